Context: an optimization exercise on an open-source flow, tuned for small area, a short achievable clock period and few clock cycles. The choices shown serve that exercise and are no tape-out recipe.
At most, simulation tests tie the RTL to the original design; equivalence was not proved.
The runs stand in the order in which they began. Some may have run side by side, so a run need not build on the results above it, and the first need not be the original design.
The series may have gaps, and a smaller design here may also do less where the tests do not look.
Function not checked in run 1: the RTL went through the layout flow alone.
No activity file was given, so power comes from the tool's default toggle rates.

`run.sh`:
```
#!/bin/bash
# synth_recipe.tcl (not shown) runs the flow's synth.tcl, then flattens the netlist and writes it again
# the make line also repeats each setting of config.mk as NAME=value (left out here)
make -C /OpenROAD-flow-scripts/flow DESIGN_CONFIG=/design/flow/config.mk WORK_HOME=/design/flow/orfs CLKGATE_MAP_FILE= SYNTH_SCRIPT=/design/flow/synth_recipe.tcl finish
```
`config.mk`:
```
export PLATFORM = sky130hd
export DESIGN_NAME = packet_chopper
export DESIGN_NICKNAME = packet_chopper
export VERILOG_FILES = /design/flow/design.v
export SDC_FILE = /design/flow/constraint.sdc
export NUM_CORES = 4
export LEC_CHECK = 0
export ABC_CLOCK_PERIOD_IN_PS = 3000
export CAP_MARGIN = 20
export CORE_MARGIN = 2
export CORE_UTILIZATION = 40
export PLACE_DENSITY = 0.6
export SETUP_SLACK_MARGIN = 5
export SLEW_MARGIN = 20
```
`constraint.sdc`:
```
create_clock -name core_clock -period 10.0 [get_ports {Clk}]
set_input_delay 2.0000 -clock core_clock [delete_from_list [all_inputs] [get_ports {Clk}]]
set_output_delay 2.0000 -clock core_clock [all_outputs]
set_load 0.01 [all_outputs]
```
`design.v`:
```
`timescale 1ns / 1ps
module sync_fifo (
	input				Clk,
	input				Rst,
	output reg			InBus_Rdy,
	input				InBus_Val,
	input [63:0]		InBus_Dat,
	output				wr,
	input [2:0]			free,		 
	output reg [63:0]	slot0,
	output reg [63:0]	slot1,
	output reg [63:0]	slot2,
	output reg [2:0]	val,
	output reg [2:0]	wp			 
);
assign wr = InBus_Val && InBus_Rdy;
wire [2:0]	wsel     = wr ? wp : 3'b000;
wire [2:0]	val_next = (val & ~free) | wsel;
wire [2:0]	wp_next  = wr ? {wp[1:0], wp[2]} : wp;
always @(posedge Clk)
begin
	if (wsel[0]) slot0 <= InBus_Dat;
	if (wsel[1]) slot1 <= InBus_Dat;
	if (wsel[2]) slot2 <= InBus_Dat;
end
always @(posedge Clk)
begin
	if (Rst)
	begin
		val			<= 3'b000;
		wp			<= 3'b001;
		InBus_Rdy	<= 1'b1;
	end
	else
	begin
		val			<= val_next;
		wp			<= wp_next;
		InBus_Rdy	<= ~|(val_next & wp_next);
	end
end
endmodule
`timescale 1ns / 1ps
module receive_packet (
	input				Rst,
	input				Clk,
	input				wr,
	input				InBus_Sop,
	input				InBus_Eop,
	input [7:0]			InBus_Mod,
	input [63:0]		slot0,
	input [63:0]		slot1,
	input [63:0]		slot2,
	input [2:0]			wp,			 
	output reg			InBus_Error
);
reg			e_val;
reg			e_sop;
reg			e_eop;
reg			e_bad;
reg [3:0]	e_bytes;
reg [15:0]	remain_length;
wire		mod_bad = InBus_Eop ? (InBus_Mod > 8'd8) : (InBus_Mod != 8'd0);
wire [3:0]	beat_bytes = (InBus_Mod[3:0] == 4'd0) ? 4'd8 : InBus_Mod[3:0];
wire [15:0]	big_len = ({16{wp[1]}} & slot0[63:48]) |
					  ({16{wp[2]}} & slot1[63:48]) |
					  ({16{wp[0]}} & slot2[63:48]);
wire [15:0]	cur_len = e_sop ? big_len : remain_length;
always @(posedge Clk)
begin
	e_sop	<= InBus_Sop;
	e_eop	<= InBus_Eop;
	e_bad	<= mod_bad;
	e_bytes	<= beat_bytes;
	if (e_val)
		remain_length	<= cur_len - 16'd8;
end
always @(posedge Clk)
begin
	if (Rst)
	begin
		e_val		<= 1'b0;
		InBus_Error	<= 1'b0;
	end
	else
	begin
		e_val		<= wr;
		if (e_val && (e_bad || (e_eop && (cur_len != {12'b0, e_bytes}))))
			InBus_Error	<= 1'b1;
	end
end
endmodule
`timescale 1ns / 1ps
module out_packet (	 
    input 						Rst,   
    input 						Clk,   
	input [63:0]				slot0,
	input [63:0]				slot1,
	input [63:0]				slot2,
	input [2:0]					val,
	output [2:0]				free,
    output reg					OutBus_Val,   
    output reg					OutBus_Sop,   
    output reg					OutBus_Eop,   
    output reg [3:0]			OutBus_Mod,   
    output reg [63:0]			OutBus_Dat,   
    output reg [15:0] 			OutBus_PktLen,   
    output reg [7:0] 			OutBus_PktType   
    );
reg [2:0]		s;			 
reg [2:0]		a;			 
reg				insub;		 
reg				first;		 
reg				lastsub;	 
reg [15:0]		rem;		 
reg [15:0]		tot;		 
wire [2:0]		s1 = {s[1:0], s[2]};
wire [2:0]		s2 = {s[0], s[2:1]};
wire [63:0]		cur = ({64{s[0]}} & slot0) | ({64{s[1]}} & slot1) | ({64{s[2]}} & slot2);
wire [63:0]		nxt = ({64{s[2]}} & slot0) | ({64{s[0]}} & slot1) | ({64{s[1]}} & slot2);
wire			cur_val = |(s & val);
wire			nxt_val = |(s1 & val);
reg [63:0]		lane_mask;
always @*
begin
	case (a)
	3'd0: lane_mask = 64'hFFFF_FFFF_FFFF_FFFF;
	3'd1: lane_mask = 64'h00FF_FFFF_FFFF_FFFF;
	3'd2: lane_mask = 64'h0000_FFFF_FFFF_FFFF;
	3'd3: lane_mask = 64'h0000_00FF_FFFF_FFFF;
	3'd4: lane_mask = 64'h0000_0000_FFFF_FFFF;
	3'd5: lane_mask = 64'h0000_0000_00FF_FFFF;
	3'd6: lane_mask = 64'h0000_0000_0000_FFFF;
	default: lane_mask = 64'h0000_0000_0000_00FF;
	endcase
end
wire [63:0]		merged = (cur & lane_mask) | (nxt & ~lane_mask);
wire [127:0]	rot2   = {merged, merged} << {a, 3'b000};
wire [63:0]		beat   = rot2[127:64];
wire [15:0]		hdr_len  = beat[63:48];
wire [7:0]		hdr_type = beat[47:40];
wire [15:0]		big_len  = cur[63:48];
wire [15:0]		len   = insub ? rem : hdr_len;
wire			le8   = (len <= 16'd8);
wire [3:0]		k     = le8 ? len[3:0] : 4'd8;
wire [3:0]		p     = {1'b0, a} + k;
wire			span = (p > 4'd8) || (!insub && (a[2:1] == 2'b11));
wire			go    = cur_val && (!span || nxt_val);
wire [15:0]		avail = first ? (big_len - 16'd3) : tot;
wire			done  = insub ? lastsub : (avail == hdr_len);
wire			jump  = le8 && done;
wire [63:0]		keep  = ~(64'hFFFF_FFFF_FFFF_FFFF >> {k, 3'b000});
assign free = !go ? 3'b000 :
			  jump ? ((p > 4'd8) ? (s | s1) : s) :
			  (p[3] ? s : 3'b000);
always @(posedge Clk)
begin
	OutBus_Sop		<= !insub;
	OutBus_Eop		<= le8;
	OutBus_Mod		<= k;
	OutBus_Dat		<= beat & keep;
	if (go && !insub)
	begin
		OutBus_PktLen	<= hdr_len;
		OutBus_PktType	<= hdr_type;
		tot				<= avail - hdr_len;
		lastsub			<= (avail == hdr_len);
	end
	if (go)
		rem			<= len - 16'd8;
end
always @(posedge Clk)
begin
	if (Rst)
	begin
		s			<= 3'b001;
		a			<= 3'd3;
		insub		<= 1'b0;
		first		<= 1'b1;
		OutBus_Val	<= 1'b0;
	end
	else
	begin
		OutBus_Val	<= go;
		if (go)
		begin
			insub	<= !le8;
			if (!insub)
				first	<= 1'b0;
			if (jump)
			begin
				s		<= (p > 4'd8) ? s2 : s1;
				a		<= 3'd3;
				first	<= 1'b1;
			end
			else
			begin
				if (p[3])
					s	<= s1;
				a		<= p[2:0];
			end
		end
	end
end
endmodule
`timescale 1ns / 1ps
module packet_chopper
(
    input 					Rst,   
    input 					Clk,   
    output 					InBus_Rdy,   
    input 					InBus_Val,   
    input 					InBus_Sop,   
    input 					InBus_Eop,   
    input [7:0]				InBus_Mod,   
    input [63:0]			InBus_Dat,   
    output 					OutBus_Val,   
    output 					OutBus_Sop,   
    output 					OutBus_Eop,   
    output [3:0]			OutBus_Mod,   
    output [63:0]			OutBus_Dat,   
    output [15:0] 			OutBus_PktLen,   
    output [7:0] 			OutBus_PktType,   
    output 					Error				 
    );
wire [63:0]		slot0, slot1, slot2;
wire [2:0]		slot_val;
wire [2:0]		slot_wp;
wire [2:0]		slot_free;
wire			wr;
sync_fifo ring_inst (
	.Clk		(Clk),
	.Rst		(Rst),
	.InBus_Rdy	(InBus_Rdy),
	.InBus_Val	(InBus_Val),
	.InBus_Dat	(InBus_Dat),
	.wr			(wr),
	.free		(slot_free),
	.slot0		(slot0),
	.slot1		(slot1),
	.slot2		(slot2),
	.val		(slot_val),
	.wp			(slot_wp)
);
receive_packet recv_packet_inst (
	.Rst		(Rst),
	.Clk		(Clk),
	.wr			(wr),
	.InBus_Sop	(InBus_Sop),
	.InBus_Eop	(InBus_Eop),
	.InBus_Mod	(InBus_Mod),
	.slot0		(slot0),
	.slot1		(slot1),
	.slot2		(slot2),
	.wp			(slot_wp),
	.InBus_Error(Error)
);
out_packet out_packet_inst (
	.Rst			(Rst),
	.Clk			(Clk),
	.slot0			(slot0),
	.slot1			(slot1),
	.slot2			(slot2),
	.val			(slot_val),
	.free			(slot_free),
	.OutBus_Val		(OutBus_Val),
	.OutBus_Sop		(OutBus_Sop),
	.OutBus_Eop		(OutBus_Eop),
	.OutBus_Mod		(OutBus_Mod),
	.OutBus_Dat		(OutBus_Dat),
	.OutBus_PktLen	(OutBus_PktLen),
	.OutBus_PktType	(OutBus_PktType)
);
endmodule
```
==> results of run 1 <==
registers in the layout (all words and copies together), names as in the netlist, 3 cells and up:
register,count
ring_inst.slot1,64
recv_packet_inst.e_bytes,4
ring_inst.slot0,64
out_packet_inst.OutBus_PktLen,16
recv_packet_inst.remain_length,16
ring_inst.val,3
out_packet_inst.rem,16
out_packet_inst.a,3
out_packet_inst.OutBus_Mod,4
ring_inst.slot2,64
ring_inst.wp,3
out_packet_inst.s,3
out_packet_inst.OutBus_PktType,8
out_packet_inst.OutBus_Dat,64
out_packet_inst.tot,16
cell type report:
type | instances | area [um^2]
repair buffers | 392 | 4100
multi-input cells | 1144 | 8340
clock inverters | 24 | 353
fillers | 3869 | 20500
clock buffers | 50 | 1050
flip-flops and latches | 360 | 9880
inverters | 47 | 220
diodes | 1 | 2.50
well taps | 600 | 751
report_power, final:
group	switching [mW]	total [mW]	internal, mW
Clock	0.626	1.58	0.959
Combinational	0.531	0.947	0.416
Sequential	0.0566	1.78	1.72
Total	1.21	4.31	3.10
metal layers:
layer	track usage	vias to the layer above
met5	0	-
met1	0.411	7949
li1	-	7065
met3	0.0597	193
met4	0.132	2
met2	0.443	1113
worst max-delay path: stages (launching register included):
cell       delay (ps)
dfxtp_4           410
buf_12            160
buf_12            150
a222oi_1          590
mux4_2            420
a222oi_1           80
buf_4             190
mux2i_4           210
o21ai_0           230
a211oi_4          380
nand2_4           130
nor2_4            140
ha_4              160
fa_2              450
nor3_4            260
o31ai_4           130
buf_6             140
nor2_4            140
buf_12            140
buf_12            120
clkbuf_16         150
worst max path at each step:
stage | startpoint | to | slack [ps] | depth (start not counted)
2_1_floorplan | out_packet_inst.a[2] | out_packet_inst.OutBus_PktLen[0] | 5000 | 16
3_3_place_gp | out_packet_inst.a[1] | ring_inst.InBus_Rdy | 3440 | 18
3_5_place_dp | out_packet_inst.a[1] | ring_inst.InBus_Rdy | 3220 | 18
4_1_cts | out_packet_inst.s[2] | out_packet_inst.tot[11] | 4930 | 18
5_1_grt | out_packet_inst.s[1] | out_packet_inst.a[2] | 4850 | 21
6_report | out_packet_inst.s[1] | out_packet_inst.OutBus_PktType[0] | 4910 | 20
timing repair:
item | CTS | global route
endpoints found under the setup margin | 135 | 76
resized for setup | 95 | 95
pin swaps | 56 | 51
gates cloned | 8 | 7
buffers inserted | 134 | 38
placed cells by master, fill, tap and decap left out, types with 20 or more instances in the layout:
cell type / netlist / routed
buf_12: 0 / 20
clkdlybuf4s50_1: 0 / 173
a211oi_1: 31 / 26
dfxtp_1: 95 / 89
buf_4: 2 / 160
clkbuf_16: 0 / 47
a222oi_1: 100 / 100
o21ai_0: 69 / 60
nor2_1: 169 / 157
nand3_1: 27 / 26
nor3_1: 25 / 23
inv_1: 46 / 38
edfxtp_1: 265 / 265
nor2b_1: 22 / 20
mux2i_1: 63 / 62
a22oi_1: 33 / 32
xnor2_1: 30 / 29
nand2_1: 193 / 187
a21oi_1: 88 / 79
mux2_2: 36 / 31
cell families (layout without fill, tap and decap cells):
group           count (synthesis)  count (layout)  synth area share
xor+xnor                       48              48            0.0230
fa+ha+maj                      23              23            0.0164
mux                           110             110            0.0698
flops                         360             360             0.540
buf+inv                       171             513            0.0403
compound gates                453             454             0.186
other cells                     0               1                 0
simple gates                  509             509             0.125
through the flow:
stage	instance area (um^2)	setup WS (ps)	instances
floorplan	18300	5000	1674
global placement	20500	3440	2355
global route	24700	4850	2617
CTS	23700	4930	2572
detailed placement	20500	3220	2356
finish	24700	4910	2618
==> qor.csv, run 1 <==
stage;metric;value;unit
run_status;outcome;finished clean;
cts;Clock Tree Buf Depth;3;
detailed_routing;vias;16300;
pwr;leakage;9.05;nW
worst_hold_path;WHS Path Cells;2;
yosys;Synthesized Nets;1773;
pwr;IR drop worst, VDD;0.000101;V
yosys;Synth top area share;0.436;
yosys;syn_area_per_cell;10.9;um^2
cts;htree depth;2;
timing;Worst slew margin;0.304;
worst_hold_path;worst hold start;recv_packet_inst.InBus_Error;
cts;TritonCTS Sinks;360;
global_routing;first-pass GRT wire length;102000;um
pwr;pwr dens;175;nW/um^2
final_layout;nets;2084;
floorplanning;die area;47400;um^2
timing;final setup vio count;0;
detailed_routing;final wirelength;73300;um
yosys;cell count after synthesis;1674;
cts;CTS Hold Bufs;0;
final_layout;layout cells sized above 1;0.223;
global_routing;grt ovf;0;
timing;Final Cycle Share;0.509;
setup_path;crit path kind;reg2reg;
yosys;most frequent cells after synthesis;265 x edfxtp_1, 193 x nand2_1, 169 x nor2_1;
timing;Final Hold Vio Count;0;
setup_path;Worst EP arrival;5380;ps
yosys;most common cell in the netlist;edfxtp_1;
placed_design;PortBufs;173;
cts;worst-skew pair later-pin latency;590;ps
timing;RSZ-0062 raised after global routing;true;
setup_path;reg2reg setup slack;4910;ps
timing;Worst Clk Skew;20.6;ps
cts;CTS buffer count;40;
detailed_routing;vias per cell;6.23;
yosys;top post-synthesis cells by area;edfxtp_1 44%, dfxtp_1 10%, a222oi_1 5.5%;
global_routing;largest net degree at the start of global routing;69;
timing;Max Fclk;197;MHz
yosys;number of flops mapped to enable cells by yosys;265;
pwr;Tot Pwr;4.31;mW
final_layout;Core Util, Final;0.546;
setup_path;Worst Path Max Fanout;18;
yosys;Post-Syn Area;18300;um^2
final_layout;synth-to-layout area growth;35.1;%
timing;hold_ws;494;ps
floorplanning;Core Footprint;45200;um^2
floorplanning;Die W;218;um
floorplanning;# IOs;174;
detailed_routing;Met1 Routed Length;29500;um
yosys;Seq cells post-synth;360;
global_routing;GRT Overall Usage;0.295;
detailed_routing;DRT antenna net count;0;
detailed_routing;DR DRC count;0;
cts;clk slew on worst S/H paths;60;ps
setup_path;CP Capture Type;flop;
worst_hold_path;hold path endpoint;recv_packet_inst.InBus_Error;
detailed_routing;highest routed layer;met5;
setup_path;FF-to-FF Start;out_packet_inst.s[1];
yosys;cell taking the most area after synthesis;edfxtp_1;
timing;Final min period;5090;ps
floorplanning;Cell Rows;78;
setup_path;Reg2Reg Depth;20;
cts;Root Driver;clkbuf_16;
placed_design;hpwl dp;46500;um
detailed_routing;met2 wire len;32300;um
yosys;Most used DFF post-synth;edfxtp_1;
placed_design;GP Congestion;0.980;
timing;setup_tns;0;ps
yosys;Synth async-reset ratio;0;
worst_hold_path;min-delay worst type;reg2reg;
yosys;Netlist cell types;85;
global_routing;initial antenna violation count;2;
yosys;Ys Warns;3;
global_routing;vias in the first global route;15100;
job;number of max-cap violations;0;
detailed_routing;metal3 WL;7970;um
detailed_routing;drt wl/cell;28.0;um
cts;CTS tree;done;
detailed_routing;initial DRC count;2495;
setup_path;element type at the critical path start;flop;
timing;Slew Limit Fails;0;
detailed_routing;DRT Pass-1 Iters;12;
setup_path;CP required;10290;ps
floorplanning;Starting Density;0.404;
setup_path;Reg2Reg Capture Point;out_packet_inst.OutBus_PktType[0];
timing;Tightest Pin Transition;1040;ps
yosys;Seq/Total Area, Yosys;0.540;
floorplanning;Die H;218;um
==> inputs of run 2 (changes only) <==
--- a/design.v
+++ b/design.v
@@ -4,12 +4,16 @@
 	input				Rst,
 	output reg			InBus_Rdy,
 	input				InBus_Val,
+	input				InBus_Eop,
+	input [7:0]			InBus_Mod,
 	input [63:0]		InBus_Dat,
 	output				wr,
 	input [2:0]			free,		 
 	output reg [63:0]	slot0,
 	output reg [63:0]	slot1,
 	output reg [63:0]	slot2,
+	output reg [2:0]	eop,		 
+	output reg [8:0]	last,		 
 	output reg [2:0]	val,
 	output reg [2:0]	wp			 
 );
@@ -17,11 +21,12 @@
 wire [2:0]	wsel     = wr ? wp : 3'b000;
 wire [2:0]	val_next = (val & ~free) | wsel;
 wire [2:0]	wp_next  = wr ? {wp[1:0], wp[2]} : wp;
-always @(posedge Clk)
-begin
-	if (wsel[0]) slot0 <= InBus_Dat;
-	if (wsel[1]) slot1 <= InBus_Dat;
-	if (wsel[2]) slot2 <= InBus_Dat;
+wire [2:0]	last_in  = InBus_Mod[2:0] - 3'd1;	 
+always @(posedge Clk)
+begin
+	if (wsel[0]) begin slot0 <= InBus_Dat; eop[0] <= InBus_Eop; last[2:0] <= last_in; end
+	if (wsel[1]) begin slot1 <= InBus_Dat; eop[1] <= InBus_Eop; last[5:3] <= last_in; end
+	if (wsel[2]) begin slot2 <= InBus_Dat; eop[2] <= InBus_Eop; last[8:6] <= last_in; end
 end
 always @(posedge Clk)
 begin
@@ -96,6 +101,8 @@
 	input [63:0]				slot0,
 	input [63:0]				slot1,
 	input [63:0]				slot2,
+	input [2:0]					eop,
+	input [8:0]					last,
 	input [2:0]					val,
 	output [2:0]				free,
     output reg					OutBus_Val,   
@@ -109,16 +116,18 @@
 reg [2:0]		s;			 
 reg [2:0]		a;			 
 reg				insub;		 
-reg				first;		 
-reg				lastsub;	 
-reg [15:0]		rem;		 
-reg [15:0]		tot;		 
+reg [15:3]		rem;		 
+reg				fit;		 
 wire [2:0]		s1 = {s[1:0], s[2]};
 wire [2:0]		s2 = {s[0], s[2:1]};
 wire [63:0]		cur = ({64{s[0]}} & slot0) | ({64{s[1]}} & slot1) | ({64{s[2]}} & slot2);
 wire [63:0]		nxt = ({64{s[2]}} & slot0) | ({64{s[0]}} & slot1) | ({64{s[1]}} & slot2);
 wire			cur_val = |(s & val);
 wire			nxt_val = |(s1 & val);
+wire			cur_eop = |(s & eop);
+wire			nxt_eop = |(s1 & eop);
+wire [2:0]		cur_last = ({3{s[0]}} & last[2:0]) | ({3{s[1]}} & last[5:3]) | ({3{s[2]}} & last[8:6]);
+wire [2:0]		nxt_last = ({3{s[2]}} & last[2:0]) | ({3{s[0]}} & last[5:3]) | ({3{s[1]}} & last[8:6]);
 reg [63:0]		lane_mask;
 always @*
 begin
@@ -138,20 +147,41 @@
 wire [63:0]		beat   = rot2[127:64];
 wire [15:0]		hdr_len  = beat[63:48];
 wire [7:0]		hdr_type = beat[47:40];
-wire [15:0]		big_len  = cur[63:48];
-wire [15:0]		len   = insub ? rem : hdr_len;
-wire			le8   = (len <= 16'd8);
-wire [3:0]		k     = le8 ? len[3:0] : 4'd8;
+reg [3:0]		hk;		 
+reg				hle8;	 
+integer			l;
+always @*
+begin
+	hk   = 4'd0;
+	hle8 = 1'b0;
+	for (l = 0; l < 8; l = l + 1)
+		if (a == l)
+		begin
+			if (cur[63-8*l -: 8] == 8'd0 &&
+				((l < 7) ? (cur[55-8*l -: 8] <= 8'd8) : (nxt[63:56] <= 8'd8)))
+			begin
+				hle8 = 1'b1;
+				hk   = (l < 7) ? cur[51-8*l -: 4] : nxt[59:56];
+			end
+			else
+				hk   = 4'd8;
+		end
+end
+wire			rle8  = (rem == 13'd1) || (rem == 13'd2 && OutBus_PktLen[2:0] == 3'd0);
+wire [3:0]		rk    = rle8 ? {1'b0, OutBus_PktLen[2:0]} | {rem[4], 3'b000} : 4'd8;
+wire			le8   = insub ? rle8 : hle8;
+wire [3:0]		k     = insub ? rk : hk;
 wire [3:0]		p     = {1'b0, a} + k;
-wire			span = (p > 4'd8) || (!insub && (a[2:1] == 2'b11));
-wire			go    = cur_val && (!span || nxt_val);
-wire [15:0]		avail = first ? (big_len - 16'd3) : tot;
-wire			done  = insub ? lastsub : (avail == hdr_len);
-wire			jump  = le8 && done;
+wire			pge8  = (k >= 4'd8 - {1'b0, a});
+wire			span  = (k > 4'd8 - {1'b0, a}) || (!insub && (a[2:1] == 2'b11));
+wire			go    = cur_val && (nxt_val || fit);
+wire [3:0]		k_cur = {1'b0, cur_last} + 4'd1 - {1'b0, a};
+wire [3:0]		k_nxt = {1'b0, nxt_last} + 4'd9 - {1'b0, a};
+wire			jump_cur = le8 && cur_eop && (k == k_cur);
+wire			jump_nxt = le8 && nxt_eop && (k == k_nxt);
+wire			jump  = jump_cur || jump_nxt;
 wire [63:0]		keep  = ~(64'hFFFF_FFFF_FFFF_FFFF >> {k, 3'b000});
-assign free = !go ? 3'b000 :
-			  jump ? ((p > 4'd8) ? (s | s1) : s) :
-			  (p[3] ? s : 3'b000);
+assign free = ({3{go && (pge8 || jump)}} & s) | ({3{go && jump_nxt}} & s1);
 always @(posedge Clk)
 begin
 	OutBus_Sop		<= !insub;
@@ -162,11 +192,9 @@
 	begin
 		OutBus_PktLen	<= hdr_len;
 		OutBus_PktType	<= hdr_type;
-		tot				<= avail - hdr_len;
-		lastsub			<= (avail == hdr_len);
 	end
 	if (go)
-		rem			<= len - 16'd8;
+		rem			<= insub ? rem - 13'd1 : hdr_len[15:3];
 end
 always @(posedge Clk)
 begin
@@ -175,26 +203,24 @@
 		s			<= 3'b001;
 		a			<= 3'd3;
 		insub		<= 1'b0;
-		first		<= 1'b1;
+		fit			<= 1'b0;
 		OutBus_Val	<= 1'b0;
 	end
 	else
 	begin
 		OutBus_Val	<= go;
+		fit			<= !go && cur_val && !span;
 		if (go)
 		begin
 			insub	<= !le8;
-			if (!insub)
-				first	<= 1'b0;
 			if (jump)
 			begin
-				s		<= (p > 4'd8) ? s2 : s1;
+				s		<= jump_nxt ? s2 : s1;
 				a		<= 3'd3;
-				first	<= 1'b1;
 			end
 			else
 			begin
-				if (p[3])
+				if (pge8)
 					s	<= s1;
 				a		<= p[2:0];
 			end
@@ -224,6 +250,8 @@
     );
 wire [63:0]		slot0, slot1, slot2;
 wire [2:0]		slot_val;
+wire [2:0]		slot_eop;
+wire [8:0]		slot_last;
 wire [2:0]		slot_wp;
 wire [2:0]		slot_free;
 wire			wr;
@@ -232,12 +260,16 @@
 	.Rst		(Rst),
 	.InBus_Rdy	(InBus_Rdy),
 	.InBus_Val	(InBus_Val),
+	.InBus_Eop	(InBus_Eop),
+	.InBus_Mod	(InBus_Mod),
 	.InBus_Dat	(InBus_Dat),
 	.wr			(wr),
 	.free		(slot_free),
 	.slot0		(slot0),
 	.slot1		(slot1),
 	.slot2		(slot2),
+	.eop		(slot_eop),
+	.last		(slot_last),
 	.val		(slot_val),
 	.wp			(slot_wp)
 );
@@ -260,6 +292,8 @@
 	.slot0			(slot0),
 	.slot1			(slot1),
 	.slot2			(slot2),
+	.eop			(slot_eop),
+	.last			(slot_last),
 	.val			(slot_val),
 	.free			(slot_free),
 	.OutBus_Val		(OutBus_Val),
==> config.mk (replaced) <==
export PLATFORM = sky130hd
export DESIGN_NAME = packet_chopper
export DESIGN_NICKNAME = packet_chopper
export VERILOG_FILES = /design/flow/design.v
export SDC_FILE = /design/flow/constraint.sdc
export NUM_CORES = 4
export LEC_CHECK = 0
export CAP_MARGIN = 20
export CORE_MARGIN = 2
export CORE_UTILIZATION = 45
export PLACE_DENSITY = 0.65
export SETUP_SLACK_MARGIN = 5
export SLEW_MARGIN = 20
export TNS_END_PERCENT = 5
==> run 2 against run 1 <==
Compared with the run above: critical endpoint is now out_packet_inst.s[0]; clock power decreased by 13%; clock skew decreased by 4.5 ps; die area decreased by 14%.
==> qor.csv, run 2 <==
stage;metric;value;unit;change
detailed_routing;final wirelength;57900;um;-21%
timing;Worst Clk Skew;16.1;ps;-4.46 ps
cts;CTS tree;done;;
setup_path;CP required;10430;ps;+140 ps
yosys;top post-synthesis cells by area;edfxtp_1 44%, dfxtp_1 11%, a222oi_1 8.2%;;
final_layout;post-route insts no fill;2282;;-13%
cts;clk slew on worst S/H paths;60;ps;about the same
yosys;Ys Warns;3;;unchanged
timing;Worst slew margin;0.252;;-0.0519
yosys;Synth top area share;0.438;;+0.00260
floorplanning;Die H;202;um;-7.3%
cts;htree depth;2;;unchanged
cts;Clock Tree Buf Depth;3;;unchanged
global_routing;GRT Overall Usage;0.278;;-0.0167
yosys;most frequent cells after synthesis;257 x edfxtp_1, 191 x nor2_1, 144 x a222oi_1;;
pwr;IR drop worst, VDD;0.000145;V;+43%
setup_path;Worst Setup SP;out_packet_inst.s[1];;
floorplanning;die area;40700;um^2;-14%
yosys;syn_area_per_cell;11.3;um^2;+3.4%
worst_hold_path;min-delay worst type;reg2reg;;
global_routing;grt ovf;0;;unchanged
run_status;outcome;finished clean;;
global_routing;vias in the first global route;13400;;-11%
floorplanning;Die W;202;um;-7.3%
timing;setup_tns;0;ps;unchanged
yosys;Post-Syn Area;17600;um^2;-3.6%
detailed_routing;DRT antenna net count;0;;unchanged
cts;Root Driver;clkbuf_16;;
worst_hold_path;worst hold start;recv_packet_inst.InBus_Error;;
yosys;Synth async-reset ratio;0;;unchanged
pwr;Tot Pwr;3.56;mW;-17%
timing;Tightest Pin Transition;1110;ps;+65.2 ps
floorplanning;Starting Density;0.456;;+0.0514
global_routing;largest net degree at the start of global routing;69;;unchanged
final_layout;Fillers;3268;;-16%
final_layout;layout cells sized above 1;0.117;;-0.106
pwr;leakage;7.69;nW;-15%
job;number of max-cap violations;0;;unchanged
setup_path;crit path kind;reg2reg;;
floorplanning;# IOs;174;;unchanged
global_routing;initial antenna violation count;0;;-2
timing;Setup WS post-layout;5200;ps;+289 ps
timing;hold_ws;487;ps;-6.59 ps
cts;CTS buffer count;36;;-10%
yosys;Synthesized Nets;1666;;-6.0%
placed_design;hpwl dp;41400;um;-11%
cts;TritonCTS Sinks;352;;-2.2%
final_layout;Ant. Diodes;0;;-1
final_layout;final instance area;21700;um^2;-12%
detailed_routing;initial DRC count;2051;;-18%
setup_path;element type at the critical path start;flop;;
final_layout;FF+latch area;9630;um^2;-2.5%
yosys;most common cell in the netlist;edfxtp_1;;
yosys;number of flops mapped to enable cells by yosys;257;;-3.0%
timing;Final Hold Vio Count;0;;unchanged
detailed_routing;vias per cell;6.24;;about the same
final_layout;Core Util, Final;0.562;;+0.0152
placed_design;PortBufs;173;;unchanged
global_routing;first-pass GRT wire length;85200;um;-17%
timing;final setup vio count;0;;unchanged
yosys;Seq cells post-synth;352;;-2.2%
detailed_routing;drt wl/cell;25.4;um;-9.3%
timing;Final Cycle Share;0.480;;-0.0289
floorplanning;Cell Rows;72;;-7.7%
timing;Max Fclk;208;MHz;+6.0%
final_layout;most frequent cells in the layout;257 x edfxtp_1, 189 x nor2_1, 173 x clkdlybuf4s50_1;;
yosys;Most used DFF post-synth;edfxtp_1;;
setup_path;Worst EP arrival;5230;ps;-150 ps
placed_design;worst slack, placed;4150;ps;+926 ps
floorplanning;Core Footprint;38600;um^2;-14%
detailed_routing;DRT Pass-1 Iters;13;;+1
placed_design;Placed Cells;2189;;-7.1%
setup_path;Worst Path Max Fanout;41;;+23
yosys;Netlist cell types;81;;-4.7%
yosys;cell taking the most area after synthesis;edfxtp_1;;
placed_design;Area after DPL;19900;um^2;-3.0%
pwr;pwr dens;164;nW/um^2;-6.1%
timing;Slew Limit Fails;0;;unchanged
final_layout;footprint of the multi-input gates;7480;um^2;-10%
final_layout;commonest non-fill, non-tap cell in the layout;edfxtp_1;;
setup_path;CP Capture Type;flop;;
detailed_routing;vias;14200;;-13%
setup_path;FF-to-FF Start;out_packet_inst.s[1];;
final_layout;nets;1843;;-12%
yosys;Seq/Total Area, Yosys;0.546;;+0.00649
detailed_routing;DR DRC count;0;;unchanged
timing;Final min period;4800;ps;-289 ps
placed_design;GP Congestion;0.942;;-3.9%
final_layout;synth-to-layout area growth;23.2;%;
timing;RSZ-0062 raised after global routing;true;;
cts;worst-skew pair later-pin latency;550;ps;-40 ps
yosys;cell count after synthesis;1561;;-6.8%
==> run 2: cell types whose count changed after synthesis, sizes merged, moves of 13 or more <==
cell,delta
a211oi,-25
a21oi,-18
a222oi,+44
a22oi,-24
buf,-31
mux2i,+60
nand2,-70
nor2,+22
nor2b,-17
nor4,+15
o21a,+13
o21ai,-24
xnor2,-13
==> run 2: layer usage <==
layer	vias to the layer above	track usage	part of all wire
met5	-	0	0
met3	113	0.0387	0.079
met4	0	0.0977	0.035
li1	6473	-	-
met2	748	0.438	0.45
met1	6907	0.395	0.43
==> run 2: logic make-up after synthesis <==
logic type                 Yosys count  share of synthesized area
muxes                              161                     0.0941
xor gates and xnor gates            31                     0.0158
adders and majority gates           28                     0.0212
AOI/OAI and AO/OA                  363                      0.166
DFF                                352                      0.546
buffers and inverters              159                     0.0353
and+or+nand+nor                    467                      0.122
==> run 2: area by class of cell <==
cell class                 count  area share
sequential                   352       0.444
clock inverter                12     0.00686
timing repair buffer         238       0.115
multi-input combinational   1051       0.344
tap                          518      0.0299
inverter                      59      0.0105
clock buffer                  52      0.0497
==> run 2: path summary, 6_finish.rpt <==
path                                        to  slack, ps  cells after the start
setup / recovery          out_packet_inst.s[0]       5200                     15
hold reg to reg   recv_packet_inst.InBus_Error        490                      2
setup reg to reg          out_packet_inst.s[0]       5200                     15
hold / removal    recv_packet_inst.InBus_Error        490                      2
==> run 2: power breakdown <==
part | switching (mW) | internal (mW) | total (mW)
combinational | 0.280 | 0.201 | 0.480
clock | 0.549 | 0.830 | 1.38
sequential | 0.0437 | 1.66 | 1.70
==> run 2: worst max-delay path, cell delays in order, from the launching register on <==
cell	delay, ps
dfxtp_4	450
buf_6	250
a222oi_1	600
nand4_1	220
buf_4	200
or4_1	580
nand2_1	100
o21ai_0	170
a2111o_1	540
nand2_4	170
inv_2	80
a2111oi_4	400
a41oi_4	250
a21oi_4	280
nor2b_1	80
a211o_1	260
==> run 2: timing repair <==
action / 4_1_cts / 5_1_grt
endpoints found under the hold margin: 0 / 0
setup endpoints to repair: 62 / 33
buffers inserted: 16 / 8
gates cloned: 2 / 3
hold buffers: 0 / 0
gates resized for setup: 29 / 17
pin swaps: 12 / 14
Testbench counts for the RTL of run 2, summed over its fixed seeds: cycles 9,508.
==> inputs of run 3 (changes only) <==
--- a/design.v
+++ b/design.v
@@ -52,46 +52,24 @@
 	input				InBus_Sop,
 	input				InBus_Eop,
 	input [7:0]			InBus_Mod,
-	input [63:0]		slot0,
-	input [63:0]		slot1,
-	input [63:0]		slot2,
-	input [2:0]			wp,			 
+	input [15:0]		InBus_Len,
 	output reg			InBus_Error
 );
-reg			e_val;
-reg			e_sop;
-reg			e_eop;
-reg			e_bad;
-reg [3:0]	e_bytes;
 reg [15:0]	remain_length;
 wire		mod_bad = InBus_Eop ? (InBus_Mod > 8'd8) : (InBus_Mod != 8'd0);
 wire [3:0]	beat_bytes = (InBus_Mod[3:0] == 4'd0) ? 4'd8 : InBus_Mod[3:0];
-wire [15:0]	big_len = ({16{wp[1]}} & slot0[63:48]) |
-					  ({16{wp[2]}} & slot1[63:48]) |
-					  ({16{wp[0]}} & slot2[63:48]);
-wire [15:0]	cur_len = e_sop ? big_len : remain_length;
-always @(posedge Clk)
-begin
-	e_sop	<= InBus_Sop;
-	e_eop	<= InBus_Eop;
-	e_bad	<= mod_bad;
-	e_bytes	<= beat_bytes;
-	if (e_val)
+wire [15:0]	cur_len = InBus_Sop ? InBus_Len : remain_length;
+always @(posedge Clk)
+begin
+	if (wr)
 		remain_length	<= cur_len - 16'd8;
 end
 always @(posedge Clk)
 begin
 	if (Rst)
-	begin
-		e_val		<= 1'b0;
 		InBus_Error	<= 1'b0;
-	end
-	else
-	begin
-		e_val		<= wr;
-		if (e_val && (e_bad || (e_eop && (cur_len != {12'b0, e_bytes}))))
-			InBus_Error	<= 1'b1;
-	end
+	else if (wr && (mod_bad || (InBus_Eop && (cur_len != {12'b0, beat_bytes}))))
+		InBus_Error	<= 1'b1;
 end
 endmodule
 `timescale 1ns / 1ps
@@ -280,10 +258,7 @@
 	.InBus_Sop	(InBus_Sop),
 	.InBus_Eop	(InBus_Eop),
 	.InBus_Mod	(InBus_Mod),
-	.slot0		(slot0),
-	.slot1		(slot1),
-	.slot2		(slot2),
-	.wp			(slot_wp),
+	.InBus_Len	(InBus_Dat[63:48]),
 	.InBus_Error(Error)
 );
 out_packet out_packet_inst (
==> flow/run.sh (new file) <==
#!/bin/bash
set -euo pipefail
bash standard.sh SETUP_SLACK_MARGIN=7 finish > make.log 2>&1
==> standard.sh (new file) <==
#!/bin/bash
# synth_recipe.tcl (not shown) runs the flow's synth.tcl, then flattens the netlist and writes it again
# the make line also repeats each setting of config.mk as NAME=value (left out here)
make -C /OpenROAD-flow-scripts/flow DESIGN_CONFIG=/design/flow/config.mk WORK_HOME=/design/flow/orfs CLKGATE_MAP_FILE= SYNTH_SCRIPT=/design/flow/synth_recipe.tcl "${@:-finish}"
--- a/config.mk
+++ b/config.mk
@@ -5,10 +5,9 @@
 export SDC_FILE = /design/flow/constraint.sdc
 export NUM_CORES = 4
 export LEC_CHECK = 0
+export ABC_AREA = 1
 export CAP_MARGIN = 20
 export CORE_MARGIN = 2
 export CORE_UTILIZATION = 45
 export PLACE_DENSITY = 0.65
-export SETUP_SLACK_MARGIN = 5
 export SLEW_MARGIN = 20
-export TNS_END_PERCENT = 5
removed: run.sh
==> run 3 against run 2 <==
Compared with the run above: final cell count up 30%; synthesized cell count grew 34%; critical endpoint is now ring_inst.InBus_Rdy; power increased by 19%; first-iteration DRC count rose by 0.63%; worst hold slack gained 2.2 ps; sequential power grew 4%; sequential share of layout area shrank 6.8 points; largest power group unchanged; still clean; worst setup slack improved by 1000 ps; critical path depth rose by 15; count of clock-buffer cells in the layout is 4 lower; final area increased by 17%.
==> qor.csv, run 3 <==
stage;metric;value;unit;change
run_status;outcome;finished clean;;
timing;setup_tns;0;ps;unchanged
placed_design;hpwl dp;37600;um;-9.3%
setup_path;max incr delay on CP;370;ps;-230 ps
final_layout;layout cells sized above 1;0.351;;+0.234
timing;hold_ws;489;ps;+2.22 ps
setup_path;Worst Path Max Fanout;7;;-83%
timing;Final min period;3770;ps;-1030 ps
floorplanning;# IOs;174;;unchanged
detailed_routing;DR DRC count;0;;unchanged
global_routing;M1 GR Usage;0.399;;+0.00480
yosys;Ys Warns;3;;unchanged
cts;CTS tree;done;;
global_routing;Top Usage Layer GRT;met2;;
final_layout;post-route insts no fill;2973;;+30%
yosys;number of flops mapped to enable cells by yosys;257;;unchanged
timing;Final Cycle Share;0.377;;-0.103
floorplanning;Die W;202;um;+0.19%
setup_path;element type at the critical path start;flop;;
timing;final setup vio count;0;;unchanged
yosys;cell count after synthesis;2093;;+34%
floorplanning;Starting Density;0.456;;+0.000749
yosys;Seq cells post-synth;344;;-2.3%
detailed_routing;final wirelength;65800;um;+14%
yosys;cell taking the most area after synthesis;edfxtp_1;;
pwr;IR drop worst, VDD;0.000123;V;-15%
timing;RSZ-0062 raised after global routing;true;;
timing;Worst Clk Skew;16.2;ps;+0.0945 ps
global_routing;vias in the first global route;15500;;+16%
final_layout;nets;2531;;+37%
global_routing;grt ovf;0;;unchanged
yosys;Synth top area share;0.436;;-0.00174
cts;CTS buffer count;37;;+2.8%
cts;clk slew on worst S/H paths;60;ps;about the same
timing;Worst slew margin;0.466;;+0.214
final_layout;Ant. Diodes;0;;unchanged
setup_path;Worst EP arrival;4190;ps;-1040 ps
pwr;Tot Pwr;4.25;mW;+19%
yosys;Synthesized Nets;2197;;+32%
timing;Tightest Pin Transition;799;ps;-308 ps
global_routing;met3 Usage GRT;0.0577;;+0.0190
cts;htree depth;2;;unchanged
floorplanning;Cell Rows;72;;unchanged
yosys;most common cell in the netlist;nand2_1;;
detailed_routing;vias per cell;5.73;;-8.2%
cts;worst-skew pair later-pin latency;560;ps;about the same
detailed_routing;initial DRC count;2064;;+0.63%
yosys;Netlist cell types;54;;-33%
setup_path;CP Capture Type;flop;;
detailed_routing;drt wl/cell;22.1;um;-13%
cts;TritonCTS Sinks;344;;-2.3%
floorplanning;die area;40900;um^2;+0.39%
yosys;syn_area_per_cell;8.45;um^2;-25%
yosys;Post-Syn Area;17700;um^2;+0.40%
yosys;Synth async-reset ratio;0;;unchanged
yosys;Most used DFF post-synth;edfxtp_1;;
placed_design;worst slack, placed;5030;ps;+879 ps
detailed_routing;DRT Pass-1 Iters;6;;-7
pwr;leakage;10.5;nW;+36%
timing;Setup WS post-layout;6230;ps;+1030 ps
setup_path;cell at the slowest stage of the critical path;dfxtp_4;;
placed_design;Placed Cells;2692;;+23%
final_layout;synth-to-layout area growth;43.6;%;
global_routing;GR Util met2;0.473;;+0.0349
floorplanning;Core Footprint;38700;um^2;+0.23%
yosys;most frequent cells after synthesis;780 x nand2_1, 257 x edfxtp_1, 165 x o21ai_0;;
global_routing;largest net degree at the start of global routing;71;;+2.9%
yosys;Seq/Total Area, Yosys;0.535;;-0.0112
detailed_routing;DRT antenna net count;0;;unchanged
detailed_routing;vias;17000;;+20%
global_routing;initial antenna violation count;0;;unchanged
final_layout;most frequent cells in the layout;691 x nand2_1, 257 x edfxtp_1, 146 x buf_4;;
cts;Root Driver;clkbuf_16;;
yosys;top post-synthesis cells by area;edfxtp_1 44%, nand2_1 17%, dfxtp_1 9.8%;;
floorplanning;Die H;202;um;+0.19%
timing;Max Fclk;265;MHz;+27%
setup_path;most frequent CP cell;nand2_1;;
job;number of max-cap violations;0;;unchanged
pwr;pwr dens;167;nW/um^2;+2.1%
placed_design;GP Congestion;0.948;;+0.63%
placed_design;PortBufs;173;;unchanged
global_routing;first-pass GRT wire length;92900;um;+9.1%
cts;Clock Tree Buf Depth;3;;unchanged
timing;Slew Limit Fails;0;;unchanged
setup_path;crit path kind;reg2reg;;
timing;Final Hold Vio Count;0;;unchanged
final_layout;commonest non-fill, non-tap cell in the layout;nand2_1;;
setup_path;CP required;10420;ps;about the same
global_routing;GRT Overall Usage;0.298;;+0.0198
worst_hold_path;min-delay worst type;reg2reg;;
==> run 3: cells by family (layout without fill, tap and decap cells) <==
kind of cell	Yosys count	in the layout	share of synthesized area
flops	344	344	0.535
buf+inv	249	608	0.0599
mux	14	14	0.00792
simple gates	1135	1138	0.265
compound gates	297	297	0.0985
fa+ha+maj	27	27	0.0204
xor+xnor	27	27	0.0134
==> run 3: report_power, final <==
group | switching, mW | internal [mW] | total, mW
registers | 0.0637 | 1.70 | 1.76
clock network | 0.577 | 0.817 | 1.39
logic | 0.644 | 0.453 | 1.10
total | 1.29 | 2.97 | 4.25
==> run 3: stage by stage <==
stage,area (um^2),utilization
final,25400,0.655
after global routing,25400,0.655
after CTS,23200,0.599
after detailed placement,20000,0.517
after global placement,20000,0.517
after floorplan,18300,-
==> run 3: routing by layer <==
layer | up-vias | share of wire
met4 | 0 | 0.053
met2 | 994 | 0.45
li1 | 7725 | -
met1 | 8078 | 0.39
met5 | - | 0
met3 | 232 | 0.10
==> run 3: worst max-delay path, delay by kind of cell, from the launching register on <==
kind / cells / cell delay (ps)
and+or+nand+nor: 25 / 2370
adders and majority gates: 1 / 220
buffers and inverters: 3 / 500
AOI/OAI and AO/OA: 1 / 170
DFF: 1 / 370
==> run 3: final timing paths <==
path / from / end / slack, ps / depth (start not counted)
hold reg to reg: ring_inst.wp[0] / ring_inst.wp[0] / 490 / 2
hold / removal: ring_inst.wp[0] / ring_inst.wp[0] / 490 / 2
setup reg to reg: out_packet_inst.s[2] / ring_inst.InBus_Rdy / 6230 / 30
setup / recovery: out_packet_inst.s[2] / ring_inst.InBus_Rdy / 6230 / 30
==> run 3: what timing repair did <==
| item | CTS | global route |
|---|---|---|
| buffers inserted | 100 | 87 |
| resized for setup | 741 | 343 |
| setup endpoints to repair | 470 | 280 |
| gates cloned | 16 | 11 |
| hold buffers | 0 | 0 |
| pin swaps | 64 | 126 |
==> run 3: cell type report <==
| cell class | count | area [um^2] |
|---|---|---|
| Clock inverter | 19 | 156 |
| Tap cell | 518 | 648 |
| Multi-Input combinational cell | 1503 | 9290 |
| Timing Repair Buffer | 390 | 3980 |
| Clock buffer | 48 | 1080 |
| Sequential cell | 344 | 9540 |
| Timing Repair inverter | 4 | 35.0 |
| Fill cell | 3018 | 13300 |
| Inverter | 147 | 652 |
Testbench counts for the RTL of run 3, summed over its fixed seeds: cycles 9,508.
==> inputs of run 4 (changes only) <==
--- a/design.v
+++ b/design.v
@@ -19,14 +19,15 @@
 );
 assign wr = InBus_Val && InBus_Rdy;
 wire [2:0]	wsel     = wr ? wp : 3'b000;
+wire [2:0]	load     = InBus_Rdy ? wp : 3'b000;
 wire [2:0]	val_next = (val & ~free) | wsel;
 wire [2:0]	wp_next  = wr ? {wp[1:0], wp[2]} : wp;
 wire [2:0]	last_in  = InBus_Mod[2:0] - 3'd1;	 
 always @(posedge Clk)
 begin
-	if (wsel[0]) begin slot0 <= InBus_Dat; eop[0] <= InBus_Eop; last[2:0] <= last_in; end
-	if (wsel[1]) begin slot1 <= InBus_Dat; eop[1] <= InBus_Eop; last[5:3] <= last_in; end
-	if (wsel[2]) begin slot2 <= InBus_Dat; eop[2] <= InBus_Eop; last[8:6] <= last_in; end
+	if (load[0]) begin slot0 <= InBus_Dat; eop[0] <= InBus_Eop; last[2:0] <= last_in; end
+	if (load[1]) begin slot1 <= InBus_Dat; eop[1] <= InBus_Eop; last[5:3] <= last_in; end
+	if (load[2]) begin slot2 <= InBus_Dat; eop[2] <= InBus_Eop; last[8:6] <= last_in; end
 end
 always @(posedge Clk)
 begin
@@ -55,14 +56,15 @@
 	input [15:0]		InBus_Len,
 	output reg			InBus_Error
 );
-reg [15:0]	remain_length;
+reg [15:0]	beat_length;	 
 wire		mod_bad = InBus_Eop ? (InBus_Mod > 8'd8) : (InBus_Mod != 8'd0);
 wire [3:0]	beat_bytes = (InBus_Mod[3:0] == 4'd0) ? 4'd8 : InBus_Mod[3:0];
-wire [15:0]	cur_len = InBus_Sop ? InBus_Len : remain_length;
+wire [15:0]	rest_length = beat_length - 16'd8;
+wire [15:0]	cur_len = InBus_Sop ? InBus_Len : rest_length;
 always @(posedge Clk)
 begin
 	if (wr)
-		remain_length	<= cur_len - 16'd8;
+		beat_length	<= cur_len;
 end
 always @(posedge Clk)
 begin
==> flow/run.sh (replaced) <==
#!/bin/bash
set -euo pipefail
bash standard.sh SETUP_SLACK_MARGIN=6.5 "BUFFER_PORTS_ARGS=-buffer_cell sky130_fd_sc_hd__buf_1" finish > make.log 2>&1
==> run 4 against run 3 <==
Compared with the run above: clock skew is 9.2 ps higher; non-clock buffer count is 110 lower; combinational power is 12% lower; power is 2.6% lower; final area is 12% lower; area after synthesis is 1.4% higher; register-to-register slack worse by 80 ps; count of clock-buffer cells in the layout is 1 lower; clock power hardly changed; sequential power is 2% higher; via count is 5.0% lower; die area is 1.4% higher.
==> qor.csv, run 4 <==
stage;metric;value;unit;change
worst_hold_path;WHS Path Cells;2;;unchanged
floorplanning;Die W;204;um;+0.68%
yosys;Netlist cell types;57;;+5.6%
cts;CTS tree;done;;
yosys;largest family of logic cells by synthesized area;simple AND/OR/NAND/NOR gates;;
worst_hold_path;worst hold start;recv_packet_inst.InBus_Error;;
pwr;Tot Pwr;4.14;mW;-2.6%
final_layout;Ant. Diodes;0;;unchanged
yosys;cell taking the most area after synthesis;edfxtp_1;;
job;number of max-cap violations;0;;unchanged
setup_path;CP required;10450;ps;+30 ps
final_layout;layout cells sized above 1;0.167;;-0.184
setup_path;Reg2Reg Capture Point;ring_inst.InBus_Rdy;;
placed_design;worst slack, placed;4850;ps;-172 ps
setup_path;crit path kind;reg2reg;;
setup_path;cell at the slowest stage of the critical path;dfxtp_4;;
final_layout;final instance area;22300;um^2;-12%
timing;Max Fclk;260;MHz;-2.1%
pwr;pwr dens;186;nW/um^2;+11%
detailed_routing;DR DRC count;0;;unchanged
floorplanning;Cell Rows;73;;+1.4%
setup_path;Worst EP arrival;4290;ps;+100 ps
yosys;number of flops mapped to enable cells by yosys;257;;unchanged
placed_design;GP Congestion;0.930;;-1.9%
global_routing;vias in the first global route;14900;;-4.0%
timing;Final Hold Vio Count;0;;unchanged
global_routing;first-pass GRT wire length;89000;um;-4.2%
cts;CTS buffer count;38;;+2.7%
yosys;post-synthesis mux area share;0.00893;;+0.00101
timing;Final min period;3850;ps;+79.8 ps
run_status;outcome;finished clean;;
final_layout;nets;2439;;-3.6%
detailed_routing;initial DRC count;1552;;-25%
yosys;Most used DFF post-synth;edfxtp_1;;
pwr;leakage;8.85;nW;-16%
timing;Worst slew margin;0.259;;-0.207
yosys;adder-cell area share of the yosys netlist;0.0201;;-0.000279
yosys;Seq cells post-synth;344;;unchanged
placed_design;hpwl dp;38000;um;+1.2%
cts;Clock Tree Buf Depth;3;;unchanged
setup_path;Worst Path Max Fanout;8;;+1
detailed_routing;DRT Pass-1 Iters;5;;-1
floorplanning;Starting Density;0.453;;-0.00317
setup_path;most frequent CP cell;nand2_1;;
setup_path;element type at the critical path start;flop;;
placed_design;Area after DPL;18900;um^2;-5.8%
pwr;IR drop worst, VDD;0.000113;V;-8.6%
yosys;Simple-Gate Fraction of Synth Area;0.265;;-0.000414
floorplanning;# IOs;174;;unchanged
yosys;Post-Syn Area;17900;um^2;+1.4%
global_routing;largest net degree at the start of global routing;73;;+2.8%
timing;Worst Clk Skew;25.5;ps;+9.23 ps
cts;clk slew on worst S/H paths;60;ps;about the same
floorplanning;Die H;204;um;+0.68%
yosys;Synthesized Nets;2220;;+1.0%
setup_path;Reg2Reg Depth;32;;+6.7%
timing;Slew Limit Fails;0;;unchanged
global_routing;grt ovf;0;;unchanged
detailed_routing;DRT antenna net count;0;;unchanged
setup_path;max incr delay on CP;440;ps;+70 ps
placed_design;PortBufs;173;;unchanged
detailed_routing;vias per cell;5.60;;-2.2%
yosys;syn_area_per_cell;8.47;um^2;+0.28%
yosys;XOR/XNOR Fraction of Synth Area;0.00733;;-0.00605
final_layout;most frequent cells in the layout;742 x nand2_1, 257 x edfxtp_1, 170 x buf_1;;
yosys;Synth async-reset ratio;0;;unchanged
detailed_routing;final wirelength;60700;um;-7.9%
cts;CTS Hold Bufs;0;;unchanged
timing;Tightest Pin Transition;1110;ps;+312 ps
yosys;Seq/Total Area, Yosys;0.528;;-0.00732
yosys;top post-synthesis cells by area;edfxtp_1 43%, nand2_1 16%, dfxtp_1 9.7%;;
yosys;most frequent cells after synthesis;764 x nand2_1, 257 x edfxtp_1, 168 x o21ai_0;;
setup_path;reg2reg setup slack;6150;ps;-80 ps
cts;TritonCTS Sinks;344;;unchanged
cts;Root Driver;clkbuf_16;;
cts;htree depth;2;;unchanged
global_routing;initial antenna violation count;0;;unchanged
setup_path;CP Capture Type;flop;;
yosys;Ys Warns;3;;unchanged
global_routing;GRT Overall Usage;0.285;;-0.0128
final_layout;commonest non-fill, non-tap cell in the layout;nand2_1;;
timing;Final Cycle Share;0.385;;+0.00798
detailed_routing;drt wl/cell;21.0;um;-5.2%
detailed_routing;vias;16200;;-5.0%
timing;Setup WS post-layout;6150;ps;-79.8 ps
timing;setup_tns;0;ps;unchanged
yosys;Synth top area share;0.430;;-0.00597
timing;final setup vio count;0;;unchanged
final_layout;synth-to-layout area growth;24.2;%;
floorplanning;die area;41500;um^2;+1.4%
yosys;Compound-Gate Fraction of Synth Area;0.105;;+0.00682
floorplanning;Core Footprint;39500;um^2;+2.1%
yosys;cell count after synthesis;2116;;+1.1%
worst_hold_path;hold path endpoint;recv_packet_inst.InBus_Error;;
setup_path;FF-to-FF Start;out_packet_inst.s[0];;
cts;worst-skew pair later-pin latency;560;ps;about the same
yosys;most common cell in the netlist;nand2_1;;
worst_hold_path;min-delay worst type;reg2reg;;
timing;RSZ-0062 raised after global routing;true;;
## run 4: cell count changes in the layout (fill, tap and decap cells not counted), moves of 40 or more
cell,delta
buf_1,+170
buf_4,-88
buf_6,-62
o21ai_0,+60
clkdlybuf4s50_1,-59
buf_2,-55
nand2_1,+51
o21ai_2,-47
dfxtp_1,+45
dfxtp_2,-43
nand2_2,-40
## run 4: critical path: cells and delay by family, from the launching register on
family / cells / cell delay [ps]
compound gates: 1 / 210
flops: 1 / 440
fa+ha+maj: 1 / 200
simple gates: 27 / 2440
buf+inv: 3 / 420
## run 4: cell type report
cell class | count | area [um^2]
fill | 3478 | 17300
sequential | 344 | 9480
multi-input combinational | 1511 | 8080
timing repair buffer | 280 | 2170
clock buffer | 47 | 1010
inverter | 158 | 657
tap | 525 | 657
clock inverter | 21 | 199
timing repair inverter | 2 | 16.3
## run 4: repair_timing
action                     in CTS  in global routing
pin swaps                      32                 46
setup endpoints to repair     116                108
cloned                         14                  4
resized for setup             151                122
setup buffers                  51                 26
## run 4: metrics by stage
stage	utilization	std cells	hold WS [ps]
floorplan	-	2116	469
global placement	0.477	2724	471
detailed placement	0.477	2724	484
CTS	0.544	2857	502
global route	0.563	2888	523
finish	0.563	2888	500
## run 4: worst max path at each step
| stage | from | endpoint | slack (ps) | cells past startpoint |
|---|---|---|---|---|
| after floorplan | InBus_Mod[1] | recv_packet_inst.InBus_Error | 6310 | 12 |
| after global placement | out_packet_inst.a[2] | out_packet_inst.rem[3] | 4920 | 19 |
| after global routing | out_packet_inst.s[0] | ring_inst.InBus_Rdy | 5920 | 36 |
| after CTS | out_packet_inst.s[0] | ring_inst.InBus_Rdy | 6310 | 36 |
| final | out_packet_inst.s[0] | ring_inst.InBus_Rdy | 6150 | 32 |
| after detailed placement | out_packet_inst.a[2] | out_packet_inst.rem[6] | 4850 | 21 |
## run 4: report_power, final
part	internal, mW	switching [mW]	leakage [nW]
clock	0.797	0.574	0.587
combinational	0.311	0.655	5.12
sequential	1.73	0.0729	3.14
## run 4: logic make-up (layout without fill, tap and decap cells)
family	count (synthesis)	in the layout
compound gates	323	323
xor+xnor	15	15
fa+ha+maj	27	27
buf+inv	261	508
flops	344	344
simple gates	1130	1130
mux	16	16
## run 4: layer usage
metal	part of all wire	vias to the layer above	GRT usage
li1	-	7555	-
met1	0.42	7682	0.390
met2	0.46	798	0.450
met3	0.084	140	0.0476
met4	0.039	0	0.121
met5	0	-	0
Testbench counts for the RTL of run 4, summed over its fixed seeds: cycles 9,508.
==> inputs of run 5 (changes only) <==
==> flow/run.sh (replaced) <==
#!/bin/bash
# The standard layout with these changes:
#  - the port buffers are buf_1 cells rather than the delay buffers
#    buffer_ports picks by default.
# Each make run's full output goes to its own log file here.
set -euo pipefail
B="BUFFER_PORTS_ARGS=-buffer_cell sky130_fd_sc_hd__buf_1"
bash standard.sh SETUP_SLACK_MARGIN=6.5 "$B" cts > make_cts.log 2>&1
bash standard.sh SETUP_SLACK_MARGIN=0 "$B" finish > make_finish.log 2>&1
==> run 5 against run 4 <==
Compared with the run above: still clean; maximum frequency rose by 2.5%; sequential cell count stayed put; count of clock-buffer cells in the layout unchanged; die area unchanged; register-to-register slack improved by 90 ps; combinational power decreased by 6.7%; final cell count decreased by 1.0%; worst hold slack improved by 1.1 ps; critical path type unchanged; largest cell class unchanged.
==> qor.csv, run 5 <==
stage;metric;value;unit;change
setup_path;Worst EP arrival;4200;ps;-90 ps
setup_path;most frequent CP cell;nand2_1;;
timing;Max Fclk;266;MHz;+2.5%
global_routing;largest net degree at the start of global routing;73;;unchanged
setup_path;Worst Path Max Fanout;8;;unchanged
yosys;most frequent cells after synthesis;764 x nand2_1, 257 x edfxtp_1, 168 x o21ai_0;;
cts;Clock Tree Buf Depth;3;;unchanged
final_layout;commonest non-fill, non-tap cell in the layout;nand2_1;;
yosys;top post-synthesis cells by area;edfxtp_1 43%, nand2_1 16%, dfxtp_1 9.7%;;
timing;Final Cycle Share;0.375;;-0.00928
cts;CTS tree;done;;
placed_design;PortBufs;173;;unchanged
timing;Tightest Pin Transition;1110;ps;+3.60 ps
pwr;IR drop worst, VDD;0.000112;V;-0.52%
timing;setup_tns;0;ps;unchanged
timing;Setup WS post-layout;6250;ps;+92.8 ps
floorplanning;# IOs;174;;unchanged
yosys;Synth top area share;0.430;;unchanged
detailed_routing;final wirelength;59300;um;-2.2%
global_routing;grt ovf;0;;unchanged
floorplanning;Core Footprint;39500;um^2;unchanged
cts;TritonCTS Sinks;344;;unchanged
yosys;syn_area_per_cell;8.47;um^2;unchanged
floorplanning;Cell Rows;73;;unchanged
floorplanning;Starting Density;0.453;;unchanged
yosys;cell count after synthesis;2116;;unchanged
setup_path;Reg2Reg Depth;34;;+6.3%
pwr;leakage;8.58;nW;-3.0%
cts;CTS buffer count;38;;unchanged
pwr;pwr dens;189;nW/um^2;+1.9%
detailed_routing;vias per cell;5.59;;-0.16%
yosys;Synthesized Nets;2220;;unchanged
yosys;Post-Syn Area;17900;um^2;unchanged
detailed_routing;DR DRC count;0;;unchanged
setup_path;crit path kind;reg2reg;;
setup_path;max incr delay on CP;460;ps;+20 ps
timing;Slew Limit Fails;0;;unchanged
worst_hold_path;WHS Path Cells;2;;unchanged
timing;Worst slew margin;0.257;;-0.00240
global_routing;GRT Overall Usage;0.285;;unchanged
yosys;Most used DFF post-synth;edfxtp_1;;
floorplanning;Die W;204;um;unchanged
timing;Worst Clk Skew;28.1;ps;+2.65 ps
yosys;Seq/Total Area, Yosys;0.528;;unchanged
final_layout;synth-to-layout area growth;20.0;%;
cts;htree depth;2;;unchanged
yosys;cell taking the most area after synthesis;edfxtp_1;;
final_layout;most frequent cells in the layout;747 x nand2_1, 257 x edfxtp_1, 170 x buf_1;;
timing;final setup vio count;0;;unchanged
yosys;Ys Warns;3;;unchanged
setup_path;element type at the critical path start;flop;;
placed_design;worst slack, placed;4850;ps;unchanged
timing;Final Hold Vio Count;0;;unchanged
final_layout;post-route insts no fill;2858;;-1.0%
timing;RSZ-0062 raised after global routing;false;;
yosys;most common cell in the netlist;nand2_1;;
worst_hold_path;min-delay worst type;reg2reg;;
placed_design;GP Congestion;0.930;;unchanged
global_routing;initial antenna violation count;0;;unchanged
floorplanning;Die H;204;um;unchanged
detailed_routing;vias;16000;;-1.2%
yosys;Netlist cell types;57;;unchanged
detailed_routing;initial DRC count;1682;;+8.4%
job;number of max-cap violations;0;;unchanged
global_routing;vias in the first global route;14900;;unchanged
detailed_routing;drt wl/cell;20.8;um;-1.2%
placed_design;Placed Cells;2724;;unchanged
yosys;Synth async-reset ratio;0;;unchanged
setup_path;CP Capture Type;flop;;
cts;Root Driver;clkbuf_16;;
timing;Final min period;3750;ps;-92.8 ps
detailed_routing;DRT antenna net count;0;;unchanged
cts;clk slew on worst S/H paths;60;ps;about the same
yosys;Seq cells post-synth;344;;unchanged
setup_path;CP required;10450;ps;about the same
final_layout;Ant. Diodes;0;;unchanged
setup_path;cell at the slowest stage of the critical path;dfxtp_4;;
final_layout;layout cells sized above 1;0.135;;-0.0321
detailed_routing;DRT Pass-1 Iters;5;;unchanged
cts;worst-skew pair later-pin latency;570;ps;about the same
run_status;outcome;finished clean;;
floorplanning;die area;41500;um^2;unchanged
placed_design;hpwl dp;38000;um;unchanged
global_routing;first-pass GRT wire length;89000;um;unchanged
yosys;number of flops mapped to enable cells by yosys;257;;unchanged
final_layout;nets;2409;;-1.2%
-- run 5: where the power goes --
part | internal (mW) | total (mW) | switching [mW]
clock network | 0.797 | 1.37 | 0.577
registers | 1.73 | 1.80 | 0.0719
logic | 0.277 | 0.901 | 0.623
total | 2.80 | 4.08 | 1.27
-- run 5: logic make-up (layout without fill, tap and decap cells) --
kind of cell,Yosys count,count (layout),share of synthesized area
compound gates,323,323,0.105
fa+ha+maj,27,27,0.0201
xor+xnor,15,15,0.00733
simple gates,1130,1130,0.265
buf+inv,261,478,0.0662
flops,344,344,0.528
mux,16,16,0.00893
-- run 5: per-layer routing --
metal  vias to the layer above  track usage  routed length, um
met5                         -            0                  0
met1                      7583        0.390              25200
met4                         0        0.121               2440
met3                       132       0.0476               4820
li1                       7499            -                  -
met2                       768        0.450              26900
-- run 5: worst max-delay path: cells and delay by family (launching register included) --
kind	cells	cell delay, ps
AND/OR/NAND/NOR	25	1940
AO/OA/AOI/OAI	4	550
flip-flops	1	460
buffers and inverters	4	450
adder cells (fa/ha/maj)	1	200
-- run 5: cell type report --
type                       instances  area, um^2
fill                            3583       18000
sequential                       344        9480
multi-input combinational       1511        7730
timing repair buffer             250        1800
clock buffer                      47        1010
tap                              525         657
inverter                         158         642
clock inverter                    21         199
timing repair inverter             2        13.8
-- run 5: path summary, 6_finish.rpt --
check / slack, ps / endpoint / from
min: 500 / recv_packet_inst.InBus_Error / recv_packet_inst.InBus_Error
min reg2reg: 500 / recv_packet_inst.InBus_Error / recv_packet_inst.InBus_Error
max reg2reg: 6250 / out_packet_inst.s[1] / out_packet_inst.s[0]
max: 6250 / out_packet_inst.s[1] / out_packet_inst.s[0]
-- run 5: what timing repair did --
item | CTS | global route
hold buffers | 0 | 0
endpoints found under the setup margin | 116 | 0
buffers inserted | 51 | 0
resized for setup | 151 | 0
-- run 5: through the flow --
| stage | util | power [mW] | hold WS, ps | cell area [um^2] |
|---|---|---|---|---|
| 2_1_floorplan | - | 2.31 | 469 | 18100 |
| 3_3_place_gp | 0.477 | 2.62 | 471 | 18900 |
| 3_5_place_dp | 0.477 | 2.63 | 484 | 18900 |
| 4_1_cts | 0.544 | 4.08 | 502 | 21500 |
| 5_1_grt | 0.544 | 4.24 | 523 | 21500 |
| 6_report | 0.544 | 4.08 | 501 | 21500 |
==> inputs of run 6 (changes only) <==
--- a/flow/run.sh
+++ b/flow/run.sh
@@ -5,5 +5,5 @@
 # Each make run's full output goes to its own log file here.
 set -euo pipefail
 B="BUFFER_PORTS_ARGS=-buffer_cell sky130_fd_sc_hd__buf_1"
-bash standard.sh SETUP_SLACK_MARGIN=6.5 "$B" cts > make_cts.log 2>&1
+bash standard.sh SETUP_SLACK_MARGIN=7 TNS_END_PERCENT=0 "$B" cts > make_cts.log 2>&1
 bash standard.sh SETUP_SLACK_MARGIN=0 "$B" finish > make_finish.log 2>&1
==> run 6 against run 5 <==
Compared with the run above: still clean; via count down 1.8%; clock skew about the same; non-clock buffer count down 30; largest cell class unchanged; largest power group unchanged.
==> qor.csv, run 6 <==
stage;metric;value;unit;change
timing;Final min period;3850;ps;+101 ps
setup_path;crit path kind;reg2reg;;
detailed_routing;highest routed layer;met5;;
setup_path;CP Capture Type;flop;;
timing;Slew Limit Fails;0;;unchanged
detailed_routing;metal3 WL;4740;um;-1.5%
detailed_routing;vias per cell;5.55;;-0.83%
cts;htree depth;2;;unchanged
timing;final setup vio count;0;;unchanged
floorplanning;Die W;204;um;unchanged
setup_path;Worst Path Max Fanout;55;;+47
final_layout;most frequent cells in the layout;760 x nand2_1, 257 x edfxtp_1, 172 x buf_1;;
final_layout;Ant. Diodes;0;;unchanged
yosys;number of flops mapped to enable cells by yosys;257;;unchanged
placed_design;Area after DPL;18800;um^2;-0.14%
detailed_routing;vias;15700;;-1.8%
final_layout;nets;2380;;-1.2%
yosys;top post-synthesis cells by area;edfxtp_1 43%, nand2_1 16%, dfxtp_1 9.7%;;
setup_path;Worst EP arrival;4250;ps;+50 ps
placed_design;PortBufs;173;;unchanged
setup_path;element type at the critical path start;flop;;
detailed_routing;drt wl/cell;20.0;um;-3.6%
global_routing;initial antenna violation count;2;;+2
pwr;pwr dens;197;nW/um^2;+3.9%
yosys;Synthesized Nets;2220;;unchanged
detailed_routing;Met1 Routed Length;24400;um;-3.1%
yosys;Most used DFF post-synth;edfxtp_1;;
yosys;cell count after synthesis;2116;;unchanged
detailed_routing;final wirelength;56700;um;-4.5%
floorplanning;Starting Density;0.453;;unchanged
final_layout;commonest non-fill, non-tap cell in the layout;nand2_1;;
timing;Final Cycle Share;0.385;;+0.0101
yosys;cell taking the most area after synthesis;edfxtp_1;;
yosys;Netlist cell types;57;;unchanged
yosys;Synth async-reset ratio;0;;unchanged
global_routing;largest net degree at the start of global routing;76;;+4.1%
timing;Setup WS post-layout;6150;ps;-101 ps
final_layout;synth-to-layout area growth;17.0;%;
global_routing;vias in the first global route;14500;;-2.9%
final_layout;Core Util, Final;0.530;;-0.0137
yosys;syn_area_per_cell;8.47;um^2;unchanged
run_status;outcome;finished clean;;
worst_hold_path;min-delay worst type;reg2reg;;
global_routing;first-pass GRT wire length;85900;um;-3.5%
pwr;leakage;8.35;nW;-2.6%
setup_path;Worst Setup SP;out_packet_inst.a[1];;
detailed_routing;initial DRC count;1670;;-0.71%
pwr;IR drop worst, VDD;0.000169;V;+51%
floorplanning;# IOs;174;;unchanged
timing;Worst slew margin;0.272;;+0.0149
global_routing;grt ovf;0;;unchanged
cts;worst-skew pair later-pin latency;560;ps;about the same
cts;Root Driver;clkbuf_16;;
floorplanning;Die H;204;um;unchanged
placed_design;hpwl dp;38100;um;+0.17%
final_layout;final instance area;21000;um^2;-2.5%
worst_hold_path;worst hold start;recv_packet_inst.InBus_Error;;
global_routing;GRT Overall Usage;0.274;;-0.0116
placed_design;worst slack, placed;4750;ps;-108 ps
floorplanning;Cell Rows;73;;unchanged
final_layout;layout cells sized above 1;0.104;;-0.0305
setup_path;FF-to-FF Start;out_packet_inst.a[1];;
timing;Worst Clk Skew;27.7;ps;-0.378 ps
timing;RSZ-0062 raised after global routing;false;;
timing;Tightest Pin Transition;1090;ps;-22.3 ps
yosys;Seq/Total Area, Yosys;0.528;;unchanged
yosys;Ys Warns;3;;unchanged
timing;hold_ws;492;ps;-8.81 ps
detailed_routing;DR DRC count;0;;unchanged
cts;TritonCTS Sinks;344;;unchanged
yosys;Post-Syn Area;17900;um^2;unchanged
yosys;Synth top area share;0.430;;unchanged
job;number of max-cap violations;0;;unchanged
floorplanning;die area;41500;um^2;unchanged
yosys;most common cell in the netlist;nand2_1;;
timing;setup_tns;0;ps;unchanged
detailed_routing;DRT Pass-1 Iters;8;;+3
detailed_routing;met2 wire len;25900;um;-3.8%
timing;Max Fclk;259;MHz;-2.6%
timing;Final Hold Vio Count;0;;unchanged
placed_design;GP Congestion;0.908;;-2.3%
floorplanning;Core Footprint;39500;um^2;unchanged
cts;Clock Tree Buf Depth;3;;unchanged
cts;CTS buffer count;38;;unchanged
yosys;Seq cells post-synth;344;;unchanged
detailed_routing;DRT antenna net count;0;;unchanged
setup_path;CP required;10390;ps;-60 ps
cts;clk slew on worst S/H paths;70;ps;about the same
cts;CTS tree;done;;
yosys;most frequent cells after synthesis;764 x nand2_1, 257 x edfxtp_1, 168 x o21ai_0;;
-- run 6: cell counts after synthesis --
No cell type changed its count.
-- run 6: per-stage QoR --
stage | total power, mW | std cells
6_report | 4.13 | 2831
5_1_grt | 4.30 | 2831
3_5_place_dp | 2.63 | 2725
2_1_floorplan | 2.31 | 2116
3_3_place_gp | 2.62 | 2725
4_1_cts | 4.14 | 2830
-- run 6: worst max-delay path: stages, from the launching register on --
cell and delay (ps):
dfxtp_2 330, buf_4 290, ha_1 290, nand2_1 220, inv_1 130, nor2_4 120, inv_2 50, nor2_4 230
inv_2 120, a21oi_4 140, inv_2 90, nor3_4 220, buf_12 150, buf_12 120, nor2_1 40, a41oi_1 210
mux2i_1 140, nand2_1 80, o21ai_0 110, a211oi_1 590
-- run 6: final cells by class --
class / count / area [um^2]
sequential: 344 / 9480
clock inverter: 21 / 244
fill: 3597 / 18600
timing repair buffer: 220 / 1370
multi-input combinational: 1511 / 7500
tap: 525 / 657
clock buffer: 49 / 1080
timing repair inverter: 3 / 22.5
inverter: 158 / 634
-- run 6: repair_timing --
item	4_1_cts	5_1_grt
hold buffers	0	0
setup endpoints to repair	254	0
setup buffers	26	0
gates resized for setup	82	0
-- run 6: path summary, 6_finish.rpt --
kind	endpoint	slack, ps	depth (start not counted)
worst max-delay path	out_packet_inst.OutBus_Dat[28]	6150	19
worst min-delay path	recv_packet_inst.InBus_Error	490	2
worst max register to register	out_packet_inst.OutBus_Dat[28]	6150	19
worst min register to register	recv_packet_inst.InBus_Error	490	2
-- run 6: layer usage --
metal  GRT usage  vias to the layer above
met5           0                        -
li1            -                     7438
met4      0.0881                        4
met3      0.0524                      108
met1       0.377                     7459
met2       0.436                      690
-- run 6: kinds of logic (layout without fill, tap and decap cells) --
group / count (synthesis) / after routing / synth area share
and+or+nand+nor: 1130 / 1130 / 0.265
DFF: 344 / 344 / 0.528
AOI/OAI and AO/OA: 323 / 323 / 0.105
buffers and inverters: 261 / 451 / 0.0662
adders and majority gates: 27 / 27 / 0.0201
muxes: 16 / 16 / 0.00893
xor gates and xnor gates: 15 / 15 / 0.00733
-- run 6: power by group --
part	internal (mW)	switching [mW]	total, mW
logic	0.253	0.606	0.859
clock network	0.895	0.573	1.47
registers	1.73	0.0708	1.80
==> inputs of run 7 (changes only) <==
--- a/flow/run.sh
+++ b/flow/run.sh
@@ -5,5 +5,5 @@
 # Each make run's full output goes to its own log file here.
 set -euo pipefail
 B="BUFFER_PORTS_ARGS=-buffer_cell sky130_fd_sc_hd__buf_1"
-bash standard.sh SETUP_SLACK_MARGIN=7 TNS_END_PERCENT=0 "$B" cts > make_cts.log 2>&1
+bash standard.sh SETUP_SLACK_MARGIN=6.5 TNS_END_PERCENT=0 "$B" cts > make_cts.log 2>&1
 bash standard.sh SETUP_SLACK_MARGIN=0 "$B" finish > make_finish.log 2>&1
==> run 7 against run 6 <==
Compared with the run above: worst setup slack unchanged; sequential share of layout area unchanged; largest power group unchanged; critical endpoint unchanged; non-clock buffer count unchanged; routed wire length unchanged; combinational power about the same; area after synthesis unchanged.
==> qor.csv, run 7 <==
stage;metric;value;unit;change
placed_design;PortBufs;173;;unchanged
worst_hold_path;min-delay worst type;reg2reg;;
worst_hold_path;WHS Path Cells;2;;unchanged
cts;Root Driver;clkbuf_16;;
floorplanning;Starting Density;0.453;;unchanged
yosys;cell count after synthesis;2116;;unchanged
floorplanning;# IOs;174;;unchanged
placed_design;GP Congestion;0.908;;unchanged
cts;CTS buffer count;38;;unchanged
worst_hold_path;worst hold start;recv_packet_inst.InBus_Error;;
yosys;Seq cells post-synth;344;;unchanged
setup_path;crit-path cells;buf_4, ha_1, nand2_1, inv_1, nor2_4, inv_2, nor2_4, inv_2, a21oi_4, inv_2, nor3_4, buf_12, buf_12, nor2_1, a41oi_1, mux2i_1, nand2_1, o21ai_0, a211oi_1;;
pwr;pwr dens;197;nW/um^2;unchanged
final_layout;Fillers;3597;;unchanged
setup_path;Reg2Reg Capture Point;out_packet_inst.OutBus_Dat[28];;
yosys;syn_area_per_cell;8.47;um^2;unchanged
cts;clk slew on worst S/H paths;70;ps;about the same
final_layout;commonest non-fill, non-tap cell in the layout;nand2_1;;
setup_path;max incr delay on CP;590;ps;about the same
global_routing;GRT Overall Usage;0.274;;unchanged
timing;Final Cycle Share;0.385;;unchanged
final_layout;most frequent cells in the layout;760 x nand2_1, 257 x edfxtp_1, 172 x buf_1;;
global_routing;first-pass GRT wire length;85900;um;unchanged
setup_path;element type at the critical path start;flop;;
worst_hold_path;hold path endpoint;recv_packet_inst.InBus_Error;;
cts;CTS Hold Bufs;0;;unchanged
job;number of max-cap violations;0;;unchanged
setup_path;most frequent CP cell;inv_2;;
timing;Tightest Pin Transition;1090;ps;unchanged
yosys;Netlist cell types;57;;unchanged
detailed_routing;DRT antenna net count;0;;unchanged
final_layout;Core Util, Final;0.530;;unchanged
timing;Max Fclk;259;MHz;unchanged
setup_path;FF-to-FF Start;out_packet_inst.a[1];;
detailed_routing;vias;15700;;unchanged
cts;Clock Tree Buf Depth;3;;unchanged
setup_path;crit path kind;reg2reg;;
final_layout;synth-to-layout area growth;17.0;%;unchanged
detailed_routing;drt wl/cell;20.0;um;unchanged
final_layout;Ant. Diodes;0;;unchanged
cts;TritonCTS Sinks;344;;unchanged
final_layout;nets;2380;;unchanged
timing;setup_tns;0;ps;unchanged
global_routing;grt ovf;0;;unchanged
floorplanning;Die W;204;um;unchanged
floorplanning;die area;41500;um^2;unchanged
setup_path;Reg2Reg Depth;19;;unchanged
global_routing;vias in the first global route;14500;;unchanged
yosys;Simple-Gate Fraction of Synth Area;0.265;;unchanged
yosys;Synth top area share;0.430;;unchanged
yosys;Synthesized Nets;2220;;unchanged
floorplanning;Cell Rows;73;;unchanged
setup_path;cell at the slowest stage of the critical path;a211oi_1;;
setup_path;CP Capture Type;flop;;
timing;Worst Clk Skew;27.7;ps;unchanged
final_layout;layout cells sized above 1;0.104;;unchanged
yosys;Seq/Total Area, Yosys;0.528;;unchanged
timing;final setup vio count;0;;unchanged
yosys;number of flops mapped to enable cells by yosys;257;;unchanged
pwr;leakage;8.35;nW;unchanged
detailed_routing;initial DRC count;1670;;unchanged
yosys;cell taking the most area after synthesis;edfxtp_1;;
placed_design;hpwl dp;38100;um;unchanged
detailed_routing;DRT Pass-1 Iters;8;;unchanged
setup_path;CP required;10390;ps;about the same
timing;RSZ-0062 raised after global routing;false;;
yosys;most common cell in the netlist;nand2_1;;
yosys;most frequent cells after synthesis;764 x nand2_1, 257 x edfxtp_1, 168 x o21ai_0;;
setup_path;Worst EP arrival;4250;ps;about the same
yosys;post-synthesis mux area share;0.00893;;unchanged
timing;Worst slew margin;0.272;;unchanged
yosys;Compound-Gate Fraction of Synth Area;0.105;;unchanged
timing;Final min period;3850;ps;unchanged
floorplanning;Core Footprint;39500;um^2;unchanged
floorplanning;Die H;204;um;unchanged
yosys;Most used DFF post-synth;edfxtp_1;;
setup_path;reg2reg setup slack;6150;ps;about the same
yosys;Post-Syn Area;17900;um^2;unchanged
pwr;IR drop worst, VDD;0.000169;V;unchanged
timing;Final Hold Vio Count;0;;unchanged
yosys;adder-cell area share of the yosys netlist;0.0201;;unchanged
timing;Slew Limit Fails;0;;unchanged
yosys;top post-synthesis cells by area;edfxtp_1 43%, nand2_1 16%, dfxtp_1 9.7%;;
yosys;Ys Warns;3;;unchanged
cts;CTS tree;done;;
detailed_routing;vias per cell;5.55;;unchanged
yosys;Synth async-reset ratio;0;;unchanged
detailed_routing;DR DRC count;0;;unchanged
cts;htree depth;2;;unchanged
yosys;XOR/XNOR Fraction of Synth Area;0.00733;;unchanged
yosys;largest family of logic cells by synthesized area;simple AND/OR/NAND/NOR gates;;
global_routing;initial antenna violation count;2;;unchanged
cts;worst-skew pair later-pin latency;560;ps;about the same
detailed_routing;final wirelength;56700;um;unchanged
run_status;outcome;finished clean;;
global_routing;largest net degree at the start of global routing;76;;unchanged
setup_path;Worst Path Max Fanout;55;;unchanged
run 7: through the flow:
step           power [mW]  setup slack, ps  std cells  area, um^2  hold WS (ps)
2_1_floorplan        2.31             6310       2116       18000           469
3_3_place_gp         2.62             4820       2725       18800           468
3_5_place_dp         2.63             4750       2725       18800           480
4_1_cts              4.14             6200       2830       21000           498
5_1_grt              4.30             5640       2831       21000           560
6_report             4.13             6150       2831       21000           492
run 7: repair_timing:
item / 4_1_cts / 5_1_grt
buffers inserted: 26 / 0
endpoints found under the setup margin: 116 / 0
resized for setup: 82 / 0
run 7: metal layers:
metal	global-route usage	vias to the layer above	part of all wire	routed length (um)
met5	0	-	0.00048	27
met4	0.0881	4	0.028	1610
met3	0.0524	108	0.084	4740
met2	0.436	690	0.46	25900
met1	0.377	7459	0.43	24400
li1	-	7438	-	-
run 7: kinds of logic (layout without fill, tap and decap cells):
family                     after synthesis  count (layout)
adders and majority gates               27              27
and+or+nand+nor                       1130            1130
xor gates and xnor gates                15              15
buffers and inverters                  261             451
DFF                                    344             344
muxes                                   16              16
AOI/OAI and AO/OA                      323             323
run 7: final cells by class:
class / count / area [um^2] / share of cell area
multi-input combinational: 1511 / 7500 / 0.357
sequential: 344 / 9480 / 0.452
inverter: 158 / 634 / 0.0302
clock inverter: 21 / 244 / 0.0116
clock buffer: 49 / 1080 / 0.0514
tap: 525 / 657 / 0.0313
timing repair buffer: 220 / 1370 / 0.0652
timing repair inverter: 3 / 22.5 / 0.00107
run 7: where the power goes:
part | internal (mW) | switching, mW
Clock | 0.895 | 0.573
Sequential | 1.73 | 0.0708
Combinational | 0.253 | 0.606
Total | 2.88 | 1.25
run 7: critical path, delay by kind of cell (launching register included):
kind / cells / cell delay [ps]
AO/OA/AOI/OAI: 4 / 1050
adder cells (fa/ha/maj): 1 / 290
buffers and inverters: 7 / 950
flip-flops: 1 / 330
multiplexers: 1 / 140
AND/OR/NAND/NOR: 6 / 910
run 7: how the worst max path moves through the flow:
stage                     slack (ps)                        endpoint            startpoint  cells after the start
after CTS                       6200             ring_inst.InBus_Rdy  out_packet_inst.s[0]                     36
after floorplan                 6310    recv_packet_inst.InBus_Error          InBus_Mod[1]                     12
after global placement          4820         out_packet_inst.rem[14]  out_packet_inst.a[2]                     19
after global routing            5640             ring_inst.InBus_Rdy  out_packet_inst.s[0]                     36
after detailed placement        4750          out_packet_inst.rem[7]  out_packet_inst.a[2]                     19
final                           6150  out_packet_inst.OutBus_Dat[28]  out_packet_inst.a[1]                     19
==> inputs of run 8 (changes only) <==
--- a/flow/run.sh
+++ b/flow/run.sh
@@ -5,5 +5,5 @@
 # Each make run's full output goes to its own log file here.
 set -euo pipefail
 B="BUFFER_PORTS_ARGS=-buffer_cell sky130_fd_sc_hd__buf_1"
-bash standard.sh SETUP_SLACK_MARGIN=6.5 TNS_END_PERCENT=0 "$B" cts > make_cts.log 2>&1
+bash standard.sh SETUP_SLACK_MARGIN=6.5 "$B" cts > make_cts.log 2>&1
 bash standard.sh SETUP_SLACK_MARGIN=0 "$B" finish > make_finish.log 2>&1
--- a/config.mk
+++ b/config.mk
@@ -8,6 +8,6 @@
 export ABC_AREA = 1
 export CAP_MARGIN = 20
 export CORE_MARGIN = 2
-export CORE_UTILIZATION = 45
-export PLACE_DENSITY = 0.65
+export CORE_UTILIZATION = 55
+export PLACE_DENSITY = 0.72
 export SLEW_MARGIN = 20
==> run 8 against run 7 <==
Compared with the run above: still clean; power is 2.6% lower; sequential share of layout area shrank 0.17 points; maximum frequency is 2.2% lower; clock power shrank 8%; critical path depth grew 8; clock skew fell by 7.7 ps; non-clock buffer count up 14; sequential power is essentially flat.
==> qor.csv, run 8 <==
stage;metric;value;unit;change
cts;CTS buffer count;37;;-2.6%
floorplanning;Die H;185;um;-9.4%
yosys;Most used DFF post-synth;edfxtp_1;;
pwr;Comb pwr share;0.218;;+0.010
timing;RSZ-0062 raised after global routing;false;;
cts;TritonCTS Sinks;344;;unchanged
worst_hold_path;worst hold start;recv_packet_inst.InBus_Error;;
timing;setup_tns;0;ps;unchanged
final_layout;Ant. Diodes;0;;unchanged
placed_design;PortBufs;173;;unchanged
yosys;most frequent cells after synthesis;764 x nand2_1, 257 x edfxtp_1, 168 x o21ai_0;;
setup_path;Worst Path Max Fanout;12;;-78%
placed_design;GP Congestion;0.978;;+7.7%
detailed_routing;final wirelength;55700;um;-1.7%
global_routing;grt ovf;0;;unchanged
detailed_routing;DR DRC count;0;;unchanged
global_routing;GRT Overall Usage;0.326;;+0.0523
cts;CTS tree;done;;
pwr;leakage;8.44;nW;+1.1%
run_status;outcome;finished clean;;
yosys;number of flops mapped to enable cells by yosys;257;;unchanged
yosys;Synth async-reset ratio;0;;unchanged
floorplanning;Starting Density;0.555;;+0.102
detailed_routing;DRT antenna net count;0;;unchanged
global_routing;vias in the first global route;14700;;+1.5%
setup_path;Worst EP arrival;4360;ps;+110 ps
cts;worst-skew pair later-pin latency;530;ps;-30 ps
cts;Root Driver;clkbuf_16;;
timing;Worst slew margin;0.292;;+0.0202
floorplanning;Core Footprint;32300;um^2;-18%
global_routing;largest net degree at the start of global routing;76;;unchanged
final_layout;layout cells sized above 1;0.122;;+0.0182
detailed_routing;drt wl/cell;20.2;um;+0.93%
yosys;syn_area_per_cell;8.47;um^2;unchanged
timing;final setup vio count;0;;unchanged
yosys;Post-Syn Area;17900;um^2;unchanged
pwr;Switch Pwr;1.24;mW;-0.63%
final_layout;Core Util, Final;0.652;;+0.122
timing;Final min period;3940;ps;+87.2 ps
pwr;IR drop worst, VDD;0.000180;V;+6.2%
pwr;clock network fraction of total power;0.335;;-0.021
floorplanning;Cell Rows;66;;-9.6%
worst_hold_path;min-delay worst type;reg2reg;;
yosys;Netlist cell types;57;;unchanged
setup_path;buffers plus inverters on the worst setup path;2;;-5
setup_path;crit path kind;reg2reg;;
floorplanning;Die W;185;um;-9.4%
pwr;cell-internal power;2.78;mW;-3.4%
cts;htree depth;2;;unchanged
setup_path;cell at the slowest stage of the critical path;dfxtp_4;;
yosys;Synthesized Nets;2220;;unchanged
pwr;pwr dens;191;nW/um^2;-2.9%
yosys;Seq cells post-synth;344;;unchanged
yosys;Seq/Total Area, Yosys;0.528;;unchanged
final_layout;nets;2391;;+0.46%
setup_path;Worst Setup SP;out_packet_inst.s[0];;
timing;Tightest Pin Transition;1060;ps;-31.5 ps
timing;Final Hold Vio Count;0;;unchanged
yosys;cell count after synthesis;2116;;unchanged
job;number of max-cap violations;0;;unchanged
yosys;Synth top area share;0.430;;unchanged
cts;clk slew on worst S/H paths;60;ps;about the same
cts;Clock Tree Buf Depth;3;;unchanged
setup_path;most frequent CP cell;nand2_1;;
setup_path;element type at the critical path start;flop;;
setup_path;max incr delay on CP;430;ps;-160 ps
setup_path;CP Capture Type;flop;;
final_layout;commonest non-fill, non-tap cell in the layout;nand2_1;;
floorplanning;die area;34100;um^2;-18%
pwr;Flop pwr share;0.447;;+0.011
timing;Worst Clk Skew;20.1;ps;-7.69 ps
floorplanning;# IOs;174;;unchanged
yosys;Ys Warns;3;;unchanged
setup_path;CP required;10410;ps;+20 ps
setup_path;FF-to-FF Start;out_packet_inst.s[0];;
final_layout;footprint of the multi-input gates;7640;um^2;+1.9%
timing;Final Cycle Share;0.394;;+0.00872
yosys;top post-synthesis cells by area;edfxtp_1 43%, nand2_1 16%, dfxtp_1 9.7%;;
detailed_routing;DRT Pass-1 Iters;5;;-3
cts;CTS Hold Bufs;0;;unchanged
final_layout;most frequent cells in the layout;754 x nand2_1, 257 x edfxtp_1, 170 x buf_1;;
global_routing;first-pass GRT wire length;84100;um;-2.2%
final_layout;FF+latch area;9470;um^2;about the same
detailed_routing;vias per cell;5.76;;+3.9%
detailed_routing;initial DRC count;1915;;+15%
yosys;most common cell in the netlist;nand2_1;;
global_routing;initial antenna violation count;1;;-1
timing;Slew Limit Fails;0;;unchanged
final_layout;Fillers;2634;;-27%
timing;Max Fclk;254;MHz;-2.2%
detailed_routing;vias;15900;;+1.2%
final_layout;synth-to-layout area growth;17.4;%;
setup_path;crit-path leading delay family;simple AND/OR/NAND/NOR gates;;
pwr;switching part of the total;0.309;;+0.00601
yosys;cell taking the most area after synthesis;edfxtp_1;;
placed_design;hpwl dp;36100;um;-5.2%
==> run 8: cell counts after synthesis <==
No cell type changed its count.
==> run 8: area by class of cell <==
type | instances | area share
Clock buffer | 47 | 0.0487
Inverter | 158 | 0.0295
Multi-Input combinational cell | 1511 | 0.363
Sequential cell | 344 | 0.450
Timing Repair inverter | 1 | 0.000238
Clock inverter | 20 | 0.00814
Timing Repair Buffer | 234 | 0.0743
Tap cell | 442 | 0.0263
==> run 8: stage by stage <==
stage	setup slack [ps]	hold WS (ps)	instances	power (mW)	instance area [um^2]
6_report	6060	491	2757	4.02	21100
5_1_grt	5780	547	2757	4.18	21100
4_1_cts	6280	495	2757	4.01	21100
3_5_place_dp	4650	480	2642	2.61	18800
3_3_place_gp	4820	490	2642	2.60	18800
2_1_floorplan	6310	469	2116	2.31	18100
==> run 8: worst reg2reg max path: stages, from the launching register on <==
cell	delay, ps
dfxtp_4	430
buf_12	190
bufbuf_16	290
nand2_1	80
nand3_1	200
nor4_1	390
nand3_1	200
nor2_2	170
nand2_1	70
nand2_1	70
nand2_1	60
nand2_2	90
nand2_1	50
nand2_1	100
nand2_1	100
nand2_4	110
ha_1	230
nand2_1	100
o21bai_1	140
nand2_1	90
nor2_2	120
nand3_2	150
nand3_2	130
nand2_2	70
nand2_1	60
nand2_1	60
nand3_1	70
nand2_1	50
==> run 8: layer usage <==
| layer | global-route usage | share of wire | up-vias |
|---|---|---|---|
| li1 | - | - | 7458 |
| met1 | 0.453 | 0.41 | 7417 |
| met2 | 0.512 | 0.45 | 872 |
| met3 | 0.0591 | 0.099 | 133 |
| met4 | 0.120 | 0.033 | 2 |
| met5 | 0 | 0.00031 | - |
==> run 8: what timing repair did <==
action | in CTS | in global routing
setup buffers | 35 | 0
resized for setup | 116 | 0
endpoints found under the hold margin | 0 | 0
setup endpoints to repair | 115 | 0
==> run 8: path summary, 6_finish.rpt <==
kind,endpoint,slack [ps],depth (start not counted)
min,recv_packet_inst.InBus_Error,490,2
min reg2reg,recv_packet_inst.InBus_Error,490,2
max reg2reg,ring_inst.InBus_Rdy,6060,27
max,ring_inst.InBus_Rdy,6060,27
==> run 8: kinds of logic (layout without fill, tap and decap cells) <==
family	count (synthesis)	after routing	synth area share
xor+xnor	15	15	0.00733
compound gates	323	323	0.105
simple gates	1130	1130	0.265
flops	344	344	0.528
mux	16	16	0.00893
fa+ha+maj	27	27	0.0201
buf+inv	261	460	0.0662
==> run 8: power by group through the flow <==
stage / combinational [mW] / sequential (mW) / clock (mW)
after floorplan: 0.458 / 1.85 / 0
after CTS: 0.859 / 1.80 / 1.36
after global placement: 0.776 / 1.82 / 0
final: 0.876 / 1.80 / 1.35
after detailed placement: 0.786 / 1.83 / 0
after global routing: 0.957 / 1.81 / 1.41
==> inputs of run 9 (changes only) <==
--- a/config.mk
+++ b/config.mk
@@ -8,6 +8,6 @@
 export ABC_AREA = 1
 export CAP_MARGIN = 20
 export CORE_MARGIN = 2
-export CORE_UTILIZATION = 55
-export PLACE_DENSITY = 0.72
+export CORE_UTILIZATION = 35
+export PLACE_DENSITY = 0.55
 export SLEW_MARGIN = 20
==> run 9 against run 8 <==
Compared with the run above: still clean; critical path depth rose by 5; routed wire length rose by 8.1%; sequential cell count stayed put; synthesized cell count is the same; combinational power rose by 5.9%; clock power about the same; final area is 3.4% higher; critical endpoint unchanged; highest routed layer unchanged.
==> qor.csv, run 9 <==
stage;metric;value;unit;change
yosys;Synth async-reset ratio;0;;unchanged
cts;htree depth;2;;unchanged
yosys;cell count after synthesis;2116;;unchanged
setup_path;cell at the slowest stage of the critical path;dfxtp_4;;
worst_hold_path;min-delay worst type;reg2reg;;
final_layout;most frequent cells in the layout;753 x nand2_1, 257 x edfxtp_1, 170 x buf_1;;
floorplanning;Cell Rows;82;;+24%
yosys;adder-cell area share of the yosys netlist;0.0201;;unchanged
yosys;Simple-Gate Fraction of Synth Area;0.265;;unchanged
cts;CTS Hold Bufs;0;;unchanged
worst_hold_path;worst hold start;recv_packet_inst.InBus_Error;;
yosys;cell taking the most area after synthesis;edfxtp_1;;
setup_path;most frequent CP cell;nand2_1;;
run_status;outcome;finished clean;;
setup_path;FF-to-FF Start;out_packet_inst.s[2];;
setup_path;Reg2Reg Depth;32;;+19%
detailed_routing;initial DRC count;1395;;-27%
yosys;most frequent cells after synthesis;764 x nand2_1, 257 x edfxtp_1, 168 x o21ai_0;;
cts;TritonCTS Sinks;344;;unchanged
floorplanning;# IOs;174;;unchanged
setup_path;element type at the critical path start;flop;;
yosys;Seq/Total Area, Yosys;0.528;;unchanged
setup_path;CP required;10440;ps;+30 ps
timing;Final Hold Vio Count;0;;unchanged
worst_hold_path;WHS Path Cells;2;;unchanged
timing;RSZ-0062 raised after global routing;false;;
global_routing;vias in the first global route;14600;;-0.54%
pwr;Tot Pwr;4.10;mW;+2.1%
yosys;Synth top area share;0.430;;unchanged
yosys;XOR/XNOR Fraction of Synth Area;0.00733;;unchanged
setup_path;Worst Path Max Fanout;36;;+24
yosys;syn_area_per_cell;8.47;um^2;unchanged
final_layout;Core Util, Final;0.432;;-0.220
yosys;post-synthesis mux area share;0.00893;;unchanged
setup_path;Reg2Reg Capture Point;ring_inst.InBus_Rdy;;
final_layout;synth-to-layout area growth;21.4;%;
setup_path;CP Capture Type;flop;;
timing;Final min period;3760;ps;-186 ps
detailed_routing;vias per cell;5.18;;-10%
global_routing;first-pass GRT wire length;89800;um;+6.8%
yosys;number of flops mapped to enable cells by yosys;257;;unchanged
yosys;Post-Syn Area;17900;um^2;unchanged
cts;CTS tree;done;;
timing;Final Cycle Share;0.376;;-0.0186
cts;Clock Tree Buf Depth;3;;unchanged
floorplanning;die area;53000;um^2;+56%
pwr;IR drop worst, VDD;0.000106;V;-41%
global_routing;grt ovf;0;;unchanged
worst_hold_path;hold path endpoint;recv_packet_inst.InBus_Error;;
setup_path;crit path kind;reg2reg;;
final_layout;commonest non-fill, non-tap cell in the layout;nand2_1;;
yosys;Seq cells post-synth;344;;unchanged
detailed_routing;vias;15600;;-1.9%
pwr;leakage;8.56;nW;+1.4%
global_routing;largest net degree at the start of global routing;72;;-5.3%
yosys;largest family of logic cells by synthesized area;simple AND/OR/NAND/NOR gates;;
cts;Root Driver;clkbuf_16;;
timing;Tightest Pin Transition;1050;ps;-7.60 ps
global_routing;GRT Overall Usage;0.224;;-0.101
detailed_routing;final wirelength;60200;um;+8.1%
setup_path;reg2reg setup slack;6240;ps;+190 ps
yosys;Netlist cell types;57;;unchanged
placed_design;PortBufs;173;;unchanged
placed_design;GP Congestion;0.910;;-7.0%
detailed_routing;DRT Pass-1 Iters;6;;+1
detailed_routing;DRT antenna net count;0;;unchanged
setup_path;max incr delay on CP;390;ps;-40 ps
yosys;Most used DFF post-synth;edfxtp_1;;
timing;final setup vio count;0;;unchanged
cts;worst-skew pair later-pin latency;560;ps;+30 ps
global_routing;initial antenna violation count;7;;+6
timing;Slew Limit Fails;0;;unchanged
yosys;most common cell in the netlist;nand2_1;;
floorplanning;Die W;230;um;+25%
final_layout;nets;2409;;+0.75%
yosys;top post-synthesis cells by area;edfxtp_1 43%, nand2_1 16%, dfxtp_1 9.7%;;
yosys;Compound-Gate Fraction of Synth Area;0.105;;unchanged
final_layout;layout cells sized above 1;0.133;;+0.0110
timing;Worst Clk Skew;14.8;ps;-5.28 ps
floorplanning;Starting Density;0.356;;-0.199
cts;clk slew on worst S/H paths;60;ps;about the same
final_layout;Ant. Diodes;0;;unchanged
detailed_routing;DR DRC count;0;;unchanged
final_layout;Fillers;4934;;+87%
job;number of max-cap violations;0;;unchanged
yosys;Synthesized Nets;2220;;unchanged
timing;Worst slew margin;0.290;;-0.00158
detailed_routing;drt wl/cell;20.0;um;-0.83%
cts;CTS buffer count;38;;+2.7%
floorplanning;Die H;230;um;+25%
yosys;Ys Warns;3;;unchanged
pwr;pwr dens;189;nW/um^2;-1.2%
timing;Max Fclk;266;MHz;+5.0%
placed_design;hpwl dp;39900;um;+11%
floorplanning;Core Footprint;50400;um^2;+56%
setup_path;Worst EP arrival;4190;ps;-170 ps
timing;setup_tns;0;ps;unchanged
[run 9: metrics by stage]
stage | area, um^2 | instances | worst slack [ps] | hold WS, ps
6_report | 21800 | 3006 | 6240 | 500
5_1_grt | 21800 | 3006 | 5790 | 540
4_1_cts | 21800 | 3006 | 6270 | 497
3_5_place_dp | 19000 | 2871 | 4650 | 485
3_3_place_gp | 19000 | 2871 | 4750 | 471
2_1_floorplan | 18100 | 2116 | 6310 | 469
[run 9: worst max path at each step]
stage | to | depth (start not counted) | start | slack (ps)
finish | ring_inst.InBus_Rdy | 32 | out_packet_inst.s[2] | 6240
global route | ring_inst.InBus_Rdy | 36 | out_packet_inst.s[1] | 5790
CTS | ring_inst.InBus_Rdy | 34 | out_packet_inst.s[1] | 6270
detailed placement | out_packet_inst.rem[14] | 19 | out_packet_inst.a[2] | 4650
global placement | out_packet_inst.rem[14] | 19 | out_packet_inst.a[2] | 4750
floorplan | recv_packet_inst.InBus_Error | 12 | InBus_Mod[1] | 6310
[run 9: kinds of logic (layout without fill, tap and decap cells)]
| logic type | after synthesis | count (layout) |
|---|---|---|
| buf+inv | 261 | 479 |
| simple gates | 1130 | 1130 |
| mux | 16 | 16 |
| flops | 344 | 344 |
| compound gates | 323 | 323 |
| fa+ha+maj | 27 | 27 |
| xor+xnor | 15 | 15 |
[run 9: timing repair]
item / 4_1_cts / 5_1_grt
buffers inserted: 55 / 0
gates resized for setup: 160 / 0
endpoints found under the hold margin: 0 / 0
setup endpoints to repair: 116 / 0
[run 9: power breakdown]
group / switching, mW / leakage [nW] / internal [mW]
clock: 0.573 / 0.593 / 0.806
combinational: 0.639 / 4.83 / 0.289
sequential: 0.0696 / 3.14 / 1.73
total: 1.28 / 8.56 / 2.82
[run 9: layout make-up]
class	count	area [um^2]	share of cell area
sequential	344	9480	0.435
multi-input combinational	1511	7790	0.358
timing repair buffer	251	1800	0.0827
clock buffer	47	1020	0.0469
tap	672	841	0.0386
inverter	158	633	0.0291
clock inverter	22	194	0.00891
timing repair inverter	1	5.00	0.000230
[run 9: metal layers]
| layer | part of all wire | global-route usage | routed length (um) |
|---|---|---|---|
| met5 | 0.0016 | 0 | 98 |
| met4 | 0.034 | 0.0877 | 2050 |
| met3 | 0.069 | 0.0423 | 4130 |
| met2 | 0.45 | 0.356 | 27200 |
| met1 | 0.44 | 0.303 | 26800 |
[run 9: worst max-delay path, delay by kind of cell (launching register included)]
family / cells / cell delay [ps]
flops: 1 / 390
compound gates: 1 / 110
buf+inv: 2 / 250
simple gates: 28 / 2670
fa+ha+maj: 1 / 200
==> inputs of run 10 (changes only) <==
--- a/design.v
+++ b/design.v
@@ -101,28 +101,37 @@
 wire [2:0]		s1 = {s[1:0], s[2]};
 wire [2:0]		s2 = {s[0], s[2:1]};
 wire [63:0]		cur = ({64{s[0]}} & slot0) | ({64{s[1]}} & slot1) | ({64{s[2]}} & slot2);
-wire [63:0]		nxt = ({64{s[2]}} & slot0) | ({64{s[0]}} & slot1) | ({64{s[1]}} & slot2);
+wire [7:0]		nxt0 = ({8{s[2]}} & slot0[63:56]) | ({8{s[0]}} & slot1[63:56]) | ({8{s[1]}} & slot2[63:56]);
 wire			cur_val = |(s & val);
 wire			nxt_val = |(s1 & val);
 wire			cur_eop = |(s & eop);
 wire			nxt_eop = |(s1 & eop);
 wire [2:0]		cur_last = ({3{s[0]}} & last[2:0]) | ({3{s[1]}} & last[5:3]) | ({3{s[2]}} & last[8:6]);
 wire [2:0]		nxt_last = ({3{s[2]}} & last[2:0]) | ({3{s[0]}} & last[5:3]) | ({3{s[1]}} & last[8:6]);
-reg [63:0]		lane_mask;
+reg [7:0]		lane_ge;
 always @*
 begin
 	case (a)
-	3'd0: lane_mask = 64'hFFFF_FFFF_FFFF_FFFF;
-	3'd1: lane_mask = 64'h00FF_FFFF_FFFF_FFFF;
-	3'd2: lane_mask = 64'h0000_FFFF_FFFF_FFFF;
-	3'd3: lane_mask = 64'h0000_00FF_FFFF_FFFF;
-	3'd4: lane_mask = 64'h0000_0000_FFFF_FFFF;
-	3'd5: lane_mask = 64'h0000_0000_00FF_FFFF;
-	3'd6: lane_mask = 64'h0000_0000_0000_FFFF;
-	default: lane_mask = 64'h0000_0000_0000_00FF;
+	3'd0: lane_ge = 8'b1111_1111;
+	3'd1: lane_ge = 8'b0111_1111;
+	3'd2: lane_ge = 8'b0011_1111;
+	3'd3: lane_ge = 8'b0001_1111;
+	3'd4: lane_ge = 8'b0000_1111;
+	3'd5: lane_ge = 8'b0000_0111;
+	3'd6: lane_ge = 8'b0000_0011;
+	default: lane_ge = 8'b0000_0001;
 	endcase
 end
-wire [63:0]		merged = (cur & lane_mask) | (nxt & ~lane_mask);
+wire [7:0]		pick0 = ({8{s[0]}} & lane_ge) | ({8{s[2]}} & ~lane_ge);
+wire [7:0]		pick1 = ({8{s[1]}} & lane_ge) | ({8{s[0]}} & ~lane_ge);
+wire [7:0]		pick2 = ({8{s[2]}} & lane_ge) | ({8{s[1]}} & ~lane_ge);
+reg [63:0]		merged;
+integer			b;
+always @*
+	for (b = 0; b < 8; b = b + 1)
+		merged[63-8*b -: 8] = ({8{pick0[7-b]}} & slot0[63-8*b -: 8]) |
+							  ({8{pick1[7-b]}} & slot1[63-8*b -: 8]) |
+							  ({8{pick2[7-b]}} & slot2[63-8*b -: 8]);
 wire [127:0]	rot2   = {merged, merged} << {a, 3'b000};
 wire [63:0]		beat   = rot2[127:64];
 wire [15:0]		hdr_len  = beat[63:48];
@@ -138,10 +147,10 @@
 		if (a == l)
 		begin
 			if (cur[63-8*l -: 8] == 8'd0 &&
-				((l < 7) ? (cur[55-8*l -: 8] <= 8'd8) : (nxt[63:56] <= 8'd8)))
+				((l < 7) ? (cur[55-8*l -: 8] <= 8'd8) : (nxt0 <= 8'd8)))
 			begin
 				hle8 = 1'b1;
-				hk   = (l < 7) ? cur[51-8*l -: 4] : nxt[59:56];
+				hk   = (l < 7) ? cur[51-8*l -: 4] : nxt0[3:0];
 			end
 			else
 				hk   = 4'd8;
--- a/config.mk
+++ b/config.mk
@@ -8,6 +8,6 @@
 export ABC_AREA = 1
 export CAP_MARGIN = 20
 export CORE_MARGIN = 2
-export CORE_UTILIZATION = 35
-export PLACE_DENSITY = 0.55
+export CORE_UTILIZATION = 45
+export PLACE_DENSITY = 0.65
 export SLEW_MARGIN = 20
==> run 10 against run 9 <==
Compared with the run above: synthesized cell count decreased by 4.2%; combinational power down 5.9%; non-clock buffer count up 6; highest routed layer is now met4; still clean.
==> qor.csv, run 10 <==
stage;metric;value;unit;change
yosys;Post-Syn Area;17500;um^2;-2.5%
pwr;IR drop worst, VDD;0.000142;V;+34%
setup_path;CP required;10440;ps;about the same
yosys;Seq/Total Area, Yosys;0.541;;+0.0134
pwr;Tot Pwr;3.99;mW;-2.8%
setup_path;crit path kind;reg2reg;;
floorplanning;die area;40400;um^2;-24%
setup_path;Worst Path Max Fanout;11;;-69%
yosys;top post-synthesis cells by area;edfxtp_1 44%, nand2_1 15%, dfxtp_1 10%;;
timing;Final Hold Vio Count;0;;unchanged
yosys;Ys Warns;3;;unchanged
cts;Root Driver;clkbuf_16;;
cts;htree depth;2;;unchanged
final_layout;Ant. Diodes;0;;unchanged
setup_path;Worst EP arrival;4450;ps;+260 ps
yosys;Netlist cell types;59;;+3.5%
yosys;Most used DFF post-synth;edfxtp_1;;
global_routing;grt ovf;0;;unchanged
yosys;cell taking the most area after synthesis;edfxtp_1;;
run_status;outcome;finished clean;;
floorplanning;Starting Density;0.455;;+0.0986
final_layout;synth-to-layout area growth;20.4;%;
cts;TritonCTS Sinks;344;;unchanged
yosys;Synth top area share;0.441;;+0.0109
detailed_routing;DRT Pass-1 Iters;5;;-1
placed_design;Area after DPL;18600;um^2;-2.3%
setup_path;buffers plus inverters on the worst setup path;3;;+1
yosys;syn_area_per_cell;8.63;um^2;+1.8%
pwr;pwr dens;189;nW/um^2;+0.44%
yosys;Seq cells post-synth;344;;unchanged
yosys;Synth async-reset ratio;0;;unchanged
job;number of max-cap violations;0;;unchanged
floorplanning;Die W;201;um;-13%
timing;Worst Clk Skew;11.4;ps;-3.34 ps
timing;Slew Limit Fails;0;;unchanged
cts;Clock Tree Buf Depth;3;;unchanged
timing;Final Cycle Share;0.401;;+0.0254
final_layout;final instance area;21100;um^2;-3.2%
yosys;Synthesized Nets;2131;;-4.0%
global_routing;vias in the first global route;14500;;-0.77%
setup_path;max incr delay on CP;410;ps;+20 ps
floorplanning;Cell Rows;72;;-12%
cts;CTS Hold Bufs;0;;unchanged
timing;Worst slew margin;0.303;;+0.0126
cts;clk slew on worst S/H paths;60;ps;about the same
setup_path;cell at the slowest stage of the critical path;dfxtp_4;;
worst_hold_path;min-delay worst type;reg2reg;;
cts;worst-skew pair later-pin latency;560;ps;about the same
final_layout;commonest non-fill, non-tap cell in the layout;nand2_1;;
floorplanning;Die H;201;um;-13%
cts;CTS buffer count;37;;-2.6%
setup_path;crit-path leading delay family;simple AND/OR/NAND/NOR gates;;
detailed_routing;DRT antenna net count;0;;unchanged
timing;Final min period;4010;ps;+254 ps
timing;RSZ-0062 raised after global routing;false;;
global_routing;largest net degree at the start of global routing;71;;-1.4%
detailed_routing;vias;15400;;-1.5%
timing;final setup vio count;0;;unchanged
cts;CTS tree;done;;
detailed_routing;vias per cell;5.49;;+5.9%
timing;Max Fclk;249;MHz;-6.3%
detailed_routing;initial DRC count;1576;;+13%
final_layout;most frequent cells in the layout;679 x nand2_1, 257 x edfxtp_1, 170 x buf_1;;
setup_path;element type at the critical path start;flop;;
final_layout;layout cells sized above 1;0.131;;-0.00255
global_routing;first-pass GRT wire length;84500;um;-5.9%
placed_design;PortBufs;173;;unchanged
placed_design;GP Congestion;0.941;;+3.4%
floorplanning;# IOs;174;;unchanged
timing;setup_tns;0;ps;unchanged
global_routing;initial antenna violation count;0;;-7
setup_path;most frequent CP cell;nand2_1;;
timing;hold_ws;471;ps;-28.8 ps
final_layout;nets;2355;;-2.2%
floorplanning;Core Footprint;38500;um^2;-24%
timing;Tightest Pin Transition;1050;ps;-7.73 ps
pwr;leakage;8.55;nW;-0.11%
yosys;most common cell in the netlist;nand2_1;;
setup_path;CP Capture Type;flop;;
detailed_routing;drt wl/cell;19.9;um;-0.75%
yosys;cell count after synthesis;2027;;-4.2%
detailed_routing;final wirelength;55600;um;-7.6%
placed_design;hpwl dp;37500;um;-6.1%
yosys;number of flops mapped to enable cells by yosys;257;;unchanged
detailed_routing;DR DRC count;0;;unchanged
yosys;most frequent cells after synthesis;688 x nand2_1, 257 x edfxtp_1, 184 x inv_1;;
global_routing;GRT Overall Usage;0.273;;+0.0485
run 10: final cells by class:
class,instances,area [um^2]
clock buffers,50,995
clock inverters,18,170
fillers,3475,17400
inverters,196,815
multi-input cells,1413,7310
flip-flops and latches,344,9480
well taps,518,648
repair buffers,257,1620
repair inverters,2,21.3
run 10: where the power goes:
part	total, mW	switching [mW]	internal, mW
clock network	1.32	0.559	0.758
registers	1.80	0.0709	1.73
logic	0.873	0.606	0.266
total	3.99	1.24	2.75
run 10: metrics by stage:
stage	instances	worst slack, ps	util
floorplan	2027	6220	-
global placement	2654	4930	0.484
detailed placement	2654	4840	0.484
CTS	2798	6200	0.547
global route	2798	5590	0.547
finish	2798	5990	0.547
run 10: final timing paths:
| kind | end | cells past startpoint | start | slack (ps) |
|---|---|---|---|---|
| hold / removal | recv_packet_inst.InBus_Error | 2 | recv_packet_inst.InBus_Error | 470 |
| setup reg to reg | ring_inst.InBus_Rdy | 32 | out_packet_inst.s[1] | 5990 |
| hold reg to reg | recv_packet_inst.InBus_Error | 2 | recv_packet_inst.InBus_Error | 470 |
| setup / recovery | ring_inst.InBus_Rdy | 32 | out_packet_inst.s[1] | 5990 |
run 10: layer usage:
| layer | GRT usage | routed length [um] | up-vias |
|---|---|---|---|
| li1 | - | - | 7253 |
| met1 | 0.370 | 23500 | 7236 |
| met2 | 0.441 | 25300 | 736 |
| met3 | 0.0547 | 4970 | 128 |
| met4 | 0.0870 | 1810 | 0 |
| met5 | 0 | 0 | - |
run 10: worst reg2reg max path: cells and delay by family, from the launching register on:
| family | cells | cell delay [ps] |
|---|---|---|
| and+or+nand+nor | 26 | 2530 |
| DFF | 1 | 410 |
| buffers and inverters | 3 | 320 |
| AOI/OAI and AO/OA | 2 | 440 |
| adders and majority gates | 1 | 200 |
run 10: cells by family after synthesis:
family / after synthesis / synth area share
simple gates: 1040 / 0.253
buf+inv: 270 / 0.0618
flops: 344 / 0.541
mux: 22 / 0.0126
compound gates: 311 / 0.105
fa+ha+maj: 27 / 0.0206
xor+xnor: 13 / 0.00651
run 10: what timing repair did:
action                     CTS  global route
setup buffers               64             0
setup endpoints to repair  114             0
resized for setup          131             0
Testbench counts for the RTL of run 10, summed over its fixed seeds: cycles 9,508.
==> inputs of run 11 (changes only) <==
--- a/design.v
+++ b/design.v
@@ -97,80 +97,99 @@
 reg [2:0]		a;			 
 reg				insub;		 
 reg [15:3]		rem;		 
-reg				fit;		 
+reg				lastc;		 
+reg [4:0]		lastc_end;	 
+reg				nb_ok;		 
+reg [3:0]		nb_k;		 
+reg				nb_le8;		 
+reg [4:0]		nb_end;		 
+reg				nb_span;	 
 wire [2:0]		s1 = {s[1:0], s[2]};
 wire [2:0]		s2 = {s[0], s[2:1]};
 wire [63:0]		cur = ({64{s[0]}} & slot0) | ({64{s[1]}} & slot1) | ({64{s[2]}} & slot2);
-wire [7:0]		nxt0 = ({8{s[2]}} & slot0[63:56]) | ({8{s[0]}} & slot1[63:56]) | ({8{s[1]}} & slot2[63:56]);
+wire [63:0]		nxt = ({64{s[2]}} & slot0) | ({64{s[0]}} & slot1) | ({64{s[1]}} & slot2);
 wire			cur_val = |(s & val);
 wire			nxt_val = |(s1 & val);
 wire			cur_eop = |(s & eop);
 wire			nxt_eop = |(s1 & eop);
 wire [2:0]		cur_last = ({3{s[0]}} & last[2:0]) | ({3{s[1]}} & last[5:3]) | ({3{s[2]}} & last[8:6]);
 wire [2:0]		nxt_last = ({3{s[2]}} & last[2:0]) | ({3{s[0]}} & last[5:3]) | ({3{s[1]}} & last[8:6]);
-reg [7:0]		lane_ge;
+reg [63:0]		lane_mask;
 always @*
 begin
 	case (a)
-	3'd0: lane_ge = 8'b1111_1111;
-	3'd1: lane_ge = 8'b0111_1111;
-	3'd2: lane_ge = 8'b0011_1111;
-	3'd3: lane_ge = 8'b0001_1111;
-	3'd4: lane_ge = 8'b0000_1111;
-	3'd5: lane_ge = 8'b0000_0111;
-	3'd6: lane_ge = 8'b0000_0011;
-	default: lane_ge = 8'b0000_0001;
+	3'd0: lane_mask = 64'hFFFF_FFFF_FFFF_FFFF;
+	3'd1: lane_mask = 64'h00FF_FFFF_FFFF_FFFF;
+	3'd2: lane_mask = 64'h0000_FFFF_FFFF_FFFF;
+	3'd3: lane_mask = 64'h0000_00FF_FFFF_FFFF;
+	3'd4: lane_mask = 64'h0000_0000_FFFF_FFFF;
+	3'd5: lane_mask = 64'h0000_0000_00FF_FFFF;
+	3'd6: lane_mask = 64'h0000_0000_0000_FFFF;
+	default: lane_mask = 64'h0000_0000_0000_00FF;
 	endcase
 end
-wire [7:0]		pick0 = ({8{s[0]}} & lane_ge) | ({8{s[2]}} & ~lane_ge);
-wire [7:0]		pick1 = ({8{s[1]}} & lane_ge) | ({8{s[0]}} & ~lane_ge);
-wire [7:0]		pick2 = ({8{s[2]}} & lane_ge) | ({8{s[1]}} & ~lane_ge);
-reg [63:0]		merged;
-integer			b;
-always @*
-	for (b = 0; b < 8; b = b + 1)
-		merged[63-8*b -: 8] = ({8{pick0[7-b]}} & slot0[63-8*b -: 8]) |
-							  ({8{pick1[7-b]}} & slot1[63-8*b -: 8]) |
-							  ({8{pick2[7-b]}} & slot2[63-8*b -: 8]);
+wire [63:0]		merged = (cur & lane_mask) | (nxt & ~lane_mask);
 wire [127:0]	rot2   = {merged, merged} << {a, 3'b000};
 wire [63:0]		beat   = rot2[127:64];
 wire [15:0]		hdr_len  = beat[63:48];
 wire [7:0]		hdr_type = beat[47:40];
-reg [3:0]		hk;		 
-reg				hle8;	 
+wire			rle8  = lastc;
+wire [3:0]		rk    = (lastc && OutBus_PktLen[2:0] != 3'd0) ? {1'b0, OutBus_PktLen[2:0]} : 4'd8;
+wire [4:0]		r_end = lastc ? lastc_end : {2'b01, a};
+wire			le8   = insub ? rle8  : nb_le8;
+wire [3:0]		k     = insub ? rk    : nb_k;
+wire [4:0]		e     = insub ? r_end : nb_end;
+wire			span  = insub ? (r_end > 5'd8) : nb_span;
+wire			pge8  = e[4] | e[3];
+wire			go    = cur_val && (insub || nb_ok) && (nxt_val || !span);
+wire [4:0]		end_cur  = {2'b00, cur_last} + 5'd1;
+wire [4:0]		end_nxt  = {2'b00, nxt_last} + 5'd9;
+wire			jump_cur = le8 && cur_eop && (e == end_cur);
+wire			jump_nxt = le8 && nxt_eop && (e == end_nxt);
+wire			jump     = jump_cur || jump_nxt;
+wire [63:0]		keep  = ~(64'hFFFF_FFFF_FFFF_FFFF >> {k, 3'b000});
+assign free = ({3{go && (pge8 || jump)}} & s) | ({3{go && jump_nxt}} & s1);
+wire			here  = !insub && !nb_ok;
+wire			adv   = !here && pge8;
+wire [2:0]		ha    = here ? a : e[2:0];			 
+wire [63:0]		s2_dat = ({64{s[1]}} & slot0) | ({64{s[2]}} & slot1) | ({64{s[0]}} & slot2);
+wire			s2_val = |(s2 & val);
+wire [63:0]		h_cur = adv ? nxt : cur;
+wire [7:0]		h_nxt = adv ? s2_dat[63:56] : nxt[63:56];
+wire			hn_ok = (adv ? nxt_val : cur_val) && (ha != 3'd7 || (adv ? s2_val : nxt_val));
+reg				hn_le8;
+reg [3:0]		hn_k;
+reg [4:0]		hn_end;
+reg [3:0]		l_k;
+reg [7:0]		l_hi, l_lo;
+reg				l_le8;
 integer			l;
 always @*
 begin
-	hk   = 4'd0;
-	hle8 = 1'b0;
+	hn_le8 = 1'b0;
+	hn_k   = 4'd0;
+	hn_end = 5'd0;
 	for (l = 0; l < 8; l = l + 1)
-		if (a == l)
+	begin
+		l_hi  = h_cur[63-8*l -: 8];
+		l_lo  = (l < 7) ? h_cur[55-8*l -: 8] : h_nxt;
+		l_le8 = (l_hi == 8'd0) && (l_lo <= 8'd8);
+		l_k   = l_le8 ? l_lo[3:0] : 4'd8;
+		if (ha == l)
 		begin
-			if (cur[63-8*l -: 8] == 8'd0 &&
-				((l < 7) ? (cur[55-8*l -: 8] <= 8'd8) : (nxt0 <= 8'd8)))
-			begin
-				hle8 = 1'b1;
-				hk   = (l < 7) ? cur[51-8*l -: 4] : nxt0[3:0];
-			end
-			else
-				hk   = 4'd8;
+			hn_le8 = l_le8;
+			hn_k   = l_k;
+			hn_end = l + l_k;
 		end
+	end
 end
-wire			rle8  = (rem == 13'd1) || (rem == 13'd2 && OutBus_PktLen[2:0] == 3'd0);
-wire [3:0]		rk    = rle8 ? {1'b0, OutBus_PktLen[2:0]} | {rem[4], 3'b000} : 4'd8;
-wire			le8   = insub ? rle8 : hle8;
-wire [3:0]		k     = insub ? rk : hk;
-wire [3:0]		p     = {1'b0, a} + k;
-wire			pge8  = (k >= 4'd8 - {1'b0, a});
-wire			span  = (k > 4'd8 - {1'b0, a}) || (!insub && (a[2:1] == 2'b11));
-wire			go    = cur_val && (nxt_val || fit);
-wire [3:0]		k_cur = {1'b0, cur_last} + 4'd1 - {1'b0, a};
-wire [3:0]		k_nxt = {1'b0, nxt_last} + 4'd9 - {1'b0, a};
-wire			jump_cur = le8 && cur_eop && (k == k_cur);
-wire			jump_nxt = le8 && nxt_eop && (k == k_nxt);
-wire			jump  = jump_cur || jump_nxt;
-wire [63:0]		keep  = ~(64'hFFFF_FFFF_FFFF_FFFF >> {k, 3'b000});
-assign free = ({3{go && (pge8 || jump)}} & s) | ({3{go && jump_nxt}} & s1);
+wire [2:0]		js    = jump_nxt ? s2 : s1;			 
+wire [15:0]		jn    = jump_nxt ? s2_dat[39:24] : nxt[39:24];
+wire			jn_ok = jump_nxt ? s2_val : nxt_val;
+wire			jn_le8 = (jn <= 16'd8);
+wire [3:0]		jn_k  = jn_le8 ? jn[3:0] : 4'd8;
+wire [4:0]		jn_end = 5'd3 + {1'b0, jn_k};
+wire			to_j  = go && jump;
 always @(posedge Clk)
 begin
 	OutBus_Sop		<= !insub;
@@ -184,6 +203,18 @@
 	end
 	if (go)
 		rem			<= insub ? rem - 13'd1 : hdr_len[15:3];
+	if (go && !insub)
+		lastc_end	<= {2'b00, a} + ((hdr_len[2:0] == 3'd0) ? 5'd8 : {2'b00, hdr_len[2:0]});
+	if (go)
+		lastc		<= insub ? (rem == 13'd2 || (rem == 13'd3 && OutBus_PktLen[2:0] == 3'd0))
+							 : (hdr_len[15:3] == 13'd1 || (hdr_len[15:3] == 13'd2 && hdr_len[2:0] == 3'd0));
+	if (go || here)
+	begin
+		nb_k		<= to_j ? jn_k   : hn_k;
+		nb_le8		<= to_j ? jn_le8 : hn_le8;
+		nb_end		<= to_j ? jn_end : hn_end;
+		nb_span		<= to_j ? (jn_end > 5'd8) : ((hn_end > 5'd8) || (ha[2:1] == 2'b11));
+	end
 end
 always @(posedge Clk)
 begin
@@ -192,26 +223,27 @@
 		s			<= 3'b001;
 		a			<= 3'd3;
 		insub		<= 1'b0;
-		fit			<= 1'b0;
+		nb_ok		<= 1'b0;
 		OutBus_Val	<= 1'b0;
 	end
 	else
 	begin
 		OutBus_Val	<= go;
-		fit			<= !go && cur_val && !span;
+		if (go || here)
+			nb_ok	<= to_j ? jn_ok : hn_ok;
 		if (go)
 		begin
 			insub	<= !le8;
 			if (jump)
 			begin
-				s		<= jump_nxt ? s2 : s1;
+				s		<= js;
 				a		<= 3'd3;
 			end
 			else
 			begin
 				if (pge8)
 					s	<= s1;
-				a		<= p[2:0];
+				a		<= e[2:0];
 			end
 		end
 	end
==> run 11 against run 10 <==
Compared with the run above: core utilization down 2.6 points; sequential power up 9%; global-route usage up 0.74 points; power up 24%; final cell count up 21%; combinational power up 74%; via count up 20%; register-to-register slack better by 350 ps; die area up 15%; routed wire length up 18%; critical path type unchanged; highest routed layer is now met5.
==> qor.csv, run 11 <==
stage;metric;value;unit;change
floorplanning;Die W;215;um;+7.0%
cts;CTS buffer count;40;;+8.1%
final_layout;synth-to-layout area growth;14.5;%;
setup_path;CP required;10330;ps;-110 ps
final_layout;most frequent cells in the layout;969 x nand2_1, 274 x edfxtp_1, 211 x nor2_1;;
setup_path;Reg2Reg Capture Point;out_packet_inst.nb_span;;
yosys;Seq/Total Area, Yosys;0.497;;-0.0445
detailed_routing;initial DRC count;1672;;+6.1%
timing;final setup vio count;0;;unchanged
timing;hold_ws;485;ps;+13.9 ps
setup_path;reg2reg setup slack;6340;ps;+350 ps
cts;clk slew on worst S/H paths;70;ps;about the same
yosys;Synth top area share;0.410;;-0.0316
detailed_routing;final wirelength;65800;um;+18%
floorplanning;Starting Density;0.455;;+0.000528
yosys;top post-synthesis cells by area;edfxtp_1 41%, nand2_1 18%, dfxtp_1 8.7%;;
timing;Worst slew margin;0.229;;-0.0743
timing;Final min period;3660;ps;-350 ps
global_routing;GRT Overall Usage;0.280;;+0.00740
setup_path;element type at the critical path start;flop;;
global_routing;grt ovf;0;;unchanged
pwr;IR drop worst, VDD;0.000150;V;+5.4%
yosys;Synth async-reset ratio;0;;unchanged
worst_hold_path;WHS Path Cells;2;;unchanged
detailed_routing;vias per cell;5.48;;about the same
cts;worst-skew pair later-pin latency;570;ps;about the same
run_status;outcome;finished clean;;
timing;Final Cycle Share;0.366;;-0.0350
yosys;Post-Syn Area;20100;um^2;+15%
cts;Clock Tree Buf Depth;3;;unchanged
yosys;most frequent cells after synthesis;972 x nand2_1, 274 x edfxtp_1, 227 x o21ai_0;;
placed_design;GP Congestion;0.985;;+4.8%
global_routing;largest net degree at the start of global routing;82;;+15%
worst_hold_path;min-delay worst type;reg2reg;;
cts;CTS tree;done;;
setup_path;CP Capture Type;flop;;
setup_path;FF-to-FF Start;out_packet_inst.a[0];;
setup_path;Worst EP arrival;3990;ps;-460 ps
yosys;cell count after synthesis;2613;;+29%
timing;Max Fclk;273;MHz;+9.6%
worst_hold_path;hold path endpoint;recv_packet_inst.InBus_Error;;
pwr;leakage;9.52;nW;+11%
yosys;number of flops mapped to enable cells by yosys;274;;+6.6%
placed_design;worst slack, placed;5300;ps;+468 ps
floorplanning;Core Footprint;44100;um^2;+15%
timing;Final Hold Vio Count;0;;unchanged
yosys;XOR/XNOR Fraction of Synth Area;0.00829;;+0.00178
timing;Slew Limit Fails;0;;unchanged
yosys;largest family of logic cells by synthesized area;simple AND/OR/NAND/NOR gates;;
yosys;Synthesized Nets;2710;;+27%
detailed_routing;DR DRC count;0;;unchanged
pwr;pwr dens;215;nW/um^2;+13%
global_routing;initial antenna violation count;1;;+1
placed_design;PortBufs;173;;unchanged
timing;setup_tns;0;ps;unchanged
floorplanning;# IOs;174;;unchanged
yosys;Seq cells post-synth;361;;+4.9%
cts;htree depth;2;;unchanged
setup_path;Worst Path Max Fanout;81;;+70
yosys;Simple-Gate Fraction of Synth Area;0.293;;+0.0405
yosys;Compound-Gate Fraction of Synth Area;0.119;;+0.0147
cts;CTS Hold Bufs;0;;unchanged
detailed_routing;drt wl/cell;19.5;um;-1.9%
final_layout;post-route insts no fill;3374;;+21%
placed_design;hpwl dp;46300;um;+24%
yosys;Most used DFF post-synth;edfxtp_1;;
global_routing;vias in the first global route;16900;;+17%
floorplanning;Cell Rows;77;;+6.9%
cts;Root Driver;clkbuf_16;;
detailed_routing;DRT antenna net count;0;;unchanged
timing;RSZ-0062 raised after global routing;false;;
setup_path;Reg2Reg Depth;22;;-31%
setup_path;crit path kind;reg2reg;;
worst_hold_path;worst hold start;recv_packet_inst.InBus_Error;;
timing;Tightest Pin Transition;1150;ps;+99.3 ps
placed_design;Placed Cells;3276;;+23%
timing;Worst Clk Skew;27.3;ps;+15.9 ps
final_layout;nets;2849;;+21%
final_layout;Core Util, Final;0.521;;-0.0262
yosys;most common cell in the netlist;nand2_1;;
detailed_routing;DRT Pass-1 Iters;6;;+1
yosys;Ys Warns;3;;unchanged
job;number of max-cap violations;0;;unchanged
yosys;syn_area_per_cell;7.68;um^2;-11%
yosys;adder-cell area share of the yosys netlist;0.0128;;-0.00777
timing;Setup WS post-layout;6340;ps;+350 ps
global_routing;first-pass GRT wire length;99600;um;+18%
final_layout;commonest non-fill, non-tap cell in the layout;nand2_1;;
floorplanning;Die H;215;um;+7.0%
yosys;post-synthesis mux area share;0.00399;;-0.00861
yosys;cell taking the most area after synthesis;edfxtp_1;;
final_layout;layout cells sized above 1;0.0651;;-0.0656
yosys;Netlist cell types;53;;-10%
detailed_routing;vias;18500;;+20%
cts;TritonCTS Sinks;361;;+4.9%
floorplanning;die area;46300;um^2;+15%
-- run 11: cell types whose count changed in the layout (fill, tap and decap cells not counted), moves of 20 or more --
cell,delta
a21oi_1,+30
buf_4,-42
inv_1,+20
nand2_1,+290
nand3_1,+78
nand3_2,-21
nor2_1,+74
o21ai_0,+87
-- run 11: kinds of logic after synthesis --
group	after synthesis
simple gates	1449
buf+inv	323
fa+ha+maj	20
xor+xnor	19
compound gates	433
mux	8
flops	361
-- run 11: per-layer routing --
layer,up-vias,global-route usage,routed length (um)
met2,764,0.459,30300
met5,-,0,13
met1,8629,0.376,28400
met4,2,0.0989,2350
met3,125,0.0461,4740
li1,8979,-,-
-- run 11: how the worst max path moves through the flow --
stage,startpoint,endpoint,slack [ps],cells past startpoint
6_report,out_packet_inst.a[0],out_packet_inst.nb_span,6340,22
5_1_grt,out_packet_inst.s[2],out_packet_inst.nb_span,6030,24
4_1_cts,out_packet_inst.a[1],out_packet_inst.nb_span,6440,24
3_5_place_dp,InBus_Sop,recv_packet_inst.InBus_Error,5300,13
3_3_place_gp,InBus_Sop,recv_packet_inst.InBus_Error,5370,13
2_1_floorplan,InBus_Mod[0],recv_packet_inst.InBus_Error,6430,16
-- run 11: cell type report --
class	instances	area, um^2
antenna	1	2.50
clock buffer	57	1210
clock inverter	14	100
fill	4233	21100
inverter	201	781
multi-input combinational	1932	8970
sequential	361	9990
tap	592	741
timing repair buffer	215	1200
timing repair inverter	1	5.00
-- run 11: report_power, final --
group          switching [mW]  internal, mW  leakage, nW  total [mW]
combinational            1.11         0.417         5.56        1.52
clock                   0.586         0.869        0.652        1.46
sequential             0.0895          1.87         3.30        1.96
-- run 11: stage by stage --
stage                     power, mW  cell area [um^2]
final                          4.94             23000
after global routing           5.18             23000
after CTS                      4.95             23000
after detailed placement       3.37             21100
after global placement         3.34             21100
after floorplan                2.88             20100
-- run 11: worst max-delay path: stages, from the launching register on --
cell and delay [ps]:
dfxtp_2 320, buf_6 400, inv_8 210, o21ai_0 280
nand2_1 190, nand2_1 230, nand2_1 90, nand2_1 70
nor2_1 60, nand3_4 150, or2_2 140, o21ai_1 100
o21ai_1 190, nand2_1 110, nor2_1 140, inv_1 90
ha_1 210, nand3_1 110, nand3_1 80, nand2_1 60
nand2_1 40, inv_1 50, nand2_1 50
-- run 11: repair_timing --
item | in CTS | in global routing
buffers inserted | 20 | 0
resized for setup | 86 | 0
setup endpoints to repair | 84 | 0
Testbench counts for the RTL of run 11, summed over its fixed seeds: cycles 9,508.
==> inputs of run 12 (changes only) <==
==> design.v: back to that of run 4 <==
--- a/flow/run.sh
+++ b/flow/run.sh
@@ -5,5 +5,5 @@
 # Each make run's full output goes to its own log file here.
 set -euo pipefail
 B="BUFFER_PORTS_ARGS=-buffer_cell sky130_fd_sc_hd__buf_1"
-bash standard.sh SETUP_SLACK_MARGIN=6.5 "$B" cts > make_cts.log 2>&1
+bash standard.sh SETUP_SLACK_MARGIN=6 "$B" cts > make_cts.log 2>&1
 bash standard.sh SETUP_SLACK_MARGIN=0 "$B" finish > make_finish.log 2>&1
==> run 12 against run 11 <==
Compared with the run above: final cell count down 16%; clock skew decreased by 6.8 ps; sequential share of layout area rose by 2.7 points; critical path depth is 12 higher; first-iteration DRC count fell by 18%; worst setup slack worse by 380 ps; via count is 17% lower; routed wire length decreased by 14%; critical path type unchanged; critical endpoint is now ring_inst.InBus_Rdy.
==> qor.csv, run 12 <==
stage;metric;value;unit;change
yosys;syn_area_per_cell;8.47;um^2;+10%
timing;RSZ-0062 raised after global routing;false;;
global_routing;grt ovf;0;;unchanged
yosys;top post-synthesis cells by area;edfxtp_1 43%, nand2_1 16%, dfxtp_1 9.7%;;
setup_path;crit path kind;reg2reg;;
global_routing;GRT Overall Usage;0.270;;-0.00978
yosys;cell count after synthesis;2116;;-19%
global_routing;largest net degree at the start of global routing;76;;-7.3%
yosys;Most used DFF post-synth;edfxtp_1;;
global_routing;initial antenna violation count;1;;unchanged
yosys;Seq cells post-synth;344;;-4.7%
setup_path;Worst EP arrival;4490;ps;+500 ps
detailed_routing;vias;15400;;-17%
floorplanning;Cell Rows;73;;-5.2%
yosys;Seq/Total Area, Yosys;0.528;;+0.0311
floorplanning;die area;41500;um^2;-11%
worst_hold_path;min-delay worst type;reg2reg;;
floorplanning;# IOs;174;;unchanged
final_layout;most frequent cells in the layout;763 x nand2_1, 257 x edfxtp_1, 172 x buf_1;;
placed_design;hpwl dp;38400;um;-17%
pwr;pwr dens;193;nW/um^2;-10%
cts;htree depth;2;;unchanged
run_status;outcome;finished clean;;
timing;Max Fclk;247;MHz;-9.5%
placed_design;Placed Cells;2724;;-17%
floorplanning;Die H;204;um;-5.4%
yosys;number of flops mapped to enable cells by yosys;257;;-6.2%
yosys;cell taking the most area after synthesis;edfxtp_1;;
timing;Worst Clk Skew;20.6;ps;-6.76 ps
timing;Worst slew margin;0.255;;+0.0264
setup_path;CP required;10440;ps;+110 ps
placed_design;PortBufs;173;;unchanged
placed_design;Area after DPL;18800;um^2;-11%
setup_path;most frequent CP cell;nand2_1;;
yosys;most common cell in the netlist;nand2_1;;
detailed_routing;vias per cell;5.48;;about the same
setup_path;CP Capture Type;flop;;
yosys;most frequent cells after synthesis;764 x nand2_1, 257 x edfxtp_1, 168 x o21ai_0;;
job;number of max-cap violations;0;;unchanged
setup_path;Worst Path Max Fanout;72;;-11%
yosys;Netlist cell types;57;;+7.5%
final_layout;post-route insts no fill;2818;;-16%
cts;CTS buffer count;37;;-7.5%
timing;final setup vio count;0;;unchanged
final_layout;layout cells sized above 1;0.0846;;+0.0195
cts;TritonCTS Sinks;344;;-4.7%
global_routing;first-pass GRT wire length;84700;um;-15%
yosys;Synth async-reset ratio;0;;unchanged
floorplanning;Starting Density;0.453;;-0.00174
timing;Tightest Pin Transition;1120;ps;-28.8 ps
cts;Root Driver;clkbuf_16;;
final_layout;Ant. Diodes;0;;-1
cts;clk slew on worst S/H paths;60;ps;about the same
setup_path;cell at the slowest stage of the critical path;buf_6;;
cts;worst-skew pair later-pin latency;560;ps;about the same
floorplanning;Die W;204;um;-5.4%
detailed_routing;initial DRC count;1365;;-18%
pwr;IR drop worst, VDD;0.000147;V;-1.7%
final_layout;synth-to-layout area growth;14.5;%;about the same
detailed_routing;DRT antenna net count;0;;unchanged
final_layout;final instance area;20500;um^2;-11%
pwr;leakage;8.19;nW;-14%
yosys;Synthesized Nets;2220;;-18%
timing;Final Cycle Share;0.404;;+0.0385
final_layout;commonest non-fill, non-tap cell in the layout;nand2_1;;
pwr;Tot Pwr;3.97;mW;-20%
yosys;Post-Syn Area;17900;um^2;-11%
timing;Slew Limit Fails;0;;unchanged
setup_path;element type at the critical path start;flop;;
cts;CTS tree;done;;
detailed_routing;drt wl/cell;20.0;um;+2.5%
cts;Clock Tree Buf Depth;3;;unchanged
timing;setup_tns;0;ps;unchanged
timing;Final Hold Vio Count;0;;unchanged
yosys;Ys Warns;3;;unchanged
detailed_routing;final wirelength;56300;um;-14%
detailed_routing;DR DRC count;0;;unchanged
floorplanning;Core Footprint;39500;um^2;-10%
yosys;Synth top area share;0.430;;+0.0207
global_routing;vias in the first global route;13900;;-18%
final_layout;nets;2371;;-17%
timing;Final min period;4040;ps;+385 ps
placed_design;GP Congestion;0.918;;-6.9%
setup_path;max incr delay on CP;420;ps;+20 ps
detailed_routing;DRT Pass-1 Iters;5;;-1
==> run 12: power breakdown <==
group          leakage (nW)  internal (mW)  switching [mW]  total (mW)
Sequential             3.14           1.73          0.0729        1.80
Combinational          4.47          0.241           0.593       0.834
Clock                 0.580          0.776           0.553        1.33
==> run 12: layout make-up <==
| class | count | area [um^2] |
|---|---|---|
| Fill cell | 3697 | 19000 |
| Sequential cell | 344 | 9470 |
| Multi-Input combinational cell | 1511 | 7330 |
| Timing Repair Buffer | 214 | 1270 |
| Clock buffer | 52 | 1080 |
| Tap cell | 525 | 657 |
| Inverter | 158 | 612 |
| Clock inverter | 13 | 91.3 |
| Timing Repair inverter | 1 | 5.00 |
==> run 12: cells by family after synthesis <==
group / after synthesis / synth area share
simple gates: 1130 / 0.265
xor+xnor: 15 / 0.00733
fa+ha+maj: 27 / 0.0201
buf+inv: 261 / 0.0662
compound gates: 323 / 0.105
flops: 344 / 0.528
mux: 16 / 0.00893
==> run 12: final timing paths <==
kind	start	endpoint	slack, ps	depth (start not counted)
min reg2reg	recv_packet_inst.InBus_Error	recv_packet_inst.InBus_Error	480	2
max	out_packet_inst.a[1]	ring_inst.InBus_Rdy	5960	34
min	recv_packet_inst.InBus_Error	recv_packet_inst.InBus_Error	480	2
max reg2reg	out_packet_inst.a[1]	ring_inst.InBus_Rdy	5960	34
==> run 12: critical path, delay by kind of cell, from the launching register on <==
family	cells	cell delay, ps
DFF	1	330
buffers and inverters	3	620
AOI/OAI and AO/OA	1	130
and+or+nand+nor	28	2200
adders and majority gates	2	570
==> run 12: routing by layer <==
metal,GRT usage,vias up,part of all wire
met1,0.382,7292,0.44
met2,0.426,643,0.45
met4,0.0933,2,0.031
met5,0,-,0.00021
met3,0.0404,101,0.077
li1,-,7405,-
==> run 12: through the flow <==
step / utilization / hold WS [ps] / setup slack (ps)
6_report: 0.519 / 483 / 5960
5_1_grt: 0.519 / 505 / 5530
4_1_cts: 0.519 / 479 / 6020
3_5_place_dp: 0.474 / 464 / 4400
3_3_place_gp: 0.474 / 454 / 4550
2_1_floorplan: - / 469 / 6020
==> run 12: what timing repair did <==
| item | in CTS | in global routing |
|---|---|---|
| gates resized for setup | 39 | 0 |
| setup buffers | 23 | 0 |
| endpoints found under the setup margin | 113 | 0 |
| hold buffers | 0 | 0 |
| endpoints found under the hold margin | 0 | 0 |
Testbench counts for the RTL of run 12, summed over its fixed seeds: cycles 9,508.
==> inputs of run 13 (changes only) <==
--- a/flow/run.sh
+++ b/flow/run.sh
@@ -5,5 +5,5 @@
 # Each make run's full output goes to its own log file here.
 set -euo pipefail
 B="BUFFER_PORTS_ARGS=-buffer_cell sky130_fd_sc_hd__buf_1"
-bash standard.sh SETUP_SLACK_MARGIN=6 "$B" cts > make_cts.log 2>&1
+bash standard.sh SETUP_SLACK_MARGIN=7 "$B" cts > make_cts.log 2>&1
 bash standard.sh SETUP_SLACK_MARGIN=0 "$B" finish > make_finish.log 2>&1
==> run 13 against run 12 <==
Compared with the run above: worst hold slack worse by 4.7 ps; maximum frequency up 5.6%; die area unchanged; clock power about the same; sequential cell count unchanged; sequential share of layout area down 5.1 points; critical path depth down 10; critical path type unchanged; still clean on timing, DRC and antenna; synthesized cell count unchanged; non-clock buffer count up 107; worst setup slack better by 220 ps; sequential power about the same.
==> qor.csv, run 13 <==
stage;metric;value;unit;change
run_status;outcome;finished clean;;
setup_path;crit path kind;reg2reg;;
yosys;Ys Warns;3;;unchanged
yosys;top post-synthesis cells by area;edfxtp_1 43%, nand2_1 16%, dfxtp_1 9.7%;;
global_routing;largest net degree at the start of global routing;72;;-5.3%
timing;Max Fclk;261;MHz;+5.6%
cts;CTS buffer count;38;;+2.7%
setup_path;crit-path cells;buf_6, buf_16, nand2_4, nand3_2, buf_4, buf_4, buf_4, buf_4, buf_4, buf_4, buf_4, buf_4, buf_4, buf_4, buf_4, buf_4, buf_4, a21o_1, inv_1, o21ai_0, mux2i_1, nand2_1, o21ai_4, o21ai_1;;
final_layout;layout cells sized above 1;0.252;;+0.168
timing;setup_tns;0;ps;unchanged
setup_path;buffers plus inverters on the worst setup path;16;;+13
placed_design;hpwl dp;37800;um;-1.6%
detailed_routing;final wirelength;60800;um;+7.9%
timing;Final min period;3830;ps;-216 ps
cts;CTS Hold Bufs;0;;unchanged
setup_path;CP required;10300;ps;-140 ps
pwr;IR drop worst, VDD;0.000137;V;-6.9%
yosys;cell count after synthesis;2116;;unchanged
timing;Tightest Pin Transition;953;ps;-163 ps
setup_path;crit-path leading delay family;buffers and inverters;;
floorplanning;Cell Rows;73;;unchanged
pwr;leakage;9.45;nW;+15%
floorplanning;Starting Density;0.453;;unchanged
setup_path;CP Capture Type;flop;;
global_routing;grt ovf;0;;unchanged
cts;htree depth;2;;unchanged
detailed_routing;initial DRC count;1770;;+30%
timing;Worst slew margin;0.364;;+0.109
job;number of max-cap violations;0;;unchanged
cts;Clock Tree Buf Depth;3;;unchanged
timing;Worst Clk Skew;31.0;ps;+10.4 ps
cts;CTS tree;done;;
setup_path;element type at the critical path start;flop;;
yosys;syn_area_per_cell;8.47;um^2;unchanged
final_layout;post-route insts no fill;2932;;+4.0%
cts;clk slew on worst S/H paths;70;ps;about the same
detailed_routing;DR DRC count;0;;unchanged
yosys;most frequent cells after synthesis;764 x nand2_1, 257 x edfxtp_1, 168 x o21ai_0;;
yosys;number of flops mapped to enable cells by yosys;257;;unchanged
timing;Final Hold Vio Count;0;;unchanged
detailed_routing;vias;16400;;+6.3%
yosys;cell taking the most area after synthesis;edfxtp_1;;
timing;final setup vio count;0;;unchanged
yosys;Synthesized Nets;2220;;unchanged
yosys;Post-Syn Area;17900;um^2;unchanged
global_routing;first-pass GRT wire length;92500;um;+9.3%
placed_design;GP Congestion;0.928;;+1.1%
final_layout;nets;2482;;+4.7%
cts;worst-skew pair later-pin latency;560;ps;about the same
setup_path;Worst Path Max Fanout;8;;-89%
setup_path;max incr delay on CP;430;ps;about the same
final_layout;commonest non-fill, non-tap cell in the layout;nand2_1;;
floorplanning;die area;41500;um^2;unchanged
timing;Final Cycle Share;0.383;;-0.0216
timing;Slew Limit Fails;0;;unchanged
timing;RSZ-0062 raised after global routing;false;;
final_layout;Fillers;3409;;-7.8%
worst_hold_path;min-delay worst type;reg2reg;;
global_routing;initial antenna violation count;0;;-1
detailed_routing;drt wl/cell;20.7;um;+3.7%
cts;Root Driver;clkbuf_16;;
final_layout;most frequent cells in the layout;725 x nand2_1, 257 x edfxtp_1, 131 x nor2_1;;
detailed_routing;DRT Pass-1 Iters;8;;+3
yosys;Seq/Total Area, Yosys;0.528;;unchanged
floorplanning;Die W;204;um;unchanged
global_routing;vias in the first global route;15500;;+11%
yosys;Seq cells post-synth;344;;unchanged
setup_path;most frequent CP cell;buf_4;;
final_layout;Core Util, Final;0.586;;+0.0673
placed_design;Placed Cells;2721;;-0.11%
floorplanning;Core Footprint;39500;um^2;unchanged
pwr;pwr dens;184;nW/um^2;-4.7%
final_layout;synth-to-layout area growth;29.3;%;
yosys;Synth top area share;0.430;;unchanged
floorplanning;# IOs;174;;unchanged
yosys;Synth async-reset ratio;0;;unchanged
pwr;Tot Pwr;4.27;mW;+7.6%
setup_path;Worst EP arrival;4130;ps;-360 ps
detailed_routing;vias per cell;5.60;;+2.2%
yosys;most common cell in the netlist;nand2_1;;
global_routing;GRT Overall Usage;0.295;;+0.0244
placed_design;PortBufs;173;;unchanged
floorplanning;Die H;204;um;unchanged
cts;TritonCTS Sinks;344;;unchanged
setup_path;cell at the slowest stage of the critical path;dfxtp_4;;
yosys;Most used DFF post-synth;edfxtp_1;;
yosys;Netlist cell types;57;;unchanged
detailed_routing;DRT antenna net count;0;;unchanged
-- run 13: worst register-to-register path, stage by stage, from the launching register on --
cell and delay [ps]:
dfxtp_4 430, buf_6 180, buf_16 140, nand2_4 60
nand3_2 80, buf_4 140, buf_4 120, buf_4 120
buf_4 120, buf_4 120, buf_4 120, buf_4 120
buf_4 120, buf_4 120, buf_4 120, buf_4 120
buf_4 120, buf_4 120, a21o_1 150, inv_1 180
o21ai_0 160, mux2i_1 230, nand2_1 130, o21ai_4 140
o21ai_1 100
-- run 13: final timing paths --
check | from | endpoint | slack, ps | cells after the start
min | recv_packet_inst.InBus_Error | recv_packet_inst.InBus_Error | 480 | 2
min reg2reg | recv_packet_inst.InBus_Error | recv_packet_inst.InBus_Error | 480 | 2
max reg2reg | out_packet_inst.s[2] | out_packet_inst.rem[7] | 6170 | 24
max | out_packet_inst.s[2] | out_packet_inst.rem[7] | 6170 | 24
-- run 13: what timing repair did --
action | 4_1_cts | 5_1_grt
buffers inserted | 120 | 0
gates resized for setup | 446 | 0
endpoints found under the setup margin | 217 | 0
-- run 13: power by group --
part / total (mW) / switching, mW / leakage [nW] / internal, mW
sequential: 1.82 / 0.0837 / 3.14 / 1.74
clock: 1.35 / 0.562 / 0.577 / 0.785
combinational: 1.10 / 0.676 / 5.73 / 0.426
total: 4.27 / 1.32 / 9.45 / 2.95
-- run 13: layer usage --
metal,vias up,global-route usage,share of wire
li1,7655,-,-
met3,133,0.0612,0.089
met1,7815,0.398,0.42
met4,0,0.102,0.033
met2,816,0.473,0.46
met5,-,0,0
-- run 13: kinds of logic after synthesis --
family	count (synthesis)	share of synthesized area
XOR/XNOR	15	0.00733
AND/OR/NAND/NOR	1130	0.265
AO/OA/AOI/OAI	323	0.105
adder cells (fa/ha/maj)	27	0.0201
multiplexers	16	0.00893
flip-flops	344	0.528
buffers and inverters	261	0.0662
-- run 13: layout make-up --
class	count	area, um^2	share of cell area
Multi-Input combinational cell	1511	8350	0.360
Clock buffer	55	1050	0.0451
Timing Repair Buffer	321	2770	0.119
Inverter	158	664	0.0287
Antenna cell	1	2.50	0.000108
Sequential cell	344	9520	0.411
Clock inverter	13	143	0.00615
Tap cell	525	657	0.0283
Timing Repair inverter	4	33.8	0.00146
-- run 13: through the flow --
| stage | setup slack, ps | hold slack [ps] | instance area, um^2 |
|---|---|---|---|
| 6_report | 6170 | 478 | 23200 |
| 5_1_grt | 5890 | 505 | 23200 |
| 4_1_cts | 6330 | 481 | 23200 |
| 3_5_place_dp | 4500 | 480 | 18900 |
| 3_3_place_gp | 4590 | 466 | 18900 |
| 2_1_floorplan | 6310 | 469 | 18200 |

[what the ideal ports hide]
The flow's constraints put no driver on any port. The routed layouts listed below were extracted and timed again, unchanged, in two steps. Step 1: set_driving_cell puts a clkbuf_16 on Clk and a buf_2 on each other input, an assumption about the parent block. Step 2 moves the port delays by t, midway between the first and last clock arrival at a register: inputs arrive t later, outputs are due t later. That takes back most of the time a late clock gives input paths. Slacks: ideal / step 1 / step 2; pairs: ideal / step 1.
run	t (ns)	slack for setup (ns)	clock arrival spread, ns
run 1	0.631	4.914 / 4.914 / 4.914	0.021 / 0.021
run 2	0.602	5.203 / 5.203 / 5.203	0.021 / 0.022
run 3	0.607	6.233 / 6.233 / 6.152	0.016 / 0.016
run 4	0.603	6.154 / 6.154 / 5.999	0.026 / 0.026
run 5	0.607	6.246 / 6.246 / 5.801	0.029 / 0.029
run 6	0.603	6.146 / 6.146 / 5.625	0.028 / 0.028
run 7	0.603	6.146 / 6.146 / 5.625	0.028 / 0.028
run 8	0.575	6.059 / 6.059 / 5.890	0.020 / 0.021
run 9	0.609	6.245 / 6.245 / 5.898	0.015 / 0.014
run 10	0.613	5.990 / 5.990 / 5.819	0.012 / 0.012
run 11	0.613	6.340 / 6.340 / 6.000	0.028 / 0.028
run 12	0.603	5.955 / 5.955 / 5.408	0.021 / 0.021
run 13	0.603	6.171 / 6.171 / 5.991	0.031 / 0.031
After both steps every run listed still meets setup and hold. For run 12, which loses most, drivers alone change the setup slack by 0.000 ns; drivers and shift together by -0.547 ns.
